This design comes from an exercise in tuning for small area, a short achievable clock period and few clock cycles on the open sky130 flow, not from production work.
At most, simulation tests tie the RTL to the original design; equivalence was not proved.
Runs are listed by start time; runs that overlapped did not see each other's results, and the first one shown may already differ from the original design.
Not every run is shown, and edits may drop behaviour that the tests do not exercise.
Function not checked in runs 4, 5, 9, 12, 21, 22 and 30: the RTL went through the layout flow alone.
In runs 8 to 33 the design's own scripts or RTL, not TritonCTS, make the clock network.
The clock input has no modelled driver; a real chip could not lean on it and would need a root buffer or a full tree.

`design.v`:
```
`timescale 1ns/10ps
module LBP(  clk,reset,gray_addr,gray_req,gray_ready,gray_data,lbp_addr,lbp_valid,lbp_data,finish );
input		clk;
input		reset;
input		gray_ready;
input		[7:0]		gray_data;
output	gray_req;
output	lbp_valid;
output	finish;
output	[7:0]		lbp_data;
output	[13:0]		gray_addr;
output	[13:0]		lbp_addr;
reg                 finish;
reg                 gray_req;
reg					lbp_valid;
reg		[2:0]		current_state;
reg		[2:0]	    next_state;
reg		[7:0]		LBP_MEMORY	[0:8];
reg     [7:0]       lbp_data;
reg		[7:0]		lbp_data_tmp;
reg     [13:0]      gray_addr;
reg     [13:0]      lbp_addr;
reg     [13:0]      gray_addr_const;
reg		[3:0]		load_cnt;
reg		[13:0]		offset;
integer i;
parameter	state0=3'd0;	 
parameter	state1=3'd1;	 
parameter	state2=3'd2;	 
parameter	state3=3'd3;	 
parameter	state4=3'd4;	 
always@(	posedge clk	or	posedge reset	)
		begin
				if(	reset	)
						current_state	<=	state0;
				else
						current_state	<=	next_state;
		end
always@(*)
		begin
				case(	current_state	)
						state0:next_state	=	(	gray_ready	==	1'd0 )?state0:state1;
						state1:next_state	=	(	load_cnt	==	4'd9	)?state2:state1;
						state2:next_state	=	state3;
						state3:next_state	=	(	gray_addr_const	==	14'd16254	)?state4:state1;
						state4:next_state	=	state4;
						default:next_state	=	state0;
				endcase
		end
always@(*)
		begin
				case(	load_cnt	)
						4'd0:	offset	=	-14'd129;
						4'd1:	offset	=	-14'd128;
						4'd2:	offset	=	-14'd127;
						4'd3:	offset	=	-14'd1;
						4'd4:	offset	=	14'd0;
						4'd5:	offset	=	14'd1;
						4'd6:	offset	=	14'd127;
						4'd7:	offset	=	14'd128;
						default:offset	=	14'd129;
				endcase
		end
always@(	posedge clk	or	posedge reset	)
		begin
				if(	reset	)
						begin
								gray_req	<=	1'd0;
								gray_addr	<=	14'd0;
								load_cnt	<=	4'd0;
								for(i=0;i<9;i=i+1)
										LBP_MEMORY[i]	<=	8'd0;
						end
				else
						begin
								case(	current_state	)
								state1:
										begin
												if(	load_cnt	!=	4'd0	)
														LBP_MEMORY[load_cnt-4'd1]	<=	gray_data;
												if(	load_cnt	==	4'd9	)
														begin
																gray_req	<=	1'd0;
																load_cnt	<=	4'd0;
														end
												else
														begin
																gray_req	<=	1'd1;
																gray_addr	<=	gray_addr_const	+	offset;
																load_cnt	<=	load_cnt	+	4'd1;
														end
										end
								default:
										begin
												gray_req	<=	1'd0;
												load_cnt	<=	4'd0;
										end
								endcase
						end
		end
always@(	posedge clk	or	posedge reset	)
		begin
				if(	reset	)
						lbp_data_tmp	<=	8'd0;
				else if(	current_state	==	state2	)
						begin
								lbp_data_tmp[0]	<=	(LBP_MEMORY[0]	>=	LBP_MEMORY[4]);
								lbp_data_tmp[1]	<=	(LBP_MEMORY[1]	>=	LBP_MEMORY[4]);
								lbp_data_tmp[2]	<=	(LBP_MEMORY[2]	>=	LBP_MEMORY[4]);
								lbp_data_tmp[3]	<=	(LBP_MEMORY[3]	>=	LBP_MEMORY[4]);
								lbp_data_tmp[4]	<=	(LBP_MEMORY[5]	>=	LBP_MEMORY[4]);
								lbp_data_tmp[5]	<=	(LBP_MEMORY[6]	>=	LBP_MEMORY[4]);
								lbp_data_tmp[6]	<=	(LBP_MEMORY[7]	>=	LBP_MEMORY[4]);
								lbp_data_tmp[7]	<=	(LBP_MEMORY[8]	>=	LBP_MEMORY[4]);
						end
		end
always@(	posedge clk	or	posedge reset	)
		begin
				if(	reset	)
						begin
								gray_addr_const	<=	14'd129;
								lbp_data	<=	8'd0;
								lbp_addr	<=	14'd0;
								lbp_valid	<=	1'd0;
						end
				else if(	current_state	==	state3	)
						begin
								lbp_valid	<=	1'd1;
								lbp_data	<=	lbp_data_tmp;
								lbp_addr	<=	gray_addr_const;
								if(	gray_addr_const[6:0]	==	7'd126	)
										gray_addr_const	<=	gray_addr_const	+	14'd3;
								else
										gray_addr_const	<=	gray_addr_const	+	14'd1;
						end
				else
						lbp_valid	<=	1'd0;
		end
always@(	posedge clk	or	posedge reset	)
		begin
				if(	reset	)
						finish	<=	1'd0;
				else if(	current_state	==	state4	)
						finish	<=	1'd1;
		end
endmodule
```
`constraint.sdc`:
```
create_clock -name core_clock -period 4.0 [get_ports {clk}]
set_input_delay 0.8000 -clock core_clock [delete_from_list [all_inputs] [get_ports {clk}]]
set_output_delay 0.8000 -clock core_clock [all_outputs]
set_load 0.01 [all_outputs]
```
`config.mk`:
```
export PLATFORM = sky130hd
export DESIGN_NAME = LBP
export DESIGN_NICKNAME = LBP
export VERILOG_FILES = /design/flow/design.v
export SDC_FILE = /design/flow/constraint.sdc
export NUM_CORES = 4
export LEC_CHECK = 0
export CAP_MARGIN = 20
export CORE_MARGIN = 2
export CORE_UTILIZATION = 40
export SLEW_MARGIN = 20
```
`run.sh`:
```
#!/bin/bash
# synth_recipe.tcl (not shown) runs the flow's synth.tcl, then flattens the netlist and writes it again
# the make line also repeats each setting of config.mk as NAME=value (left out here)
make -C /OpenROAD-flow-scripts/flow DESIGN_CONFIG=/design/flow/config.mk WORK_HOME=/design/flow/orfs CLKGATE_MAP_FILE= SYNTH_SCRIPT=/design/flow/synth_recipe.tcl finish
```
==> results of run 1 <==
## sequential cells by signal, summed over array words and instances, names as in the netlist
signal and cells:
current_state 3, LBP_MEMORY 72, gray_addr_const 14, gray_req 1, gray_addr 14, lbp_data 8, finish 1, load_cnt 4
lbp_data_tmp 8, lbp_valid 1, lbp_addr 14
## routing by layer
layer / track usage (%) / vias up
met5: 0 / -
met4: 4.42 / 0
met3: 4.08 / 17
met2: 31.3 / 82
met1: 23.0 / 2617
li1: - / 2548
## path summary, 6_finish.rpt
kind | to | depth (start not counted)
max | gray_addr[11]$_DFFE_PP0P_ | 12
min | finish$_DFFE_PP0N_ | 1
max reg2reg | gray_addr[11]$_DFFE_PP0P_ | 12
min reg2reg | finish$_DFFE_PP0N_ | 1
max in group asynchronous | LBP_MEMORY[7][6]$_DFFE_PP0P_ | 3
min in group asynchronous | gray_addr[6]$_DFFE_PP0P_ | 2
## cell type report
type | instances | area (um^2)
fill | 1646 | 9770
multi-input combinational | 499 | 3820
sequential | 140 | 3510
timing repair buffer | 53 | 533
clock buffer | 21 | 460
tap | 234 | 293
inverter | 37 | 143
clock inverter | 11 | 118
## cell usage after synthesis, drive strengths merged, types with 4 or more instances
library cell,n,area (um^2)
o2111ai,4,35.0
buf,10,80.1
nand2b,14,87.6
mux2,72,811
o21a,4,30.0
nor2,30,123
nand4,7,50.1
a21oi,33,176
dfrtp,138,3450
xnor2,17,149
o22a,4,35.0
nand2,98,370
and3,5,36.3
nor2b,7,46.3
o21ai,32,160
a211oi,5,37.5
ha,84,1050
xor2,4,35.0
nand3,17,100
inv,37,139
nor3,7,35.0
or3,4,30.0
clkbuf,10,37.5
a21o,18,136
## cell families after synthesis
family | share of synthesized area (%)
adder cells (fa/ha/maj) | 14.4
flip-flops | 46.2
AO/OA/AOI/OAI | 10.1
AND/OR/NAND/NOR | 12.5
multiplexers | 11.0
buffers and inverters | 3.38
XOR/XNOR | 2.42
## stage by stage
step	hold WS, ps	cells	util [%]	setup slack, ps	area (um^2)
2_1_floorplan	433	696	-	1220	7590
3_3_place_gp	452	963	44.5	943	8300
3_5_place_dp	451	963	44.5	772	8300
4_1_cts	475	995	47.6	757	8870
5_1_grt	503	995	47.6	440	8870
6_report	469	995	47.6	705	8870
==> impl_metrics.yaml, run 1 <==
flow_run:
  drv_cap: 0
setup_path:
  critPathLaunchType: "flop"
  path_class: "reg2reg"
  critPathMaxStageDelay_ps: 510
  path_max_fanout: 9
  worst_setup_path_end_kind: "flop"
  path_cells: "inv_1, ha_1, o21ai_0, nand2_1, inv_1, ha_1, a211oi_1, nor2_1, o31ai_2, a21oi_1, a22o_1, a211o_1"
  cp_slowest_cell: "dfrtp_1"
  arrival_ps: 3600
  worstSetupStartpoint: "load_cnt[0]$_DFF_PP0_"
  critPathTopFamily: "compound AO/OA/AOI/OAI gates"
  r2r_slack_ps: 710
  required_ps: 4300
  worstReg2RegStart: "load_cnt[0]$_DFF_PP0_"
  cp_num_buf_inv: 2
timing:
  clock_skew_ps: 9.17
  period_share_pct: 82.4
  relSlewSlack_pct: 33.2
  hold_viol_final: 0
  max_freq_mhz: 304
  finalSetupViolations: 0
  rsz0062_at_grt: "false"
  fin_tns_setup_ps: 0
  worst_pin_slew_ps: 998
  period_minus_slack_ps: 3290
  slew_violations: 0
layout:
  layout_common_cells: "138 x dfrtp_1, 97 x nand2_1, 84 x ha_1"
  final_nets: 845
  antenna_cells: 0
  layout-area-overhead-vs-synth_pct: 17.0
  layout_commonest_cell: "dfrtp_1"
  drive_gt1_share_pct: 16.8
placement:
  hpwl_mm: 12.3
  gp_congestion: 0.892
  port_buffers: 49
floorplan:
  initial_core_util_pct: 40.7
  die_h_um: 142
  pin_count: 50
  core_mm2: 0.0186
  die_w_um: 142
  rows: 50
  fp.dieArea_mm2: 0.0201
detailed_routing:
  wl_met2_mm: 8.43
  wire_per_inst_um: 17.1
  wirelength_mm: 17.0
  via_count: 5264
  firstDrtPassIters: 4
  wl_met1_mm: 7.80
  viasPerCell: 5.29
  routed.top_layer: "met4"
  drc: 0
  antenna_left: 0
  initialDrtViolationCount: 216
  wl_met3_um: 541
logic_synthesis:
  yosysWarnings: 2
  syn_avg_cell_area_um2: 10.9
  ys_async_sr_fraction_pct: 100
  synth_edf_count: 0
  syn_area_mm2: 0.00758
  synthFlopType: "dfrtp_1"
  syn_inst: 696
  synth_nets: 793
  yosysUniqueCellTypes: 62
  synth_seq_area_share_pct: 46.2
  ys_ff_latch: 140
grt:
  grt-ovfl-total: 0
  antenna_found_initial: 0
  grt_max_degree: 66
  grt_pass1_vias: 5471
  grt_pass1_wl_mm: 28.5
  gr-usage-all-layers_pct: 18.1
cts:
  numCtsBuffers: 17
  insertion_delay_ps: 420
  cts_max_level: 4
  cts_sinks: 140
  path_clk_slew_ps: 60
  postCtsResizedCells: 0
  cts_tree: "yes"
  ctsHoldBuffers: 0
  root_buffer: "clkbuf_16"
  clock_path_buffers: 2
  post_cts_buffers: 0
status:
  outcome: "no timing/DRC/antenna violations"
worst_hold_path:
  hold_path.class: "reg2reg"
  min_from: "finish$_DFFE_PP0N_"
Testbench counts, summed over its fixed seeds: cycles 2,286,168.
Power of run 1 is not shown: the default activity estimate is doubtful for this run.
==> run 2: changes to the inputs <==
==> design.v (replaced) <==
`timescale 1ns/10ps
module LBP(  clk,reset,gray_addr,gray_req,gray_ready,gray_data,lbp_addr,lbp_valid,lbp_data,finish );
input           clk;
input           reset;
input           gray_ready;
input   [7:0]   gray_data;
output          gray_req;
output          lbp_valid;
output          finish;
output  [7:0]   lbp_data;
output  [13:0]  gray_addr;
output  [13:0]  lbp_addr;
reg             gray_req;
reg             lbp_valid;
reg             finish;
reg     [7:0]   lbp_data;
reg     [13:0]  lbp_addr;
reg     [6:0]   row;
reg     [6:0]   col;
reg     [2:0]   j;           
assign gray_addr = {row, col};
reg     [7:0]   p1, p2, p3, p4, p5, p6, p7, p8, p9;
reg     [3:0]   q1;
reg     [4:0]   q2, q3, q4, q5, q6, q7;
reg     [5:0]   q8;
reg     [6:0]   q9;
wire    [7:0]   x = gray_data;
always @(posedge clk or posedge reset)
begin
    if (reset) begin
        gray_req  <= 1'b0;
        finish    <= 1'b0;
        lbp_valid <= 1'b0;
        row       <= 7'd0;
        col       <= 7'd0;
        j         <= 3'd0;
    end else begin
        lbp_valid <= gray_req & (j[2:1] != 2'd0) & (row[6:1] != 6'd0);
        if (gray_req) begin
            j <= j + 3'd1;
            if (j == 3'd7) begin
                row <= row + 7'd1;
                if (row == 7'd127) begin
                    col <= col - 7'd1;
                    if (col == 7'd127) begin
                        gray_req <= 1'b0;
                        finish   <= 1'b1;
                    end
                end else
                    col <= col - 7'd7;
            end else
                col <= col + 7'd1;
        end else if (gray_ready & ~finish)
            gray_req <= 1'b1;
    end
end
always @(posedge clk)
begin
    p1 <= x;  p2 <= p1; p3 <= p2; p4 <= p3; p5 <= p4;
    p6 <= p5; p7 <= p6; p8 <= p7; p9 <= p8;
    q1 <= {p1 >= x, p7 >= x, p8 >= x, p9 >= x};
    q2 <= {x >= p1, q1};
    q3 <= q2; q4 <= q3; q5 <= q4; q6 <= q5; q7 <= q6;
    q8 <= {x >= p7, q7};
    q9 <= {x >= p8, q8};
    lbp_data <= {x >= p9, q9};
    lbp_addr <= {row - 7'd1, col - 7'd1};
end
endmodule
==> impl_metrics.yaml, run 2 <==
status:
  outcome: "no timing/DRC/antenna violations"
timing:
  worst_pin_slew_ps: 819
  hold_viol_final: 0
  holdWs_ps: 324
  period_share_pct: 67.2
  relSlewSlack_pct: 45.3
  period_minus_slack_ps: 2690
  slew_violations: 0
  setup_ws_ps: 1310
  max_freq_mhz: 372
  clock_skew_ps: 4.91
  fin_tns_setup_ps: 0
  rsz0062_at_grt: "false"
  finalSetupViolations: 0
layout:
  n_fill_cell: 1078
  design_area_mm2: 0.00613
  drive_gt1_share_pct: 8.84
  regArea_mm2: 0.00332
  layout_commonest_cell: "dfxtp_1"
  layout-area-overhead-vs-synth_pct: 24.2
  final_nets: 500
  largest_register_ffs: 14
  top_register: "lbp_addr"
  multi_input_area_mm2: 0.00140
  antenna_cells: 0
  layout_common_cells: "141 x dfxtp_1, 49 x clkdlybuf4s50_1, 41 x inv_1"
logic_synthesis:
  syn_inst: 391
  synth_edf_count: 0
  syn_avg_cell_area_um2: 12.6
  synth_nets: 440
  synthTopCellsByArea: "dfxtp_1 57%, dfrtp_1 10%, ha_1 9.6%"
  yosysUniqueCellTypes: 49
  yosysWarnings: 1
  yosysTopAreaCell: "dfxtp_1"
  synthFlopType: "dfxtp_1"
  synth_top_area_share_pct: 57.2
  syn_area_mm2: 0.00494
  synthMostInstantiatedCell: "dfxtp_1"
  yosys-top-cells-count: "141 x dfxtp_1, 41 x inv_1, 38 x ha_1"
  ys_async_sr_fraction_pct: 12.4
  ys_ff_latch: 161
  synth_seq_area_share_pct: 67.3
floorplan:
  rows: 40
  initial_core_util_pct: 41.1
  fp.dieArea_mm2: 0.0132
  die_w_um: 115
  die_h_um: 115
  core_mm2: 0.0120
  pin_count: 50
setup_path:
  path_cells: "clkdlybuf4s50_1"
  required_ps: 3200
  cp_slowest_cell: "dfrtp_1"
  path_max_fanout: 22
  cp_num_buf_inv: 1
  critPathLaunchType: "flop"
  arrival_ps: 1890
  path_class: "reg2out"
  critPathMaxStageDelay_ps: 800
  critPathTopFamily: "flip-flops"
  worst_setup_path_end_kind: "primary output"
placement:
  placed_area_mm2: 0.00555
  port_buffers: 49
  preCtsSetupSlack_ps: 1300
  gp_congestion: 0.800
  hpwl_mm: 5.08
grt:
  grt-ovfl-total: 0
  antenna_found_initial: 0
  gr-usage-all-layers_pct: 12.3
  grt_pass1_wl_mm: 12.1
  grt_pass1_vias: 2641
  grt_max_degree: 23
cts:
  numCtsBuffers: 17
  ctsHoldBuffers: 0
  root_buffer: "clkbuf_16"
  clock_path_buffers: 2
  cts_tree: "yes"
  insertion_delay_ps: 420
  postCtsResizedCells: 0
  cts_max_level: 4
  cts_sinks: 161
  path_clk_slew_ps: 60
  post_cts_buffers: 0
worst_hold_path:
  hold_path.class: "reg2reg"
detailed_routing:
  antenna_left: 0
  initialDrtViolationCount: 155
  via_count: 2778
  viasPerCell: 4.55
  firstDrtPassIters: 4
  drc: 0
  wire_per_inst_um: 11.9
  wirelength_mm: 7.27
flow_run:
  drv_cap: 0
==> run 2: per-stage QoR <==
step                cells  utilization (%)
floorplan             391                -
global placement      579             46.2
detailed placement    579             46.2
CTS                   611             51.1
global route          611             51.1
finish                611             51.1
==> run 2: layout make-up <==
cell class	count	area share (%)
multi-input cells	181	22.9
repair buffers	49	8.00
clock buffers	19	7.39
inverters	41	2.51
clock inverters	13	2.06
flip-flops and latches	161	54.2
well taps	147	3.00
==> run 2: final timing paths <==
check,cells after the start,to,from,slack (ps)
min in group asynchronous,2,lbp_valid$_DFF_PP0_,reset,850
setup / recovery,1,gray_req,gray_req$_DFF_PP0_,1310
hold reg to reg,0,q8[1]$_DFF_P_,q7[1]$_DFF_P_,320
hold / removal,0,q8[1]$_DFF_P_,q7[1]$_DFF_P_,320
setup reg to reg,6,row[5]$_DFFE_PP0P_,j[0]$_DFFE_PP0P_,1980
max in group asynchronous,2,finish$_DFFE_PP0P_,reset,2640
==> run 2: layer usage <==
layer	global-route usage, %	share of wire (%)
met5	0	0
met4	7.71	2.6
met3	4.64	5.0
met2	19.0	46
met1	14.4	46
==> run 2: logic make-up (layout without fill, tap and decap cells) <==
| kind of cell | count (synthesis) | in the layout | synth area share [%] |
|---|---|---|---|
| AOI/OAI and AO/OA | 43 | 43 | 5.48 |
| xor gates and xnor gates | 22 | 22 | 4.06 |
| adders and majority gates | 38 | 38 | 9.63 |
| buffers and inverters | 49 | 122 | 4.28 |
| DFF | 161 | 161 | 67.3 |
| muxes | 3 | 3 | 0.659 |
| and+or+nand+nor | 75 | 75 | 8.57 |
Testbench counts for the RTL of run 2, summed over its fixed seeds: cycles 258,060.
Power of run 2 is not shown: the default activity estimate is doubtful for this run.
==> run 3: changes to the inputs <==
--- a/config.mk
+++ b/config.mk
@@ -9,3 +9,4 @@
 export CORE_MARGIN = 2
 export CORE_UTILIZATION = 40
+export SETUP_SLACK_MARGIN = 2.5
 export SLEW_MARGIN = 20
==> impl_metrics.yaml, run 3 <==
cts:
  cts_tree: "yes"
  cts_max_level: 4
  ctsHoldBuffers: 0
  cts_sinks: 161
  numCtsBuffers: 17
  insertion_delay_ps: 410
  clock_path_buffers: 2
  path_clk_slew_ps: 60
  root_buffer: "clkbuf_16"
logic_synthesis:
  syn_avg_cell_area_um2: 12.6
  ys_ff_latch: 161
  yosys-top-cells-count: "141 x dfxtp_1, 41 x inv_1, 38 x ha_1"
  synth_seq_area_share_pct: 67.3
  synth_nets: 440
  yosysUniqueCellTypes: 49
  syn_inst: 391
  syn_area_mm2: 0.00494
  yosysWarnings: 1
  synthTopCellsByArea: "dfxtp_1 57%, dfrtp_1 10%, ha_1 9.6%"
  synth_top_area_share_pct: 57.2
  synth_edf_count: 0
  ys_async_sr_fraction_pct: 12.4
  synthFlopType: "dfxtp_1"
  synthMostInstantiatedCell: "dfxtp_1"
  yosysTopAreaCell: "dfxtp_1"
setup_path:
  worstSetupStartpoint: "gray_req$_DFF_PP0_"
  worstReg2RegStart: "col[2]$_DFFE_PP0P_"
  arrival_ps: 1010
  cp_slowest_cell: "dfrtp_4"
  path_class: "reg2out"
  cp_num_buf_inv: 1
  required_ps: 3200
  path_max_fanout: 2
  worst_setup_path_end_kind: "primary output"
  critPathTopFamily: "flip-flops"
  critPathLaunchType: "flop"
  critPathMaxStageDelay_ps: 480
  path_cells: "buf_6"
  r2r_slack_ps: 2230
layout:
  largest_register_ffs: 14
  antenna_cells: 0
  layout_commonest_cell: "dfxtp_1"
  layout_common_cells: "134 x dfxtp_1, 37 x inv_1, 33 x buf_4"
  top_register: "lbp_addr"
  drive_gt1_share_pct: 43.8
  final_util_pct: 58.9
  final_nets: 543
  n_fill_cell: 964
  layout-area-overhead-vs-synth_pct: 43.4
detailed_routing:
  drc: 0
  antenna_left: 0
  wl_met3_um: 434
  wire_per_inst_um: 13.4
  initialDrtViolationCount: 95
  wirelength_mm: 8.74
  firstDrtPassIters: 4
  viasPerCell: 4.57
  via_count: 2988
  wl_met2_mm: 4.41
  wl_met1_mm: 3.76
  routed.top_layer: "met4"
floorplan:
  fp.dieArea_mm2: 0.0132
  initial_core_util_pct: 41.1
  die_h_um: 115
  rows: 40
  pin_count: 50
  core_mm2: 0.0120
  die_w_um: 115
timing:
  relSlewSlack_pct: 68.4
  period_share_pct: 45.3
  holdWs_ps: 324
  clock_skew_ps: 4.62
  rsz0062_at_grt: "true"
  worst_pin_slew_ps: 472
  finalSetupViolations: 0
  slew_violations: 0
  hold_viol_final: 0
  fin_tns_setup_ps: 0
  period_minus_slack_ps: 1810
  max_freq_mhz: 552
grt:
  grt_pass1_vias: 3017
  grt_pass1_wl_mm: 14.0
  gr-usage-all-layers_pct: 14.1
  grt-ovfl-total: 0
  antenna_found_initial: 0
  grt_max_degree: 21
worst_hold_path:
  hold_path.class: "reg2reg"
  min_from: "q7[4]$_DFF_P_"
placement:
  port_buffers: 49
  gp_congestion: 0.732
  hpwl_mm: 5.09
flow_run:
  drv_cap: 0
status:
  outcome: "no timing/DRC/antenna violations"
-- run 3: cell types whose count changed in the layout (fill, tap and decap cells not counted), moves of 20 or more --
cell and delta:
buf_2 +20, buf_4 +33, buf_6 +32, clkdlybuf4s50_1 -47, ha_1 -25, ha_4 +23
-- run 3: path summary, 6_finish.rpt --
kind                                       endpoint  depth (start not counted)
worst min register to register        q8[4]$_DFF_P_                          0
min in group asynchronous       lbp_valid$_DFF_PP0_                          2
worst min-delay path                  q8[4]$_DFF_P_                          0
worst max register to register   col[6]$_DFFE_PP0P_                          6
worst max-delay path                       gray_req                          1
max in group asynchronous        gray_req$_DFF_PP0_                          2
-- run 3: metal layers --
metal  up-vias  GRT usage, %
li1       1498             -
met1      1417          16.1
met5         -             0
met2        61          23.5
met3        12          5.69
met4         0          6.02
-- run 3: cells by family after synthesis --
logic type	share of synthesized area (%)
compound gates	5.48
buf+inv	4.28
fa+ha+maj	9.63
flops	67.3
simple gates	8.57
xor+xnor	4.06
mux	0.659
-- run 3: cell type report --
type,instances,area [um^2],share of cell area [%]
timing repair buffer,92,816,11.5
clock inverter,14,170,2.40
sequential,161,3350,47.4
inverter,41,163,2.30
tap,147,184,2.60
multi-input combinational,181,1960,27.6
clock buffer,18,439,6.20
-- run 3: what timing repair did --
action                                  in CTS  in global routing
pin swaps                                   28                 34
resized for setup                          268                 53
setup buffers                               31                 12
endpoints found under the setup margin      58                 78
-- run 3: metrics by stage --
step | std cells | worst slack, ps | instance area (um^2)
global placement | 579 | 1250 | 5730
CTS | 642 | 2160 | 6740
floorplan | 391 | 2120 | 5120
detailed placement | 579 | 1230 | 5730
finish | 654 | 2190 | 7080
global route | 654 | 2150 | 7080
Power of run 3 is not shown: the default activity estimate is doubtful for this run.
==> run 4: changes to the inputs <==
--- a/design.v
+++ b/design.v
@@ -11,5 +11,6 @@
 output  [13:0]  gray_addr;
 output  [13:0]  lbp_addr;
-reg             gray_req;
+reg             gray_req;    
+reg             run;         
 reg             lbp_valid;
 reg             finish;
@@ -19,4 +20,8 @@
 reg     [6:0]   col;
 reg     [2:0]   j;           
+reg             eol;         
+reg             lastrow;     
+reg             inrow;       
+reg             incol;       
 assign gray_addr = {row, col};
 reg     [7:0]   p1, p2, p3, p4, p5, p6, p7, p8, p9;
@@ -26,31 +31,47 @@
 reg     [6:0]   q9;
 wire    [7:0]   x = gray_data;
+wire            done = eol & lastrow & (col == 7'd127);
 always @(posedge clk or posedge reset)
 begin
     if (reset) begin
         gray_req  <= 1'b0;
+        run       <= 1'b0;
         finish    <= 1'b0;
         lbp_valid <= 1'b0;
-        row       <= 7'd0;
-        col       <= 7'd0;
-        j         <= 3'd0;
     end else begin
-        lbp_valid <= gray_req & (j[2:1] != 2'd0) & (row[6:1] != 6'd0);
-        if (gray_req) begin
-            j <= j + 3'd1;
-            if (j == 3'd7) begin
-                row <= row + 7'd1;
-                if (row == 7'd127) begin
-                    col <= col - 7'd1;
-                    if (col == 7'd127) begin
-                        gray_req <= 1'b0;
-                        finish   <= 1'b1;
-                    end
-                end else
-                    col <= col - 7'd7;
-            end else
-                col <= col + 7'd1;
-        end else if (gray_ready & ~finish)
+        lbp_valid <= run & inrow & incol;
+        if (run) begin
+            if (done) begin
+                gray_req <= 1'b0;
+                run      <= 1'b0;
+                finish   <= 1'b1;
+            end
+        end else if (gray_ready & ~finish) begin
             gray_req <= 1'b1;
+            run      <= 1'b1;
+        end
+    end
+end
+always @(posedge clk)
+begin
+    if (~run) begin
+        row     <= 7'd0;
+        col     <= 7'd0;
+        j       <= 3'd0;
+        eol     <= 1'b0;
+        lastrow <= 1'b0;
+        inrow   <= 1'b0;
+        incol   <= 1'b0;
+    end else begin
+        j     <= j + 3'd1;
+        eol   <= (j == 3'd6);
+        inrow <= (j != 3'd7) & (j != 3'd0);
+        if (eol) begin
+            row     <= row + 7'd1;
+            lastrow <= (row == 7'd126);
+            incol   <= (row != 7'd127) & (row != 7'd0);
+            col     <= lastrow ? col - 7'd1 : col - 7'd7;
+        end else
+            col     <= col + 7'd1;
     end
 end
--- a/config.mk
+++ b/config.mk
@@ -9,4 +9,4 @@
 export CORE_MARGIN = 2
 export CORE_UTILIZATION = 40
-export SETUP_SLACK_MARGIN = 2.5
+export SETUP_SLACK_MARGIN = 2.3
 export SLEW_MARGIN = 20
==> impl_metrics.yaml, run 4 <==
timing:
  worst_pin_slew_ps: 487
  fin_tns_setup_ps: 0
  rsz0062_at_grt: "true"
  finalSetupViolations: 0
  slew_violations: 0
  period_minus_slack_ps: 1750
  period_share_pct: 43.8
  relSlewSlack_pct: 67.6
  clock_skew_ps: 5.02
  hold_viol_final: 0
  max_freq_mhz: 570
layout:
  layout_common_cells: "143 x dfxtp_1, 37 x inv_1, 27 x buf_2"
  antenna_cells: 0
  largest_register_ffs: 14
  layout_commonest_cell: "dfxtp_1"
  top_register: "lbp_addr"
  final_util_pct: 53.9
  final_nets: 559
  drive_gt1_share_pct: 31.0
  layout-area-overhead-vs-synth_pct: 31.9
setup_path:
  cp_slowest_cell: "or4b_1"
  required_ps: 4290
  worstReg2RegStart: "p9[1]$_DFF_P_"
  worst_r2r_endpoint: "lbp_data[7]$_DFF_P_"
  critPathMaxStageDelay_ps: 510
  path_class: "in2reg"
  ff2ff_path_depth: 6
  path_max_fanout: 4
  worst_setup_path_end_kind: "flop"
  path_cells: "buf_12, ha_4, nor2b_4, o211ai_1, a21oi_2, or4b_1"
  critPathLaunchType: "input pin"
  arrival_ps: 2040
  r2r_slack_ps: 2350
cts:
  cts_max_level: 4
  path_clk_slew_ps: 60
  numCtsBuffers: 17
  cts_sinks: 166
  clock_path_buffers: 2
  root_buffer: "clkbuf_16"
  cts_tree: "yes"
  insertion_delay_ps: 420
worst_hold_path:
  min_from: "q5[1]$_DFF_P_"
  min_to: "q6[1]$_DFF_P_"
  hold_path.class: "reg2reg"
  hold-path-cell-count: 0
placement:
  gp_congestion: 0.733
  hpwl_mm: 5.33
  port_buffers: 49
flow_run:
  drv_cap: 0
detailed_routing:
  initialDrtViolationCount: 131
  via_count: 3181
  drc: 0
  antenna_left: 0
  wire_per_inst_um: 12.1
  wirelength_mm: 8.40
  firstDrtPassIters: 5
  viasPerCell: 4.60
logic_synthesis:
  synthMostInstantiatedCell: "dfxtp_1"
  synth_top_area_share_pct: 63.2
  synthFlopType: "dfxtp_1"
  synthTopCellsByArea: "dfxtp_1 63%, ha_1 10%, inv_1 3.0%"
  synth_nets: 477
  ys_ff_latch: 166
  ys_async_sr_fraction_pct: 2.41
  syn_avg_cell_area_um2: 12.1
  yosys-top-cells-count: "162 x dfxtp_1, 41 x ha_1, 41 x inv_1"
  syn_area_mm2: 0.00513
  yosysWarnings: 1
  syn_inst: 425
  yosysTopAreaCell: "dfxtp_1"
  yosysUniqueCellTypes: 53
  synth_edf_count: 0
  synth_seq_area_share_pct: 65.1
floorplan:
  rows: 41
  initial_core_util_pct: 40.8
  core_mm2: 0.0126
  fp.dieArea_mm2: 0.0138
  die_w_um: 117
  die_h_um: 117
  pin_count: 50
grt:
  grt_pass1_vias: 3147
  grt-ovfl-total: 0
  gr-usage-all-layers_pct: 13.6
  grt_max_degree: 22
  antenna_found_initial: 0
  grt_pass1_wl_mm: 14.1
status:
  outcome: "no timing/DRC/antenna violations"
run 4: cell types whose count changed after synthesis, sizes merged, moves of 3 or more:
cell | previous run | this run
a21boi | 1 | 4
a21oi | 14 | 17
dfrtp | 20 | 4
dfxtp | 141 | 162
ha | 38 | 41
nand3 | 5 | 9
nand4 | 8 | 11
nor2 | 12 | 17
nor3 | 3 | 8
o211ai | 0 | 4
o21ai | 10 | 7
or4b | 0 | 3
xnor2 | 12 | 7
run 4: worst max path at each step:
stage	slack (ps)	from	endpoint	cells past startpoint
after CTS	2190	col[2]$_SDFF_PN0_	gray_addr[2]	1
after floorplan	2050	gray_data[1]	q2[4]$_DFF_P_	5
final	2250	gray_data[1]	lbp_data[7]$_DFF_P_	6
after global placement	1220	gray_data[1]	q2[4]$_DFF_P_	6
after detailed placement	1150	gray_data[1]	q2[4]$_DFF_P_	6
after global routing	2210	gray_data[1]	lbp_data[7]$_DFF_P_	6
run 4: per-layer routing:
layer | GRT usage (%) | up-vias | share of wire, %
li1 | - | 1600 | -
met1 | 15.6 | 1494 | 45
met2 | 22.0 | 65 | 48
met3 | 4.74 | 22 | 4.0
met4 | 8.08 | 0 | 2.9
met5 | 0 | - | 0
run 4: cell type report:
class | count | area [um^2]
inverters | 41 | 163
flip-flops and latches | 166 | 3400
multi-input cells | 209 | 1870
well taps | 172 | 215
clock buffers | 19 | 433
repair buffers | 72 | 548
fillers | 1100 | 5800
clock inverters | 13 | 139
run 4: cells by family after synthesis:
| kind of cell | synth area share [%] |
|---|---|
| AO/OA/AOI/OAI | 6.51 |
| XOR/XNOR | 2.90 |
| adder cells (fa/ha/maj) | 10.0 |
| buffers and inverters | 4.05 |
| flip-flops | 65.1 |
| multiplexers | 0.585 |
| AND/OR/NAND/NOR | 10.8 |
run 4: critical path: cells and delay by family:
family / cells / cell delay, ps
AOI/OAI and AO/OA: 2 / 280
adders and majority gates: 1 / 210
buffers and inverters: 1 / 110
and+or+nand+nor: 2 / 630
run 4: repair_timing:
action                                  CTS  global route
hold buffers                              0             0
resized for setup                       255            27
setup buffers                            22             1
endpoints found under the setup margin   53            28
pin swaps                                12             8
run 4: per-stage QoR:
stage | setup WS (ps) | instance area, um^2 | instances | hold slack (ps)
after floorplan | 2050 | 5210 | 425 | 310
after global placement | 1220 | 5860 | 637 | 310
after detailed placement | 1150 | 5860 | 637 | 312
after CTS | 2190 | 6660 | 691 | 325
after global routing | 2210 | 6770 | 692 | 328
final | 2250 | 6770 | 692 | 324
Power of run 4 is not shown: the default activity estimate is doubtful for this run.
==> run 5: changes to the inputs <==
--- a/config.mk
+++ b/config.mk
@@ -9,4 +9,6 @@
 export CORE_MARGIN = 2
 export CORE_UTILIZATION = 40
+export CTS_CLUSTER_DIAMETER = 100
+export CTS_CLUSTER_SIZE = 40
 export SETUP_SLACK_MARGIN = 2.3
 export SLEW_MARGIN = 20
==> impl_metrics.yaml, run 5 <==
timing:
  period_share_pct: 43.8
  relSlewSlack_pct: 67.6
  period_minus_slack_ps: 1750
  fin_tns_setup_ps: 0
  worst_pin_slew_ps: 487
  finalSetupViolations: 0
  max_freq_mhz: 570
  hold_viol_final: 0
  clock_skew_ps: 5.02
  rsz0062_at_grt: "true"
  slew_violations: 0
detailed_routing:
  wire_per_inst_um: 12.1
  via_count: 3181
  viasPerCell: 4.60
  antenna_left: 0
  initialDrtViolationCount: 131
  drc: 0
  firstDrtPassIters: 5
  wirelength_mm: 8.40
cts:
  cts_max_level: 4
  insertion_delay_ps: 420
  clock_path_buffers: 2
  cts_tree: "yes"
  ctsHoldBuffers: 0
  cts_sinks: 166
  numCtsBuffers: 17
  path_clk_slew_ps: 60
  root_buffer: "clkbuf_16"
layout:
  multi_input_area_mm2: 0.00187
  layout-area-overhead-vs-synth_pct: 31.9
  layout_commonest_cell: "dfxtp_1"
  antenna_cells: 0
  largest_register_ffs: 14
  top_register: "lbp_addr"
  drive_gt1_share_pct: 31.0
  n_fill_cell: 1100
  regArea_mm2: 0.00340
  layout_common_cells: "143 x dfxtp_1, 37 x inv_1, 27 x buf_2"
  final_nets: 559
grt:
  gr-usage-all-layers_pct: 13.6
  grtUsageMet2_pct: 22.0
  antenna_found_initial: 0
  grt_max_degree: 22
  grt_use_met3_pct: 4.74
  grt_pass1_wl_mm: 14.1
  grt-ovfl-total: 0
  grt_pass1_vias: 3147
  grtUsageMet1_pct: 15.6
  globalRoute.busiestLayer: "met2"
logic_synthesis:
  ys_ff_latch: 166
  synth_nets: 477
  synth_edf_count: 0
  yosysTopAreaCell: "dfxtp_1"
  yosys-top-cells-count: "162 x dfxtp_1, 41 x ha_1, 41 x inv_1"
  synthMostInstantiatedCell: "dfxtp_1"
  syn_avg_cell_area_um2: 12.1
  synthTopCellsByArea: "dfxtp_1 63%, ha_1 10%, inv_1 3.0%"
  synth_top_area_share_pct: 63.2
  syn_inst: 425
  yosysWarnings: 1
  ys_async_sr_fraction_pct: 2.41
  syn_area_mm2: 0.00513
  synth_seq_area_share_pct: 65.1
  yosysUniqueCellTypes: 53
  synthFlopType: "dfxtp_1"
placement:
  port_buffers: 49
  gp_congestion: 0.733
  hpwl_mm: 5.33
setup_path:
  path_max_fanout: 4
  worst_setup_path_end_kind: "flop"
  required_ps: 4290
  critPathLaunchType: "input pin"
  arrival_ps: 2040
  path_class: "in2reg"
floorplan:
  rows: 41
  initial_core_util_pct: 40.8
  fp.dieArea_mm2: 0.0138
  pin_count: 50
  die_h_um: 117
  die_w_um: 117
  core_mm2: 0.0126
status:
  outcome: "no timing/DRC/antenna violations"
flow_run:
  drv_cap: 0
worst_hold_path:
  hold_path.class: "reg2reg"
==> run 5: cells by family (layout without fill, tap and decap cells) <==
family	count (synthesis)	in the layout	share of synthesized area, %
adders and majority gates	41	41	10.0
xor gates and xnor gates	17	17	2.90
DFF	166	166	65.1
and+or+nand+nor	97	97	10.8
buffers and inverters	50	145	4.05
AOI/OAI and AO/OA	51	51	6.51
muxes	3	3	0.585
==> run 5: layout make-up <==
type	count	share of cell area [%]
Sequential cell	166	50.2
Multi-Input combinational cell	209	27.7
Timing Repair Buffer	72	8.09
Clock buffer	19	6.39
Tap cell	172	3.18
Inverter	41	2.40
Clock inverter	13	2.05
==> run 5: routing by layer <==
| metal | routed length [um] | vias up |
|---|---|---|
| met3 | 337 | 22 |
| li1 | - | 1600 |
| met1 | 3760 | 1494 |
| met5 | 0 | - |
| met4 | 245 | 0 |
| met2 | 4060 | 65 |
==> run 5: path summary, 6_finish.rpt <==
| kind | start | to | slack [ps] | cells past startpoint |
|---|---|---|---|---|
| max in group asynchronous | reset | gray_req$_DFFE_PP0P_ | 3280 | 2 |
| min | q5[1]$_DFF_P_ | q6[1]$_DFF_P_ | 320 | 0 |
| max | gray_data[1] | lbp_data[7]$_DFF_P_ | 2250 | 6 |
| min reg2reg | q5[1]$_DFF_P_ | q6[1]$_DFF_P_ | 320 | 0 |
| min in group asynchronous | reset | finish$_DFFE_PP0P_ | 570 | 2 |
| max reg2reg | p9[1]$_DFF_P_ | lbp_data[7]$_DFF_P_ | 2350 | 6 |
==> run 5: critical path: stages <==
cell	delay, ps
buf_12	110
ha_4	210
nor2b_4	120
o211ai_1	200
a21oi_2	80
or4b_1	510
==> run 5: what timing repair did <==
item                       4_1_cts  5_1_grt
setup endpoints to repair       53       28
setup buffers                   22        1
pin swaps                       12        8
resized for setup              255       27
==> run 5: metrics by stage <==
step	setup slack, ps	instance area (um^2)	cells	utilization, %	hold slack, ps
after global placement	1220	5860	637	46.7	310
after CTS	2190	6660	691	53.0	325
final	2250	6770	692	53.9	324
after global routing	2210	6770	692	53.9	328
after floorplan	2050	5210	425	-	310
after detailed placement	1150	5860	637	46.7	312
Power of run 5 is not shown: the default activity estimate is doubtful for this run.
==> run 6: changes to the inputs <==
--- a/design.v
+++ b/design.v
@@ -22,12 +22,10 @@
 reg             eol;         
 reg             lastrow;     
-reg             inrow;       
-reg             incol;       
 assign gray_addr = {row, col};
 reg     [7:0]   p1, p2, p3, p4, p5, p6, p7, p8, p9;
-reg     [3:0]   q1;
-reg     [4:0]   q2, q3, q4, q5, q6, q7;
-reg     [5:0]   q8;
-reg     [6:0]   q9;
+reg     [2:0]   q1, q2, q3, q4, q5, q6, q7;
+reg     [3:0]   q8;
+reg     [4:0]   q9;
+reg             b3;          
 wire    [7:0]   x = gray_data;
 wire            done = eol & lastrow & (col == 7'd127);
@@ -40,5 +38,5 @@
         lbp_valid <= 1'b0;
     end else begin
-        lbp_valid <= run & inrow & incol;
+        lbp_valid <= run & (j[2] | j[1]) & (row[6:1] != 6'd0);
         if (run) begin
             if (done) begin
@@ -61,14 +59,10 @@
         eol     <= 1'b0;
         lastrow <= 1'b0;
-        inrow   <= 1'b0;
-        incol   <= 1'b0;
     end else begin
         j     <= j + 3'd1;
         eol   <= (j == 3'd6);
-        inrow <= (j != 3'd7) & (j != 3'd0);
         if (eol) begin
             row     <= row + 7'd1;
             lastrow <= (row == 7'd126);
-            incol   <= (row != 7'd127) & (row != 7'd0);
             col     <= lastrow ? col - 7'd1 : col - 7'd7;
         end else
@@ -80,10 +74,10 @@
     p1 <= x;  p2 <= p1; p3 <= p2; p4 <= p3; p5 <= p4;
     p6 <= p5; p7 <= p6; p8 <= p7; p9 <= p8;
-    q1 <= {p1 >= x, p7 >= x, p8 >= x, p9 >= x};
-    q2 <= {x >= p1, q1};
-    q3 <= q2; q4 <= q3; q5 <= q4; q6 <= q5; q7 <= q6;
+    q1 <= {p7 >= x, p8 >= x, p9 >= x};
+    q2 <= q1; q3 <= q2; q4 <= q3; q5 <= q4; q6 <= q5; q7 <= q6;
     q8 <= {x >= p7, q7};
     q9 <= {x >= p8, q8};
-    lbp_data <= {x >= p9, q9};
+    b3 <= p9 >= p8;
+    lbp_data <= {x >= p9, q9[4:3], p8 >= p9, b3, q9[2:0]};
     lbp_addr <= {row - 7'd1, col - 7'd1};
 end
==> flow/run.sh (new file) <==
#!/bin/bash
export CTS_ARGS="-sink_clustering_enable -repair_clock_nets -sink_clustering_size 40 -sink_clustering_max_diameter 100 -dont_use_dummy_load -buf_list sky130_fd_sc_hd__clkbuf_8"
export BUFFER_PORTS_ARGS="-buffer_cell sky130_fd_sc_hd__buf_2"
bash standard.sh > standard.log 2>&1
==> standard.sh (new file) <==
#!/bin/bash
# synth_recipe.tcl (not shown) runs the flow's synth.tcl, then flattens the netlist and writes it again
# the make line also repeats each setting of config.mk as NAME=value (left out here)
make -C /OpenROAD-flow-scripts/flow DESIGN_CONFIG=/design/flow/config.mk WORK_HOME=/design/flow/orfs CLKGATE_MAP_FILE= SYNTH_SCRIPT=/design/flow/synth_recipe.tcl "${@:-finish}"
--- a/config.mk
+++ b/config.mk
@@ -9,6 +9,4 @@
 export CORE_MARGIN = 2
 export CORE_UTILIZATION = 40
-export CTS_CLUSTER_DIAMETER = 100
-export CTS_CLUSTER_SIZE = 40
 export SETUP_SLACK_MARGIN = 2.3
 export SLEW_MARGIN = 20
removed: run.sh
==> impl_metrics.yaml, run 6 <==
setup_path:
  path_cells: "buf_2"
  arrival_ps: 930
  path_max_fanout: 2
  critPathTopFamily: "flip-flops"
  critPathLaunchType: "flop"
  required_ps: 3200
  path_class: "reg2out"
  critPathMaxStageDelay_ps: 380
  cp_num_buf_inv: 1
  cp_slowest_cell: "dfrtp_1"
  worst_setup_path_end_kind: "primary output"
grt:
  gr-usage-all-layers_pct: 13.4
  grt-ovfl-total: 0
  grt_max_degree: 17
  grt_pass1_wl_mm: 12.8
  grt_pass1_vias: 2729
  antenna_found_initial: 0
layout:
  design_area_mm2: 0.00563
  n_fill_cell: 1018
  antenna_cells: 0
  multi_input_area_mm2: 0.00151
  regArea_mm2: 0.00305
  final_nets: 510
  layout-area-overhead-vs-synth_pct: 23.3
  drive_gt1_share_pct: 27.7
  largest_register_ffs: 14
  layout_commonest_cell: "dfxtp_1"
  top_register: "lbp_addr"
  stdcell_count: 601
  layout_common_cells: "119 x dfxtp_1, 35 x inv_1, 34 x ha_1"
worst_hold_path:
  hold_path.class: "in2async"
flow_run:
  drv_cap: 0
status:
  outcome: "no timing/DRC/antenna violations"
cts:
  cts_max_level: 4
  path_clk_slew_ps: 60
  numCtsBuffers: 17
  root_buffer: "clkbuf_8"
  ctsHoldBuffers: 0
  clock_path_buffers: 2
  cts_tree: "yes"
  cts_sinks: 148
  insertion_delay_ps: 440
timing:
  relSlewSlack_pct: 65.5
  period_minus_slack_ps: 1730
  slew_violations: 0
  clock_skew_ps: 31.2
  rsz0062_at_grt: "true"
  hold_viol_final: 0
  period_share_pct: 43.3
  setup_ws_ps: 2270
  fin_tns_setup_ps: 0
  max_freq_mhz: 577
  finalSetupViolations: 0
  worst_pin_slew_ps: 517
detailed_routing:
  wire_per_inst_um: 12.5
  drc: 0
  firstDrtPassIters: 4
  viasPerCell: 4.69
  wl_met3_um: 373
  antenna_left: 0
  via_count: 2817
  wl_met1_mm: 3.62
  routed.top_layer: "met4"
  wl_met2_mm: 3.43
  wirelength_mm: 7.53
  initialDrtViolationCount: 93
logic_synthesis:
  syn_area_mm2: 0.00457
  synth_edf_count: 0
  yosys-top-cells-count: "144 x dfxtp_1, 39 x ha_1, 36 x inv_1"
  synthFlopType: "dfxtp_1"
  syn_avg_cell_area_um2: 12.0
  synth_top_area_share_pct: 63.1
  syn_inst: 381
  ys_ff_latch: 148
  yosysWarnings: 1
  synth_nets: 431
  yosysTopAreaCell: "dfxtp_1"
  synthTopCellsByArea: "dfxtp_1 63%, ha_1 11%, inv_1 3.0%"
  yosysUniqueCellTypes: 39
  synthMostInstantiatedCell: "dfxtp_1"
  ys_async_sr_fraction_pct: 2.70
  synth_seq_area_share_pct: 65.3
placement:
  port_buffers: 49
  hpwl_mm: 5.20
  gp_congestion: 0.831
  placed_area_mm2: 0.00503
  preCtsSetupSlack_ps: 1990
  dp_cells: 567
floorplan:
  fp.dieArea_mm2: 0.0123
  pin_count: 50
  rows: 39
  die_w_um: 111
  initial_core_util_pct: 40.5
  die_h_um: 111
  core_mm2: 0.0113
run 6: changes by cell type after synthesis, moves of 4 or more:
cell | previous run | this run
o21ai_1 | 4 | 0
inv_1 | 41 | 36
dfxtp_1 | 162 | 144
nand3_1 | 9 | 5
o22ai_1 | 1 | 6
o21ai_0 | 3 | 8
buf_2 | 4 | 0
run 6: logic make-up after synthesis:
| logic type | Yosys count | synth area share [%] |
|---|---|---|
| DFF | 148 | 65.3 |
| and+or+nand+nor | 79 | 9.15 |
| AOI/OAI and AO/OA | 51 | 6.74 |
| buffers and inverters | 42 | 3.78 |
| adders and majority gates | 39 | 10.7 |
| xor gates and xnor gates | 18 | 3.45 |
| muxes | 4 | 0.877 |
run 6: final cells by class:
class | instances | share of cell area, %
multi-input combinational | 191 | 26.7
timing repair buffer | 66 | 9.40
inverter | 36 | 2.40
tap | 143 | 3.18
sequential | 148 | 54.1
clock buffer | 17 | 4.16
run 6: routing by layer:
layer	up-vias	GRT usage, %
met5	-	0
met4	0	5.42
met3	10	6.07
met2	63	20.4
met1	1322	16.6
li1	1422	-
run 6: path summary, 6_finish.rpt:
| path | cells past startpoint | from | endpoint | slack [ps] |
|---|---|---|---|---|
| max | 1 | gray_req$_DFFE_PP0P_ | gray_req | 2270 |
| min | 2 | reset | lbp_valid$_DFF_PP0_ | 250 |
| max reg2reg | 7 | col[1]$_SDFF_PN0_ | col[4]$_SDFF_PN0_ | 2370 |
| min reg2reg | 0 | q5[0]$_DFF_P_ | q6[0]$_DFF_P_ | 310 |
| max in group asynchronous | 2 | reset | run$_DFF_PP0_ | 3590 |
| min in group core_clock | 0 | q5[0]$_DFF_P_ | q6[0]$_DFF_P_ | 310 |
run 6: stage by stage:
stage | utilization, % | hold slack, ps
global route | 49.9 | 228
detailed placement | 44.7 | 312
finish | 49.9 | 245
CTS | 49.1 | 215
floorplan | - | 310
global placement | 44.7 | 310
run 6: repair_timing:
action	in CTS	in global routing
pin swaps	0	0
setup buffers	15	2
endpoints found under the hold margin	0	0
setup endpoints to repair	29	42
gates resized for setup	46	20
Testbench counts for the RTL of run 6, summed over its fixed seeds: cycles 258,060.
Power of run 6 is not shown: the default activity estimate is doubtful for this run.
==> run 7: changes to the inputs <==
==> flow/run.sh (replaced) <==
#!/bin/bash
export CTS_ARGS="-sink_clustering_enable -repair_clock_nets -sink_clustering_size 40 -sink_clustering_max_diameter 100 -dont_use_dummy_load"
export BUFFER_PORTS_ARGS="-buffer_cell sky130_fd_sc_hd__buf_2"
bash standard.sh > standard.log 2>&1
==> impl_metrics.yaml, run 7 <==
logic_synthesis:
  ys_async_sr_fraction_pct: 2.70
  synth_nets: 431
  synthFlopType: "dfxtp_1"
  synth_mux_area_share_pct: 0.877
  synthMostInstantiatedCell: "dfxtp_1"
  synth-adder-area-share_pct: 10.7
  yosysUniqueCellTypes: 39
  syn_avg_cell_area_um2: 12.0
  synth_top_family_by_area: "adder cells"
  syn_inst: 381
  yosys-top-cells-count: "144 x dfxtp_1, 39 x ha_1, 36 x inv_1"
  syn_area_mm2: 0.00457
  synth_xor_area_share_pct: 3.45
  synth_top_area_share_pct: 63.1
  synth_edf_count: 0
  ys_ff_latch: 148
  yosysTopAreaCell: "dfxtp_1"
  synth_seq_area_share_pct: 65.3
  synthTopCellsByArea: "dfxtp_1 63%, ha_1 11%, inv_1 3.0%"
  synth_compound_area_share_pct: 6.74
  yosysWarnings: 1
  synth-simple-area-share_pct: 9.15
floorplan:
  initial_core_util_pct: 40.5
  die_h_um: 111
  core_mm2: 0.0113
  fp.dieArea_mm2: 0.0123
  die_w_um: 111
  pin_count: 50
  rows: 39
layout:
  drive_gt1_share_pct: 25.8
  top_register: "lbp_addr"
  regArea_mm2: 0.00303
  design_area_mm2: 0.00571
  stdcell_count: 601
  multi_input_area_mm2: 0.00150
  layout-area-overhead-vs-synth_pct: 25.0
  layout_commonest_cell: "dfxtp_1"
  final_nets: 510
  antenna_cells: 0
  largest_register_ffs: 14
  layout_common_cells: "129 x dfxtp_1, 41 x buf_2, 35 x inv_1"
  n_fill_cell: 1008
placement:
  hpwl_mm: 5.20
  port_buffers: 49
  gp_congestion: 0.831
  placed_area_mm2: 0.00503
  dp_cells: 567
  preCtsSetupSlack_ps: 1990
cts:
  numCtsBuffers: 17
  cts_max_level: 4
  path_clk_slew_ps: 50
  cts_tree: "yes"
  clock_path_buffers: 2
  cts_sinks: 148
  root_buffer: "clkbuf_16"
  insertion_delay_ps: 410
timing:
  period_share_pct: 42.6
  rsz0062_at_grt: "true"
  period_minus_slack_ps: 1700
  slew_violations: 0
  relSlewSlack_pct: 66.6
  setup_ws_ps: 2300
  hold_viol_final: 0
  fin_tns_setup_ps: 0
  worst_pin_slew_ps: 501
  finalSetupViolations: 0
  max_freq_mhz: 587
  clock_skew_ps: 24.4
detailed_routing:
  drc: 0
  antenna_left: 0
  wirelength_mm: 7.61
  firstDrtPassIters: 4
  wire_per_inst_um: 12.7
  viasPerCell: 4.69
  via_count: 2818
  initialDrtViolationCount: 92
grt:
  grt_pass1_wl_mm: 13.0
  antenna_found_initial: 0
  grtUsageMet2_pct: 21.3
  grt-ovfl-total: 0
  grtUsageMet1_pct: 16.5
  globalRoute.busiestLayer: "met2"
  grt_pass1_vias: 2795
  grt_max_degree: 17
  grt_use_met3_pct: 4.37
  gr-usage-all-layers_pct: 13.5
setup_path:
  path_class: "reg2out"
  arrival_ps: 900
  path_max_fanout: 2
  cp_num_buf_inv: 1
  critPathMaxStageDelay_ps: 370
  worst_setup_path_end_kind: "primary output"
  required_ps: 3200
  critPathTopFamily: "flip-flops"
  path_cells: "buf_2"
  cp_slowest_cell: "dfrtp_1"
  critPathLaunchType: "flop"
status:
  outcome: "no timing/DRC/antenna violations"
flow_run:
  drv_cap: 0
worst_hold_path:
  hold_path.class: "in2async"
## run 7: worst paths after layout
check	start	endpoint	slack, ps	cells past startpoint
max	gray_req$_DFFE_PP0P_	gray_req	2300	1
min	reset	lbp_valid$_DFF_PP0_	270	2
max reg2reg	col[0]$_SDFF_PN0_	gray_req$_DFFE_PP0P_	2400	6
min reg2reg	q6[1]$_DFF_P_	q7[1]$_DFF_P_	310	0
max in group asynchronous	reset	run$_DFF_PP0_	3570	2
min in group core_clock	q6[1]$_DFF_P_	q7[1]$_DFF_P_	310	0
## run 7: repair_timing
action | CTS | global route
endpoints found under the setup margin | 18 | 8
hold buffers | 0 | 0
cloned | 0 | 0
setup buffers | 16 | 1
resized for setup | 34 | 5
## run 7: cell type report
class	instances	share of cell area, %
sequential	148	53.1
multi-input combinational	191	26.3
timing repair buffer	66	7.62
clock buffer	17	7.45
tap	143	3.13
inverter	36	2.37
## run 7: through the flow
| stage | utilization [%] | hold slack, ps |
|---|---|---|
| 4_1_cts | 50.4 | 259 |
| 6_report | 50.7 | 275 |
| 2_1_floorplan | - | 310 |
| 3_3_place_gp | 44.7 | 310 |
| 5_1_grt | 50.7 | 277 |
| 3_5_place_dp | 44.7 | 312 |
## run 7: layer usage
metal	part of all wire, %	wire (um)	vias up
met5	0	0	-
met4	2.1	160	0
li1	-	-	1421
met1	48	3630	1334
met2	47	3560	50
met3	3.4	262	13
## run 7: kinds of logic (layout without fill, tap and decap cells)
group,count (synthesis),in the layout
AOI/OAI and AO/OA,51,51
xor gates and xnor gates,18,18
adders and majority gates,39,39
buffers and inverters,42,119
DFF,148,148
muxes,4,4
and+or+nand+nor,79,79
Power of run 7 is not shown: the default activity estimate is doubtful for this run.
==> run 8: changes to the inputs <==
==> flow/run.sh (replaced) <==
#!/bin/bash
HERE=$(cd "$(dirname "$0")" && pwd)
export PRE_CTS_TCL=$HERE/cts_manual.tcl
export CTS_MANUAL_NROOT=4
export CTS_MANUAL_NLEAF=0
export CTS_MANUAL_ROOTBUF=sky130_fd_sc_hd__clkbuf_16
export CTS_MANUAL_LEAFBUF=sky130_fd_sc_hd__clkbuf_16
export BUFFER_PORTS_ARGS="-buffer_cell sky130_fd_sc_hd__buf_2"
bash standard.sh > standard.log 2>&1
==> flow/cts_manual.tcl (new file) <==
# Hand-built balanced clock tree: the clock port drives NROOT buffers; each
# drives NLEAF leaf buffers (or, with NLEAF 0, the registers directly); each
# leaf drives one spatial cluster of the register clock pins. Clusters come
# from recursive bisection of the register positions, so every register sees
# the same number of buffers.
proc mcts_split {items k} {
  if {$k <= 1 || [llength $items] <= 1} { return [list $items] }
  set xs {}; set ys {}
  foreach s $items { lappend xs [lindex $s 1]; lappend ys [lindex $s 2] }
  set xs [lsort -integer $xs]; set ys [lsort -integer $ys]
  set idx [expr {([lindex $xs end]-[lindex $xs 0]) >= ([lindex $ys end]-[lindex $ys 0]) ? 1 : 2}]
  set sorted [lsort -integer -index $idx $items]
  set k1 [expr {$k / 2}]
  set n1 [expr {int(round([llength $sorted] * double($k1) / $k))}]
  return [concat [mcts_split [lrange $sorted 0 [expr {$n1-1}]] $k1] \
                 [mcts_split [lrange $sorted $n1 end] [expr {$k-$k1}]]]
}
proc mcts_buffer {block master name innet items} {
  set sx 0; set sy 0
  foreach s $items { set sx [expr {$sx + [lindex $s 1]}]; set sy [expr {$sy + [lindex $s 2]}] }
  set cx [expr {int($sx / [llength $items])}]
  set cy [expr {int($sy / [llength $items])}]
  set inst [odb::dbInst_create $block $master $name]
  set net [odb::dbNet_create $block "${name}_net"]
  $net setSigType CLOCK
  [$inst findITerm A] connect $innet
  [$inst findITerm X] connect $net
  foreach s $items { set it [lindex $s 0]; $it disconnect; $it connect $net }
  $inst setLocation $cx $cy
  $inst setPlacementStatus PLACED
  return [list [$inst findITerm A] $cx $cy]
}
proc manual_cts {nroot nleaf rootbuf leafbuf} {
  set block [ord::get_db_block]
  set clknet [$block findNet clk]
  set sinks {}
  foreach it [$clknet getITerms] {
    set bb [[$it getInst] getBBox]
    lappend sinks [list $it [expr {([$bb xMin]+[$bb xMax])/2}] [expr {([$bb yMin]+[$bb yMax])/2}]]
  }
  set rm [[ord::get_db] findMaster $rootbuf]
  if {$nleaf == 0} {
    set i 0
    foreach g [mcts_split $sinks $nroot] {
      mcts_buffer $block $rm "clkroot_$i" $clknet $g
      puts "manual_cts: root $i drives [llength $g] registers"
      incr i
    }
  } else {
    set lm [[ord::get_db] findMaster $leafbuf]
    set groups [mcts_split $sinks [expr {$nroot*$nleaf}]]
    set leaves {}
    set i 0
    foreach g $groups {
      lappend leaves [mcts_buffer $block $lm "clkleaf_$i" $clknet $g]
      puts "manual_cts: leaf $i drives [llength $g] registers"
      incr i
    }
    set i 0
    foreach g [mcts_split $leaves $nroot] {
      mcts_buffer $block $rm "clkroot_$i" $clknet $g
      puts "manual_cts: root $i drives [llength $g] leaves"
      incr i
    }
  }
  set_propagated_clock [all_clocks]
}

# cts.tcl calls clock_tree_synthesis right after this hook; build the tree
# by hand instead.
rename clock_tree_synthesis orig_clock_tree_synthesis
proc clock_tree_synthesis {args} {
  manual_cts $::env(CTS_MANUAL_NROOT) $::env(CTS_MANUAL_NLEAF) \
    $::env(CTS_MANUAL_ROOTBUF) $::env(CTS_MANUAL_LEAFBUF)
}
--- a/config.mk
+++ b/config.mk
@@ -8,5 +8,5 @@
 export CAP_MARGIN = 20
 export CORE_MARGIN = 2
-export CORE_UTILIZATION = 40
-export SETUP_SLACK_MARGIN = 2.3
+export CORE_UTILIZATION = 60
+export SETUP_SLACK_MARGIN = 2.5
 export SLEW_MARGIN = 20
==> impl_metrics.yaml, run 8 <==
logic_synthesis:
  synthMostInstantiatedCell: "dfxtp_1"
  synth_nets: 431
  synth_compound_area_share_pct: 6.74
  synth_edf_count: 0
  synth-adder-area-share_pct: 10.7
  synth_top_family_by_area: "adder cells"
  synth_xor_area_share_pct: 3.45
  syn_inst: 381
  synth-simple-area-share_pct: 9.15
  syn_avg_cell_area_um2: 12.0
  yosysTopAreaCell: "dfxtp_1"
  synthFlopType: "dfxtp_1"
  ys_ff_latch: 148
  yosysWarnings: 1
  syn_area_mm2: 0.00457
  synth_mux_area_share_pct: 0.877
  synth_seq_area_share_pct: 65.3
  ys_async_sr_fraction_pct: 2.70
  yosys-top-cells-count: "144 x dfxtp_1, 39 x ha_1, 36 x inv_1"
  synth_top_area_share_pct: 63.1
  yosysUniqueCellTypes: 39
  synthTopCellsByArea: "dfxtp_1 63%, ha_1 11%, inv_1 3.0%"
setup_path:
  worst_setup_path_end_kind: "flop"
  worstSetupStartpoint: "gray_data[1]"
  worst_r2r_endpoint: "col[4]$_SDFF_PN0_"
  path_max_fanout: 4
  critPathTopFamily: "simple AND/OR/NAND/NOR gates"
  required_ps: 4080
  path_class: "in2reg"
  worstReg2RegStart: "col[1]$_SDFF_PN0_"
  cp_slowest_cell: "or2_4"
  path_cells: "buf_8, ha_4, nor2b_4, o211ai_1, a31oi_1, or2_4"
  critPathLaunchType: "input pin"
  arrival_ps: 1840
  cp_num_buf_inv: 1
  r2r_slack_ps: 2520
  critPathMaxStageDelay_ps: 250
  ff2ff_path_depth: 6
grt:
  gr-usage-all-layers_pct: 18.3
  grt_pass1_vias: 2751
  grt_use_met3_pct: 1.33
  grt_pass1_wl_mm: 12.7
  grt_max_degree: 38
  antenna_found_initial: 0
  grtUsageMet1_pct: 22.6
  globalRoute.busiestLayer: "met2"
  grt-ovfl-total: 0
  grtUsageMet2_pct: 35.0
floorplan:
  die_w_um: 91.2
  core_mm2: 0.00733
  fp.dieArea_mm2: 0.00833
  initial_core_util_pct: 62.3
  die_h_um: 91.2
  pin_count: 50
  rows: 31
status:
  outcome: "no timing/DRC/antenna violations"
timing:
  hold_viol_final: 0
  slew_violations: 0
  max_freq_mhz: 568
  clock_skew_ps: 7.93
  period_share_pct: 44.0
  period_minus_slack_ps: 1760
  rsz0062_at_grt: "true"
  finalSetupViolations: 0
  worst_pin_slew_ps: 484
  fin_tns_setup_ps: 0
  relSlewSlack_pct: 67.7
detailed_routing:
  wirelength_mm: 7.98
  firstDrtPassIters: 4
  initialDrtViolationCount: 58
  wire_per_inst_um: 14.4
  viasPerCell: 5.13
  antenna_left: 0
  drc: 0
  via_count: 2838
layout:
  regArea_mm2: 0.00304
  top_register: "lbp_addr"
  layout-area-overhead-vs-synth_pct: 23.1
  multi_input_area_mm2: 0.00167
  n_fill_cell: 481
  antenna_cells: 0
  drive_gt1_share_pct: 29.5
  layout_common_cells: "127 x dfxtp_1, 32 x inv_1, 32 x buf_2"
  largest_register_ffs: 14
  layout_commonest_cell: "dfxtp_1"
  final_nets: 506
cts:
  path_clk_slew_ps: 120
  insertion_delay_ps: 180
worst_hold_path:
  hold_path.class: "reg2reg"
  min_to: "q3[1]$_DFF_P_"
  min_from: "q2[1]$_DFF_P_"
  hold-path-cell-count: 0
placement:
  gp_congestion: 0.798
  port_buffers: 49
  hpwl_mm: 5.02
flow_run:
  drv_cap: 0
[run 8: cell types whose count changed in the layout (fill, tap and decap cells not counted), sizes merged]
cell	change
clkbuf	-13
buf	+9
[run 8: area by class of cell]
class,count,area share [%]
Multi-Input combinational cell,191,29.7
Timing Repair Buffer,75,9.86
Inverter,36,2.45
Tap cell,99,2.20
Sequential cell,148,54.0
Buffer,4,1.78
[run 8: per-stage QoR]
step                util [%]  hold slack, ps  instances  worst slack, ps  instance area (um^2)
floorplan                  -             310        381             2250                  4650
global placement        67.9             310        523             2050                  4980
detailed placement      67.9             312        523             2020                  4980
CTS                     73.5             338        543             2290                  5390
global route            76.7             346        553             2200                  5620
finish                  76.7             336        553             2240                  5620
[run 8: metal layers]
metal,share of wire [%],vias to the layer above
li1,-,1413
met1,43,1340
met2,51,73
met3,3.6,12
met4,2.2,0
met5,0,-
[run 8: how the worst max path moves through the flow]
stage,to,slack (ps),cells after the start
after floorplan,q8[3]$_DFF_P_,2250,5
after global placement,lbp_data[7]$_DFF_P_,2050,6
after detailed placement,q8[3]$_DFF_P_,2020,6
after CTS,q8[3]$_DFF_P_,2290,6
after global routing,lbp_data[7]$_DFF_P_,2200,6
final,lbp_data[7]$_DFF_P_,2240,6
[run 8: cell families (layout without fill, tap and decap cells)]
group / after synthesis / count (layout)
compound gates: 51 / 51
xor+xnor: 18 / 18
fa+ha+maj: 39 / 39
buf+inv: 42 / 115
flops: 148 / 148
mux: 4 / 4
simple gates: 79 / 79
[run 8: what timing repair did]
| action | CTS | global route |
|---|---|---|
| endpoints found under the setup margin | 29 | 29 |
| pin swaps | 16 | 19 |
| resized for setup | 57 | 28 |
| hold buffers | 0 | 0 |
| setup buffers | 16 | 10 |
| gates cloned | 0 | 0 |
[run 8: worst reg2reg max path: cells and delay by family (launching register included)]
kind,cells,cell delay (ps)
fa+ha+maj,1,150
xor+xnor,1,250
simple gates,1,180
buf+inv,1,90
flops,1,400
compound gates,2,320
Power of run 8 is not shown: the default activity estimate is doubtful for this run.
==> run 9: changes to the inputs <==
--- a/design.v
+++ b/design.v
@@ -13,4 +13,5 @@
 reg             gray_req;    
 reg             run;         
+reg             vld;         
 reg             lbp_valid;
 reg             finish;
@@ -23,11 +24,29 @@
 reg             lastrow;     
 assign gray_addr = {row, col};
-reg     [7:0]   p1, p2, p3, p4, p5, p6, p7, p8, p9;
+reg     [7:0]   p0, p1, p2, p3, p4, p5, p6, p7, p8, p9;
 reg     [2:0]   q1, q2, q3, q4, q5, q6, q7;
 reg     [3:0]   q8;
 reg     [4:0]   q9;
 reg             b3;          
-wire    [7:0]   x = gray_data;
 wire            done = eol & lastrow & (col == 7'd127);
+function [1:0] cmp;
+    input [7:0] a;
+    input [7:0] b;
+    integer k;
+    reg ge, le;
+    begin
+        ge = 1'b1;
+        le = 1'b1;
+        for (k = 0; k < 8; k = k + 1) begin
+            ge = (a[k] & ~b[k]) | (a[k] & ge) | (~b[k] & ge);
+            le = (b[k] & ~a[k]) | (b[k] & le) | (~a[k] & le);
+        end
+        cmp = {ge, le};
+    end
+endfunction
+wire    [1:0]   c07 = cmp(p0, p7);      
+wire    [1:0]   c08 = cmp(p0, p8);
+wire    [1:0]   c09 = cmp(p0, p9);
+wire    [1:0]   c89 = cmp(p8, p9);      
 always @(posedge clk or posedge reset)
 begin
@@ -36,14 +55,17 @@
         run       <= 1'b0;
         finish    <= 1'b0;
+        vld       <= 1'b0;
         lbp_valid <= 1'b0;
     end else begin
-        lbp_valid <= run & (j[2] | j[1]) & (row[6:1] != 6'd0);
+        vld       <= run & (j[2] | j[1]) & (row[6:1] != 6'd0);
+        lbp_valid <= vld;
+        if (vld & ~run)      
+            finish <= 1'b1;
         if (run) begin
             if (done) begin
                 gray_req <= 1'b0;
                 run      <= 1'b0;
-                finish   <= 1'b1;
             end
-        end else if (gray_ready & ~finish) begin
+        end else if (gray_ready & ~finish & ~vld) begin
             gray_req <= 1'b1;
             run      <= 1'b1;
@@ -72,13 +94,17 @@
 always @(posedge clk)
 begin
-    p1 <= x;  p2 <= p1; p3 <= p2; p4 <= p3; p5 <= p4;
+    p0 <= gray_data;
+    p1 <= p0; p2 <= p1; p3 <= p2; p4 <= p3; p5 <= p4;
     p6 <= p5; p7 <= p6; p8 <= p7; p9 <= p8;
-    q1 <= {p7 >= x, p8 >= x, p9 >= x};
+    q1 <= {c07[0], c08[0], c09[0]};
     q2 <= q1; q3 <= q2; q4 <= q3; q5 <= q4; q6 <= q5; q7 <= q6;
-    q8 <= {x >= p7, q7};
-    q9 <= {x >= p8, q8};
-    b3 <= p9 >= p8;
-    lbp_data <= {x >= p9, q9[4:3], p8 >= p9, b3, q9[2:0]};
-    lbp_addr <= {row - 7'd1, col - 7'd1};
+    q8 <= {c07[1], q7};
+    q9 <= {c08[1], q8};
+    b3 <= c89[0];
+    lbp_data <= {c09[1], q9[4:3], c89[1], b3, q9[2:0]};
+    if (j == 3'd0)
+        lbp_addr <= {row - 7'd2, (row == 7'd0) ? col : col + 7'd6};
+    else
+        lbp_addr <= {row - 7'd1, col - 7'd2};
 end
 endmodule
--- a/flow/run.sh
+++ b/flow/run.sh
@@ -3,5 +3,5 @@
 export PRE_CTS_TCL=$HERE/cts_manual.tcl
 export CTS_MANUAL_NROOT=4
-export CTS_MANUAL_NLEAF=0
+export CTS_MANUAL_NLEAF=2
 export CTS_MANUAL_ROOTBUF=sky130_fd_sc_hd__clkbuf_16
 export CTS_MANUAL_LEAFBUF=sky130_fd_sc_hd__clkbuf_16
--- a/flow/cts_manual.tcl
+++ b/flow/cts_manual.tcl
@@ -4,15 +4,44 @@
 # from recursive bisection of the register positions, so every register sees
 # the same number of buffers.
+# Estimated clock load (fF) of one cluster driven from its centroid: pin
+# capacitance plus wire, the wire taken as proportional to the total
+# Manhattan distance of the pins from the centroid (fitted on earlier layouts).
+proc mcts_cost {items} {
+  set n [llength $items]
+  if {$n == 0} { return 0 }
+  set sx 0; set sy 0
+  foreach s $items { set sx [expr {$sx + [lindex $s 1]}]; set sy [expr {$sy + [lindex $s 2]}] }
+  set cx [expr {double($sx)/$n}]; set cy [expr {double($sy)/$n}]
+  set st 0
+  foreach s $items { set st [expr {$st + abs([lindex $s 1]-$cx) + abs([lindex $s 2]-$cy)}] }
+  return [expr {1.75*$n + 0.0258*$st/1000.0}]
+}
+proc mcts_best {items k} {
+  if {$k <= 1 || [llength $items] <= 1} { return [list [mcts_cost $items] [list $items]] }
+  set k1 [expr {$k / 2}]
+  set k2 [expr {$k - $k1}]
+  set n [llength $items]
+  set best [list 1e30 {}]
+  foreach idx {1 2} {
+    set sorted [lsort -integer -index $idx $items]
+    set mid [expr {double($n) * $k1 / $k}]
+    set lo [expr {max(1, int($mid * 0.8))}]
+    set hi [expr {min($n-1, int(ceil($mid * 1.2)))}]
+    for {set n1 $lo} {$n1 <= $hi} {incr n1} {
+      set l [mcts_best [lrange $sorted 0 [expr {$n1-1}]] $k1]
+      if {[lindex $l 0] >= [lindex $best 0]} { continue }
+      set r [mcts_best [lrange $sorted $n1 end] $k2]
+      set c [expr {max([lindex $l 0], [lindex $r 0])}]
+      if {$c < [lindex $best 0]} {
+        set best [list $c [concat [lindex $l 1] [lindex $r 1]]]
+      }
+    }
+  }
+  return $best
+}
 proc mcts_split {items k} {
-  if {$k <= 1 || [llength $items] <= 1} { return [list $items] }
-  set xs {}; set ys {}
-  foreach s $items { lappend xs [lindex $s 1]; lappend ys [lindex $s 2] }
-  set xs [lsort -integer $xs]; set ys [lsort -integer $ys]
-  set idx [expr {([lindex $xs end]-[lindex $xs 0]) >= ([lindex $ys end]-[lindex $ys 0]) ? 1 : 2}]
-  set sorted [lsort -integer -index $idx $items]
-  set k1 [expr {$k / 2}]
-  set n1 [expr {int(round([llength $sorted] * double($k1) / $k))}]
-  return [concat [mcts_split [lrange $sorted 0 [expr {$n1-1}]] $k1] \
-                 [mcts_split [lrange $sorted $n1 end] [expr {$k-$k1}]]]
+  set b [mcts_best $items $k]
+  puts "manual_cts: $k clusters, largest estimated load [format %.1f [lindex $b 0]] fF"
+  return [lindex $b 1]
 }
 proc mcts_buffer {block master name innet items} {
==> impl_metrics.yaml, run 9 <==
logic_synthesis:
  ys_async_sr_fraction_pct: 3.18
  synthFlopType: "dfxtp_1"
  syn_avg_cell_area_um2: 11.6
  synth_seq_area_share_pct: 65.8
  synth_edf_count: 0
  yosysWarnings: 1
  syn_area_mm2: 0.00482
  yosysUniqueCellTypes: 45
  syn_inst: 415
  yosys-top-cells-count: "152 x dfxtp_1, 34 x inv_1, 27 x nor2_1"
  synthTopCellsByArea: "dfxtp_1 63%, maj3_1 4.8%, ha_1 4.2%"
  synthMostInstantiatedCell: "dfxtp_1"
  synth_top_area_share_pct: 63.2
  yosysTopAreaCell: "dfxtp_1"
  synth_nets: 443
  ys_ff_latch: 157
setup_path:
  ff2ff_path_depth: 6
  worst_r2r_endpoint: "b3$_DFF_P_"
  critPathMaxStageDelay_ps: 320
  cp_slowest_cell: "dfxtp_2"
  crit_top_cell: "maj3_2"
  r2r_slack_ps: 2060
  path_class: "reg2reg"
  worstReg2RegStart: "p9[0]$_DFF_P_"
  critPathLaunchType: "flop"
  worst_setup_path_end_kind: "flop"
  arrival_ps: 2110
  path_cells: "nand2b_4, maj3_2, maj3_2, maj3_2, o31a_1, maj3_2"
  required_ps: 4160
  path_max_fanout: 2
cts:
  insertion_delay_ps: 270
  path_clk_slew_ps: 70
status:
  outcome: "no timing/DRC/antenna violations"
timing:
  period_minus_slack_ps: 1940
  rsz0062_at_grt: "true"
  max_freq_mhz: 514
  hold_viol_final: 0
  worst_pin_slew_ps: 362
  finalSetupViolations: 0
  slew_violations: 0
  period_share_pct: 48.6
  clock_skew_ps: 5.72
  fin_tns_setup_ps: 0
  relSlewSlack_pct: 75.5
floorplan:
  rows: 32
  core_mm2: 0.00777
  die_w_um: 93.6
  fp.dieArea_mm2: 0.00876
  die_h_um: 93.6
  initial_core_util_pct: 62.0
  pin_count: 50
layout:
  n_fill_cell: 413
  layout_commonest_cell: "dfxtp_1"
  largest_register_ffs: 14
  final_nets: 540
  layout_common_cells: "113 x dfxtp_1, 35 x buf_4, 28 x inv_1, 28 x buf_6"
  antenna_cells: 0
  layout-area-overhead-vs-synth_pct: 32.6
  drive_gt1_share_pct: 42.5
  regArea_mm2: 0.00327
  multi_input_area_mm2: 0.00182
  top_register: "lbp_addr"
grt:
  grt_pass1_vias: 3219
  gr-usage-all-layers_pct: 20.2
  grt-ovfl-total: 0
  antenna_found_initial: 0
  grt_pass1_wl_mm: 14.5
  grt_max_degree: 21
worst_hold_path:
  min_to: "p4[0]$_DFF_P_"
  hold_path.class: "reg2reg"
  hold-path-cell-count: 0
  min_from: "p3[0]$_DFF_P_"
detailed_routing:
  wirelength_mm: 9.46
  wire_per_inst_um: 15.5
  initialDrtViolationCount: 65
  drc: 0
  via_count: 3213
  antenna_left: 0
  firstDrtPassIters: 4
  viasPerCell: 5.25
placement:
  gp_congestion: 0.841
  hpwl_mm: 5.44
  port_buffers: 49
flow_run:
  drv_cap: 0
[run 9: critical path: cells and delay by family (launching register included)]
family | cells | cell delay (ps)
DFF | 1 | 320
and+or+nand+nor | 1 | 130
adders and majority gates | 4 | 1150
AOI/OAI and AO/OA | 1 | 240
[run 9: cell families after synthesis]
| family | Yosys count | synth area share, % |
|---|---|---|
| adders and majority gates | 44 | 10.3 |
| muxes | 2 | 0.416 |
| xor gates and xnor gates | 19 | 3.45 |
| and+or+nand+nor | 86 | 8.49 |
| AOI/OAI and AO/OA | 64 | 8.23 |
| buffers and inverters | 43 | 3.35 |
| DFF | 157 | 65.8 |
[run 9: cell type report]
type / count / share of cell area [%]
Buffer: 12 / 4.70
Inverter: 37 / 2.39
Multi-Input combinational cell: 215 / 28.5
Sequential cell: 157 / 51.1
Tap cell: 102 / 2.00
Timing Repair Buffer: 89 / 11.3
[run 9: per-stage QoR]
step / setup WS [ps] / hold slack [ps] / util, % / cells / instance area, um^2
finish: 2060 / 325 / 82.2 / 612 / 6390
global route: 1990 / 334 / 82.2 / 612 / 6390
CTS: 2050 / 324 / 77.7 / 597 / 6030
detailed placement: 1970 / 312 / 67.5 / 560 / 5250
global placement: 1990 / 310 / 67.5 / 560 / 5250
floorplan: 2050 / 310 / - / 415 / 4920
[run 9: repair_timing]
item                       in CTS  in global routing
pin swaps                      23                 27
setup endpoints to repair      49                 61
gates cloned                    0                  0
resized for setup              85                 59
hold buffers                    0                  0
buffers inserted               25                 15
[run 9: worst max-delay path by stage]
| stage | end | from | slack (ps) |
|---|---|---|---|
| 2_1_floorplan | b3$_DFF_P_ | p9[0]$_DFF_P_ | 2050 |
| 3_3_place_gp | col[6]$_SDFF_PN0_ | eol$_SDFF_PN0_ | 1990 |
| 3_5_place_dp | col[6]$_SDFF_PN0_ | eol$_SDFF_PN0_ | 1970 |
| 4_1_cts | b3$_DFF_P_ | p9[0]$_DFF_P_ | 2050 |
| 5_1_grt | b3$_DFF_P_ | p9[0]$_DFF_P_ | 1990 |
| 6_report | b3$_DFF_P_ | p9[0]$_DFF_P_ | 2060 |
[run 9: per-layer routing]
metal / wire (um) / share of wire (%) / track usage [%]
met5: 0 / 0 / 0
met4: 199 / 2.1 / 5.07
met3: 276 / 2.9 / 1.85
met2: 5070 / 54 / 39.0
met1: 3910 / 41 / 24.0
Power of run 9 is not shown: the default activity estimate is doubtful for this run.
==> run 10: changes to the inputs <==
==> design.v (replaced) <==
`timescale 1ns/10ps
module LBP(  clk,reset,gray_addr,gray_req,gray_ready,gray_data,lbp_addr,lbp_valid,lbp_data,finish );
input           clk;
input           reset;
input           gray_ready;
input   [7:0]   gray_data;
output          gray_req;
output          lbp_valid;
output          finish;
output  [7:0]   lbp_data;
output  [13:0]  gray_addr;
output  [13:0]  lbp_addr;
reg             gray_req;    
reg             run;         
reg             lbp_valid;
reg             finish;
reg     [7:0]   lbp_data;
reg     [13:0]  lbp_addr;
reg     [6:0]   row;
reg     [6:0]   col;
reg     [2:0]   j;           
reg             eol;         
reg             lastrow;     
assign gray_addr = {row, col};
reg     [7:0]   p1, p2, p3, p4, p5, p6, p7, p8, p9;
reg     [2:0]   q1, q2, q3, q4, q5, q6, q7;
reg     [3:0]   q8;
reg     [4:0]   q9;
reg             b3;          
wire    [7:0]   x = gray_data;
wire            done = eol & lastrow & (col == 7'd127);
always @(posedge clk or posedge reset)
begin
    if (reset) begin
        gray_req  <= 1'b0;
        run       <= 1'b0;
        finish    <= 1'b0;
        lbp_valid <= 1'b0;
    end else begin
        lbp_valid <= run & (j[2] | j[1]) & (row[6:1] != 6'd0);
        if (run) begin
            if (done) begin
                gray_req <= 1'b0;
                run      <= 1'b0;
                finish   <= 1'b1;
            end
        end else if (gray_ready & ~finish) begin
            gray_req <= 1'b1;
            run      <= 1'b1;
        end
    end
end
always @(posedge clk)
begin
    if (~run) begin
        row     <= 7'd0;
        col     <= 7'd0;
        j       <= 3'd0;
        eol     <= 1'b0;
        lastrow <= 1'b0;
    end else begin
        j     <= j + 3'd1;
        eol   <= (j == 3'd6);
        if (eol) begin
            row     <= row + 7'd1;
            lastrow <= (row == 7'd126);
            col     <= lastrow ? col - 7'd1 : col - 7'd7;
        end else
            col     <= col + 7'd1;
    end
end
always @(posedge clk)
begin
    p1 <= x;  p2 <= p1; p3 <= p2; p4 <= p3; p5 <= p4;
    p6 <= p5; p7 <= p6; p8 <= p7; p9 <= p8;
    q1 <= {p7 >= x, p8 >= x, p9 >= x};
    q2 <= q1; q3 <= q2; q4 <= q3; q5 <= q4; q6 <= q5; q7 <= q6;
    q8 <= {x >= p7, q7};
    q9 <= {x >= p8, q8};
    b3 <= p9 >= p8;
    lbp_data <= {x >= p9, q9[4:3], p8 >= p9, b3, q9[2:0]};
    lbp_addr <= {row - 7'd1, col - 7'd1};
end
endmodule
==> impl_metrics.yaml, run 10 <==
grt:
  grt_use_met3_pct: 2.16
  antenna_found_initial: 0
  grtUsageMet1_pct: 23.9
  grt_pass1_vias: 2860
  grtUsageMet2_pct: 35.9
  gr-usage-all-layers_pct: 19.1
  grt_pass1_wl_mm: 13.2
  grt-ovfl-total: 0
  grt_max_degree: 20
  globalRoute.busiestLayer: "met2"
timing:
  hold_viol_final: 0
  worst_pin_slew_ps: 488
  period_share_pct: 41.4
  period_minus_slack_ps: 1660
  finalSetupViolations: 0
  rsz0062_at_grt: "true"
  fin_tns_setup_ps: 0
  max_freq_mhz: 604
  relSlewSlack_pct: 67.4
  clock_skew_ps: 6.97
  slew_violations: 0
floorplan:
  core_mm2: 0.00733
  rows: 31
  die_h_um: 91.2
  die_w_um: 91.2
  fp.dieArea_mm2: 0.00833
  initial_core_util_pct: 62.3
  pin_count: 50
logic_synthesis:
  synth_top_area_share_pct: 63.1
  yosysTopAreaCell: "dfxtp_1"
  synth_edf_count: 0
  synth_seq_area_share_pct: 65.3
  synth_compound_area_share_pct: 6.74
  synthMostInstantiatedCell: "dfxtp_1"
  synthFlopType: "dfxtp_1"
  syn_avg_cell_area_um2: 12.0
  yosysWarnings: 1
  synth-simple-area-share_pct: 9.15
  syn_inst: 381
  syn_area_mm2: 0.00457
  synthTopCellsByArea: "dfxtp_1 63%, ha_1 11%, inv_1 3.0%"
  ys_async_sr_fraction_pct: 2.70
  synth_xor_area_share_pct: 3.45
  synth_mux_area_share_pct: 0.877
  yosysUniqueCellTypes: 39
  ys_ff_latch: 148
  synth_top_family_by_area: "adder cells"
  synth-adder-area-share_pct: 10.7
  yosys-top-cells-count: "144 x dfxtp_1, 39 x ha_1, 36 x inv_1"
  synth_nets: 431
detailed_routing:
  via_count: 2815
  initialDrtViolationCount: 57
  wire_per_inst_um: 14.5
  viasPerCell: 5.08
  firstDrtPassIters: 4
  drc: 0
  antenna_left: 0
  wirelength_mm: 8.04
layout:
  layout_commonest_cell: "dfxtp_1"
  regArea_mm2: 0.00304
  largest_register_ffs: 14
  antenna_cells: 0
  layout-area-overhead-vs-synth_pct: 29.0
  final_nets: 507
  n_fill_cell: 436
  multi_input_area_mm2: 0.00174
  drive_gt1_share_pct: 32.7
  layout_common_cells: "121 x dfxtp_1, 32 x inv_1, 25 x buf_2"
  top_register: "lbp_addr"
  design_area_mm2: 0.00589
placement:
  placed_area_mm2: 0.00498
  gp_congestion: 0.798
  hpwl_mm: 5.02
  port_buffers: 49
setup_path:
  path_cells: "buf_8, ha_4, nor2b_1, o211ai_1, a31oi_1, or2_4"
  path_class: "in2reg"
  worst_setup_path_end_kind: "flop"
  critPathLaunchType: "input pin"
  path_max_fanout: 4
  required_ps: 4160
  arrival_ps: 1820
  cp_slowest_cell: "o211ai_1"
  critPathMaxStageDelay_ps: 230
status:
  outcome: "no timing/DRC/antenna violations"
flow_run:
  drv_cap: 0
worst_hold_path:
  hold_path.class: "reg2reg"
cts:
  ctsHoldBuffers: 0
  path_clk_slew_ps: 70
  insertion_delay_ps: 270
-- run 10: final cells by class --
cell class,count,area share [%]
sequential,148,51.7
multi-input combinational,191,29.5
timing repair buffer,68,9.26
buffer,12,5.10
inverter,36,2.38
tap,99,2.10
-- run 10: cell families after synthesis --
family                     after synthesis
adders and majority gates               39
and+or+nand+nor                         79
AOI/OAI and AO/OA                       51
muxes                                    4
DFF                                    148
buffers and inverters                   42
xor gates and xnor gates                18
-- run 10: layer usage --
layer / vias to the layer above / part of all wire (%)
met5: - / 0
met4: 0 / 2.0
met3: 12 / 4.1
met2: 67 / 51
met1: 1322 / 43
li1: 1414 / -
-- run 10: worst paths after layout --
path / to / slack (ps) / cells after the start / start
max: q8[3]$_DFF_P_ / 2340 / 6 / gray_data[1]
min: q6[0]$_DFF_P_ / 320 / 0 / q5[0]$_DFF_P_
max reg2reg: lbp_data[4]$_DFF_P_ / 2490 / 6 / p9[1]$_DFF_P_
min reg2reg: q6[0]$_DFF_P_ / 320 / 0 / q5[0]$_DFF_P_
max in group asynchronous: lbp_valid$_DFF_PP0_ / 3460 / 2 / reset
min in group asynchronous: finish$_DFFE_PP0P_ / 390 / 2 / reset
-- run 10: repair_timing --
item,CTS,global route
gates resized for setup,75,32
endpoints found under the setup margin,39,49
buffers inserted,16,3
hold endpoints to repair,0,0
pin swaps,21,13
-- run 10: metrics by stage --
stage | setup WS (ps) | cells | hold slack, ps | utilization (%)
global route | 2310 | 554 | 333 | 80.4
global placement | 2050 | 523 | 310 | 67.9
finish | 2340 | 554 | 324 | 80.4
CTS | 2370 | 551 | 326 | 77.9
detailed placement | 2020 | 523 | 312 | 67.9
floorplan | 2250 | 381 | 310 | -
-- run 10: critical path: cells and delay by family --
family / cells / cell delay, ps
adder cells (fa/ha/maj): 1 / 200
buffers and inverters: 1 / 110
AND/OR/NAND/NOR: 2 / 350
AO/OA/AOI/OAI: 2 / 350
Testbench counts for the RTL of run 10, summed over its fixed seeds: cycles 258,060.
Power of run 10 is not shown: the default activity estimate is doubtful for this run.
==> run 11: changes to the inputs <==
==> flow/run.sh (replaced) <==
#!/bin/bash
HERE=$(cd "$(dirname "$0")" && pwd)
export PRE_CTS_TCL=$HERE/cts_manual.tcl
export CTS_MANUAL_NROOT=4
export CTS_MANUAL_NLEAF=2
export CTS_MANUAL_ROOTBUF=sky130_fd_sc_hd__clkbuf_8
export CTS_MANUAL_LEAFBUF=sky130_fd_sc_hd__clkbuf_8
export BUFFER_PORTS_ARGS="-buffer_cell sky130_fd_sc_hd__buf_2"
bash standard.sh > standard.log 2>&1
--- a/config.mk
+++ b/config.mk
@@ -9,4 +9,4 @@
 export CORE_MARGIN = 2
 export CORE_UTILIZATION = 60
-export SETUP_SLACK_MARGIN = 2.5
+export SETUP_SLACK_MARGIN = 2.4
 export SLEW_MARGIN = 20
==> impl_metrics.yaml, run 11 <==
detailed_routing:
  wirelength_mm: 7.30
  viasPerCell: 5.03
  wire_per_inst_um: 13.1
  initialDrtViolationCount: 74
  antenna_left: 0
  drc: 0
  via_count: 2795
  firstDrtPassIters: 4
grt:
  grt_pass1_wl_mm: 12.3
  grt_max_degree: 20
  grt_pass1_vias: 2717
  grt-ovfl-total: 0
  antenna_found_initial: 0
  gr-usage-all-layers_pct: 17.4
layout:
  layout-area-overhead-vs-synth_pct: 20.4
  multi_input_area_mm2: 0.00155
  layout_commonest_cell: "dfxtp_1"
  top_register: "lbp_addr"
  antenna_cells: 0
  n_fill_cell: 511
  final_nets: 509
  drive_gt1_share_pct: 27.4
  largest_register_ffs: 14
  layout_common_cells: "127 x dfxtp_1, 36 x buf_2, 34 x inv_1"
  regArea_mm2: 0.00304
logic_synthesis:
  yosys-top-cells-count: "144 x dfxtp_1, 39 x ha_1, 36 x inv_1"
  ys_ff_latch: 148
  synth_mux_area_share_pct: 0.877
  synth_top_family_by_area: "adder cells"
  synth_xor_area_share_pct: 3.45
  ys_async_sr_fraction_pct: 2.70
  synthTopCellsByArea: "dfxtp_1 63%, ha_1 11%, inv_1 3.0%"
  synth-adder-area-share_pct: 10.7
  synth_seq_area_share_pct: 65.3
  synthFlopType: "dfxtp_1"
  yosysUniqueCellTypes: 39
  syn_area_mm2: 0.00457
  synth_edf_count: 0
  synth_top_area_share_pct: 63.1
  synthMostInstantiatedCell: "dfxtp_1"
  synth-simple-area-share_pct: 9.15
  syn_inst: 381
  syn_avg_cell_area_um2: 12.0
  yosysTopAreaCell: "dfxtp_1"
  synth_compound_area_share_pct: 6.74
  synth_nets: 431
  yosysWarnings: 1
cts:
  path_clk_slew_ps: 100
  insertion_delay_ps: 280
placement:
  port_buffers: 49
  hpwl_mm: 5.06
  gp_congestion: 0.796
timing:
  holdWs_ps: 331
  fin_tns_setup_ps: 0
  worst_pin_slew_ps: 517
  max_freq_mhz: 613
  hold_viol_final: 0
  period_share_pct: 40.8
  clock_skew_ps: 8.19
  period_minus_slack_ps: 1630
  rsz0062_at_grt: "true"
  slew_violations: 0
  finalSetupViolations: 0
  relSlewSlack_pct: 65.5
setup_path:
  arrival_ps: 1810
  path_class: "in2reg"
  critPathLaunchType: "input pin"
  path_max_fanout: 4
  required_ps: 4180
  worst_setup_path_end_kind: "flop"
floorplan:
  core_mm2: 0.00733
  initial_core_util_pct: 62.3
  fp.dieArea_mm2: 0.00833
  die_w_um: 91.2
  die_h_um: 91.2
  pin_count: 50
  rows: 31
flow_run:
  drv_cap: 0
worst_hold_path:
  hold_path.class: "reg2reg"
status:
  outcome: "no timing/DRC/antenna violations"
run 11: path summary, 6_finish.rpt:
kind / cells past startpoint / slack [ps] / end / startpoint
worst max-delay path: 6 / 2370 / q8[3]$_DFF_P_ / gray_data[1]
worst min-delay path: 0 / 330 / p6[6]$_DFF_P_ / p5[6]$_DFF_P_
worst max register to register: 5 / 2510 / gray_req$_DFFE_PP0P_ / col[1]$_SDFF_PN0_
worst min register to register: 0 / 330 / p6[6]$_DFF_P_ / p5[6]$_DFF_P_
max in group asynchronous: 2 / 3480 / run$_DFF_PP0_ / reset
min in group asynchronous: 2 / 380 / finish$_DFFE_PP0P_ / reset
run 11: critical path: stages:
cell      delay, ps
buf_8           110
ha_4            200
nor2b_1         120
o211ai_1        230
a31oi_1         120
or2_4           230
run 11: metal layers:
layer | global-route usage, % | vias to the layer above | share of wire, %
met1 | 23.0 | 1296 | 46
met2 | 30.9 | 61 | 47
met5 | 0 | - | 0
li1 | - | 1419 | -
met4 | 3.91 | 0 | 2.5
met3 | 1.99 | 19 | 4.2
run 11: logic make-up (layout without fill, tap and decap cells):
kind of cell    after synthesis  in the layout
compound gates               51             51
mux                           4              4
simple gates                 79             79
xor+xnor                     18             18
buf+inv                      42            118
fa+ha+maj                    39             39
flops                       148            148
run 11: cell type report:
cell class,count,area share [%]
timing repair buffer,70,8.87
sequential,148,55.2
inverter,36,2.50
tap,99,2.25
multi-input combinational,191,28.2
buffer,12,3.00
run 11: repair_timing:
item | CTS | global route
endpoints found under the setup margin | 25 | 25
gates resized for setup | 38 | 24
buffers inserted | 14 | 7
hold buffers | 0 | 0
pin swaps | 9 | 13
run 11: stage by stage:
stage / util [%] / area [um^2] / setup slack, ps / instances
3_3_place_gp: 67.9 / 4980 / 2050 / 523
3_5_place_dp: 67.9 / 4980 / 2010 / 523
2_1_floorplan: - / 4650 / 2250 / 381
4_1_cts: 72.8 / 5340 / 2340 / 549
5_1_grt: 75.0 / 5500 / 2300 / 556
6_report: 75.0 / 5500 / 2370 / 556
Power of run 11 is not shown: the default activity estimate is doubtful for this run.
==> run 12: changes to the inputs <==
--- a/design.v
+++ b/design.v
@@ -13,4 +13,5 @@
 reg             gray_req;    
 reg             run;         
+reg             vld;         
 reg             lbp_valid;
 reg             finish;
@@ -23,10 +24,9 @@
 reg             lastrow;     
 assign gray_addr = {row, col};
-reg     [7:0]   p1, p2, p3, p4, p5, p6, p7, p8, p9;
+reg     [7:0]   p0, p1, p2, p3, p4, p5, p6, p7, p8, p9;
 reg     [2:0]   q1, q2, q3, q4, q5, q6, q7;
 reg     [3:0]   q8;
 reg     [4:0]   q9;
 reg             b3;          
-wire    [7:0]   x = gray_data;
 wire            done = eol & lastrow & (col == 7'd127);
 always @(posedge clk or posedge reset)
@@ -36,14 +36,17 @@
         run       <= 1'b0;
         finish    <= 1'b0;
+        vld       <= 1'b0;
         lbp_valid <= 1'b0;
     end else begin
-        lbp_valid <= run & (j[2] | j[1]) & (row[6:1] != 6'd0);
+        vld       <= run & (j[2] | j[1]) & (row[6:1] != 6'd0);
+        lbp_valid <= vld;
+        if (vld & ~run)      
+            finish <= 1'b1;
         if (run) begin
             if (done) begin
                 gray_req <= 1'b0;
                 run      <= 1'b0;
-                finish   <= 1'b1;
             end
-        end else if (gray_ready & ~finish) begin
+        end else if (gray_ready & ~finish & ~vld) begin
             gray_req <= 1'b1;
             run      <= 1'b1;
@@ -72,13 +75,17 @@
 always @(posedge clk)
 begin
-    p1 <= x;  p2 <= p1; p3 <= p2; p4 <= p3; p5 <= p4;
+    p0 <= gray_data;
+    p1 <= p0; p2 <= p1; p3 <= p2; p4 <= p3; p5 <= p4;
     p6 <= p5; p7 <= p6; p8 <= p7; p9 <= p8;
-    q1 <= {p7 >= x, p8 >= x, p9 >= x};
+    q1 <= {p7 >= p0, p8 >= p0, p9 >= p0};
     q2 <= q1; q3 <= q2; q4 <= q3; q5 <= q4; q6 <= q5; q7 <= q6;
-    q8 <= {x >= p7, q7};
-    q9 <= {x >= p8, q8};
+    q8 <= {p0 >= p7, q7};
+    q9 <= {p0 >= p8, q8};
     b3 <= p9 >= p8;
-    lbp_data <= {x >= p9, q9[4:3], p8 >= p9, b3, q9[2:0]};
-    lbp_addr <= {row - 7'd1, col - 7'd1};
+    lbp_data <= {p0 >= p9, q9[4:3], p8 >= p9, b3, q9[2:0]};
+    if (j == 3'd0)
+        lbp_addr <= {row - 7'd2, (row == 7'd0) ? col : col + 7'd6};
+    else
+        lbp_addr <= {row - 7'd1, col - 7'd2};
 end
 endmodule
==> impl_metrics.yaml, run 12 <==
setup_path:
  cp_slowest_cell: "dfrtp_1"
  critPathTopFamily: "flip-flops"
  critPathMaxStageDelay_ps: 400
  worst_setup_path_end_kind: "primary output"
  worstReg2RegStart: "eol$_SDFF_PN0_"
  path_class: "reg2out"
  path_cells: "buf_2"
  r2r_slack_ps: 2440
  worstSetupStartpoint: "gray_req$_DFFE_PP0P_"
  required_ps: 3200
  arrival_ps: 830
  path_max_fanout: 2
  critPathLaunchType: "flop"
  cp_num_buf_inv: 1
layout:
  drive_gt1_share_pct: 25.2
  largest_register_ffs: 14
  final_nets: 544
  layout-area-overhead-vs-synth_pct: 17.2
  antenna_cells: 0
  layout_commonest_cell: "dfxtp_1"
  layout_common_cells: "134 x dfxtp_1, 43 x ha_1, 36 x buf_2"
  top_register: "lbp_addr"
logic_synthesis:
  synthTopCellsByArea: "dfxtp_1 61%, ha_1 12%, xnor2_1 3.0%"
  ys_ff_latch: 157
  yosysWarnings: 1
  ys_async_sr_fraction_pct: 3.18
  syn_avg_cell_area_um2: 12.1
  yosys-top-cells-count: "152 x dfxtp_1, 47 x ha_1, 33 x inv_1"
  synth_seq_area_share_pct: 63.8
  syn_inst: 410
  yosysUniqueCellTypes: 47
  synthMostInstantiatedCell: "dfxtp_1"
  syn_area_mm2: 0.00497
  yosysTopAreaCell: "dfxtp_1"
  synth_edf_count: 0
  synth_nets: 468
  synth_top_area_share_pct: 61.2
  synthFlopType: "dfxtp_1"
grt:
  grt_max_degree: 22
  antenna_found_initial: 0
  grt-ovfl-total: 0
  grt_pass1_wl_mm: 12.6
  gr-usage-all-layers_pct: 17.2
  grt_pass1_vias: 2799
timing:
  relSlewSlack_pct: 73.1
  holdWs_ps: 333
  period_minus_slack_ps: 1630
  fin_tns_setup_ps: 0
  rsz0062_at_grt: "true"
  period_share_pct: 40.7
  slew_violations: 0
  finalSetupViolations: 0
  worst_pin_slew_ps: 399
  clock_skew_ps: 9.79
  hold_viol_final: 0
  max_freq_mhz: 614
detailed_routing:
  initialDrtViolationCount: 69
  drc: 0
  antenna_left: 0
  via_count: 2958
  viasPerCell: 5.02
  wirelength_mm: 7.84
  firstDrtPassIters: 4
  wire_per_inst_um: 13.3
cts:
  path_clk_slew_ps: 110
  insertion_delay_ps: 290
floorplan:
  pin_count: 50
  initial_core_util_pct: 61.1
  core_mm2: 0.00813
  die_h_um: 95
  die_w_um: 95
  rows: 33
  fp.dieArea_mm2: 0.00903
worst_hold_path:
  hold_path.class: "reg2reg"
  min_from: "q3[2]$_DFF_P_"
placement:
  port_buffers: 49
  hpwl_mm: 5.48
  gp_congestion: 0.816
flow_run:
  drv_cap: 0
status:
  outcome: "no timing/DRC/antenna violations"
[run 12: layer usage]
layer	vias to the layer above	routed length (um)	track usage, %
met4	0	243	6.04
met1	1353	3480	21.8
met3	18	281	1.60
li1	1522	-	-
met2	65	3830	30.7
met5	-	0	0
[run 12: final timing paths]
kind	end	cells past startpoint
max in group asynchronous	lbp_valid$_DFF_PP0_	2
setup reg to reg	col[4]$_SDFF_PN0_	7
hold / removal	q4[2]$_DFF_P_	0
setup / recovery	gray_req	1
hold reg to reg	q4[2]$_DFF_P_	0
min in group asynchronous	run$_DFF_PP0_	2
[run 12: logic make-up after synthesis]
group                      Yosys count  share of synthesized area, %
muxes                                5                          1.11
AOI/OAI and AO/OA                   59                          7.50
DFF                                157                          63.8
buffers and inverters               42                          3.55
and+or+nand+nor                     79                          8.54
adders and majority gates           47                          11.8
xor gates and xnor gates            21                          3.70
[run 12: through the flow]
step           utilization (%)  setup slack (ps)  std cells  cell area, um^2
2_1_floorplan                -              2420        410             4970
3_3_place_gp              65.1              2180        556             5300
3_5_place_dp              65.1              2130        556             5300
4_1_cts                   70.0              2350        588             5700
5_1_grt                   71.6              2330        589             5820
6_report                  71.6              2370        589             5820
[run 12: area by class of cell]
type | instances | area (um^2)
Buffer | 12 | 165
Fill cell | 614 | 2310
Inverter | 34 | 131
Multi-Input combinational cell | 211 | 1680
Sequential cell | 157 | 3230
Tap cell | 105 | 131
Timing Repair Buffer | 70 | 484
[run 12: what timing repair did]
action	CTS	global route
hold buffers	0	0
gates resized for setup	35	22
buffers inserted	20	1
pin swaps	0	3
endpoints found under the setup margin	21	23
Power of run 12 is not shown: the default activity estimate is doubtful for this run.
==> run 13: changes to the inputs <==
--- a/design.v
+++ b/design.v
@@ -13,5 +13,4 @@
 reg             gray_req;    
 reg             run;         
-reg             vld;         
 reg             lbp_valid;
 reg             finish;
@@ -24,9 +23,10 @@
 reg             lastrow;     
 assign gray_addr = {row, col};
-reg     [7:0]   p0, p1, p2, p3, p4, p5, p6, p7, p8, p9;
+reg     [7:0]   p1, p2, p3, p4, p5, p6, p7, p8, p9;
 reg     [2:0]   q1, q2, q3, q4, q5, q6, q7;
 reg     [3:0]   q8;
 reg     [4:0]   q9;
 reg             b3;          
+wire    [7:0]   x = gray_data;
 wire            done = eol & lastrow & (col == 7'd127);
 always @(posedge clk or posedge reset)
@@ -36,17 +36,14 @@
         run       <= 1'b0;
         finish    <= 1'b0;
-        vld       <= 1'b0;
         lbp_valid <= 1'b0;
     end else begin
-        vld       <= run & (j[2] | j[1]) & (row[6:1] != 6'd0);
-        lbp_valid <= vld;
-        if (vld & ~run)      
-            finish <= 1'b1;
+        lbp_valid <= run & (j[2] | j[1]) & (row[6:1] != 6'd0);
         if (run) begin
             if (done) begin
                 gray_req <= 1'b0;
                 run      <= 1'b0;
+                finish   <= 1'b1;
             end
-        end else if (gray_ready & ~finish & ~vld) begin
+        end else if (gray_ready & ~finish) begin
             gray_req <= 1'b1;
             run      <= 1'b1;
@@ -75,17 +72,13 @@
 always @(posedge clk)
 begin
-    p0 <= gray_data;
-    p1 <= p0; p2 <= p1; p3 <= p2; p4 <= p3; p5 <= p4;
+    p1 <= x;  p2 <= p1; p3 <= p2; p4 <= p3; p5 <= p4;
     p6 <= p5; p7 <= p6; p8 <= p7; p9 <= p8;
-    q1 <= {p7 >= p0, p8 >= p0, p9 >= p0};
+    q1 <= {p7 >= x, p8 >= x, p9 >= x};
     q2 <= q1; q3 <= q2; q4 <= q3; q5 <= q4; q6 <= q5; q7 <= q6;
-    q8 <= {p0 >= p7, q7};
-    q9 <= {p0 >= p8, q8};
+    q8 <= {x >= p7, q7};
+    q9 <= {x >= p8, q8};
     b3 <= p9 >= p8;
-    lbp_data <= {p0 >= p9, q9[4:3], p8 >= p9, b3, q9[2:0]};
-    if (j == 3'd0)
-        lbp_addr <= {row - 7'd2, (row == 7'd0) ? col : col + 7'd6};
-    else
-        lbp_addr <= {row - 7'd1, col - 7'd2};
+    lbp_data <= {x >= p9, q9[4:3], p8 >= p9, b3, q9[2:0]};
+    lbp_addr <= {row - 7'd1, col - 7'd1};
 end
 endmodule
--- a/flow/run.sh
+++ b/flow/run.sh
@@ -6,4 +6,4 @@
 export CTS_MANUAL_ROOTBUF=sky130_fd_sc_hd__clkbuf_8
 export CTS_MANUAL_LEAFBUF=sky130_fd_sc_hd__clkbuf_8
-export BUFFER_PORTS_ARGS="-buffer_cell sky130_fd_sc_hd__buf_2"
+export BUFFER_PORTS_ARGS="-buffer_cell sky130_fd_sc_hd__buf_1"
 bash standard.sh > standard.log 2>&1
==> impl_metrics.yaml, run 13 <==
placement:
  placed_area_mm2: 0.00492
  gp_congestion: 0.837
  port_buffers: 49
  hpwl_mm: 4.96
  dp_cells: 523
timing:
  fin_tns_setup_ps: 0
  max_freq_mhz: 601
  relSlewSlack_pct: 64.2
  period_share_pct: 41.6
  slew_violations: 0
  rsz0062_at_grt: "true"
  hold_viol_final: 0
  period_minus_slack_ps: 1660
  finalSetupViolations: 0
  worst_pin_slew_ps: 536
  clock_skew_ps: 12.7
setup_path:
  worst_r2r_endpoint: "col[6]$_SDFF_PN0_"
  critPathMaxStageDelay_ps: 250
  path_cells: "buf_12, ha_4, nor2b_4, o211ai_1, a31oi_1, or2_4"
  required_ps: 4190
  cp_slowest_cell: "or2_4"
  worstReg2RegStart: "col[0]$_SDFF_PN0_"
  worst_setup_path_end_kind: "flop"
  critPathTopFamily: "simple AND/OR/NAND/NOR gates"
  critPathLaunchType: "input pin"
  ff2ff_path_depth: 5
  path_class: "in2reg"
  cp_num_buf_inv: 1
  arrival_ps: 1850
  r2r_slack_ps: 2450
  path_max_fanout: 4
layout:
  antenna_cells: 0
  layout_common_cells: "128 x dfxtp_1, 34 x inv_1, 28 x ha_1"
  drive_gt1_share_pct: 24.8
  layout-area-overhead-vs-synth_pct: 21.1
  stdcell_count: 555
  layout_commonest_cell: "dfxtp_1"
  multi_input_area_mm2: 0.00161
  final_nets: 508
  largest_register_ffs: 14
  n_fill_cell: 505
  top_register: "lbp_addr"
  regArea_mm2: 0.00304
  design_area_mm2: 0.00553
  final_util_pct: 75.5
worst_hold_path:
  min_from: "p6[2]$_DFF_P_"
  min_to: "p7[2]$_DFF_P_"
  hold_path.class: "reg2reg"
  hold-path-cell-count: 0
logic_synthesis:
  synthTopCellsByArea: "dfxtp_1 63%, ha_1 11%, inv_1 3.0%"
  synth-adder-area-share_pct: 10.7
  synth_mux_area_share_pct: 0.877
  synth-simple-area-share_pct: 9.15
  syn_avg_cell_area_um2: 12.0
  synth_edf_count: 0
  syn_inst: 381
  synth_xor_area_share_pct: 3.45
  synth_seq_area_share_pct: 65.3
  synth_top_area_share_pct: 63.1
  synth_compound_area_share_pct: 6.74
  synth_top_family_by_area: "adder cells"
  ys_async_sr_fraction_pct: 2.70
  synth_nets: 431
  yosysUniqueCellTypes: 39
  synthFlopType: "dfxtp_1"
  yosysWarnings: 1
  ys_ff_latch: 148
  synthMostInstantiatedCell: "dfxtp_1"
  syn_area_mm2: 0.00457
  yosys-top-cells-count: "144 x dfxtp_1, 39 x ha_1, 36 x inv_1"
  yosysTopAreaCell: "dfxtp_1"
detailed_routing:
  viasPerCell: 5.06
  wirelength_mm: 7.52
  antenna_left: 0
  initialDrtViolationCount: 75
  drc: 0
  via_count: 2807
  wire_per_inst_um: 13.5
  firstDrtPassIters: 4
cts:
  path_clk_slew_ps: 100
  insertion_delay_ps: 290
grt:
  grt_pass1_vias: 2734
  grt_max_degree: 20
  antenna_found_initial: 0
  gr-usage-all-layers_pct: 17.4
  grt-ovfl-total: 0
  grt_pass1_wl_mm: 12.2
floorplan:
  pin_count: 50
  die_w_um: 91.2
  initial_core_util_pct: 62.3
  core_mm2: 0.00733
  fp.dieArea_mm2: 0.00833
  rows: 31
  die_h_um: 91.2
flow_run:
  drv_cap: 0
status:
  outcome: "no timing/DRC/antenna violations"
==> run 13: worst max path at each step <==
| stage | from | to | slack [ps] | depth (start not counted) |
|---|---|---|---|---|
| detailed placement | gray_data[1] | lbp_data[7]$_DFF_P_ | 1820 | 6 |
| CTS | gray_data[7] | lbp_data[7]$_DFF_P_ | 2350 | 5 |
| finish | gray_data[1] | lbp_data[7]$_DFF_P_ | 2340 | 6 |
| global placement | gray_data[1] | lbp_data[7]$_DFF_P_ | 1870 | 6 |
| floorplan | gray_data[1] | q8[3]$_DFF_P_ | 2250 | 5 |
| global route | gray_data[1] | q8[3]$_DFF_P_ | 2280 | 6 |
==> run 13: cell type report <==
cell class                      instances  share of cell area (%)
Buffer                                 12                    2.99
Tap cell                               99                    2.24
Timing Repair Buffer                   69                    8.41
Multi-Input combinational cell        191                    29.0
Inverter                               36                    2.44
Sequential cell                       148                    54.9
==> run 13: layer usage <==
layer	global-route usage (%)	up-vias	wire length (um)
met3	1.99	15	312
met2	30.3	75	3580
met5	0	-	0
met1	22.8	1305	3360
met4	5.43	0	261
li1	-	1412	-
==> run 13: cells by family (layout without fill, tap and decap cells) <==
| group | after synthesis | after routing |
|---|---|---|
| flip-flops | 148 | 148 |
| AND/OR/NAND/NOR | 79 | 79 |
| AO/OA/AOI/OAI | 51 | 51 |
| buffers and inverters | 42 | 117 |
| adder cells (fa/ha/maj) | 39 | 39 |
| XOR/XNOR | 18 | 18 |
| multiplexers | 4 | 4 |
==> run 13: stage by stage <==
step | worst slack, ps | hold slack, ps
2_1_floorplan | 2250 | 310
3_3_place_gp | 1870 | 310
3_5_place_dp | 1820 | 312
4_1_cts | 2350 | 331
5_1_grt | 2280 | 340
6_report | 2340 | 329
==> run 13: repair_timing <==
item / 4_1_cts / 5_1_grt
setup endpoints to repair: 26 / 35
hold buffers: 0 / 0
pin swaps: 4 / 16
resized for setup: 54 / 48
buffers inserted: 14 / 6
Testbench counts for the RTL of run 13, summed over its fixed seeds: cycles 258,060.
Power of run 13 is not shown: the default activity estimate is doubtful for this run.
==> run 14: changes to the inputs <==
--- a/flow/run.sh
+++ b/flow/run.sh
@@ -6,4 +6,4 @@
 export CTS_MANUAL_ROOTBUF=sky130_fd_sc_hd__clkbuf_8
 export CTS_MANUAL_LEAFBUF=sky130_fd_sc_hd__clkbuf_8
-export BUFFER_PORTS_ARGS="-buffer_cell sky130_fd_sc_hd__buf_1"
+export BUFFER_PORTS_ARGS="-buffer_cell sky130_fd_sc_hd__buf_2"
 bash standard.sh > standard.log 2>&1
--- a/config.mk
+++ b/config.mk
@@ -9,4 +9,4 @@
 export CORE_MARGIN = 2
 export CORE_UTILIZATION = 60
-export SETUP_SLACK_MARGIN = 2.4
+export SETUP_SLACK_MARGIN = 2.3
 export SLEW_MARGIN = 20
==> impl_metrics.yaml, run 14 <==
detailed_routing:
  drc: 0
  antenna_left: 0
  firstDrtPassIters: 4
  wirelength_mm: 6.93
  via_count: 2683
  wire_per_inst_um: 12.9
  viasPerCell: 5.01
  initialDrtViolationCount: 62
logic_synthesis:
  ys_ff_latch: 148
  syn_avg_cell_area_um2: 12.0
  yosysUniqueCellTypes: 39
  synthFlopType: "dfxtp_1"
  syn_area_mm2: 0.00457
  syn_inst: 381
  synth_top_area_share_pct: 63.1
  synth_seq_area_share_pct: 65.3
  yosys-top-cells-count: "144 x dfxtp_1, 39 x ha_1, 36 x inv_1"
  ys_async_sr_fraction_pct: 2.70
  synth_nets: 431
  synthTopCellsByArea: "dfxtp_1 63%, ha_1 11%, inv_1 3.0%"
  synth_edf_count: 0
  yosysTopAreaCell: "dfxtp_1"
  yosysWarnings: 1
  synthMostInstantiatedCell: "dfxtp_1"
timing:
  max_freq_mhz: 597
  clock_skew_ps: 11.3
  period_share_pct: 41.8
  hold_viol_final: 0
  finalSetupViolations: 0
  slew_violations: 0
  rsz0062_at_grt: "true"
  relSlewSlack_pct: 66.0
  worst_pin_slew_ps: 510
  period_minus_slack_ps: 1670
  fin_tns_setup_ps: 0
floorplan:
  initial_core_util_pct: 62.3
  pin_count: 50
  die_h_um: 91.2
  rows: 31
  core_mm2: 0.00733
  fp.dieArea_mm2: 0.00833
  die_w_um: 91.2
layout:
  n_fill_cell: 557
  antenna_cells: 0
  layout_common_cells: "131 x dfxtp_1, 46 x buf_2, 35 x inv_1"
  top_register: "lbp_addr"
  final_util_pct: 70.9
  drive_gt1_share_pct: 21.3
  final_nets: 489
  largest_register_ffs: 14
  regArea_mm2: 0.00301
  layout-area-overhead-vs-synth_pct: 13.9
  multi_input_area_mm2: 0.00149
  layout_commonest_cell: "dfxtp_1"
setup_path:
  worst_r2r_endpoint: "col[6]$_SDFF_PN0_"
  critPathMaxStageDelay_ps: 430
  cp_slowest_cell: "dfxtp_4"
  required_ps: 3200
  ff2ff_path_depth: 5
  worstReg2RegStart: "col[0]$_SDFF_PN0_"
  path_class: "reg2out"
  path_cells: "buf_2"
  r2r_slack_ps: 2450
  arrival_ps: 870
  worst_setup_path_end_kind: "primary output"
  path_max_fanout: 11
  critPathLaunchType: "flop"
  cp_num_buf_inv: 1
  critPathTopFamily: "flip-flops"
grt:
  grt_pass1_vias: 2621
  gr-usage-all-layers_pct: 16.8
  antenna_found_initial: 0
  grt_pass1_wl_mm: 11.8
  grt-ovfl-total: 0
  grt_max_degree: 20
status:
  outcome: "no timing/DRC/antenna violations"
cts:
  ctsHoldBuffers: 0
  insertion_delay_ps: 290
  path_clk_slew_ps: 100
worst_hold_path:
  hold_path.class: "reg2reg"
  hold-path-cell-count: 0
  min_to: "p6[6]$_DFF_P_"
  min_from: "p5[6]$_DFF_P_"
placement:
  gp_congestion: 0.796
  port_buffers: 49
  hpwl_mm: 5.06
flow_run:
  drv_cap: 0
[run 14: logic make-up after synthesis]
group | synth area share, %
AOI/OAI and AO/OA | 6.74
xor gates and xnor gates | 3.45
adders and majority gates | 10.7
buffers and inverters | 3.78
DFF | 65.3
muxes | 0.877
and+or+nand+nor | 9.15
[run 14: repair_timing]
item | CTS | global route
buffers inserted | 0 | 1
pin swaps | 2 | 4
gates resized for setup | 16 | 10
endpoints found under the setup margin | 12 | 11
[run 14: how the worst max path moves through the flow]
stage	from	end	slack, ps	depth (start not counted)
3_5_place_dp	gray_data[1]	lbp_data[7]$_DFF_P_	2010	6
6_report	col[3]$_SDFF_PN0_	gray_addr[3]	2330	1
5_1_grt	col[3]$_SDFF_PN0_	gray_addr[3]	2290	1
3_3_place_gp	gray_data[1]	lbp_data[7]$_DFF_P_	2050	6
2_1_floorplan	gray_data[1]	q8[3]$_DFF_P_	2250	5
4_1_cts	col[3]$_SDFF_PN0_	gray_addr[3]	2260	1
[run 14: layout make-up]
type / instances / share of cell area (%)
Multi-Input combinational cell: 191 / 28.7
Tap cell: 99 / 2.38
Buffer: 12 / 3.18
Inverter: 36 / 2.60
Sequential cell: 148 / 58.0
Timing Repair Buffer: 50 / 5.15
[run 14: layer usage]
metal  vias to the layer above  GRT usage [%]  wire, um
met1                      1235           22.3      3220
met5                         -              0         0
met3                        17           1.99       291
met4                         0           3.54       168
li1                       1378              -         -
met2                        53           29.7      3250
[run 14: metrics by stage]
stage / cells / hold WS, ps / instance area, um^2 / worst slack (ps)
floorplan: 381 / 310 / 4650 / 2250
global placement: 523 / 309 / 4980 / 2050
detailed placement: 523 / 312 / 4980 / 2010
CTS: 535 / 328 / 5170 / 2260
global route: 536 / 333 / 5200 / 2290
finish: 536 / 329 / 5200 / 2330
Power of run 14 is not shown: the default activity estimate is doubtful for this run.
==> run 15: changes to the inputs <==
--- a/config.mk
+++ b/config.mk
@@ -8,5 +8,5 @@
 export CAP_MARGIN = 20
 export CORE_MARGIN = 2
-export CORE_UTILIZATION = 60
-export SETUP_SLACK_MARGIN = 2.3
+export CORE_UTILIZATION = 70
+export SETUP_SLACK_MARGIN = 2.4
 export SLEW_MARGIN = 20
==> impl_metrics.yaml, run 15 <==
cts:
  ctsHoldBuffers: 0
  path_clk_slew_ps: 110
  insertion_delay_ps: 290
logic_synthesis:
  yosysUniqueCellTypes: 39
  yosys-top-cells-count: "144 x dfxtp_1, 39 x ha_1, 36 x inv_1"
  synth_nets: 431
  ys_async_sr_fraction_pct: 2.70
  synthTopCellsByArea: "dfxtp_1 63%, ha_1 11%, inv_1 3.0%"
  yosysWarnings: 1
  yosysTopAreaCell: "dfxtp_1"
  synthFlopType: "dfxtp_1"
  synth_top_area_share_pct: 63.1
  ys_ff_latch: 148
  synth_edf_count: 0
  synth_seq_area_share_pct: 65.3
  syn_avg_cell_area_um2: 12.0
  syn_area_mm2: 0.00457
  syn_inst: 381
  synthMostInstantiatedCell: "dfxtp_1"
setup_path:
  path_class: "in2reg"
  r2r_slack_ps: 2410
  path_max_fanout: 4
  worst_r2r_endpoint: "q1[2]$_DFF_P_"
  worst_setup_path_end_kind: "flop"
  worstReg2RegStart: "p7[1]$_DFF_P_"
  arrival_ps: 1960
  critPathLaunchType: "input pin"
  required_ps: 4170
  ff2ff_path_depth: 8
floorplan:
  die_h_um: 84.8
  die_w_um: 84.8
  initial_core_util_pct: 72.3
  fp.dieArea_mm2: 0.00719
  rows: 29
  core_mm2: 0.00631
  pin_count: 50
worst_hold_path:
  min_from: "p5[3]$_DFF_P_"
  min_to: "p6[3]$_DFF_P_"
  hold-path-cell-count: 0
  hold_path.class: "reg2reg"
grt:
  grtUsageMet2_pct: 41.2
  grtUsageMet1_pct: 27.9
  grt-ovfl-total: 0
  grt_pass1_vias: 2912
  globalRoute.busiestLayer: "met2"
  grt_max_degree: 20
  grt_use_met3_pct: 2.65
  grt_pass1_wl_mm: 13.4
  gr-usage-all-layers_pct: 22.6
  antenna_found_initial: 0
placement:
  preCtsSetupSlack_ps: 1960
  dp_cells: 501
  gp_congestion: 0.797
  hpwl_mm: 5.28
  port_buffers: 49
timing:
  period_share_pct: 44.8
  slew_violations: 0
  hold_viol_final: 0
  max_freq_mhz: 558
  clock_skew_ps: 11.4
  setup_ws_ps: 2210
  fin_tns_setup_ps: 0
  relSlewSlack_pct: 68.3
  rsz0062_at_grt: "true"
  worst_pin_slew_ps: 475
  holdWs_ps: 331
  finalSetupViolations: 0
  period_minus_slack_ps: 1790
detailed_routing:
  wirelength_mm: 9.33
  initialDrtViolationCount: 91
  viasPerCell: 5.51
  drc: 0
  antenna_left: 0
  via_count: 2937
  wire_per_inst_um: 17.5
  firstDrtPassIters: 4
layout:
  n_fill_cell: 291
  final_nets: 508
  layout_common_cells: "128 x dfxtp_1, 40 x buf_2, 35 x inv_1"
  layout-area-overhead-vs-synth_pct: 22.8
  top_register: "lbp_addr"
  layout_commonest_cell: "dfxtp_1"
  stdcell_count: 533
  drive_gt1_share_pct: 30.0
  largest_register_ffs: 14
  antenna_cells: 0
flow_run:
  drv_cap: 0
status:
  outcome: "no timing/DRC/antenna violations"
[run 15: cell counts after synthesis]
Identical to the previous run, type by type.
[run 15: per-stage QoR]
step	utilization [%]	area (um^2)
after floorplan	-	4650
after global placement	78.4	4950
after detailed placement	78.4	4950
after CTS	84.8	5360
after global routing	88.8	5610
final	88.8	5610
[run 15: worst max-delay path: stages]
cell and delay, ps:
buf_12 110, ha_4 260, nor2b_4 130, o211ai_1 140, buf_4 160, buf_6 100
a21oi_2 140, o22ai_1 100
[run 15: layout make-up]
cell class,count,area (um^2),area share [%]
Buffer,12,165,2.95
Inverter,36,138,2.45
Multi-Input combinational cell,191,1710,30.5
Sequential cell,148,3040,54.1
Tap cell,77,96.3,1.72
Timing Repair Buffer,69,460,8.21
[run 15: cell families (layout without fill, tap and decap cells)]
| group | count (synthesis) | count (layout) | synth area share, % |
|---|---|---|---|
| and+or+nand+nor | 79 | 79 | 9.15 |
| DFF | 148 | 148 | 65.3 |
| buffers and inverters | 42 | 117 | 3.78 |
| AOI/OAI and AO/OA | 51 | 51 | 6.74 |
| muxes | 4 | 4 | 0.877 |
| xor gates and xnor gates | 18 | 18 | 3.45 |
| adders and majority gates | 39 | 39 | 10.7 |
[run 15: timing repair]
item | 4_1_cts | 5_1_grt
pin swaps | 9 | 17
setup buffers | 16 | 4
setup endpoints to repair | 26 | 22
resized for setup | 41 | 35
[run 15: how the worst max path moves through the flow]
stage | startpoint | end | slack [ps] | depth (start not counted)
final | gray_data[1] | q1[2]$_DFF_P_ | 2210 | 8
after global placement | gray_data[1] | lbp_data[7]$_DFF_P_ | 2050 | 6
after CTS | gray_data[3] | q1[0]$_DFF_P_ | 2350 | 6
after detailed placement | gray_data[7] | q8[3]$_DFF_P_ | 1960 | 5
after global routing | gray_data[1] | q1[2]$_DFF_P_ | 2190 | 8
after floorplan | gray_data[1] | q8[3]$_DFF_P_ | 2250 | 5
[run 15: per-layer routing]
| layer | part of all wire [%] | vias to the layer above |
|---|---|---|
| met4 | 2.2 | 0 |
| li1 | - | 1418 |
| met3 | 5.3 | 21 |
| met5 | 0 | - |
| met1 | 39 | 1388 |
| met2 | 53 | 110 |
Power of run 15 is not shown: the default activity estimate is doubtful for this run.
==> run 16: changes to the inputs <==
--- a/config.mk
+++ b/config.mk
@@ -8,5 +8,5 @@
 export CAP_MARGIN = 20
 export CORE_MARGIN = 2
-export CORE_UTILIZATION = 70
-export SETUP_SLACK_MARGIN = 2.4
+export CORE_UTILIZATION = 60
+export SETUP_SLACK_MARGIN = 2.1
 export SLEW_MARGIN = 20
==> impl_metrics.yaml, run 16 <==
logic_synthesis:
  syn_area_mm2: 0.00457
  synthFlopType: "dfxtp_1"
  ys_ff_latch: 148
  yosys-top-cells-count: "144 x dfxtp_1, 39 x ha_1, 36 x inv_1"
  ys_async_sr_fraction_pct: 2.70
  syn_avg_cell_area_um2: 12.0
  synth_top_area_share_pct: 63.1
  synthTopCellsByArea: "dfxtp_1 63%, ha_1 11%, inv_1 3.0%"
  yosysWarnings: 1
  synth_nets: 431
  yosysUniqueCellTypes: 39
  syn_inst: 381
  synthMostInstantiatedCell: "dfxtp_1"
  synth_seq_area_share_pct: 65.3
  synth_edf_count: 0
  yosysTopAreaCell: "dfxtp_1"
detailed_routing:
  drc: 0
  wirelength_mm: 6.63
  viasPerCell: 4.89
  wire_per_inst_um: 12.4
  firstDrtPassIters: 5
  antenna_left: 0
  initialDrtViolationCount: 85
  via_count: 2621
timing:
  max_freq_mhz: 546
  rsz0062_at_grt: "false"
  hold_viol_final: 0
  worst_pin_slew_ps: 498
  period_minus_slack_ps: 1830
  finalSetupViolations: 0
  slew_violations: 0
  fin_tns_setup_ps: 0
  clock_skew_ps: 10.3
  period_share_pct: 45.8
  relSlewSlack_pct: 66.8
setup_path:
  critPathLaunchType: "input pin"
  critPathMaxStageDelay_ps: 320
  cp_slowest_cell: "ha_1"
  required_ps: 4180
  cp_num_buf_inv: 1
  path_class: "in2reg"
  critPathTopFamily: "simple AND/OR/NAND/NOR gates"
  worst_setup_path_end_kind: "flop"
  path_max_fanout: 4
  path_cells: "buf_2, ha_1, nor2b_1, o211ai_1, a31oi_1, or2_2"
  arrival_ps: 2010
placement:
  hpwl_mm: 4.86
  port_buffers: 49
  gp_congestion: 0.817
floorplan:
  pin_count: 50
  die_h_um: 91.2
  core_mm2: 0.00733
  rows: 31
  fp.dieArea_mm2: 0.00833
  die_w_um: 91.2
  initial_core_util_pct: 62.3
grt:
  gr-usage-all-layers_pct: 15.9
  antenna_found_initial: 0
  grtUsageMet1_pct: 25.2
  grt_pass1_wl_mm: 11.2
  grt_max_degree: 20
  grt_use_met3_pct: 1.41
  globalRoute.busiestLayer: "met1"
  grtUsageMet2_pct: 24.3
  grt_pass1_vias: 2439
  grt-ovfl-total: 0
layout:
  layout_common_cells: "142 x dfxtp_1, 49 x buf_2, 39 x ha_1"
  drive_gt1_share_pct: 16.5
  antenna_cells: 0
  layout-area-overhead-vs-synth_pct: 11.1
  final_nets: 489
  regArea_mm2: 0.00299
  top_register: "lbp_addr"
  multi_input_area_mm2: 0.00141
  largest_register_ffs: 14
  layout_commonest_cell: "dfxtp_1"
  n_fill_cell: 562
status:
  outcome: "no timing/DRC/antenna violations"
worst_hold_path:
  hold_path.class: "reg2reg"
cts:
  insertion_delay_ps: 280
  ctsHoldBuffers: 0
  path_clk_slew_ps: 100
flow_run:
  drv_cap: 0
## run 16: cell types whose count changed in the layout (fill, tap and decap cells not counted), sizes merged
cell  previous run  this run
buf             69        50
## run 16: area by class of cell
type                       count  share of cell area, %
sequential                   148                   58.8
buffer                        12                   3.26
tap                           99                   2.44
multi-input combinational    191                   27.8
inverter                      36                   2.66
timing repair buffer          50                   4.98
## run 16: cell families after synthesis
| logic type | share of synthesized area, % |
|---|---|
| AOI/OAI and AO/OA | 6.74 |
| xor gates and xnor gates | 3.45 |
| adders and majority gates | 10.7 |
| buffers and inverters | 3.78 |
| DFF | 65.3 |
| muxes | 0.877 |
| and+or+nand+nor | 9.15 |
## run 16: metal layers
layer  vias to the layer above  part of all wire, %  routed length (um)
li1                       1374                    -                   -
met1                      1197                   54                3580
met2                        45                   41                2730
met3                         5                  3.6                 242
met4                         0                  1.3                  86
met5                         -                    0                   0
## run 16: worst reg2reg max path, stage by stage, from the launching register on
cell and delay [ps]:
dfxtp_1 460, ha_1 290, nand2_1 100, or3_4 350
nor3_2 250, o22ai_1 120
## run 16: final timing paths
| check | start | end | slack (ps) | depth (start not counted) |
|---|---|---|---|---|
| setup / recovery | gray_data[1] | q8[3]$_DFF_P_ | 2170 | 6 |
| hold / removal | q6[1]$_DFF_P_ | q7[1]$_DFF_P_ | 330 | 0 |
| setup reg to reg | col[0]$_SDFF_PN0_ | gray_req$_DFFE_PP0P_ | 2330 | 5 |
| hold reg to reg | q6[1]$_DFF_P_ | q7[1]$_DFF_P_ | 330 | 0 |
| max in group asynchronous | reset | gray_req$_DFFE_PP0P_ | 3470 | 2 |
| min in group asynchronous | reset | lbp_valid$_DFF_PP0_ | 380 | 2 |
## run 16: per-stage QoR
stage	setup WS [ps]	util (%)	hold WS [ps]	instance area [um^2]	std cells
CTS	2140	69.1	336	5060	535
global route	2110	69.2	341	5070	536
finish	2170	69.2	335	5070	536
floorplan	2140	-	310	4570	381
detailed placement	1910	66.8	312	4900	523
global placement	1960	66.8	310	4900	523
## run 16: timing repair
item	4_1_cts	5_1_grt
gates resized for setup	0	2
endpoints found under the setup margin	0	3
buffers inserted	0	1
hold endpoints to repair	0	0
Power of run 16 is not shown: the default activity estimate is doubtful for this run.
==> run 17: changes to the inputs <==
--- a/config.mk
+++ b/config.mk
@@ -9,4 +9,4 @@
 export CORE_MARGIN = 2
 export CORE_UTILIZATION = 60
-export SETUP_SLACK_MARGIN = 2.1
+export SETUP_SLACK_MARGIN = 2.2
 export SLEW_MARGIN = 20
==> impl_metrics.yaml, run 17 <==
cts:
  ctsHoldBuffers: 0
  path_clk_slew_ps: 100
  insertion_delay_ps: 280
timing:
  worst_pin_slew_ps: 510
  period_share_pct: 44.1
  fin_tns_setup_ps: 0
  clock_skew_ps: 11.3
  max_freq_mhz: 567
  period_minus_slack_ps: 1760
  finalSetupViolations: 0
  rsz0062_at_grt: "true"
  hold_viol_final: 0
  slew_violations: 0
  relSlewSlack_pct: 65.9
detailed_routing:
  firstDrtPassIters: 4
  wirelength_mm: 6.60
  wire_per_inst_um: 12.3
  viasPerCell: 4.97
  via_count: 2657
  drc: 0
  antenna_left: 0
  initialDrtViolationCount: 60
logic_synthesis:
  yosysTopAreaCell: "dfxtp_1"
  synth_nets: 431
  syn_area_mm2: 0.00457
  syn_avg_cell_area_um2: 12.0
  synthFlopType: "dfxtp_1"
  yosys-top-cells-count: "144 x dfxtp_1, 39 x ha_1, 36 x inv_1"
  yosysUniqueCellTypes: 39
  yosysWarnings: 1
  synth_seq_area_share_pct: 65.3
  syn_inst: 381
  ys_async_sr_fraction_pct: 2.70
  synthMostInstantiatedCell: "dfxtp_1"
  synthTopCellsByArea: "dfxtp_1 63%, ha_1 11%, inv_1 3.0%"
  synth_top_area_share_pct: 63.1
  ys_ff_latch: 148
  synth_edf_count: 0
grt:
  grt-ovfl-total: 0
  grt_max_degree: 20
  gr-usage-all-layers_pct: 16.3
  antenna_found_initial: 0
  grt_pass1_vias: 2520
  grt_pass1_wl_mm: 11.5
layout:
  top_register: "lbp_addr"
  antenna_cells: 0
  layout-area-overhead-vs-synth_pct: 11.8
  largest_register_ffs: 14
  drive_gt1_share_pct: 18.3
  n_fill_cell: 554
  final_nets: 488
  layout_common_cells: "136 x dfxtp_1, 49 x buf_2, 37 x ha_1"
  layout_commonest_cell: "dfxtp_1"
  stdcell_count: 535
setup_path:
  required_ps: 4210
  arrival_ps: 1980
  r2r_slack_ps: 2330
  ff2ff_path_depth: 5
  path_max_fanout: 4
  path_class: "in2reg"
  worst_setup_path_end_kind: "flop"
  critPathLaunchType: "input pin"
floorplan:
  core_mm2: 0.00733
  rows: 31
  die_w_um: 91.2
  die_h_um: 91.2
  fp.dieArea_mm2: 0.00833
  pin_count: 50
  initial_core_util_pct: 62.3
flow_run:
  drv_cap: 0
status:
  outcome: "no timing/DRC/antenna violations"
placement:
  gp_congestion: 0.810
  hpwl_mm: 4.80
  port_buffers: 49
  dp_cells: 523
worst_hold_path:
  hold_path.class: "reg2reg"
  hold-path-cell-count: 0
==> run 17: cell counts after synthesis <==
Identical to the previous run, type by type.
==> run 17: metal layers <==
metal / track usage [%] / vias up / wire length [um]
met5: 0 / - / 0
met4: 2.78 / 0 / 106
met3: 1.83 / 10 / 341
met2: 26.5 / 56 / 2950
met1: 24.0 / 1214 / 3200
li1: - / 1377 / -
==> run 17: timing repair <==
item,in CTS,in global routing
buffers inserted,0,0
resized for setup,4,5
setup endpoints to repair,4,8
pin swaps,0,2
==> run 17: cells by family (layout without fill, tap and decap cells) <==
family / count (synthesis) / after routing / share of synthesized area [%]
XOR/XNOR: 18 / 18 / 3.45
AO/OA/AOI/OAI: 51 / 51 / 6.74
adder cells (fa/ha/maj): 39 / 39 / 10.7
buffers and inverters: 42 / 97 / 3.78
multiplexers: 4 / 4 / 0.877
flip-flops: 148 / 148 / 65.3
AND/OR/NAND/NOR: 79 / 79 / 9.15
==> run 17: cell type report <==
type,count,area (um^2),share of cell area [%]
Buffer,12,165,3.24
Inverter,36,135,2.65
Multi-Input combinational cell,191,1440,28.3
Sequential cell,148,2990,58.6
Tap cell,99,124,2.43
Timing Repair Buffer,49,245,4.80
==> run 17: per-stage QoR <==
| step | worst slack, ps | instance area, um^2 | util, % | hold WS (ps) |
|---|---|---|---|---|
| floorplan | 2210 | 4590 | - | 310 |
| global placement | 2000 | 4920 | 67.2 | 310 |
| detailed placement | 1970 | 4920 | 67.2 | 312 |
| CTS | 2220 | 5090 | 69.5 | 336 |
| global route | 2190 | 5100 | 69.6 | 341 |
| finish | 2240 | 5100 | 69.6 | 326 |
==> run 17: critical path, stage by stage <==
cell and delay (ps):
buf_2 130, ha_1 340, and3_1 220, a221oi_1 270, o221ai_1 130, o21ai_0 90
==> run 17: path summary, 6_finish.rpt <==
kind	startpoint	end
min reg2reg	b3$_DFF_P_	lbp_data[3]$_DFF_P_
max in group asynchronous	reset	gray_req$_DFFE_PP0P_
max	gray_data[3]	q1[1]$_DFF_P_
min	b3$_DFF_P_	lbp_data[3]$_DFF_P_
max reg2reg	col[1]$_SDFF_PN0_	gray_req$_DFFE_PP0P_
min in group asynchronous	reset	run$_DFF_PP0_
Power of run 17 is not shown: the default activity estimate is doubtful for this run.
==> run 18: changes to the inputs <==
--- a/config.mk
+++ b/config.mk
@@ -8,5 +8,5 @@
 export CAP_MARGIN = 20
 export CORE_MARGIN = 2
-export CORE_UTILIZATION = 60
-export SETUP_SLACK_MARGIN = 2.2
+export CORE_UTILIZATION = 40
+export SETUP_SLACK_MARGIN = 2.3
 export SLEW_MARGIN = 20
==> impl_metrics.yaml, run 18 <==
status:
  outcome: "no timing/DRC/antenna violations"
logic_synthesis:
  synthTopCellsByArea: "dfxtp_1 63%, ha_1 11%, inv_1 3.0%"
  yosysTopAreaCell: "dfxtp_1"
  synthFlopType: "dfxtp_1"
  ys_ff_latch: 148
  syn_area_mm2: 0.00457
  synth_nets: 431
  synth_top_area_share_pct: 63.1
  synth_edf_count: 0
  synthMostInstantiatedCell: "dfxtp_1"
  syn_avg_cell_area_um2: 12.0
  yosysUniqueCellTypes: 39
  syn_inst: 381
  synth_seq_area_share_pct: 65.3
  yosys-top-cells-count: "144 x dfxtp_1, 39 x ha_1, 36 x inv_1"
  ys_async_sr_fraction_pct: 2.70
  yosysWarnings: 1
layout:
  layout_commonest_cell: "dfxtp_1"
  layout_common_cells: "130 x dfxtp_1, 48 x buf_2, 35 x inv_1"
  top_register: "lbp_addr"
  layout-area-overhead-vs-synth_pct: 16.4
  drive_gt1_share_pct: 23.1
  final_nets: 497
  antenna_cells: 0
  n_fill_cell: 1033
  largest_register_ffs: 14
floorplan:
  fp.dieArea_mm2: 0.0123
  core_mm2: 0.0113
  die_w_um: 111
  rows: 39
  initial_core_util_pct: 40.5
  pin_count: 50
  die_h_um: 111
timing:
  slew_violations: 0
  relSlewSlack_pct: 66.2
  clock_skew_ps: 20.6
  rsz0062_at_grt: "false"
  finalSetupViolations: 0
  holdWs_ps: 324
  fin_tns_setup_ps: 0
  period_share_pct: 42.1
  worst_pin_slew_ps: 507
  period_minus_slack_ps: 1680
  setup_ws_ps: 2320
  max_freq_mhz: 594
  hold_viol_final: 0
placement:
  gp_congestion: 0.831
  hpwl_mm: 5.20
  port_buffers: 49
  preCtsSetupSlack_ps: 1990
setup_path:
  critPathTopFamily: "compound AO/OA/AOI/OAI gates"
  endpoint: "q8[3]$_DFF_P_"
  path_max_fanout: 4
  path_cells: "buf_6, ha_4, nor2b_1, o211ai_1, a31oi_1, or2_4"
  critPathLaunchType: "input pin"
  cp_num_buf_inv: 1
  path_class: "in2reg"
  worst_setup_path_end_kind: "flop"
  r2r_slack_ps: 2440
  worstReg2RegStart: "col[1]$_SDFF_PN0_"
  arrival_ps: 1860
  cp_slowest_cell: "o211ai_1"
  critPathMaxStageDelay_ps: 240
  worst_r2r_endpoint: "gray_req$_DFFE_PP0P_"
  path_depth: 6
  ff2ff_path_depth: 5
  required_ps: 4180
  worstSetupStartpoint: "gray_data[1]"
detailed_routing:
  antenna_left: 0
  via_count: 2743
  initialDrtViolationCount: 81
  viasPerCell: 4.66
  drc: 0
  wire_per_inst_um: 12.2
  firstDrtPassIters: 4
  wirelength_mm: 7.18
grt:
  antenna_found_initial: 0
  grt-ovfl-total: 0
  grt_pass1_wl_mm: 12.3
  gr-usage-all-layers_pct: 11.6
  grt_pass1_vias: 2614
  grt_max_degree: 20
cts:
  path_clk_slew_ps: 110
  insertion_delay_ps: 290
  ctsHoldBuffers: 0
flow_run:
  drv_cap: 0
worst_hold_path:
  hold_path.class: "reg2reg"
run 18: repair_timing:
item,CTS,global route
buffers inserted,0,9
cloned,0,0
setup endpoints to repair,15,12
pin swaps,1,2
resized for setup,16,12
hold endpoints to repair,0,0
run 18: worst min-delay path by stage:
| stage | from | endpoint | cells after the start |
|---|---|---|---|
| floorplan | q9[0]$_DFF_P_ | lbp_data[0]$_DFF_P_ | 0 |
| global placement | q4[2]$_DFF_P_ | q5[2]$_DFF_P_ | 0 |
| CTS | p6[6]$_DFF_P_ | p7[6]$_DFF_P_ | 0 |
| detailed placement | q2[0]$_DFF_P_ | q3[0]$_DFF_P_ | 0 |
| finish | q2[1]$_DFF_P_ | q3[1]$_DFF_P_ | 0 |
| global route | q4[0]$_DFF_P_ | q5[0]$_DFF_P_ | 0 |
run 18: layout make-up:
type                       instances  area, um^2  share of cell area, %
sequential                       148        3020                   56.8
multi-input combinational        191        1500                   28.2
timing repair buffer              58         319                   6.00
tap                              143         179                   3.36
buffer                            12         165                   3.11
inverter                          36         135                   2.54
run 18: kinds of logic (layout without fill, tap and decap cells):
family | count (synthesis) | after routing | share of synthesized area (%)
compound gates | 51 | 51 | 6.74
xor+xnor | 18 | 18 | 3.45
fa+ha+maj | 39 | 39 | 10.7
buf+inv | 42 | 106 | 3.78
flops | 148 | 148 | 65.3
mux | 4 | 4 | 0.877
simple gates | 79 | 79 | 9.15
run 18: stage by stage:
step                      std cells  utilization (%)  instance area, um^2
final                           588             47.2                 5320
after global routing            588             47.2                 5320
after CTS                       579             46.3                 5220
after floorplan                 381                -                 4650
after global placement          567             44.7                 5030
after detailed placement        567             44.7                 5030
run 18: worst register-to-register path, cell delays in order, from the launching register on:
cell	delay, ps
dfxtp_2	390
ha_1	250
nand2_1	100
or3_4	340
nor3_2	260
o22ai_1	120
run 18: routing by layer:
layer	GRT usage [%]	share of wire, %	vias up
met3	1.48	4.3	13
met5	0	0	-
met4	2.50	2.0	0
met1	16.0	48	1287
li1	-	-	1391
met2	19.7	45	52
Power of run 18 is not shown: the default activity estimate is doubtful for this run.
==> run 19: changes to the inputs <==
--- a/flow/run.sh
+++ b/flow/run.sh
@@ -4,5 +4,5 @@
 export CTS_MANUAL_NROOT=4
 export CTS_MANUAL_NLEAF=2
-export CTS_MANUAL_ROOTBUF=sky130_fd_sc_hd__clkbuf_8
+export CTS_MANUAL_ROOTBUF=sky130_fd_sc_hd__clkbuf_4
 export CTS_MANUAL_LEAFBUF=sky130_fd_sc_hd__clkbuf_8
 export BUFFER_PORTS_ARGS="-buffer_cell sky130_fd_sc_hd__buf_2"
--- a/config.mk
+++ b/config.mk
@@ -8,5 +8,5 @@
 export CAP_MARGIN = 20
 export CORE_MARGIN = 2
-export CORE_UTILIZATION = 40
+export CORE_UTILIZATION = 50
 export SETUP_SLACK_MARGIN = 2.3
 export SLEW_MARGIN = 20
==> impl_metrics.yaml, run 19 <==
timing:
  fin_tns_setup_ps: 0
  worst_pin_slew_ps: 510
  slew_violations: 0
  finalSetupViolations: 0
  period_minus_slack_ps: 1660
  relSlewSlack_pct: 66.0
  hold_viol_final: 0
  rsz0062_at_grt: "false"
  max_freq_mhz: 602
  period_share_pct: 41.5
  clock_skew_ps: 14.4
logic_synthesis:
  syn_avg_cell_area_um2: 12.0
  yosysWarnings: 1
  yosys-top-cells-count: "144 x dfxtp_1, 39 x ha_1, 36 x inv_1"
  synthFlopType: "dfxtp_1"
  synthTopCellsByArea: "dfxtp_1 63%, ha_1 11%, inv_1 3.0%"
  ys_ff_latch: 148
  synth_edf_count: 0
  synth_top_area_share_pct: 63.1
  syn_inst: 381
  yosysUniqueCellTypes: 39
  synth_seq_area_share_pct: 65.3
  syn_area_mm2: 0.00457
  ys_async_sr_fraction_pct: 2.70
  synth_nets: 431
  yosysTopAreaCell: "dfxtp_1"
  synthMostInstantiatedCell: "dfxtp_1"
grt:
  gr-usage-all-layers_pct: 14.0
  grt-ovfl-total: 0
  grt_max_degree: 20
  grt_pass1_wl_mm: 11.7
  grt_pass1_vias: 2583
  antenna_found_initial: 0
detailed_routing:
  initialDrtViolationCount: 49
  drc: 0
  wirelength_mm: 6.97
  wire_per_inst_um: 12.6
  viasPerCell: 4.93
  via_count: 2727
  firstDrtPassIters: 4
  antenna_left: 0
worst_hold_path:
  min_from: "p5[1]$_DFF_P_"
  hold_path.class: "reg2reg"
cts:
  insertion_delay_ps: 310
  path_clk_slew_ps: 100
placement:
  gp_congestion: 0.823
  hpwl_mm: 5.04
  port_buffers: 49
layout:
  antenna_cells: 0
  layout_commonest_cell: "dfxtp_1"
  largest_register_ffs: 14
  final_util_pct: 59.5
  top_register: "lbp_addr"
  n_fill_cell: 745
  final_nets: 497
  drive_gt1_share_pct: 22.7
  layout_common_cells: "130 x dfxtp_1, 48 x buf_2, 35 x inv_1, 35 x ha_1, 20 x a21oi_1"
  layout-area-overhead-vs-synth_pct: 14.8
setup_path:
  path_max_fanout: 4
  worstReg2RegStart: "col[0]$_SDFF_PN0_"
  path_class: "in2reg"
  worst_setup_path_end_kind: "flop"
  critPathMaxStageDelay_ps: 350
  worstSetupStartpoint: "gray_data[3]"
  cp_slowest_cell: "ha_1"
  required_ps: 4200
  arrival_ps: 1870
  path_cells: "buf_2, ha_1, a21oi_1, a31oi_1, or2_4"
  critPathLaunchType: "input pin"
floorplan:
  core_mm2: 0.00881
  die_w_um: 99.6
  initial_core_util_pct: 51.9
  die_h_um: 99.6
  rows: 34
  pin_count: 50
  fp.dieArea_mm2: 0.00991
status:
  outcome: "no timing/DRC/antenna violations"
flow_run:
  drv_cap: 0
[run 19: repair_timing]
item	4_1_cts	5_1_grt
pin swaps	0	3
endpoints found under the hold margin	0	0
gates resized for setup	17	9
buffers inserted	0	9
hold buffers	0	0
setup endpoints to repair	14	15
[run 19: cell families (layout without fill, tap and decap cells)]
kind of cell | Yosys count | after routing | synth area share [%]
AOI/OAI and AO/OA | 51 | 51 | 6.74
xor gates and xnor gates | 18 | 18 | 3.45
adders and majority gates | 39 | 39 | 10.7
buffers and inverters | 42 | 106 | 3.78
DFF | 148 | 148 | 65.3
muxes | 4 | 4 | 0.877
and+or+nand+nor | 79 | 79 | 9.15
[run 19: final cells by class]
cell class / count / area (um^2) / share of cell area [%]
Sequential cell: 148 / 3030 / 57.7
Timing Repair Buffer: 58 / 315 / 6.01
Inverter: 36 / 135 / 2.58
Multi-Input combinational cell: 191 / 1490 / 28.4
Tap cell: 108 / 135 / 2.58
Buffer: 12 / 140 / 2.67
[run 19: critical path, delay by kind of cell]
kind | cells | cell delay [ps]
adders and majority gates | 1 | 350
AOI/OAI and AO/OA | 2 | 340
and+or+nand+nor | 1 | 230
buffers and inverters | 1 | 150
[run 19: per-stage QoR]
stage                     hold slack, ps  instances  cell area (um^2)  setup WS (ps)
after detailed placement             312        532              4990           1990
after global placement               310        532              4990           2040
after global routing                 326        553              5240           2300
after CTS                            325        544              5160           2250
final                                323        553              5240           2340
after floorplan                      310        381              4650           2250
[run 19: routing by layer]
metal | track usage (%) | vias to the layer above | wire length (um)
li1 | - | 1391 | -
met1 | 19.3 | 1267 | 3330
met2 | 23.7 | 61 | 3210
met3 | 1.90 | 8 | 307
met4 | 2.95 | 0 | 121
met5 | 0 | - | 0
[run 19: final timing paths]
| path | endpoint | slack [ps] | depth (start not counted) |
|---|---|---|---|
| worst min-delay path | p6[1]$_DFF_P_ | 320 | 0 |
| worst max register to register | gray_req$_DFFE_PP0P_ | 2420 | 5 |
| worst max-delay path | q8[3]$_DFF_P_ | 2340 | 5 |
| max in group asynchronous | finish$_DFFE_PP0P_ | 3480 | 2 |
| min in group asynchronous | lbp_valid$_DFF_PP0_ | 350 | 2 |
| worst min register to register | p6[1]$_DFF_P_ | 320 | 0 |
Power of run 19 is not shown: the default activity estimate is doubtful for this run.
==> run 20: changes to the inputs <==
--- a/flow/run.sh
+++ b/flow/run.sh
@@ -4,5 +4,5 @@
 export CTS_MANUAL_NROOT=4
 export CTS_MANUAL_NLEAF=2
-export CTS_MANUAL_ROOTBUF=sky130_fd_sc_hd__clkbuf_4
+export CTS_MANUAL_ROOTBUF=sky130_fd_sc_hd__clkbuf_8
 export CTS_MANUAL_LEAFBUF=sky130_fd_sc_hd__clkbuf_8
 export BUFFER_PORTS_ARGS="-buffer_cell sky130_fd_sc_hd__buf_2"
==> impl_metrics.yaml, run 20 <==
status:
  outcome: "no timing/DRC/antenna violations"
cts:
  ctsHoldBuffers: 0
  insertion_delay_ps: 280
  path_clk_slew_ps: 100
timing:
  slew_violations: 0
  rsz0062_at_grt: "true"
  max_freq_mhz: 603
  worst_pin_slew_ps: 529
  hold_viol_final: 0
  period_minus_slack_ps: 1660
  relSlewSlack_pct: 64.7
  clock_skew_ps: 10.7
  period_share_pct: 41.5
  finalSetupViolations: 0
  fin_tns_setup_ps: 0
layout:
  top_register: "lbp_addr"
  antenna_cells: 0
  drive_gt1_share_pct: 21.3
  layout_commonest_cell: "dfxtp_1"
  regArea_mm2: 0.00302
  n_fill_cell: 745
  largest_register_ffs: 14
  layout_common_cells: "130 x dfxtp_1, 48 x buf_2, 35 x inv_1, 35 x ha_1, 19 x a21oi_1"
  multi_input_area_mm2: 0.00150
  layout-area-overhead-vs-synth_pct: 13.9
  final_nets: 488
setup_path:
  critPathTopFamily: "flip-flops"
  path_max_fanout: 11
  worstReg2RegStart: "col[0]$_SDFF_PN0_"
  critPathLaunchType: "flop"
  ff2ff_path_depth: 5
  critPathMaxStageDelay_ps: 430
  arrival_ps: 860
  path_class: "reg2out"
  worstSetupStartpoint: "col[3]$_SDFF_PN0_"
  endpoint: "gray_addr[3]"
  r2r_slack_ps: 2400
  cp_slowest_cell: "dfxtp_4"
  path_cells: "buf_2"
  worst_setup_path_end_kind: "primary output"
  required_ps: 3200
  path_depth: 1
  worst_r2r_endpoint: "gray_req$_DFFE_PP0P_"
  cp_num_buf_inv: 1
placement:
  gp_congestion: 0.823
  hpwl_mm: 5.04
  port_buffers: 49
detailed_routing:
  via_count: 2698
  drc: 0
  antenna_left: 0
  firstDrtPassIters: 4
  wirelength_mm: 6.91
  initialDrtViolationCount: 60
  viasPerCell: 4.96
  wire_per_inst_um: 12.7
worst_hold_path:
  hold_path.class: "reg2reg"
  hold-path-cell-count: 0
floorplan:
  rows: 34
  fp.dieArea_mm2: 0.00991
  pin_count: 50
  die_w_um: 99.6
  core_mm2: 0.00881
  die_h_um: 99.6
  initial_core_util_pct: 51.9
grt:
  grt_pass1_vias: 2591
  grt_pass1_wl_mm: 11.8
  grt_max_degree: 20
  antenna_found_initial: 0
  grt-ovfl-total: 0
  gr-usage-all-layers_pct: 14.0
logic_synthesis:
  synthTopCellsByArea: "dfxtp_1 63%, ha_1 11%, inv_1 3.0%"
  yosysUniqueCellTypes: 39
  yosysTopAreaCell: "dfxtp_1"
  synthFlopType: "dfxtp_1"
  synth_nets: 431
  synth_seq_area_share_pct: 65.3
  syn_avg_cell_area_um2: 12.0
  syn_inst: 381
  syn_area_mm2: 0.00457
  synth_top_area_share_pct: 63.1
  yosys-top-cells-count: "144 x dfxtp_1, 39 x ha_1, 36 x inv_1"
  yosysWarnings: 1
  synth_edf_count: 0
  ys_async_sr_fraction_pct: 2.70
  ys_ff_latch: 148
  synthMostInstantiatedCell: "dfxtp_1"
flow_run:
  drv_cap: 0
==> run 20: cell counts after synthesis <==
No cell type changed its count.
==> run 20: how the worst min path moves through the flow <==
| stage | from | end | slack (ps) |
|---|---|---|---|
| floorplan | q9[0]$_DFF_P_ | lbp_data[0]$_DFF_P_ | 310 |
| global placement | p5[1]$_DFF_P_ | p6[1]$_DFF_P_ | 310 |
| detailed placement | p3[4]$_DFF_P_ | p4[4]$_DFF_P_ | 310 |
| CTS | p5[1]$_DFF_P_ | p6[1]$_DFF_P_ | 330 |
| global route | q1[1]$_DFF_P_ | q2[1]$_DFF_P_ | 330 |
| finish | p5[1]$_DFF_P_ | p6[1]$_DFF_P_ | 320 |
==> run 20: kinds of logic (layout without fill, tap and decap cells) <==
| kind of cell | Yosys count | after routing | share of synthesized area, % |
|---|---|---|---|
| flops | 148 | 148 | 65.3 |
| simple gates | 79 | 79 | 9.15 |
| compound gates | 51 | 51 | 6.74 |
| buf+inv | 42 | 97 | 3.78 |
| fa+ha+maj | 39 | 39 | 10.7 |
| xor+xnor | 18 | 18 | 3.45 |
| mux | 4 | 4 | 0.877 |
==> run 20: routing by layer <==
layer	global-route usage [%]	wire length, um	vias to the layer above
li1	-	-	1370
met1	19.5	3270	1265
met2	23.6	3210	55
met3	2.32	346	8
met4	2.32	80	0
met5	0	0	-
==> run 20: final cells by class <==
type	count	share of cell area, %
multi-input combinational	191	28.8
timing repair buffer	49	4.84
tap	108	2.60
sequential	148	58.0
buffer	12	3.18
inverter	36	2.60
==> run 20: per-stage QoR <==
stage	hold WS [ps]	util (%)	area, um^2	instances	setup slack (ps)
2_1_floorplan	310	-	4650	381	2250
3_3_place_gp	310	56.7	4990	532	2040
4_1_cts	325	58.8	5170	544	2270
5_1_grt	331	59.1	5200	544	2280
6_report	323	59.1	5200	544	2340
3_5_place_dp	312	56.7	4990	532	1990
==> run 20: repair_timing <==
action                                  4_1_cts  5_1_grt
endpoints found under the hold margin         0        0
resized for setup                            13       13
buffers inserted                              0        0
pin swaps                                     0        4
endpoints found under the setup margin       12       14
Power of run 20 is not shown: the default activity estimate is doubtful for this run.
==> run 21: changes to the inputs <==
--- a/design.v
+++ b/design.v
@@ -24,7 +24,7 @@
 assign gray_addr = {row, col};
 reg     [7:0]   p1, p2, p3, p4, p5, p6, p7, p8, p9;
-reg     [2:0]   q1, q2, q3, q4, q5, q6, q7;
-reg     [3:0]   q8;
-reg     [4:0]   q9;
+reg             q1;
+reg     [2:0]   q2, q3, q4, q5, q6, q7, q8;
+reg     [3:0]   q9;
 reg             b3;          
 wire    [7:0]   x = gray_data;
@@ -74,10 +74,10 @@
     p1 <= x;  p2 <= p1; p3 <= p2; p4 <= p3; p5 <= p4;
     p6 <= p5; p7 <= p6; p8 <= p7; p9 <= p8;
-    q1 <= {p7 >= x, p8 >= x, p9 >= x};
-    q2 <= q1; q3 <= q2; q4 <= q3; q5 <= q4; q6 <= q5; q7 <= q6;
-    q8 <= {x >= p7, q7};
-    q9 <= {x >= p8, q8};
+    q1 <= p9 >= x;
+    q2 <= {p8 >= p1, p9 >= p1, q1};
+    q3 <= q2; q4 <= q3; q5 <= q4; q6 <= q5; q7 <= q6; q8 <= q7;
+    q9 <= {p1 >= p8, q8};
     b3 <= p9 >= p8;
-    lbp_data <= {x >= p9, q9[4:3], p8 >= p9, b3, q9[2:0]};
+    lbp_data <= {x >= p9, p1 >= p9, q9[3], p8 >= p9, b3, q9[2:0]};
     lbp_addr <= {row - 7'd1, col - 7'd1};
 end
==> impl_metrics.yaml, run 21 <==
grt:
  grt-ovfl-total: 0
  antenna_found_initial: 0
  grt_pass1_vias: 2506
  gr-usage-all-layers_pct: 13.9
  grt_max_degree: 20
  grt_pass1_wl_mm: 11.6
timing:
  max_freq_mhz: 594
  rsz0062_at_grt: "true"
  setup_ws_ps: 2320
  slew_violations: 0
  finalSetupViolations: 0
  relSlewSlack_pct: 66.9
  period_share_pct: 42.1
  worst_pin_slew_ps: 493
  fin_tns_setup_ps: 0
  clock_skew_ps: 12.5
  hold_viol_final: 0
  period_minus_slack_ps: 1680
placement:
  hpwl_mm: 4.85
  preCtsSetupSlack_ps: 2070
  port_buffers: 49
  dp_cells: 521
  gp_congestion: 0.737
worst_hold_path:
  hold_path.class: "reg2reg"
logic_synthesis:
  syn_inst: 372
  synthFlopType: "dfxtp_1"
  syn_area_mm2: 0.00448
  synthTopCellsByArea: "dfxtp_1 63%, ha_1 11%, inv_1 2.3%"
  synthMostInstantiatedCell: "dfxtp_1"
  syn_avg_cell_area_um2: 12.0
  ys_async_sr_fraction_pct: 2.78
  synth_top_area_share_pct: 62.6
  yosysWarnings: 1
  yosysUniqueCellTypes: 42
  yosys-top-cells-count: "140 x dfxtp_1, 39 x ha_1, 28 x inv_1"
  ys_ff_latch: 144
  synth_seq_area_share_pct: 64.8
  synth_edf_count: 0
  synth_nets: 422
  yosysTopAreaCell: "dfxtp_1"
setup_path:
  required_ps: 3200
  r2r_slack_ps: 2380
  path_cells: "buf_2"
  endpoint: "gray_addr[3]"
  ff2ff_path_depth: 5
  worstReg2RegStart: "p9[3]$_DFF_P_"
  path_depth: 1
  arrival_ps: 880
  worst_setup_path_end_kind: "primary output"
  worst_r2r_endpoint: "lbp_data[4]$_DFF_P_"
  cp_num_buf_inv: 1
  critPathTopFamily: "flip-flops"
  critPathMaxStageDelay_ps: 450
  path_max_fanout: 12
  critPathLaunchType: "flop"
  path_class: "reg2out"
  cp_slowest_cell: "dfxtp_4"
  worstSetupStartpoint: "col[3]$_SDFF_PN0_"
floorplan:
  initial_core_util_pct: 51.3
  die_w_um: 98.6
  fp.dieArea_mm2: 0.00973
  pin_count: 50
  core_mm2: 0.00872
  rows: 34
  die_h_um: 98.6
layout:
  largest_register_ffs: 14
  antenna_cells: 0
  layout_commonest_cell: "dfxtp_1"
  top_register: "lbp_addr"
  drive_gt1_share_pct: 20.7
  layout-area-overhead-vs-synth_pct: 12.7
  final_nets: 477
  layout_common_cells: "126 x dfxtp_1, 49 x buf_2, 38 x ha_1"
  stdcell_count: 533
  n_fill_cell: 749
detailed_routing:
  wl_met2_mm: 2.98
  viasPerCell: 4.87
  routed.top_layer: "met4"
  initialDrtViolationCount: 81
  drc: 0
  firstDrtPassIters: 6
  wl_met1_mm: 3.51
  wire_per_inst_um: 12.8
  wl_met3_um: 186
  antenna_left: 0
  wirelength_mm: 6.80
  via_count: 2596
cts:
  post_cts_buffers: 0
  ctsHoldBuffers: 0
  insertion_delay_ps: 280
  path_clk_slew_ps: 100
flow_run:
  drv_cap: 0
status:
  outcome: "no timing/DRC/antenna violations"
run 21: changes by cell type after synthesis, sizes merged, moves of 2 or more:
cell / before / now
buf: 3 / 5
nand2: 17 / 14
dfxtp: 144 / 140
nand4: 8 / 10
nand3: 6 / 2
nor4: 0 / 2
nor3: 8 / 10
inv: 36 / 28
run 21: layout make-up:
type / count / area [um^2] / share of cell area [%]
flip-flops and latches: 144 / 2940 / 58.3
multi-input cells: 191 / 1450 / 28.7
repair buffers: 49 / 245 / 4.86
plain buffers: 12 / 165 / 3.27
well taps: 108 / 135 / 2.68
inverters: 29 / 109 / 2.16
run 21: kinds of logic (layout without fill, tap and decap cells):
group           after synthesis  in the layout  synth area share (%)
flops                       144            144                  64.8
buf+inv                      37             90                  3.38
mux                           3              3                 0.671
compound gates               52             52                  7.55
xor+xnor                     17             17                  3.33
simple gates                 80             80                  9.33
fa+ha+maj                    39             39                  10.9
run 21: metrics by stage:
| step | hold slack (ps) | area (um^2) | utilization [%] |
|---|---|---|---|
| 4_1_cts | 322 | 5020 | 57.6 |
| 6_report | 322 | 5050 | 57.9 |
| 5_1_grt | 335 | 5050 | 57.9 |
| 2_1_floorplan | 310 | 4490 | - |
| 3_5_place_dp | 312 | 4830 | 55.4 |
| 3_3_place_gp | 310 | 4830 | 55.4 |
run 21: how the worst min path moves through the flow:
stage | start | to | slack [ps] | cells after the start
2_1_floorplan | q9[0]$_DFF_P_ | lbp_data[0]$_DFF_P_ | 310 | 0
3_3_place_gp | q3[0]$_DFF_P_ | q4[0]$_DFF_P_ | 310 | 0
3_5_place_dp | p4[5]$_DFF_P_ | p5[5]$_DFF_P_ | 310 | 0
4_1_cts | p7[1]$_DFF_P_ | p8[1]$_DFF_P_ | 320 | 0
5_1_grt | p6[4]$_DFF_P_ | p7[4]$_DFF_P_ | 340 | 0
6_report | p2[4]$_DFF_P_ | p3[4]$_DFF_P_ | 320 | 0
run 21: what timing repair did:
action / CTS / global route
resized for setup: 16 / 9
pin swaps: 0 / 0
endpoints found under the setup margin: 14 / 9
run 21: metal layers:
metal | vias up | global-route usage (%)
met2 | 31 | 21.6
met3 | 10 | 1.35
met4 | 0 | 3.06
li1 | 1358 | -
met5 | - | 0
met1 | 1197 | 21.3
Power of run 21 is not shown: the default activity estimate is doubtful for this run.
==> run 22: changes to the inputs <==
==> flow/run.sh (replaced) <==
#!/bin/bash
HERE=$(cd "$(dirname "$0")" && pwd)
export PRE_CTS_TCL=$HERE/cts_manual.tcl
export CTS_MANUAL_NROOT=4
export CTS_MANUAL_NLEAF=0
export CTS_MANUAL_ROOTBUF=sky130_fd_sc_hd__clkbuf_16
export CTS_MANUAL_LEAFBUF=sky130_fd_sc_hd__clkbuf_16
export BUFFER_PORTS_ARGS="-buffer_cell sky130_fd_sc_hd__buf_2"
bash standard.sh > standard.log 2>&1
--- a/config.mk
+++ b/config.mk
@@ -9,4 +9,4 @@
 export CORE_MARGIN = 2
 export CORE_UTILIZATION = 50
-export SETUP_SLACK_MARGIN = 2.3
+export SETUP_SLACK_MARGIN = 2.4
 export SLEW_MARGIN = 20
==> impl_metrics.yaml, run 22 <==
floorplan:
  die_w_um: 98.6
  fp.dieArea_mm2: 0.00973
  core_mm2: 0.00872
  die_h_um: 98.6
  initial_core_util_pct: 51.3
  rows: 34
  pin_count: 50
logic_synthesis:
  yosys-top-cells-count: "140 x dfxtp_1, 39 x ha_1, 28 x inv_1"
  synthFlopType: "dfxtp_1"
  yosysUniqueCellTypes: 42
  synth_seq_area_share_pct: 64.8
  syn_inst: 372
  synth_top_area_share_pct: 62.6
  yosysTopAreaCell: "dfxtp_1"
  ys_async_sr_fraction_pct: 2.78
  ys_ff_latch: 144
  synth_nets: 422
  yosysWarnings: 1
  synthMostInstantiatedCell: "dfxtp_1"
  syn_avg_cell_area_um2: 12.0
  synth_edf_count: 0
  synthTopCellsByArea: "dfxtp_1 63%, ha_1 11%, inv_1 2.3%"
  syn_area_mm2: 0.00448
detailed_routing:
  antenna_left: 0
  initialDrtViolationCount: 55
  wirelength_mm: 6.88
  drc: 0
  firstDrtPassIters: 4
  via_count: 2562
  wire_per_inst_um: 13.0
  viasPerCell: 4.85
setup_path:
  path_max_fanout: 2
  arrival_ps: 1780
  path_cells: "buf_6, ha_4, nor2b_4, o211ai_1, a31oi_1, or2_4"
  cp_slowest_cell: "or2_4"
  critPathMaxStageDelay_ps: 230
  worst_setup_path_end_kind: "flop"
  cp_num_buf_inv: 1
  path_class: "in2reg"
  required_ps: 4080
  critPathLaunchType: "input pin"
  critPathTopFamily: "simple AND/OR/NAND/NOR gates"
grt:
  grt_pass1_vias: 2420
  gr-usage-all-layers_pct: 13.6
  grt-ovfl-total: 0
  grt_pass1_wl_mm: 11.4
  grt_max_degree: 39
  antenna_found_initial: 0
timing:
  holdWs_ps: 336
  slew_violations: 0
  relSlewSlack_pct: 66.9
  worst_pin_slew_ps: 493
  period_share_pct: 42.4
  finalSetupViolations: 0
  fin_tns_setup_ps: 0
  rsz0062_at_grt: "true"
  hold_viol_final: 0
  clock_skew_ps: 4.50
  period_minus_slack_ps: 1700
  max_freq_mhz: 590
  setup_ws_ps: 2300
cts:
  insertion_delay_ps: 180
  path_clk_slew_ps: 120
flow_run:
  drv_cap: 0
placement:
  gp_congestion: 0.737
  dp_cells: 521
  port_buffers: 49
  hpwl_mm: 4.85
  preCtsSetupSlack_ps: 2070
status:
  outcome: "no timing/DRC/antenna violations"
worst_hold_path:
  hold_path.class: "reg2reg"
layout:
  top_register: "lbp_addr"
  layout_common_cells: "123 x dfxtp_1, 48 x buf_2, 35 x ha_1"
  final_nets: 472
  layout_commonest_cell: "dfxtp_1"
  stdcell_count: 528
  layout-area-overhead-vs-synth_pct: 13.7
  largest_register_ffs: 14
  drive_gt1_share_pct: 23.3
  n_fill_cell: 741
  antenna_cells: 0
## run 22: cell counts after synthesis
Identical to the previous run, type by type.
## run 22: layer usage
| metal | vias to the layer above | GRT usage [%] | share of wire, % |
|---|---|---|---|
| li1 | 1349 | - | - |
| met5 | - | 0 | 0 |
| met2 | 26 | 21.5 | 44 |
| met1 | 1179 | 21.4 | 52 |
| met3 | 8 | 0.780 | 2.1 |
| met4 | 0 | 1.58 | 1.3 |
## run 22: cell families (layout without fill, tap and decap cells)
logic type | count (synthesis) | in the layout | share of synthesized area [%]
AO/OA/AOI/OAI | 52 | 52 | 7.55
adder cells (fa/ha/maj) | 39 | 39 | 10.9
XOR/XNOR | 17 | 17 | 3.33
flip-flops | 144 | 144 | 64.8
buffers and inverters | 37 | 85 | 3.38
AND/OR/NAND/NOR | 80 | 80 | 9.33
multiplexers | 3 | 3 | 0.671
## run 22: path summary, 6_finish.rpt
kind	startpoint	endpoint	slack, ps	depth (start not counted)
setup / recovery	gray_data[1]	lbp_data[7]$_DFF_P_	2300	6
hold / removal	p7[1]$_DFF_P_	p8[1]$_DFF_P_	340	0
hold reg to reg	p7[1]$_DFF_P_	p8[1]$_DFF_P_	340	0
min in group asynchronous	reset	lbp_valid$_DFF_PP0_	480	2
max in group asynchronous	reset	finish$_DFFE_PP0P_	3380	2
setup reg to reg	p8[1]$_DFF_P_	b3$_DFF_P_	2470	6
## run 22: metrics by stage
stage,utilization [%],instance area [um^2]
6_report,58.4,5090
5_1_grt,58.4,5090
4_1_cts,57.1,4980
3_5_place_dp,55.4,4830
3_3_place_gp,55.4,4830
2_1_floorplan,-,4490
## run 22: area by class of cell
class	count	area, um^2	area share [%]
plain buffers	4	100	1.97
flip-flops and latches	144	2950	58.0
repair buffers	52	274	5.38
inverters	29	109	2.14
multi-input cells	191	1520	29.9
well taps	108	135	2.66
## run 22: repair_timing
action	4_1_cts	5_1_grt
setup buffers	1	2
endpoints found under the hold margin	0	0
pin swaps	5	10
setup endpoints to repair	21	20
gates resized for setup	20	26
hold buffers	0	0
Power of run 22 is not shown: the default activity estimate is doubtful for this run.
==> run 23: changes to the inputs <==
--- a/design.v
+++ b/design.v
@@ -29,4 +29,15 @@
 reg             b3;          
 wire    [7:0]   x = gray_data;
+function [1:0] cmpl;
+    input [7:0] a;
+    input [7:0] b;
+    reg hgt, hlt, lge, lle;
+    begin
+        hgt = a[7:4] > b[7:4]; hlt = a[7:4] < b[7:4];
+        lge = a[3:0] >= b[3:0]; lle = a[3:0] <= b[3:0];
+        cmpl = {hgt | (~hlt & lge), hlt | (~hgt & lle)};
+    end
+endfunction
+wire    [1:0]   cx9 = cmpl(x, p9);      
 wire            done = eol & lastrow & (col == 7'd127);
 always @(posedge clk or posedge reset)
@@ -74,10 +85,10 @@
     p1 <= x;  p2 <= p1; p3 <= p2; p4 <= p3; p5 <= p4;
     p6 <= p5; p7 <= p6; p8 <= p7; p9 <= p8;
-    q1 <= p9 >= x;
+    q1 <= cx9[0];
     q2 <= {p8 >= p1, p9 >= p1, q1};
     q3 <= q2; q4 <= q3; q5 <= q4; q6 <= q5; q7 <= q6; q8 <= q7;
     q9 <= {p1 >= p8, q8};
     b3 <= p9 >= p8;
-    lbp_data <= {x >= p9, p1 >= p9, q9[3], p8 >= p9, b3, q9[2:0]};
+    lbp_data <= {cx9[1], p1 >= p9, q9[3], p8 >= p9, b3, q9[2:0]};
     lbp_addr <= {row - 7'd1, col - 7'd1};
 end
--- a/config.mk
+++ b/config.mk
@@ -9,4 +9,4 @@
 export CORE_MARGIN = 2
 export CORE_UTILIZATION = 50
-export SETUP_SLACK_MARGIN = 2.4
+export SETUP_SLACK_MARGIN = 2.5
 export SLEW_MARGIN = 20
==> impl_metrics.yaml, run 23 <==
status:
  outcome: "no timing/DRC/antenna violations"
layout:
  layout-area-overhead-vs-synth_pct: 22.2
  final_nets: 494
  top_register: "lbp_addr"
  largest_register_ffs: 14
  antenna_cells: 0
  layout_common_cells: "119 x dfxtp_1, 37 x buf_2, 25 x inv_1, 25 x ha_1, 23 x buf_4"
  final_util_pct: 62.7
  drive_gt1_share_pct: 30.8
  layout_commonest_cell: "dfxtp_1"
setup_path:
  worst_r2r_endpoint: "lbp_data[4]$_DFF_P_"
  path_max_fanout: 3
  ff2ff_path_depth: 5
  worstReg2RegStart: "p8[0]$_DFF_P_"
  r2r_slack_ps: 2500
  required_ps: 4070
  arrival_ps: 1650
  worst_setup_path_end_kind: "flop"
  critPathLaunchType: "input pin"
  path_class: "in2reg"
grt:
  grtUsageMet2_pct: 23.4
  grt-ovfl-total: 0
  grtUsageMet1_pct: 21.1
  gr-usage-all-layers_pct: 14.1
  globalRoute.busiestLayer: "met2"
  grt_pass1_vias: 2493
  grt_max_degree: 39
  antenna_found_initial: 0
  grt_use_met3_pct: 0.780
  grt_pass1_wl_mm: 11.6
detailed_routing:
  initialDrtViolationCount: 70
  drc: 0
  wirelength_mm: 7.35
  firstDrtPassIters: 4
  viasPerCell: 4.92
  wire_per_inst_um: 13.4
  via_count: 2704
  antenna_left: 0
logic_synthesis:
  synthFlopType: "dfxtp_1"
  synth_edf_count: 0
  synthMostInstantiatedCell: "dfxtp_1"
  yosysTopAreaCell: "dfxtp_1"
  syn_area_mm2: 0.00448
  ys_ff_latch: 144
  ys_async_sr_fraction_pct: 2.78
  yosys-top-cells-count: "140 x dfxtp_1, 39 x ha_1, 31 x inv_1"
  syn_avg_cell_area_um2: 12.0
  synth_top_area_share_pct: 62.6
  synth_seq_area_share_pct: 64.8
  yosysWarnings: 1
  yosysUniqueCellTypes: 44
  syn_inst: 372
  synthTopCellsByArea: "dfxtp_1 63%, ha_1 11%, inv_1 2.6%"
  synth_nets: 422
floorplan:
  core_mm2: 0.00872
  fp.dieArea_mm2: 0.00973
  die_w_um: 98.6
  pin_count: 50
  rows: 34
  initial_core_util_pct: 51.3
  die_h_um: 98.6
timing:
  hold_viol_final: 0
  worst_pin_slew_ps: 499
  fin_tns_setup_ps: 0
  period_minus_slack_ps: 1570
  period_share_pct: 39.4
  rsz0062_at_grt: "true"
  clock_skew_ps: 6.21
  max_freq_mhz: 635
  slew_violations: 0
  relSlewSlack_pct: 66.7
  finalSetupViolations: 0
cts:
  path_clk_slew_ps: 120
  insertion_delay_ps: 180
  ctsHoldBuffers: 0
worst_hold_path:
  min_to: "p8[2]$_DFF_P_"
  hold-path-cell-count: 0
  hold_path.class: "reg2reg"
  min_from: "p7[2]$_DFF_P_"
flow_run:
  drv_cap: 0
placement:
  gp_congestion: 0.846
  port_buffers: 49
  hpwl_mm: 4.91
## run 23: metal layers
layer	vias up	routed length (um)
met3	9	165
met4	0	143
met2	31	3370
met5	-	0
met1	1279	3670
li1	1385	-
## run 23: worst max path at each step
| stage | startpoint | endpoint | slack [ps] | cells after the start |
|---|---|---|---|---|
| global route | p8[0]$_DFF_P_ | lbp_data[4]$_DFF_P_ | 2420 | 5 |
| global placement | gray_data[3] | q1$_DFF_P_ | 2250 | 6 |
| CTS | gray_data[3] | q1$_DFF_P_ | 2440 | 6 |
| finish | gray_data[2] | q1$_DFF_P_ | 2430 | 6 |
| detailed placement | gray_data[3] | q1$_DFF_P_ | 2230 | 6 |
| floorplan | gray_data[1] | q1$_DFF_P_ | 2410 | 5 |
## run 23: what timing repair did
action                                  in CTS  in global routing
endpoints found under the setup margin      26                 22
buffers inserted                            13                  9
endpoints found under the hold margin        0                  0
pin swaps                                    4                 24
gates resized for setup                     38                 47
## run 23: cell families after synthesis
family	count (synthesis)	share of synthesized area [%]
DFF	144	64.8
muxes	4	0.894
and+or+nand+nor	80	9.28
buffers and inverters	36	3.33
adders and majority gates	39	10.9
AOI/OAI and AO/OA	51	7.24
xor gates and xnor gates	18	3.52
## run 23: cell type report
| class | instances | area, um^2 |
|---|---|---|
| buffer | 4 | 100 |
| fill | 703 | 3250 |
| inverter | 31 | 119 |
| multi-input combinational | 192 | 1670 |
| sequential | 144 | 2970 |
| tap | 108 | 135 |
| timing repair buffer | 71 | 482 |
## run 23: worst max-delay path, stage by stage
cell,delay (ps)
buf_6,100
ha_4,260
and3_4,190
nand2b_1,60
a22oi_1,160
o21ai_1,90
## run 23: stage by stage
stage | hold slack [ps] | cell area, um^2 | instances | setup slack, ps
after detailed placement | 312 | 4860 | 524 | 2230
after global routing | 343 | 5470 | 550 | 2420
after CTS | 341 | 5160 | 541 | 2440
final | 336 | 5470 | 550 | 2430
after global placement | 310 | 4860 | 524 | 2250
after floorplan | 310 | 4510 | 372 | 2410
Testbench counts for the RTL of run 23, summed over its fixed seeds: cycles 258,060.
Power of run 23 is not shown: the default activity estimate is doubtful for this run.
==> run 24: changes to the inputs <==
==> flow/run.sh (replaced) <==
#!/bin/bash
HERE=$(cd "$(dirname "$0")" && pwd)
export PRE_CTS_TCL=$HERE/cts_manual.tcl
export CTS_MANUAL_NROOT=4
export CTS_MANUAL_NLEAF=2
export CTS_MANUAL_ROOTBUF=sky130_fd_sc_hd__clkbuf_8
export CTS_MANUAL_LEAFBUF=sky130_fd_sc_hd__clkbuf_8
export BUFFER_PORTS_ARGS="-buffer_cell sky130_fd_sc_hd__buf_2"
bash standard.sh > standard.log 2>&1
--- a/config.mk
+++ b/config.mk
@@ -9,4 +9,4 @@
 export CORE_MARGIN = 2
 export CORE_UTILIZATION = 50
-export SETUP_SLACK_MARGIN = 2.5
+export SETUP_SLACK_MARGIN = 2.3
 export SLEW_MARGIN = 20
==> impl_metrics.yaml, run 24 <==
floorplan:
  die_h_um: 98.6
  die_w_um: 98.6
  initial_core_util_pct: 51.3
  pin_count: 50
  rows: 34
  core_mm2: 0.00872
  fp.dieArea_mm2: 0.00973
layout:
  stdcell_count: 536
  largest_register_ffs: 14
  antenna_cells: 0
  drive_gt1_share_pct: 18.9
  final_nets: 480
  n_fill_cell: 732
  layout_commonest_cell: "dfxtp_1"
  layout-area-overhead-vs-synth_pct: 12.2
  multi_input_area_mm2: 0.00143
  layout_common_cells: "126 x dfxtp_1, 49 x buf_2, 39 x ha_1"
  final_util_pct: 57.6
  top_register: "lbp_addr"
  design_area_mm2: 0.00502
  regArea_mm2: 0.00293
cts:
  path_clk_slew_ps: 100
  insertion_delay_ps: 290
  post_cts_buffers: 0
detailed_routing:
  wire_per_inst_um: 12.1
  viasPerCell: 4.87
  firstDrtPassIters: 4
  initialDrtViolationCount: 88
  antenna_left: 0
  via_count: 2611
  wirelength_mm: 6.50
  drc: 0
setup_path:
  path_cells: "buf_2"
  worstSetupStartpoint: "col[3]$_SDFF_PN0_"
  arrival_ps: 870
  required_ps: 3200
  critPathMaxStageDelay_ps: 430
  ff2ff_path_depth: 6
  worstReg2RegStart: "p9[3]$_DFF_P_"
  path_class: "reg2out"
  cp_slowest_cell: "dfxtp_4"
  path_max_fanout: 12
  cp_num_buf_inv: 1
  endpoint: "gray_addr[3]"
  critPathLaunchType: "flop"
  worst_r2r_endpoint: "b3$_DFF_P_"
  critPathTopFamily: "flip-flops"
  r2r_slack_ps: 2460
  path_depth: 1
  worst_setup_path_end_kind: "primary output"
logic_synthesis:
  yosysUniqueCellTypes: 44
  synth_nets: 422
  syn_inst: 372
  syn_area_mm2: 0.00448
  yosysWarnings: 1
  synth_seq_area_share_pct: 64.8
  synth_top_area_share_pct: 62.6
  synthMostInstantiatedCell: "dfxtp_1"
  synthTopCellsByArea: "dfxtp_1 63%, ha_1 11%, inv_1 2.6%"
  ys_async_sr_fraction_pct: 2.78
  syn_avg_cell_area_um2: 12.0
  yosysTopAreaCell: "dfxtp_1"
  synthFlopType: "dfxtp_1"
  yosys-top-cells-count: "140 x dfxtp_1, 39 x ha_1, 31 x inv_1"
  synth_edf_count: 0
  ys_ff_latch: 144
timing:
  period_share_pct: 41.7
  finalSetupViolations: 0
  relSlewSlack_pct: 65.7
  period_minus_slack_ps: 1670
  rsz0062_at_grt: "true"
  clock_skew_ps: 19.2
  worst_pin_slew_ps: 514
  slew_violations: 0
  max_freq_mhz: 600
  hold_viol_final: 0
  fin_tns_setup_ps: 0
grt:
  grt_pass1_wl_mm: 11.2
  grt_max_degree: 20
  grt-ovfl-total: 0
  antenna_found_initial: 0
  gr-usage-all-layers_pct: 13.5
  grt_pass1_vias: 2482
placement:
  dp_cells: 524
  port_buffers: 49
  hpwl_mm: 4.78
  placed_area_mm2: 0.00482
  gp_congestion: 0.770
status:
  outcome: "no timing/DRC/antenna violations"
flow_run:
  drv_cap: 0
worst_hold_path:
  hold_path.class: "reg2reg"
[run 24: metrics by stage]
stage          worst slack [ps]  hold slack [ps]
6_report                   2330              329
5_1_grt                    2290              342
4_1_cts                    2260              330
3_5_place_dp               2180              312
3_3_place_gp               2180              310
2_1_floorplan              2360              310
[run 24: per-layer routing]
layer | vias to the layer above | share of wire [%] | global-route usage, %
met5 | - | 0 | 0
li1 | 1354 | - | -
met1 | 1194 | 50 | 19.5
met4 | 0 | 2.5 | 3.16
met3 | 14 | 3.5 | 1.35
met2 | 49 | 44 | 22.2
[run 24: worst min path at each step]
stage                        startpoint                  end  slack (ps)  cells past startpoint
after floorplan           q9[0]$_DFF_P_  lbp_data[0]$_DFF_P_         310                      0
after global placement    p4[0]$_DFF_P_        p5[0]$_DFF_P_         310                      0
after detailed placement  p7[7]$_DFF_P_        p8[7]$_DFF_P_         310                      0
after CTS                 q3[2]$_DFF_P_        q4[2]$_DFF_P_         330                      0
after global routing      p2[4]$_DFF_P_        p3[4]$_DFF_P_         340                      0
final                     q7[2]$_DFF_P_        q8[2]$_DFF_P_         330                      0
[run 24: cells by family after synthesis]
group,Yosys count,share of synthesized area [%]
adders and majority gates,39,10.9
AOI/OAI and AO/OA,51,7.24
buffers and inverters,36,3.33
and+or+nand+nor,80,9.28
muxes,4,0.894
DFF,144,64.8
xor gates and xnor gates,18,3.52
[run 24: layout make-up]
class / instances / area share (%)
tap: 108 / 2.69
multi-input combinational: 192 / 28.5
inverter: 31 / 2.32
buffer: 12 / 3.29
timing repair buffer: 49 / 4.88
sequential: 144 / 58.3
[run 24: repair_timing]
item | 4_1_cts | 5_1_grt
hold buffers | 0 | 0
endpoints found under the setup margin | 13 | 5
gates resized for setup | 14 | 5
Power of run 24 is not shown: the default activity estimate is doubtful for this run.
==> run 25: changes to the inputs <==
==> flow/run.sh (replaced) <==
#!/bin/bash
HERE=$(cd "$(dirname "$0")" && pwd)
export PRE_CTS_TCL=$HERE/cts_manual.tcl
export CTS_MANUAL_NROOT=4
export CTS_MANUAL_NLEAF=0
export CTS_MANUAL_ROOTBUF=sky130_fd_sc_hd__clkbuf_16
export CTS_MANUAL_LEAFBUF=sky130_fd_sc_hd__clkbuf_16
export BUFFER_PORTS_ARGS="-buffer_cell sky130_fd_sc_hd__buf_2"
bash standard.sh > standard.log 2>&1
==> impl_metrics.yaml, run 25 <==
placement:
  gp_congestion: 0.770
  port_buffers: 49
  hpwl_mm: 4.78
grt:
  gr-usage-all-layers_pct: 12.9
  grt_pass1_vias: 2329
  grt-ovfl-total: 0
  antenna_found_initial: 0
  grt_pass1_wl_mm: 10.8
  grt_max_degree: 39
setup_path:
  required_ps: 3200
  arrival_ps: 840
  path_class: "reg2out"
  path_depth: 1
  worst_r2r_endpoint: "row[5]$_SDFFE_PN0P_"
  path_cells: "buf_2"
  r2r_slack_ps: 2450
  endpoint: "gray_addr[10]"
  critPathTopFamily: "flip-flops"
  ff2ff_path_depth: 4
  worstReg2RegStart: "eol$_SDFF_PN0_"
  worst_setup_path_end_kind: "primary output"
  cp_num_buf_inv: 1
  critPathLaunchType: "flop"
  worstSetupStartpoint: "row[3]$_SDFFE_PN0P_"
  path_max_fanout: 7
  critPathMaxStageDelay_ps: 480
  cp_slowest_cell: "dfxtp_1"
floorplan:
  pin_count: 50
  core_mm2: 0.00872
  die_w_um: 98.6
  die_h_um: 98.6
  initial_core_util_pct: 51.3
  rows: 34
  fp.dieArea_mm2: 0.00973
logic_synthesis:
  ys_ff_latch: 144
  synthTopCellsByArea: "dfxtp_1 63%, ha_1 11%, inv_1 2.6%"
  synth_nets: 422
  yosysWarnings: 1
  synthMostInstantiatedCell: "dfxtp_1"
  yosysUniqueCellTypes: 44
  synth_top_area_share_pct: 62.6
  synthFlopType: "dfxtp_1"
  syn_avg_cell_area_um2: 12.0
  syn_inst: 372
  yosysTopAreaCell: "dfxtp_1"
  ys_async_sr_fraction_pct: 2.78
  synth_seq_area_share_pct: 64.8
  synth_edf_count: 0
  syn_area_mm2: 0.00448
  yosys-top-cells-count: "140 x dfxtp_1, 39 x ha_1, 31 x inv_1"
detailed_routing:
  firstDrtPassIters: 4
  antenna_left: 0
  drc: 0
  wire_per_inst_um: 11.9
  initialDrtViolationCount: 81
  via_count: 2559
  viasPerCell: 4.85
  wirelength_mm: 6.29
cts:
  path_clk_slew_ps: 120
  post_cts_buffers: 0
  ctsHoldBuffers: 0
  insertion_delay_ps: 180
layout:
  top_register: "lbp_addr"
  drive_gt1_share_pct: 16.4
  layout_common_cells: "132 x dfxtp_1, 49 x buf_2, 39 x ha_1"
  antenna_cells: 0
  final_nets: 472
  largest_register_ffs: 14
  layout_commonest_cell: "dfxtp_1"
  layout-area-overhead-vs-synth_pct: 10.6
timing:
  period_minus_slack_ps: 1640
  hold_viol_final: 0
  period_share_pct: 41.1
  finalSetupViolations: 0
  fin_tns_setup_ps: 0
  clock_skew_ps: 12.1
  slew_violations: 0
  relSlewSlack_pct: 65.4
  rsz0062_at_grt: "false"
  worst_pin_slew_ps: 518
  max_freq_mhz: 608
flow_run:
  drv_cap: 0
worst_hold_path:
  hold_path.class: "reg2reg"
status:
  outcome: "no timing/DRC/antenna violations"
==> run 25: cell counts after synthesis <==
No cell type changed its count.
==> run 25: layer usage <==
layer | vias to the layer above | track usage, % | routed length [um]
met3 | 6 | 0.780 | 221
met1 | 1164 | 19.3 | 3240
met2 | 45 | 21.5 | 2730
met4 | 0 | 1.58 | 93
li1 | 1344 | - | -
met5 | - | 0 | 0
==> run 25: worst min-delay path by stage <==
stage / from / to / slack [ps] / depth (start not counted)
after floorplan: q9[0]$_DFF_P_ / lbp_data[0]$_DFF_P_ / 310 / 0
after global placement: p4[0]$_DFF_P_ / p5[0]$_DFF_P_ / 310 / 0
after detailed placement: p7[7]$_DFF_P_ / p8[7]$_DFF_P_ / 310 / 0
after CTS: p4[7]$_DFF_P_ / p5[7]$_DFF_P_ / 330 / 0
after global routing: p2[4]$_DFF_P_ / p3[4]$_DFF_P_ / 350 / 0
final: p5[0]$_DFF_P_ / p6[0]$_DFF_P_ / 330 / 0
==> run 25: cell families (layout without fill, tap and decap cells) <==
logic type,Yosys count,count (layout),synth area share (%)
xor+xnor,18,18,3.52
simple gates,80,80,9.28
flops,144,144,64.8
compound gates,51,51,7.24
fa+ha+maj,39,39,10.9
mux,4,4,0.894
buf+inv,36,84,3.33
==> run 25: area by class of cell <==
type,instances,area (um^2)
Sequential cell,144,2910
Timing Repair Buffer,49,245
Buffer,4,100
Inverter,31,116
Fill cell,733,3770
Multi-Input combinational cell,192,1440
Tap cell,108,135
==> run 25: what timing repair did <==
| action | in CTS | in global routing |
|---|---|---|
| pin swaps | 0 | 0 |
| endpoints found under the setup margin | 2 | 12 |
| resized for setup | 2 | 10 |
==> run 25: worst register-to-register path: cells and delay by family, from the launching register on <==
family	cells	cell delay (ps)
compound gates	1	140
flops	1	620
simple gates	3	730
==> run 25: through the flow <==
stage	instances	setup slack, ps	instance area (um^2)	utilization [%]	hold slack [ps]
finish	528	2360	4950	56.8	331
global route	528	2300	4950	56.8	345
CTS	528	2320	4930	56.5	334
detailed placement	524	2180	4820	55.3	312
global placement	524	2180	4820	55.3	310
floorplan	372	2360	4480	-	310
Power of run 25 is not shown: the default activity estimate is doubtful for this run.
==> run 26: changes to the inputs <==
--- a/config.mk
+++ b/config.mk
@@ -9,4 +9,4 @@
 export CORE_MARGIN = 2
 export CORE_UTILIZATION = 50
-export SETUP_SLACK_MARGIN = 2.3
+export SETUP_SLACK_MARGIN = 2.4
 export SLEW_MARGIN = 20
==> impl_metrics.yaml, run 26 <==
status:
  outcome: "no timing/DRC/antenna violations"
floorplan:
  fp.dieArea_mm2: 0.00973
  pin_count: 50
  die_w_um: 98.6
  core_mm2: 0.00872
  die_h_um: 98.6
  rows: 34
  initial_core_util_pct: 51.3
layout:
  final_nets: 473
  design_area_mm2: 0.00502
  largest_register_ffs: 14
  layout_commonest_cell: "dfxtp_1"
  layout_common_cells: "126 x dfxtp_1, 49 x buf_2, 37 x ha_1"
  antenna_cells: 0
  drive_gt1_share_pct: 19.7
  layout-area-overhead-vs-synth_pct: 12.2
  top_register: "lbp_addr"
logic_synthesis:
  ys_ff_latch: 144
  synth_nets: 422
  yosys-top-cells-count: "140 x dfxtp_1, 39 x ha_1, 31 x inv_1"
  synthMostInstantiatedCell: "dfxtp_1"
  ys_async_sr_fraction_pct: 2.78
  yosysTopAreaCell: "dfxtp_1"
  synth_seq_area_share_pct: 64.8
  synth_edf_count: 0
  synth_top_area_share_pct: 62.6
  syn_area_mm2: 0.00448
  syn_avg_cell_area_um2: 12.0
  yosysUniqueCellTypes: 44
  synthFlopType: "dfxtp_1"
  yosysWarnings: 1
  synthTopCellsByArea: "dfxtp_1 63%, ha_1 11%, inv_1 2.6%"
  syn_inst: 372
grt:
  grt_pass1_vias: 2387
  gr-usage-all-layers_pct: 13.6
  grt_pass1_wl_mm: 11.3
  grt-ovfl-total: 0
  antenna_found_initial: 0
  grt_max_degree: 39
setup_path:
  path_class: "in2reg"
  r2r_slack_ps: 2450
  worst_r2r_endpoint: "lbp_data[4]$_DFF_P_"
  worst_setup_path_end_kind: "flop"
  worstSetupStartpoint: "gray_data[7]"
  arrival_ps: 1660
  required_ps: 4070
  worstReg2RegStart: "p9[3]$_DFF_P_"
  critPathLaunchType: "input pin"
  ff2ff_path_depth: 5
  path_max_fanout: 3
detailed_routing:
  viasPerCell: 4.82
  antenna_left: 0
  initialDrtViolationCount: 43
  wirelength_mm: 6.78
  firstDrtPassIters: 4
  drc: 0
  wire_per_inst_um: 12.8
  via_count: 2552
timing:
  max_freq_mhz: 628
  relSlewSlack_pct: 67.4
  period_minus_slack_ps: 1590
  slew_violations: 0
  finalSetupViolations: 0
  setup_ws_ps: 2410
  worst_pin_slew_ps: 489
  hold_viol_final: 0
  period_share_pct: 39.8
  holdWs_ps: 339
  fin_tns_setup_ps: 0
  clock_skew_ps: 9.48
  rsz0062_at_grt: "true"
placement:
  placed_area_mm2: 0.00485
  hpwl_mm: 4.95
  port_buffers: 49
  preCtsSetupSlack_ps: 2150
  gp_congestion: 0.804
cts:
  ctsHoldBuffers: 0
  path_clk_slew_ps: 120
  insertion_delay_ps: 180
worst_hold_path:
  min_to: "lbp_data[3]$_DFF_P_"
  min_from: "b3$_DFF_P_"
  hold_path.class: "reg2reg"
  hold-path-cell-count: 0
flow_run:
  drv_cap: 0
==> run 26: cell counts after synthesis <==
No cell type changed its count.
==> run 26: what timing repair did <==
action,in CTS,in global routing
pin swaps,1,2
resized for setup,15,13
setup endpoints to repair,19,14
buffers inserted,0,1
==> run 26: cell type report <==
cell class                 count  area (um^2)
fill                         757         3700
timing repair buffer          50          253
inverter                      31          116
tap                          108          135
multi-input combinational    192         1480
sequential                   144         2940
buffer                         4          100
==> run 26: logic make-up after synthesis <==
logic type      after synthesis  synth area share, %
fa+ha+maj                    39                 10.9
flops                       144                 64.8
compound gates               51                 7.24
buf+inv                      36                 3.33
simple gates                 80                 9.28
xor+xnor                     18                 3.52
mux                           4                0.894
==> run 26: worst max path at each step <==
stage                          endpoint  cells after the start  slack [ps]
floorplan                    q1$_DFF_P_                      5        2390
global placement    lbp_data[7]$_DFF_P_                      5        2210
detailed placement  lbp_data[7]$_DFF_P_                      5        2150
CTS                        gray_addr[3]                      1        2350
global route        lbp_data[7]$_DFF_P_                      5        2360
finish              lbp_data[7]$_DFF_P_                      5        2410
==> run 26: per-layer routing <==
metal / vias up / global-route usage [%] / share of wire, %
met5: - / 0 / 0
met1: 1164 / 21.1 / 53
met2: 30 / 21.6 / 43
met3: 12 / 0.780 / 2.3
li1: 1346 / - / -
met4: 0 / 2.32 / 2.0
==> run 26: stage by stage <==
step / cells / util, %
after floorplan: 372 / -
after global placement: 524 / 55.6
after detailed placement: 524 / 55.6
after CTS: 528 / 57.0
after global routing: 529 / 57.6
final: 529 / 57.6
==> run 26: critical path: stages <==
cell and delay, ps:
buf_2 120, ha_1 310, nand4_1 160, a21oi_1 160
a21boi_0 110
Power of run 26 is not shown: the default activity estimate is doubtful for this run.
==> run 27: changes to the inputs <==
--- a/config.mk
+++ b/config.mk
@@ -9,4 +9,4 @@
 export CORE_MARGIN = 2
 export CORE_UTILIZATION = 50
-export SETUP_SLACK_MARGIN = 2.4
+export SETUP_SLACK_MARGIN = 2.45
 export SLEW_MARGIN = 20
==> impl_metrics.yaml, run 27 <==
grt:
  grt_pass1_wl_mm: 11.6
  gr-usage-all-layers_pct: 13.9
  antenna_found_initial: 0
  grt_pass1_vias: 2503
  grt_max_degree: 39
  grt-ovfl-total: 0
timing:
  fin_tns_setup_ps: 0
  hold_viol_final: 0
  rsz0062_at_grt: "true"
  setup_ws_ps: 2450
  clock_skew_ps: 7.96
  period_minus_slack_ps: 1550
  finalSetupViolations: 0
  period_share_pct: 38.7
  max_freq_mhz: 646
  worst_pin_slew_ps: 521
  slew_violations: 0
  relSlewSlack_pct: 65.3
logic_synthesis:
  syn_area_mm2: 0.00448
  synthFlopType: "dfxtp_1"
  ys_async_sr_fraction_pct: 2.78
  synth_top_area_share_pct: 62.6
  synthTopCellsByArea: "dfxtp_1 63%, ha_1 11%, inv_1 2.6%"
  synth_nets: 422
  synth_edf_count: 0
  ys_ff_latch: 144
  yosys-top-cells-count: "140 x dfxtp_1, 39 x ha_1, 31 x inv_1"
  yosysWarnings: 1
  syn_avg_cell_area_um2: 12.0
  yosysTopAreaCell: "dfxtp_1"
  synthMostInstantiatedCell: "dfxtp_1"
  synth_seq_area_share_pct: 64.8
  yosysUniqueCellTypes: 44
  syn_inst: 372
placement:
  gp_congestion: 0.778
  port_buffers: 49
  preCtsSetupSlack_ps: 2220
  hpwl_mm: 4.91
detailed_routing:
  drc: 0
  viasPerCell: 4.88
  wire_per_inst_um: 12.8
  wirelength_mm: 6.92
  antenna_left: 0
  firstDrtPassIters: 4
  via_count: 2632
  initialDrtViolationCount: 61
floorplan:
  initial_core_util_pct: 51.3
  fp.dieArea_mm2: 0.00973
  pin_count: 50
  rows: 34
  die_w_um: 98.6
  core_mm2: 0.00872
  die_h_um: 98.6
setup_path:
  arrival_ps: 1620
  worst_setup_path_end_kind: "flop"
  critPathLaunchType: "input pin"
  r2r_slack_ps: 2490
  required_ps: 4070
  path_max_fanout: 3
  path_class: "in2reg"
layout:
  drive_gt1_share_pct: 26.7
  antenna_cells: 0
  layout_commonest_cell: "dfxtp_1"
  final_nets: 483
  final_util_pct: 60.8
  layout-area-overhead-vs-synth_pct: 18.4
  largest_register_ffs: 14
  top_register: "lbp_addr"
  layout_common_cells: "123 x dfxtp_1, 44 x buf_2, 30 x ha_1"
cts:
  insertion_delay_ps: 180
  path_clk_slew_ps: 120
worst_hold_path:
  hold_path.class: "reg2reg"
status:
  outcome: "no timing/DRC/antenna violations"
flow_run:
  drv_cap: 0
[run 27: cell counts after synthesis]
No cell type changed its count.
[run 27: area by class of cell]
type	instances	area, um^2
plain buffers	4	100
fillers	724	3420
inverters	31	116
multi-input cells	192	1640
flip-flops and latches	144	2960
well taps	108	135
repair buffers	60	355
[run 27: worst max-delay path, cell delays in order]
cell and delay, ps:
buf_6 100, ha_4 250, and3_4 210, nand2b_4 60
a22oi_2 120, o21ai_1 80
[run 27: stage by stage]
stage | area [um^2] | cells | hold slack [ps]
finish | 5300 | 539 | 332
detailed placement | 4860 | 524 | 312
global placement | 4860 | 524 | 310
floorplan | 4510 | 372 | 310
CTS | 5080 | 530 | 336
global route | 5300 | 539 | 344
[run 27: worst paths after layout]
check / start / end / depth (start not counted)
max in group asynchronous: reset / run$_DFF_PP0_ / 2
worst max register to register: col[0]$_SDFF_PN0_ / col[4]$_SDFF_PN0_ / 6
min in group asynchronous: reset / finish$_DFFE_PP0P_ / 2
worst max-delay path: gray_data[2] / q1$_DFF_P_ / 6
worst min-delay path: p5[4]$_DFF_P_ / p6[4]$_DFF_P_ / 0
worst min register to register: p5[4]$_DFF_P_ / p6[4]$_DFF_P_ / 0
[run 27: layer usage]
metal / routed length [um] / part of all wire (%) / track usage, % / up-vias
li1: - / - / - / 1362
met3: 230 / 3.3 / 1.28 / 5
met5: 0 / 0 / 0 / -
met4: 53 / 0.77 / 0.948 / 0
met1: 3340 / 48 / 20.1 / 1235
met2: 3290 / 48 / 23.8 / 30
[run 27: timing repair]
item,in CTS,in global routing
endpoints found under the setup margin,23,23
pin swaps,9,12
hold buffers,0,0
buffers inserted,2,9
gates resized for setup,36,30
[run 27: cell families (layout without fill, tap and decap cells)]
logic type | Yosys count | count (layout) | synth area share [%]
DFF | 144 | 144 | 64.8
and+or+nand+nor | 80 | 80 | 9.28
AOI/OAI and AO/OA | 51 | 51 | 7.24
adders and majority gates | 39 | 39 | 10.9
buffers and inverters | 36 | 95 | 3.33
xor gates and xnor gates | 18 | 18 | 3.52
muxes | 4 | 4 | 0.894
Power of run 27 is not shown: the default activity estimate is doubtful for this run.
==> run 28: changes to the inputs <==
--- a/config.mk
+++ b/config.mk
@@ -8,5 +8,5 @@
 export CAP_MARGIN = 20
 export CORE_MARGIN = 2
-export CORE_UTILIZATION = 50
-export SETUP_SLACK_MARGIN = 2.45
+export CORE_UTILIZATION = 55
+export SETUP_SLACK_MARGIN = 2.4
 export SLEW_MARGIN = 20
==> impl_metrics.yaml, run 28 <==
status:
  outcome: "no timing/DRC/antenna violations"
logic_synthesis:
  syn_area_mm2: 0.00448
  synth-adder-area-share_pct: 10.9
  synth_compound_area_share_pct: 7.24
  synth_xor_area_share_pct: 3.52
  yosysUniqueCellTypes: 44
  synthMostInstantiatedCell: "dfxtp_1"
  synth-simple-area-share_pct: 9.28
  yosysWarnings: 1
  synth_nets: 422
  ys_ff_latch: 144
  yosys-top-cells-count: "140 x dfxtp_1, 39 x ha_1, 31 x inv_1"
  synth_seq_area_share_pct: 64.8
  synth_top_area_share_pct: 62.6
  ys_async_sr_fraction_pct: 2.78
  synthTopCellsByArea: "dfxtp_1 63%, ha_1 11%, inv_1 2.6%"
  syn_avg_cell_area_um2: 12.0
  synth_top_family_by_area: "adder cells"
  syn_inst: 372
  synth_edf_count: 0
  synth_mux_area_share_pct: 0.894
  synthFlopType: "dfxtp_1"
  yosysTopAreaCell: "dfxtp_1"
setup_path:
  worst_setup_path_end_kind: "flop"
  arrival_ps: 1650
  cp_slowest_cell: "ha_1"
  critPathLaunchType: "input pin"
  path_max_fanout: 3
  required_ps: 4070
  path_cells: "buf_2, ha_1, a21oi_1, o21ai_1, a21boi_0"
  worst_r2r_endpoint: "col[6]$_SDFF_PN0_"
  worstSetupStartpoint: "gray_data[7]"
  r2r_slack_ps: 2460
  ff2ff_path_depth: 5
  critPathMaxStageDelay_ps: 320
  worstReg2RegStart: "col[0]$_SDFF_PN0_"
  path_class: "in2reg"
cts:
  path_clk_slew_ps: 120
  insertion_delay_ps: 180
detailed_routing:
  wirelength_mm: 6.73
  viasPerCell: 4.90
  via_count: 2571
  antenna_left: 0
  drc: 0
  firstDrtPassIters: 4
  initialDrtViolationCount: 52
  wire_per_inst_um: 12.8
worst_hold_path:
  hold_path.class: "reg2reg"
  min_to: "p8[5]$_DFF_P_"
  hold-path-cell-count: 0
  min_from: "p7[5]$_DFF_P_"
placement:
  port_buffers: 49
  gp_congestion: 0.836
  hpwl_mm: 4.88
grt:
  grt_max_degree: 39
  antenna_found_initial: 0
  grt_pass1_vias: 2367
  grt_pass1_wl_mm: 11.1
  grt-ovfl-total: 0
  gr-usage-all-layers_pct: 15.3
layout:
  regArea_mm2: 0.00293
  layout_commonest_cell: "dfxtp_1"
  n_fill_cell: 659
  layout-area-overhead-vs-synth_pct: 12.6
  antenna_cells: 0
  multi_input_area_mm2: 0.00150
  drive_gt1_share_pct: 20.1
  largest_register_ffs: 14
  final_nets: 475
  layout_common_cells: "126 x dfxtp_1, 49 x buf_2, 36 x ha_1"
  top_register: "lbp_addr"
floorplan:
  fp.dieArea_mm2: 0.00888
  core_mm2: 0.00781
  rows: 32
  die_h_um: 94.2
  die_w_um: 94.2
  pin_count: 50
  initial_core_util_pct: 57.3
timing:
  worst_pin_slew_ps: 534
  max_freq_mhz: 634
  relSlewSlack_pct: 64.4
  hold_viol_final: 0
  finalSetupViolations: 0
  fin_tns_setup_ps: 0
  period_share_pct: 39.4
  period_minus_slack_ps: 1580
  slew_violations: 0
  clock_skew_ps: 9.01
  rsz0062_at_grt: "true"
flow_run:
  drv_cap: 0
==> run 28: cell counts after synthesis <==
No cell type changed its count.
==> run 28: area by class of cell <==
cell class / instances / area share [%]
Sequential cell: 144 / 58.1
Multi-Input combinational cell: 192 / 29.8
Timing Repair Buffer: 52 / 5.31
Tap cell: 102 / 2.53
Inverter: 31 / 2.31
Buffer: 4 / 1.99
==> run 28: timing repair <==
action	CTS	global route
pin swaps	1	2
resized for setup	16	9
buffers inserted	0	3
hold buffers	0	0
endpoints found under the setup margin	18	9
==> run 28: worst max-delay path, delay by kind of cell <==
family / cells / cell delay [ps]
AO/OA/AOI/OAI: 3 / 410
adder cells (fa/ha/maj): 1 / 320
buffers and inverters: 1 / 120
==> run 28: cell families (layout without fill, tap and decap cells) <==
logic type               count (synthesis)  count (layout)
adder cells (fa/ha/maj)                 39              39
AND/OR/NAND/NOR                         80              80
flip-flops                             144             144
multiplexers                             4               4
buffers and inverters                   36              87
XOR/XNOR                                18              18
AO/OA/AOI/OAI                           51              51
==> run 28: how the worst max path moves through the flow <==
| stage | depth (start not counted) | to | slack [ps] |
|---|---|---|---|
| 6_report | 5 | lbp_data[7]$_DFF_P_ | 2420 |
| 5_1_grt | 1 | gray_addr[4] | 2390 |
| 4_1_cts | 1 | gray_addr[3] | 2350 |
| 3_5_place_dp | 6 | q1$_DFF_P_ | 2190 |
| 3_3_place_gp | 6 | q1$_DFF_P_ | 2200 |
| 2_1_floorplan | 5 | q1$_DFF_P_ | 2390 |
==> run 28: routing by layer <==
layer | part of all wire, % | track usage (%) | vias to the layer above | routed length (um)
met4 | 1.3 | 1.69 | 0 | 86
li1 | - | - | 1348 | -
met1 | 51 | 23.2 | 1181 | 3460
met5 | 0 | 0 | - | 0
met2 | 43 | 24.8 | 37 | 2930
met3 | 3.8 | 1.12 | 5 | 253
==> run 28: stage by stage <==
stage / utilization, % / area (um^2) / worst slack, ps / hold slack (ps) / cells
floorplan: - / 4500 / 2390 / 310 / 372
finish: 64.6 / 5040 / 2420 / 339 / 525
global placement: 62.0 / 4840 / 2200 / 310 / 518
CTS: 63.7 / 4970 / 2350 / 339 / 522
detailed placement: 62.0 / 4840 / 2190 / 312 / 518
global route: 64.6 / 5040 / 2390 / 344 / 525
Power of run 28 is not shown: the default activity estimate is doubtful for this run.
==> run 29: changes to the inputs <==
--- a/config.mk
+++ b/config.mk
@@ -8,5 +8,5 @@
 export CAP_MARGIN = 20
 export CORE_MARGIN = 2
-export CORE_UTILIZATION = 55
+export CORE_UTILIZATION = 45
 export SETUP_SLACK_MARGIN = 2.4
 export SLEW_MARGIN = 20
==> impl_metrics.yaml, run 29 <==
status:
  outcome: "no timing/DRC/antenna violations"
layout:
  regArea_mm2: 0.00294
  antenna_cells: 0
  n_fill_cell: 881
  design_area_mm2: 0.00508
  layout-area-overhead-vs-synth_pct: 13.6
  top_register: "lbp_addr"
  largest_register_ffs: 14
  multi_input_area_mm2: 0.00149
  stdcell_count: 557
  layout_commonest_cell: "dfxtp_1"
  final_nets: 476
  drive_gt1_share_pct: 20.8
  layout_common_cells: "125 x dfxtp_1, 49 x buf_2, 37 x ha_1"
detailed_routing:
  via_count: 2615
  viasPerCell: 4.69
  drc: 0
  antenna_left: 0
  wirelength_mm: 6.86
  wire_per_inst_um: 12.3
  initialDrtViolationCount: 50
  firstDrtPassIters: 4
setup_path:
  worst_r2r_endpoint: "b3$_DFF_P_"
  worstReg2RegStart: "p9[2]$_DFF_P_"
  critPathLaunchType: "input pin"
  worst_setup_path_end_kind: "flop"
  arrival_ps: 1650
  path_class: "in2reg"
  path_max_fanout: 3
  ff2ff_path_depth: 6
  r2r_slack_ps: 2440
  required_ps: 4080
timing:
  finalSetupViolations: 0
  slew_violations: 0
  fin_tns_setup_ps: 0
  setup_ws_ps: 2430
  rsz0062_at_grt: "true"
  clock_skew_ps: 6.72
  hold_viol_final: 0
  period_minus_slack_ps: 1570
  worst_pin_slew_ps: 506
  relSlewSlack_pct: 66.2
  max_freq_mhz: 636
  period_share_pct: 39.3
placement:
  preCtsSetupSlack_ps: 2190
  hpwl_mm: 5.12
  gp_congestion: 0.791
  placed_area_mm2: 0.00488
  port_buffers: 49
  dp_cells: 549
logic_synthesis:
  synth-adder-area-share_pct: 10.9
  ys_ff_latch: 144
  syn_inst: 372
  ys_async_sr_fraction_pct: 2.78
  syn_area_mm2: 0.00448
  yosysTopAreaCell: "dfxtp_1"
  synth_nets: 422
  synth_compound_area_share_pct: 7.24
  synth_edf_count: 0
  synth_mux_area_share_pct: 0.894
  synth-simple-area-share_pct: 9.28
  synth_top_area_share_pct: 62.6
  yosysWarnings: 1
  yosysUniqueCellTypes: 44
  synth_top_family_by_area: "adder cells"
  synth_xor_area_share_pct: 3.52
  synthTopCellsByArea: "dfxtp_1 63%, ha_1 11%, inv_1 2.6%"
  syn_avg_cell_area_um2: 12.0
  yosys-top-cells-count: "140 x dfxtp_1, 39 x ha_1, 31 x inv_1"
  synthFlopType: "dfxtp_1"
  synth_seq_area_share_pct: 64.8
  synthMostInstantiatedCell: "dfxtp_1"
floorplan:
  pin_count: 50
  core_mm2: 0.00973
  die_h_um: 104
  rows: 36
  initial_core_util_pct: 46.0
  fp.dieArea_mm2: 0.0108
  die_w_um: 104
cts:
  insertion_delay_ps: 180
  ctsHoldBuffers: 0
  path_clk_slew_ps: 120
grt:
  grt-ovfl-total: 0
  grt_max_degree: 39
  antenna_found_initial: 0
  gr-usage-all-layers_pct: 12.5
  grt_pass1_vias: 2486
  grt_pass1_wl_mm: 11.7
worst_hold_path:
  hold_path.class: "reg2reg"
  min_from: "p7[2]$_DFF_P_"
  hold-path-cell-count: 0
  min_to: "p8[2]$_DFF_P_"
flow_run:
  drv_cap: 0
-- run 29: cell counts after synthesis --
No cell type changed its count.
-- run 29: worst max path at each step --
stage / startpoint / end / slack [ps] / cells after the start
floorplan: gray_data[2] / q1$_DFF_P_ / 2390 / 5
global placement: gray_data[2] / q1$_DFF_P_ / 2240 / 6
detailed placement: gray_data[7] / lbp_data[7]$_DFF_P_ / 2190 / 5
CTS: col[3]$_SDFF_PN0_ / gray_addr[3] / 2360 / 1
global route: p9[2]$_DFF_P_ / b3$_DFF_P_ / 2340 / 6
finish: gray_data[3] / q1$_DFF_P_ / 2430 / 6
-- run 29: cell type report --
class	count	area share, %
multi-input combinational	192	29.3
inverter	31	2.29
tap	133	3.27
sequential	144	57.8
buffer	4	1.97
timing repair buffer	53	5.41
-- run 29: what timing repair did --
| item | in CTS | in global routing |
|---|---|---|
| pin swaps | 1 | 3 |
| resized for setup | 16 | 15 |
| setup buffers | 0 | 4 |
| gates cloned | 0 | 0 |
| setup endpoints to repair | 21 | 14 |
-- run 29: critical path, stage by stage --
cell and delay (ps):
buf_2 120, ha_4 270, and3_4 200, nand2b_1 70
a22oi_2 120, o21ai_1 70
-- run 29: per-stage QoR --
step                util (%)  hold slack (ps)
global route            52.3              345
CTS                     51.4              341
floorplan                  -              310
finish                  52.3              337
detailed placement      50.1              312
global placement        50.1              310
-- run 29: layer usage --
layer | global-route usage, % | part of all wire (%) | wire length, um | vias to the layer above
met5 | 0 | 0 | 0 | -
met4 | 2.41 | 2.0 | 135 | 0
met3 | 1.01 | 2.4 | 164 | 11
met2 | 20.6 | 44 | 3010 | 31
met1 | 18.3 | 52 | 3560 | 1229
li1 | - | - | - | 1344
-- run 29: cells by family (layout without fill, tap and decap cells) --
family          Yosys count  in the layout
simple gates             80             80
xor+xnor                 18             18
flops                   144            144
fa+ha+maj                39             39
buf+inv                  36             88
mux                       4              4
compound gates           51             51
Power of run 29 is not shown: the default activity estimate is doubtful for this run.
==> run 30: changes to the inputs <==
--- a/design.v
+++ b/design.v
@@ -40,4 +40,7 @@
 endfunction
 wire    [1:0]   cx9 = cmpl(x, p9);      
+wire    [1:0]   c18 = cmpl(p1, p8);
+wire    [1:0]   c19 = cmpl(p1, p9);
+wire    [1:0]   c89 = cmpl(p8, p9);
 wire            done = eol & lastrow & (col == 7'd127);
 always @(posedge clk or posedge reset)
@@ -86,9 +89,9 @@
     p6 <= p5; p7 <= p6; p8 <= p7; p9 <= p8;
     q1 <= cx9[0];
-    q2 <= {p8 >= p1, p9 >= p1, q1};
+    q2 <= {c18[0], c19[0], q1};
     q3 <= q2; q4 <= q3; q5 <= q4; q6 <= q5; q7 <= q6; q8 <= q7;
-    q9 <= {p1 >= p8, q8};
-    b3 <= p9 >= p8;
-    lbp_data <= {cx9[1], p1 >= p9, q9[3], p8 >= p9, b3, q9[2:0]};
+    q9 <= {c18[1], q8};
+    b3 <= c89[0];
+    lbp_data <= {cx9[1], c19[1], q9[3], c89[1], b3, q9[2:0]};
     lbp_addr <= {row - 7'd1, col - 7'd1};
 end
--- a/config.mk
+++ b/config.mk
@@ -8,5 +8,5 @@
 export CAP_MARGIN = 20
 export CORE_MARGIN = 2
-export CORE_UTILIZATION = 45
+export CORE_UTILIZATION = 50
 export SETUP_SLACK_MARGIN = 2.4
 export SLEW_MARGIN = 20
==> impl_metrics.yaml, run 30 <==
status:
  outcome: "no timing/DRC/antenna violations"
layout:
  top_register: "lbp_addr"
  antenna_cells: 0
  largest_register_ffs: 14
  layout_commonest_cell: "dfxtp_1"
  final_nets: 486
  drive_gt1_share_pct: 22.4
  layout-area-overhead-vs-synth_pct: 13.5
  design_area_mm2: 0.00514
  layout_common_cells: "126 x dfxtp_1, 49 x buf_2, 35 x ha_1"
grt:
  grt_pass1_vias: 2372
  antenna_found_initial: 0
  grt_pass1_wl_mm: 11.0
  grt-ovfl-total: 0
  grt_max_degree: 39
  gr-usage-all-layers_pct: 13.0
logic_synthesis:
  ys_ff_latch: 144
  synth_top_area_share_pct: 61.9
  yosysUniqueCellTypes: 40
  syn_area_mm2: 0.00453
  synth_xor_area_share_pct: 3.48
  synth_top_family_by_area: "adder cells"
  yosysTopAreaCell: "dfxtp_1"
  ys_async_sr_fraction_pct: 2.78
  synth-simple-area-share_pct: 9.42
  yosysWarnings: 1
  synth_edf_count: 0
  syn_inst: 378
  synthTopCellsByArea: "dfxtp_1 62%, ha_1 11%, inv_1 2.6%"
  syn_avg_cell_area_um2: 12.0
  synth_mux_area_share_pct: 0.884
  synthFlopType: "dfxtp_1"
  yosys-top-cells-count: "140 x dfxtp_1, 39 x ha_1, 31 x inv_1"
  synth_seq_area_share_pct: 64.1
  synth_compound_area_share_pct: 7.57
  synth_nets: 428
  synthMostInstantiatedCell: "dfxtp_1"
  synth-adder-area-share_pct: 10.8
floorplan:
  pin_count: 50
  rows: 34
  die_h_um: 99.2
  initial_core_util_pct: 51.7
  fp.dieArea_mm2: 0.00984
  die_w_um: 99.2
  core_mm2: 0.00876
setup_path:
  required_ps: 4070
  path_max_fanout: 3
  critPathLaunchType: "input pin"
  critPathMaxStageDelay_ps: 270
  worst_setup_path_end_kind: "flop"
  path_cells: "buf_2, ha_1, and3_4, nand2b_1, a22oi_2, o21ai_1"
  arrival_ps: 1640
  path_class: "in2reg"
  cp_slowest_cell: "ha_1"
placement:
  gp_congestion: 0.849
  port_buffers: 49
  hpwl_mm: 4.77
  placed_area_mm2: 0.00489
timing:
  worst_pin_slew_ps: 481
  period_share_pct: 39.2
  fin_tns_setup_ps: 0
  rsz0062_at_grt: "false"
  hold_viol_final: 0
  slew_violations: 0
  max_freq_mhz: 638
  period_minus_slack_ps: 1570
  relSlewSlack_pct: 67.9
  clock_skew_ps: 9.42
  finalSetupViolations: 0
detailed_routing:
  wire_per_inst_um: 11.9
  drc: 0
  via_count: 2592
  viasPerCell: 4.78
  firstDrtPassIters: 4
  initialDrtViolationCount: 87
  wirelength_mm: 6.46
  antenna_left: 0
cts:
  path_clk_slew_ps: 120
  insertion_delay_ps: 180
  ctsHoldBuffers: 0
flow_run:
  drv_cap: 0
worst_hold_path:
  hold_path.class: "reg2reg"
## run 30: cell count changes after synthesis, sizes merged, moves of 2 or more
cell | before | now
a22oi | 1 | 4
o211ai | 2 | 0
a21boi | 1 | 4
a21o | 3 | 5
nor2b | 4 | 1
nand4 | 7 | 5
a221oi | 2 | 0
nand2b | 8 | 12
o21ai | 10 | 14
nand3 | 6 | 4
o221ai | 2 | 0
a21oi | 18 | 21
nand2 | 15 | 13
## run 30: through the flow
| step | setup slack (ps) | util (%) | hold WS [ps] | cells |
|---|---|---|---|---|
| after floorplan | 2410 | - | 310 | 378 |
| after global placement | 2250 | 55.8 | 310 | 529 |
| after detailed placement | 2180 | 55.8 | 312 | 529 |
| after CTS | 2330 | 57.3 | 338 | 533 |
| after global routing | 2380 | 58.7 | 344 | 542 |
| final | 2430 | 58.7 | 331 | 542 |
## run 30: worst max-delay path: cells and delay by family
kind            cells  cell delay, ps
buf+inv             1             110
compound gates      2             190
simple gates        2             270
fa+ha+maj           1             270
## run 30: repair_timing
item	in CTS	in global routing
pin swaps	0	4
setup endpoints to repair	18	17
resized for setup	15	18
buffers inserted	0	9
## run 30: cells by family after synthesis
logic type	Yosys count
compound gates	57
xor+xnor	18
fa+ha+maj	39
buf+inv	37
flops	144
mux	4
simple gates	79
## run 30: area by class of cell
cell class / instances / area [um^2]
fill: 741 / 3620
sequential: 144 / 2940
multi-input combinational: 197 / 1530
timing repair buffer: 58 / 313
tap: 108 / 135
inverter: 31 / 116
buffer: 4 / 100
## run 30: worst paths after layout
path	start	end	slack, ps	cells past startpoint
worst max-delay path	gray_data[1]	q1$_DFF_P_	2430	6
worst min-delay path	q4[0]$_DFF_P_	q5[0]$_DFF_P_	330	0
worst max register to register	col[0]$_SDFF_PN0_	finish$_DFFE_PP0P_	2460	6
worst min register to register	q4[0]$_DFF_P_	q5[0]$_DFF_P_	330	0
max in group asynchronous	reset	finish$_DFFE_PP0P_	3370	2
min in group asynchronous	reset	gray_req$_DFFE_PP0P_	480	2
## run 30: metal layers
layer  vias to the layer above  routed length (um)  global-route usage (%)
met5                         -                   0                       0
met4                         0                 134                    1.90
met3                         8                 297                   0.984
met2                        52                2920                    22.1
met1                      1164                3110                    18.8
li1                       1368                   -                       -
Power of run 30 is not shown: the default activity estimate is doubtful for this run.
==> run 31: changes to the inputs <==
--- a/design.v
+++ b/design.v
@@ -40,7 +40,4 @@
 endfunction
 wire    [1:0]   cx9 = cmpl(x, p9);      
-wire    [1:0]   c18 = cmpl(p1, p8);
-wire    [1:0]   c19 = cmpl(p1, p9);
-wire    [1:0]   c89 = cmpl(p8, p9);
 wire            done = eol & lastrow & (col == 7'd127);
 always @(posedge clk or posedge reset)
@@ -89,9 +86,9 @@
     p6 <= p5; p7 <= p6; p8 <= p7; p9 <= p8;
     q1 <= cx9[0];
-    q2 <= {c18[0], c19[0], q1};
+    q2 <= {p8 >= p1, p9 >= p1, q1};
     q3 <= q2; q4 <= q3; q5 <= q4; q6 <= q5; q7 <= q6; q8 <= q7;
-    q9 <= {c18[1], q8};
-    b3 <= c89[0];
-    lbp_data <= {cx9[1], c19[1], q9[3], c89[1], b3, q9[2:0]};
+    q9 <= {p1 >= p8, q8};
+    b3 <= p9 >= p8;
+    lbp_data <= {cx9[1], p1 >= p9, q9[3], p8 >= p9, b3, q9[2:0]};
     lbp_addr <= {row - 7'd1, col - 7'd1};
 end
--- a/config.mk
+++ b/config.mk
@@ -8,5 +8,6 @@
 export CAP_MARGIN = 20
 export CORE_MARGIN = 2
-export CORE_UTILIZATION = 50
+export CORE_UTILIZATION = 55
+export PLACE_DENSITY = 0.75
 export SETUP_SLACK_MARGIN = 2.4
 export SLEW_MARGIN = 20
==> impl_metrics.yaml, run 31 <==
cts:
  path_clk_slew_ps: 120
  ctsHoldBuffers: 0
  insertion_delay_ps: 180
timing:
  slew_violations: 0
  worst_pin_slew_ps: 516
  period_share_pct: 39.2
  hold_viol_final: 0
  fin_tns_setup_ps: 0
  finalSetupViolations: 0
  clock_skew_ps: 8.19
  relSlewSlack_pct: 65.6
  max_freq_mhz: 638
  period_minus_slack_ps: 1570
  rsz0062_at_grt: "true"
setup_path:
  path_class: "in2reg"
  path_cells: "buf_6, ha_4, and3_4, nand2b_1, a22oi_2, o21ai_1"
  critPathMaxStageDelay_ps: 260
  critPathTopFamily: "simple AND/OR/NAND/NOR gates"
  cp_num_buf_inv: 1
  path_max_fanout: 3
  arrival_ps: 1650
  cp_slowest_cell: "ha_4"
  worst_setup_path_end_kind: "flop"
  required_ps: 4080
  critPathLaunchType: "input pin"
floorplan:
  rows: 32
  die_h_um: 94.2
  pin_count: 50
  fp.dieArea_mm2: 0.00888
  core_mm2: 0.00781
  initial_core_util_pct: 57.3
  die_w_um: 94.2
grt:
  grt_pass1_wl_mm: 11.2
  gr-usage-all-layers_pct: 15.3
  grt_max_degree: 38
  grt-ovfl-total: 0
  antenna_found_initial: 0
  grt_pass1_vias: 2493
layout:
  layout_commonest_cell: "dfxtp_1"
  top_register: "lbp_addr"
  largest_register_ffs: 14
  drive_gt1_share_pct: 22.6
  layout_common_cells: "124 x dfxtp_1, 46 x buf_2, 35 x ha_1"
  final_nets: 477
  layout-area-overhead-vs-synth_pct: 14.2
  antenna_cells: 0
worst_hold_path:
  hold_path.class: "reg2reg"
detailed_routing:
  via_count: 2581
  wire_per_inst_um: 12.8
  drc: 0
  viasPerCell: 4.90
  initialDrtViolationCount: 102
  wirelength_mm: 6.74
  firstDrtPassIters: 4
  antenna_left: 0
logic_synthesis:
  ys_async_sr_fraction_pct: 2.78
  synthTopCellsByArea: "dfxtp_1 63%, ha_1 11%, inv_1 2.6%"
  synthFlopType: "dfxtp_1"
  synth_edf_count: 0
  yosysUniqueCellTypes: 44
  synth_nets: 422
  syn_inst: 372
  yosysTopAreaCell: "dfxtp_1"
  synth_seq_area_share_pct: 64.8
  syn_avg_cell_area_um2: 12.0
  yosysWarnings: 1
  synth_top_area_share_pct: 62.6
  ys_ff_latch: 144
  yosys-top-cells-count: "140 x dfxtp_1, 39 x ha_1, 31 x inv_1"
  synthMostInstantiatedCell: "dfxtp_1"
  syn_area_mm2: 0.00448
placement:
  gp_congestion: 0.850
  hpwl_mm: 5.03
  port_buffers: 49
status:
  outcome: "no timing/DRC/antenna violations"
flow_run:
  drv_cap: 0
run 31: kinds of logic after synthesis:
group | count (synthesis) | share of synthesized area [%]
multiplexers | 4 | 0.894
buffers and inverters | 36 | 3.33
AND/OR/NAND/NOR | 80 | 9.28
flip-flops | 144 | 64.8
adder cells (fa/ha/maj) | 39 | 10.9
XOR/XNOR | 18 | 3.52
AO/OA/AOI/OAI | 51 | 7.24
run 31: routing by layer:
layer	global-route usage (%)	share of wire, %	vias up
li1	-	-	1350
met1	22.3	49	1186
met2	26.0	47	41
met3	1.52	3.3	4
met4	1.09	0.67	0
met5	0	0	-
run 31: worst paths after layout:
check / from / to / slack [ps] / cells past startpoint
worst max-delay path: gray_data[2] / q1$_DFF_P_ / 2430 / 6
worst min-delay path: p2[6]$_DFF_P_ / p3[6]$_DFF_P_ / 340 / 0
worst max register to register: col[0]$_SDFF_PN0_ / col[4]$_SDFF_PN0_ / 2460 / 6
worst min register to register: p2[6]$_DFF_P_ / p3[6]$_DFF_P_ / 340 / 0
max in group asynchronous: reset / finish$_DFFE_PP0P_ / 3400 / 2
min in group asynchronous: reset / gray_req$_DFFE_PP0P_ / 470 / 2
run 31: area by class of cell:
class / instances / area [um^2]
inverter: 31 / 119
buffer: 4 / 100
sequential: 144 / 2940
fill: 612 / 2690
multi-input combinational: 192 / 1530
tap: 102 / 128
timing repair buffer: 54 / 302
run 31: through the flow:
step           worst slack (ps)  hold WS, ps  util (%)  instance area [um^2]  cells
2_1_floorplan              2390          310         -                  4500    372
3_3_place_gp               2240          310      62.0                  4840    518
3_5_place_dp               2220          312      62.0                  4840    518
4_1_cts                    2370          336      63.6                  4960    522
5_1_grt                    2330          335      65.5                  5110    527
6_report                   2430          336      65.5                  5110    527
run 31: repair_timing:
item / 4_1_cts / 5_1_grt
endpoints found under the setup margin: 18 / 17
gates cloned: 0 / 0
pin swaps: 0 / 8
resized for setup: 15 / 28
setup buffers: 0 / 5
Testbench counts for the RTL of run 31, summed over its fixed seeds: cycles 258,060.
Power of run 31 is not shown: the default activity estimate is doubtful for this run.
==> run 32: changes to the inputs <==
--- a/config.mk
+++ b/config.mk
@@ -9,5 +9,5 @@
 export CORE_MARGIN = 2
 export CORE_UTILIZATION = 55
-export PLACE_DENSITY = 0.75
+export PLACE_DENSITY = 0.45
 export SETUP_SLACK_MARGIN = 2.4
 export SLEW_MARGIN = 20
==> impl_metrics.yaml, run 32 <==
status:
  outcome: "no timing/DRC/antenna violations"
grt:
  antenna_found_initial: 0
  grt-ovfl-total: 0
  globalRoute.busiestLayer: "met2"
  grt_pass1_wl_mm: 11.1
  grtUsageMet1_pct: 23.2
  grt_pass1_vias: 2367
  gr-usage-all-layers_pct: 15.3
  grtUsageMet2_pct: 24.8
  grt_max_degree: 39
  grt_use_met3_pct: 1.12
floorplan:
  rows: 32
  pin_count: 50
  fp.dieArea_mm2: 0.00888
  die_h_um: 94.2
  core_mm2: 0.00781
  initial_core_util_pct: 57.3
  die_w_um: 94.2
setup_path:
  required_ps: 4070
  worst_setup_path_end_kind: "flop"
  arrival_ps: 1650
  cp_slowest_cell: "ha_1"
  path_max_fanout: 3
  path_class: "in2reg"
  critPathTopFamily: "compound AO/OA/AOI/OAI gates"
  path_cells: "buf_2, ha_1, a21oi_1, o21ai_1, a21boi_0"
  critPathMaxStageDelay_ps: 320
  cp_num_buf_inv: 1
  critPathLaunchType: "input pin"
logic_synthesis:
  synth_mux_area_share_pct: 0.894
  synth_edf_count: 0
  yosysUniqueCellTypes: 44
  synth_xor_area_share_pct: 3.52
  synth_nets: 422
  synthFlopType: "dfxtp_1"
  yosys-top-cells-count: "140 x dfxtp_1, 39 x ha_1, 31 x inv_1"
  yosysTopAreaCell: "dfxtp_1"
  syn_inst: 372
  synth_top_area_share_pct: 62.6
  yosysWarnings: 1
  synth-simple-area-share_pct: 9.28
  synth_top_family_by_area: "adder cells"
  synth_compound_area_share_pct: 7.24
  ys_ff_latch: 144
  synth-adder-area-share_pct: 10.9
  synth_seq_area_share_pct: 64.8
  ys_async_sr_fraction_pct: 2.78
  synthMostInstantiatedCell: "dfxtp_1"
  syn_avg_cell_area_um2: 12.0
  syn_area_mm2: 0.00448
  synthTopCellsByArea: "dfxtp_1 63%, ha_1 11%, inv_1 2.6%"
timing:
  relSlewSlack_pct: 64.4
  finalSetupViolations: 0
  clock_skew_ps: 9.01
  hold_viol_final: 0
  period_minus_slack_ps: 1580
  worst_pin_slew_ps: 534
  slew_violations: 0
  rsz0062_at_grt: "true"
  fin_tns_setup_ps: 0
  period_share_pct: 39.4
  max_freq_mhz: 634
detailed_routing:
  drc: 0
  viasPerCell: 4.90
  wirelength_mm: 6.73
  firstDrtPassIters: 4
  wire_per_inst_um: 12.8
  initialDrtViolationCount: 52
  via_count: 2571
  antenna_left: 0
worst_hold_path:
  hold_path.class: "reg2reg"
layout:
  top_register: "lbp_addr"
  largest_register_ffs: 14
  layout-area-overhead-vs-synth_pct: 12.6
  layout_commonest_cell: "dfxtp_1"
  layout_common_cells: "126 x dfxtp_1, 49 x buf_2, 36 x ha_1"
  drive_gt1_share_pct: 20.1
  final_nets: 475
  antenna_cells: 0
placement:
  port_buffers: 49
  gp_congestion: 0.836
  hpwl_mm: 4.88
cts:
  ctsHoldBuffers: 0
  insertion_delay_ps: 180
  path_clk_slew_ps: 120
flow_run:
  drv_cap: 0
## run 32: through the flow
stage	cell area [um^2]	utilization [%]	setup slack (ps)	hold WS, ps	std cells
floorplan	4500	-	2390	310	372
global placement	4840	62.0	2200	310	518
detailed placement	4840	62.0	2190	312	518
CTS	4970	63.7	2350	339	522
global route	5040	64.6	2390	344	525
finish	5040	64.6	2420	339	525
## run 32: final timing paths
| path | start | to | slack, ps | depth (start not counted) |
|---|---|---|---|---|
| worst max-delay path | gray_data[7] | lbp_data[7]$_DFF_P_ | 2420 | 5 |
| worst min-delay path | p7[5]$_DFF_P_ | p8[5]$_DFF_P_ | 340 | 0 |
| worst max register to register | col[0]$_SDFF_PN0_ | col[6]$_SDFF_PN0_ | 2460 | 5 |
| worst min register to register | p7[5]$_DFF_P_ | p8[5]$_DFF_P_ | 340 | 0 |
| max in group asynchronous | reset | gray_req$_DFFE_PP0P_ | 3380 | 2 |
| min in group asynchronous | reset | finish$_DFFE_PP0P_ | 470 | 2 |
## run 32: timing repair
item / in CTS / in global routing
buffers inserted: 0 / 3
resized for setup: 16 / 9
pin swaps: 1 / 2
endpoints found under the setup margin: 18 / 9
## run 32: cells by family after synthesis
kind of cell	count (synthesis)
simple gates	80
compound gates	51
mux	4
buf+inv	36
fa+ha+maj	39
flops	144
xor+xnor	18
## run 32: area by class of cell
type	instances	area (um^2)
inverter	31	116
sequential	144	2930
tap	102	128
multi-input combinational	192	1500
timing repair buffer	52	268
fill	659	2770
buffer	4	100
## run 32: per-layer routing
layer | vias up | routed length, um
met3 | 5 | 253
li1 | 1348 | -
met2 | 37 | 2930
met4 | 0 | 86
met5 | - | 0
met1 | 1181 | 3460
Power of run 32 is not shown: the default activity estimate is doubtful for this run.
==> run 33: changes to the inputs <==
--- a/config.mk
+++ b/config.mk
@@ -6,8 +6,7 @@
 export NUM_CORES = 4
 export LEC_CHECK = 0
-export CAP_MARGIN = 20
+export CAP_MARGIN = 0
 export CORE_MARGIN = 2
-export CORE_UTILIZATION = 55
-export PLACE_DENSITY = 0.45
+export CORE_UTILIZATION = 50
 export SETUP_SLACK_MARGIN = 2.4
-export SLEW_MARGIN = 20
+export SLEW_MARGIN = 0
==> impl_metrics.yaml, run 33 <==
status:
  outcome: "no timing/DRC/antenna violations"
floorplan:
  die_h_um: 98.6
  die_w_um: 98.6
  pin_count: 50
  fp.dieArea_mm2: 0.00973
  core_mm2: 0.00872
  rows: 34
  initial_core_util_pct: 51.3
layout:
  largest_register_ffs: 14
  layout-area-overhead-vs-synth_pct: 12.2
  layout_common_cells: "126 x dfxtp_1, 49 x buf_2, 37 x ha_1"
  layout_commonest_cell: "dfxtp_1"
  top_register: "lbp_addr"
  antenna_cells: 0
  drive_gt1_share_pct: 19.7
  final_nets: 473
setup_path:
  cp_num_buf_inv: 1
  critPathMaxStageDelay_ps: 310
  critPathTopFamily: "adder cells"
  r2r_slack_ps: 2450
  worstReg2RegStart: "p9[3]$_DFF_P_"
  path_class: "in2reg"
  arrival_ps: 1660
  ff2ff_path_depth: 5
  critPathLaunchType: "input pin"
  path_max_fanout: 3
  required_ps: 4070
  cp_slowest_cell: "ha_1"
  path_cells: "buf_2, ha_1, nand4_1, a21oi_1, a21boi_0"
  worst_r2r_endpoint: "lbp_data[4]$_DFF_P_"
  worst_setup_path_end_kind: "flop"
grt:
  grt-ovfl-total: 0
  grtUsageMet1_pct: 21.1
  grtUsageMet2_pct: 21.6
  grt_pass1_vias: 2387
  antenna_found_initial: 0
  grt_pass1_wl_mm: 11.3
  globalRoute.busiestLayer: "met2"
  grt_max_degree: 39
  grt_use_met3_pct: 0.780
  gr-usage-all-layers_pct: 13.6
logic_synthesis:
  synthFlopType: "dfxtp_1"
  yosysWarnings: 1
  ys_ff_latch: 144
  synthMostInstantiatedCell: "dfxtp_1"
  yosysTopAreaCell: "dfxtp_1"
  yosysUniqueCellTypes: 44
  synth_nets: 422
  syn_area_mm2: 0.00448
  synth_top_area_share_pct: 62.6
  synthTopCellsByArea: "dfxtp_1 63%, ha_1 11%, inv_1 2.6%"
  syn_inst: 372
  ys_async_sr_fraction_pct: 2.78
  synth_seq_area_share_pct: 64.8
  yosys-top-cells-count: "140 x dfxtp_1, 39 x ha_1, 31 x inv_1"
  syn_avg_cell_area_um2: 12.0
  synth_edf_count: 0
placement:
  hpwl_mm: 4.95
  gp_congestion: 0.804
  port_buffers: 49
worst_hold_path:
  min_to: "lbp_data[3]$_DFF_P_"
  hold_path.class: "reg2reg"
  hold-path-cell-count: 0
  min_from: "b3$_DFF_P_"
detailed_routing:
  firstDrtPassIters: 4
  viasPerCell: 4.82
  antenna_left: 0
  wirelength_mm: 6.78
  drc: 0
  wire_per_inst_um: 12.8
  via_count: 2552
  initialDrtViolationCount: 43
timing:
  max_freq_mhz: 628
  fin_tns_setup_ps: 0
  period_share_pct: 39.8
  clock_skew_ps: 9.48
  finalSetupViolations: 0
  worst_pin_slew_ps: 489
  rsz0062_at_grt: "true"
  relSlewSlack_pct: 67.4
  period_minus_slack_ps: 1590
  slew_violations: 0
  hold_viol_final: 0
cts:
  insertion_delay_ps: 180
  ctsHoldBuffers: 0
  path_clk_slew_ps: 120
flow_run:
  drv_cap: 0
==> run 33: cell counts after synthesis <==
Identical to the previous run, type by type.
==> run 33: cells by family (layout without fill, tap and decap cells) <==
logic type | Yosys count | after routing | share of synthesized area (%)
xor gates and xnor gates | 18 | 18 | 3.52
muxes | 4 | 4 | 0.894
adders and majority gates | 39 | 39 | 10.9
and+or+nand+nor | 80 | 80 | 9.28
DFF | 144 | 144 | 64.8
AOI/OAI and AO/OA | 51 | 51 | 7.24
buffers and inverters | 36 | 85 | 3.33
==> run 33: layer usage <==
layer	vias up	wire [um]
met5	-	0
met4	0	137
met3	12	158
met2	30	2910
met1	1164	3570
li1	1346	-
==> run 33: layout make-up <==
class	instances	area [um^2]
buffer	4	100
inverter	31	116
fill	757	3700
timing repair buffer	50	253
multi-input combinational	192	1480
tap	108	135
sequential	144	2940
==> run 33: worst max-delay path by stage <==
stage | cells past startpoint | from | endpoint | slack [ps]
after floorplan | 5 | gray_data[2] | q1$_DFF_P_ | 2390
after global placement | 5 | gray_data[7] | lbp_data[7]$_DFF_P_ | 2210
after global routing | 5 | gray_data[7] | lbp_data[7]$_DFF_P_ | 2360
after detailed placement | 5 | gray_data[7] | lbp_data[7]$_DFF_P_ | 2150
final | 5 | gray_data[7] | lbp_data[7]$_DFF_P_ | 2410
after CTS | 1 | col[3]$_SDFF_PN0_ | gray_addr[3] | 2350
==> run 33: what timing repair did <==
item	CTS	global route
resized for setup	15	13
buffers inserted	0	1
hold endpoints to repair	0	0
pin swaps	1	2
endpoints found under the setup margin	19	14
==> run 33: worst register-to-register path: stages, from the launching register on <==
cell	delay, ps
dfxtp_1	350
inv_2	70
ha_1	310
and3_1	220
a221oi_1	300
o221ai_1	180
==> run 33: per-stage QoR <==
step	cell area (um^2)	instances	hold WS [ps]	utilization, %	setup slack (ps)
CTS	4970	528	341	57.0	2350
floorplan	4500	372	310	-	2390
global route	5020	529	344	57.6	2360
detailed placement	4850	524	312	55.6	2150
finish	5020	529	339	57.6	2410
global placement	4850	524	310	55.6	2210
Power of run 33 is not shown: the default activity estimate is doubtful for this run.

## port drivers added, routing unchanged
The flow's constraints put no driver on any port. The routed layouts listed below were extracted and timed again, unchanged, in two steps. Step 1 sets driving cells, clkbuf_16 on the clock port and buf_2 on the other inputs (assumed; they add their load-dependent delay and slew). Step 2, shift: input delay + t, output delay - t, t = (earliest + latest rising clock arrival at the registers) / 2. This alone moves slack from input paths to output paths. Three values: no drivers, after step 1, after step 2; two values: the first two.
run	shift t [ns]	setup WS [ns]	pins driven straight from the clock port
run 1	0.456	0.705 / 0.705 / 0.705	1
run 2	0.450	1.314 / 1.277 / 1.272	1
run 3	0.450	2.188 / 2.148 / 1.916	1
run 4	0.452	2.247 / 2.234 / 1.788	1
run 5	0.452	2.247 / 2.234 / 1.788	1
run 6	0.454	2.268 / 2.236 / 1.974	1
run 7	0.441	2.297 / 2.257 / 1.985	1
run 8	0.259	2.239 / 2.279 / 2.020	4
run 9	0.347	2.056 / 2.056 / 2.056	4
run 10	0.345	2.344 / 2.338 / 2.041	4
run 11	0.348	2.368 / 2.325 / 2.047	4
run 12	0.350	2.371 / 2.306 / 2.441	4
run 13	0.343	2.337 / 2.333 / 2.005	4
run 14	0.349	2.326 / 2.259 / 2.021	4
run 15	0.342	2.209 / 2.221 / 1.879	4
run 16	0.335	2.167 / 2.118 / 1.874	4
run 17	0.334	2.236 / 2.218 / 1.937	4
run 18	0.348	2.317 / 2.287 / 2.003	4
run 19	0.358	2.339 / 2.287 / 2.020	4
run 20	0.339	2.341 / 2.278 / 2.051	4
run 21	0.340	2.316 / 2.253 / 2.083	4
run 22	0.253	2.304 / 2.351 / 2.098	4
run 23	0.257	2.426 / 2.401 / 2.216	4
run 24	0.339	2.333 / 2.273 / 2.188	4
run 25	0.254	2.356 / 2.277 / 2.193	4
run 26	0.252	2.406 / 2.346 / 2.212	4
run 27	0.254	2.453 / 2.402 / 2.244	4
run 28	0.252	2.422 / 2.350 / 2.228	4
run 29	0.249	2.429 / 2.365 / 2.236	4
run 30	0.253	2.431 / 2.379 / 2.240	4
run 31	0.249	2.432 / 2.363 / 2.227	4
run 32	0.252	2.422 / 2.350 / 2.228	4
run 33	0.252	2.406 / 2.346 / 2.212	4
After both steps every run listed still meets setup and hold.
